Context: an optimization exercise on an open-source flow, tuned for small area. The choices shown serve that exercise and are no tape-out recipe. The RTL was checked by simulation tests, not by an equivalence proof against the original design. The runs stand in the order in which they began. Some may have run side by side, so a run need not build on the results above it, and the first need not be the original design. Not every run is shown, and edits may drop behaviour that the tests do not exercise. Power figures rest on the tool's default switching activity, not on a simulated workload.

### design/flow/design.v
module font(
    input [7:0]  word_column,
    input [7:0]  word_row,
    input [7:0]  pixel_char,
    input [15:0] pixel_cnt,
    output [15:0] x_start,
    output [15:0] x_end,
    output [15:0] y_start,
    output [15:0] y_end,
    output [15:0] pixel    
);
assign x_start = 8'h28 + word_column*16;
assign x_end   = 8'h37 + word_column*16;
assign y_start = 8'h34 + word_row*15;
assign y_end   = 8'h42 + word_row*15;
wire [15:0] symbol_A [15:0];
wire [15:0] symbol_B [15:0];
wire [15:0] symbol_C [15:0];
wire [15:0] symbol_D [15:0];
wire [15:0] symbol_E [15:0];
wire [15:0] symbol_F [15:0];
wire [15:0] symbol_G [15:0];
wire [15:0] symbol_H [15:0];
wire [15:0] symbol_I [15:0];
wire [15:0] symbol_J [15:0];
wire [15:0] symbol_K [15:0];
wire [15:0] symbol_L [15:0];
wire [15:0] symbol_M [15:0];
wire [15:0] symbol_N [15:0];
wire [15:0] symbol_O [15:0];
wire [15:0] symbol_P [15:0];
wire [15:0] symbol_Q [15:0];
wire [15:0] symbol_R [15:0];
wire [15:0] symbol_S [15:0];
wire [15:0] symbol_T [15:0];
wire [15:0] symbol_U [15:0];
wire [15:0] symbol_V [15:0];
wire [15:0] symbol_W [15:0];
wire [15:0] symbol_X [15:0];
wire [15:0] symbol_Y [15:0];
wire [15:0] symbol_Z [15:0];
wire [15:0] _n0 [15:0];
wire [15:0] _n1 [15:0];
wire [15:0] _n2 [15:0];
wire [15:0] _n3 [15:0];
wire [15:0] _n4 [15:0];
wire [15:0] _n5 [15:0];
wire [15:0] _n6 [15:0];
wire [15:0] _n7 [15:0];
wire [15:0] _n8 [15:0];
wire [15:0] _n9 [15:0];
wire [15:0] _space = 16'h0000;
assign symbol_A[0]  = 16'h0000;
assign symbol_A[1]  = 16'h0600;
assign symbol_A[2]  = 16'h0e00;
assign symbol_A[3]  = 16'h0f00;
assign symbol_A[4]  = 16'h1f00;
assign symbol_A[5]  = 16'h1b00;
assign symbol_A[6]  = 16'h1380;
assign symbol_A[7]  = 16'h3f80;
assign symbol_A[8]  = 16'h31c0;
assign symbol_A[9]  = 16'h61c0;
assign symbol_A[10] = 16'h60e0;
assign symbol_A[11] = 16'hf1f0;
assign symbol_A[12] = 16'h0000;
assign symbol_A[13] = 16'h0000;
assign symbol_A[14] = 16'h0000;
assign symbol_A[15] = 16'h0000;
assign symbol_B[0]  = 16'h0000;
assign symbol_B[1]  = 16'hff80;
assign symbol_B[2]  = 16'h73c0;
assign symbol_B[3]  = 16'h71c0;
assign symbol_B[4]  = 16'h71c0;
assign symbol_B[5]  = 16'h7380;
assign symbol_B[6]  = 16'h7f80;
assign symbol_B[7]  = 16'h73c0;
assign symbol_B[8]  = 16'h71c0;
assign symbol_B[9]  = 16'h71c0;
assign symbol_B[10] = 16'h73c0;
assign symbol_B[11] = 16'hff80;
assign symbol_B[12] = 16'h0000;
assign symbol_B[13] = 16'h0000;
assign symbol_B[14] = 16'h0000;
assign symbol_B[15] = 16'h0000;
assign symbol_C[0]  = 16'h0000;
assign symbol_C[1]  = 16'h3fC0;
assign symbol_C[2]  = 16'h79C0;
assign symbol_C[3]  = 16'h70C0;
assign symbol_C[4]  = 16'hE040;
assign symbol_C[5]  = 16'hE000;
assign symbol_C[6]  = 16'hE000;
assign symbol_C[7]  = 16'hE000;
assign symbol_C[8]  = 16'hE000;
assign symbol_C[9]  = 16'h7060;
assign symbol_C[10] = 16'h79C0;
assign symbol_C[11] = 16'h3F80;
assign symbol_C[12] = 16'h0000;
assign symbol_C[13] = 16'h0000;
assign symbol_C[14] = 16'h0000;
assign symbol_C[15] = 16'h0000;
assign symbol_D[0]  = 16'h0000;
assign symbol_D[1]  = 16'hFF80;
assign symbol_D[2]  = 16'h73C0;
assign symbol_D[3]  = 16'h70E0;
assign symbol_D[4]  = 16'h70E0;
assign symbol_D[5]  = 16'h7060;
assign symbol_D[6]  = 16'h7060;
assign symbol_D[7]  = 16'h7060;
assign symbol_D[8]  = 16'h70E0;
assign symbol_D[9]  = 16'h70E0;
assign symbol_D[10] = 16'h73c0;
assign symbol_D[11] = 16'hff80;
assign symbol_D[12] = 16'h0000;
assign symbol_D[13] = 16'h0000;
assign symbol_D[14] = 16'h0000;
assign symbol_D[15] = 16'h0000;
assign symbol_E[0]  = 16'h0000;
assign symbol_E[1]  = 16'hff80;
assign symbol_E[2]  = 16'h7180;
assign symbol_E[3]  = 16'h7080;
assign symbol_E[4]  = 16'h7300;
assign symbol_E[5]  = 16'h7F00;
assign symbol_E[6]  = 16'h7300;
assign symbol_E[7]  = 16'h7100;
assign symbol_E[8]  = 16'h7000;
assign symbol_E[9]  = 16'h70C0;
assign symbol_E[10] = 16'h71C0;
assign symbol_E[11] = 16'hff80;
assign symbol_E[12] = 16'h0000;
assign symbol_E[13] = 16'h0000;
assign symbol_E[14] = 16'h0000;
assign symbol_E[15] = 16'h0000;
assign symbol_F[0]  = 16'hff80;
assign symbol_F[1]  = 16'hff80;
assign symbol_F[2]  = 16'h7180;
assign symbol_F[3]  = 16'h7380;
assign symbol_F[4]  = 16'h7600;
assign symbol_F[5]  = 16'h7e00;
assign symbol_F[6]  = 16'h7e00;
assign symbol_F[7]  = 16'h7200;
assign symbol_F[8]  = 16'h7000;
assign symbol_F[9]  = 16'h7000;
assign symbol_F[10] = 16'hf800;
assign symbol_F[11] = 16'hf800;
assign symbol_F[12] = 16'h0000;
assign symbol_F[13] = 16'h0000;
assign symbol_F[14] = 16'h0000;
assign symbol_F[15] = 16'h0000;
assign symbol_G[0]  = 16'h1fc0;
assign symbol_G[1]  = 16'h3fc0;
assign symbol_G[2]  = 16'h78e0;
assign symbol_G[3]  = 16'hf060;
assign symbol_G[4]  = 16'he1f0;
assign symbol_G[5]  = 16'he1f0;
assign symbol_G[6]  = 16'he0e0;
assign symbol_G[7]  = 16'he0e0;
assign symbol_G[8]  = 16'hf0e0;
assign symbol_G[9]  = 16'h78e0;
assign symbol_G[10] = 16'h7fe0;
assign symbol_G[11] = 16'h1fc0;
assign symbol_G[12] = 16'h0000;
assign symbol_G[13] = 16'h0000;
assign symbol_G[14] = 16'h0000;
assign symbol_G[15] = 16'h0000;
assign symbol_H[0]  = 16'h70e0;
assign symbol_H[1]  = 16'h70e0;
assign symbol_H[2]  = 16'h70e0;
assign symbol_H[3]  = 16'h7f30;
assign symbol_H[4]  = 16'h7fe0;
assign symbol_H[5]  = 16'h7fe0;
assign symbol_H[6]  = 16'h7fe0;
assign symbol_H[7]  = 16'h7fe0;
assign symbol_H[8]  = 16'h70e0;
assign symbol_H[9]  = 16'h70e0;
assign symbol_H[10] = 16'h70e0;
assign symbol_H[11] = 16'h70e0;
assign symbol_H[12] = 16'h70e0;
assign symbol_H[13] = 16'h0000;
assign symbol_H[14] = 16'h0000;
assign symbol_H[15] = 16'h0000;
assign symbol_I[0]  = 16'h7c00;
assign symbol_I[1]  = 16'h7c00;
assign symbol_I[2]  = 16'h7c00;
assign symbol_I[3]  = 16'h3800;
assign symbol_I[4]  = 16'h3800;
assign symbol_I[5]  = 16'h3800;
assign symbol_I[6]  = 16'h3800;
assign symbol_I[7]  = 16'h3800;
assign symbol_I[8]  = 16'h3800;
assign symbol_I[9]  = 16'h3800;
assign symbol_I[10] = 16'h7c00;
assign symbol_I[11] = 16'h7c00;
assign symbol_I[12] = 16'h7c00;
assign symbol_I[13] = 16'h0000;
assign symbol_I[14] = 16'h0000;
assign symbol_I[15] = 16'h0000;
assign symbol_J[0]  = 16'h7c00;
assign symbol_J[1]  = 16'h7e00;
assign symbol_J[2]  = 16'h1800;
assign symbol_J[3]  = 16'h1800;
assign symbol_J[4]  = 16'h1800;
assign symbol_J[5]  = 16'h1800;
assign symbol_J[6]  = 16'h1800;
assign symbol_J[7]  = 16'h1800;
assign symbol_J[8]  = 16'h5800;
assign symbol_J[9]  = 16'hf800;
assign symbol_J[10] = 16'hf800;
assign symbol_J[11] = 16'hf000;
assign symbol_J[12] = 16'h0000;
assign symbol_J[13] = 16'h0000;
assign symbol_J[14] = 16'h0000;
assign symbol_J[15] = 16'h0000;
assign symbol_K[0]  = 16'hfbe0;
assign symbol_K[1]  = 16'hfbe0;
assign symbol_K[2]  = 16'h7780;
assign symbol_K[3]  = 16'h7f00;
assign symbol_K[4]  = 16'h7e00;
assign symbol_K[5]  = 16'h7c00;
assign symbol_K[6]  = 16'h7e00;
assign symbol_K[7]  = 16'h7f00;
assign symbol_K[8]  = 16'h7f80;
assign symbol_K[9]  = 16'h77c0;
assign symbol_K[10] = 16'hfbf0;
assign symbol_K[11] = 16'hfbf0;
assign symbol_K[12] = 16'h0000;
assign symbol_K[13] = 16'h0000;
assign symbol_K[14] = 16'h0000;
assign symbol_K[15] = 16'h0000;
assign symbol_L[0]  = 16'hf800;
assign symbol_L[1]  = 16'hfc00;
assign symbol_L[2]  = 16'h7000;
assign symbol_L[3]  = 16'h7000;
assign symbol_L[4]  = 16'h7000;
assign symbol_L[5]  = 16'h7000;
assign symbol_L[6]  = 16'h7000;
assign symbol_L[7]  = 16'h7040;
assign symbol_L[8]  = 16'h70c0;
assign symbol_L[9]  = 16'h71c0;
assign symbol_L[10] = 16'hffc0;
assign symbol_L[11] = 16'hff80;
assign symbol_L[12] = 16'h0000;
assign symbol_L[13] = 16'h0000;
assign symbol_L[14] = 16'h0000;
assign symbol_L[15] = 16'h0000;
assign symbol_M[0]  = 16'hf03c;
assign symbol_M[1]  = 16'hf83c;
assign symbol_M[2]  = 16'h7878;
assign symbol_M[3]  = 16'h7878;
assign symbol_M[4]  = 16'h7cf8;
assign symbol_M[5]  = 16'h7cf8;
assign symbol_M[6]  = 16'h7ff8;
assign symbol_M[7]  = 16'h6fb8;
assign symbol_M[8]  = 16'h6fb8;
assign symbol_M[9]  = 16'h67b8;
assign symbol_M[10] = 16'hf77c;
assign symbol_M[11] = 16'hf37c;
assign symbol_M[12] = 16'h0000;
assign symbol_M[13] = 16'h0000;
assign symbol_M[14] = 16'h0000;
assign symbol_M[15] = 16'h0000;
assign symbol_N[0]  = 16'hf1f0;
assign symbol_N[1]  = 16'hf9f0;
assign symbol_N[2]  = 16'h7840;
assign symbol_N[3]  = 16'h7c40;
assign symbol_N[4]  = 16'h7e40;
assign symbol_N[5]  = 16'h7f40;
assign symbol_N[6]  = 16'h6fc0;
assign symbol_N[7]  = 16'h67c0;
assign symbol_N[8]  = 16'h63c0;
assign symbol_N[9]  = 16'h61c0;
assign symbol_N[10] = 16'hf8c0;
assign symbol_N[11] = 16'hf8c0;
assign symbol_N[12] = 16'h0000;
assign symbol_N[13] = 16'h0000;
assign symbol_N[14] = 16'h0000;
assign symbol_N[15] = 16'h0000;
assign symbol_O[0]  = 16'h1f80;
assign symbol_O[1]  = 16'h7fc0;
assign symbol_O[2]  = 16'h79e0;
assign symbol_O[3]  = 16'hf0e0;
assign symbol_O[4]  = 16'he0e0;
assign symbol_O[5]  = 16'he060;
assign symbol_O[6]  = 16'he060;
assign symbol_O[7]  = 16'he0e0;
assign symbol_O[8]  = 16'hf0e0;
assign symbol_O[9]  = 16'h79e0;
assign symbol_O[10] = 16'h7fc0;
assign symbol_O[11] = 16'h3f80;
assign symbol_O[12] = 16'h0000;
assign symbol_O[13] = 16'h0000;
assign symbol_O[14] = 16'h0000;
assign symbol_O[15] = 16'h0000;
assign symbol_P[0]  = 16'hff00;
assign symbol_P[1]  = 16'hff80;
assign symbol_P[2]  = 16'h7780;
assign symbol_P[3]  = 16'h7380;
assign symbol_P[4]  = 16'h7780;
assign symbol_P[5]  = 16'h7f80;
assign symbol_P[6]  = 16'h7f00;
assign symbol_P[7]  = 16'h7000;
assign symbol_P[8]  = 16'h7000;
assign symbol_P[9]  = 16'h7000;
assign symbol_P[10] = 16'hf800;
assign symbol_P[11] = 16'hf800;
assign symbol_P[12] = 16'h0000;
assign symbol_P[13] = 16'h0000;
assign symbol_P[14] = 16'h0000;
assign symbol_P[15] = 16'h0000;
assign symbol_Q[0]  = 16'h0000;
assign symbol_Q[1]  = 16'h0000;
assign symbol_Q[2]  = 16'h0000;
assign symbol_Q[3]  = 16'h7e00;
assign symbol_Q[4]  = 16'h6600;
assign symbol_Q[5]  = 16'he600;
assign symbol_Q[6]  = 16'hc600;
assign symbol_Q[7]  = 16'hc600;
assign symbol_Q[8]  = 16'he600;
assign symbol_Q[9]  = 16'hfe00;
assign symbol_Q[10] = 16'h7e00;
assign symbol_Q[11] = 16'h0600;
assign symbol_Q[12] = 16'h0600;
assign symbol_Q[13] = 16'h0600;
assign symbol_Q[14] = 16'h0700;
assign symbol_Q[15] = 16'h0000;
assign symbol_R[0]  = 16'hff00;
assign symbol_R[1]  = 16'hff80;
assign symbol_R[2]  = 16'h7780;
assign symbol_R[3]  = 16'h7380;
assign symbol_R[4]  = 16'h7780;
assign symbol_R[5]  = 16'h7f80;
assign symbol_R[6]  = 16'h7f00;
assign symbol_R[7]  = 16'h7f00;
assign symbol_R[8]  = 16'h7780;
assign symbol_R[9]  = 16'h73c0;
assign symbol_R[10] = 16'hfbe0;
assign symbol_R[11] = 16'hf9e0;
assign symbol_R[12] = 16'h0000;
assign symbol_R[13] = 16'h0000;
assign symbol_R[14] = 16'h0000;
assign symbol_R[15] = 16'h0000;
assign symbol_S[0]  = 16'h3f00;
assign symbol_S[1]  = 16'h7f00;
assign symbol_S[2]  = 16'h6700;
assign symbol_S[3]  = 16'h7300;
assign symbol_S[4]  = 16'h7f00;
assign symbol_S[5]  = 16'h7e00;
assign symbol_S[6]  = 16'h3f00;
assign symbol_S[7]  = 16'h4f00;
assign symbol_S[8]  = 16'h4780;
assign symbol_S[9]  = 16'h6780;
assign symbol_S[10] = 16'h7f00;
assign symbol_S[11] = 16'h7f00;
assign symbol_S[12] = 16'h0000;
assign symbol_S[13] = 16'h0000;
assign symbol_S[14] = 16'h0000;
assign symbol_S[15] = 16'h0000;
assign symbol_T[0]  = 16'hffc0;
assign symbol_T[1]  = 16'hffc0;
assign symbol_T[2]  = 16'hccc0;
assign symbol_T[3]  = 16'h8c40;
assign symbol_T[4]  = 16'h0c00;
assign symbol_T[5]  = 16'h0c00;
assign symbol_T[6]  = 16'h0c00;
assign symbol_T[7]  = 16'h0c00;
assign symbol_T[8]  = 16'h0c00;
assign symbol_T[9]  = 16'h0c00;
assign symbol_T[10] = 16'h3f00;
assign symbol_T[11] = 16'h3f00;
assign symbol_T[12] = 16'h0000;
assign symbol_T[13] = 16'h0000;
assign symbol_T[14] = 16'h0000;
assign symbol_T[15] = 16'h0000;
assign symbol_U[0]  = 16'hf9f0;
assign symbol_U[1]  = 16'hf9f0;
assign symbol_U[2]  = 16'h7040;
assign symbol_U[3]  = 16'h7040;
assign symbol_U[4]  = 16'h7040;
assign symbol_U[5]  = 16'h7040;
assign symbol_U[6]  = 16'h7040;
assign symbol_U[7]  = 16'h7040;
assign symbol_U[8]  = 16'h70c0;
assign symbol_U[9]  = 16'h79c0;
assign symbol_U[10] = 16'h3fc0;
assign symbol_U[11] = 16'h3f80;
assign symbol_U[12] = 16'h0000;
assign symbol_U[13] = 16'h0000;
assign symbol_U[14] = 16'h0000;
assign symbol_U[15] = 16'h0000;
assign symbol_V[0]  = 16'hf8f0;
assign symbol_V[1]  = 16'hf8f0;
assign symbol_V[2]  = 16'h70e0;
assign symbol_V[3]  = 16'h78c0;
assign symbol_V[4]  = 16'h39c0;
assign symbol_V[5]  = 16'h3d80;
assign symbol_V[6]  = 16'h1d80;
assign symbol_V[7]  = 16'h1f80;
assign symbol_V[8]  = 16'h0f00;
assign symbol_V[9]  = 16'h0f00;
assign symbol_V[10] = 16'h0600;
assign symbol_V[11] = 16'h0600;
assign symbol_V[12] = 16'h0000;
assign symbol_V[13] = 16'h0000;
assign symbol_V[14] = 16'h0000;
assign symbol_V[15] = 16'h0000;
assign symbol_W[0]  = 16'hf7de;
assign symbol_W[1]  = 16'hffde;
assign symbol_W[2]  = 16'h738c;
assign symbol_W[3]  = 16'h73cc;
assign symbol_W[4]  = 16'h3bdc;
assign symbol_W[5]  = 16'h3bd8;
assign symbol_W[6]  = 16'h3ff8;
assign symbol_W[7]  = 16'h1ef8;
assign symbol_W[8]  = 16'h1ef0;
assign symbol_W[9]  = 16'h1e70;
assign symbol_W[10] = 16'h0c60;
assign symbol_W[11] = 16'h0c60;
assign symbol_W[12] = 16'h0000;
assign symbol_W[13] = 16'h0000;
assign symbol_W[14] = 16'h0000;
assign symbol_W[15] = 16'h0000;
assign symbol_X[0]  = 16'h0000;
assign symbol_X[1]  = 16'hfdf0;
assign symbol_X[2]  = 16'h3dc0;
assign symbol_X[3]  = 16'h3f80;
assign symbol_X[4]  = 16'h1f00;
assign symbol_X[5]  = 16'h0f00;
assign symbol_X[6]  = 16'h0f00;
assign symbol_X[7]  = 16'h1f80;
assign symbol_X[8]  = 16'h3bc0;
assign symbol_X[9]  = 16'h7bc0;
assign symbol_X[10] = 16'h73f0;
assign symbol_X[11] = 16'hf3f0;
assign symbol_X[12] = 16'h0000;
assign symbol_X[13] = 16'h0000;
assign symbol_X[14] = 16'h0000;
assign symbol_X[15] = 16'h0000;
assign symbol_Y[0]  = 16'h0000;
assign symbol_Y[1]  = 16'hf9f0;
assign symbol_Y[2]  = 16'h79c0;
assign symbol_Y[3]  = 16'h39c0;
assign symbol_Y[4]  = 16'h3f80;
assign symbol_Y[5]  = 16'h1f00;
assign symbol_Y[6]  = 16'h0f00;
assign symbol_Y[7]  = 16'h0e00;
assign symbol_Y[8]  = 16'h0e00;
assign symbol_Y[9]  = 16'h0e00;
assign symbol_Y[10] = 16'h1f00;
assign symbol_Y[11] = 16'h1f00;
assign symbol_Y[12] = 16'h0000;
assign symbol_Y[13] = 16'h0000;
assign symbol_Y[14] = 16'h0000;
assign symbol_Y[15] = 16'h0000;
assign symbol_Z[0]  = 16'h0000;
assign symbol_Z[1]  = 16'h7fc0;
assign symbol_Z[2]  = 16'h6780;
assign symbol_Z[3]  = 16'h4f00;
assign symbol_Z[4]  = 16'h0f00;
assign symbol_Z[5]  = 16'h1e00;
assign symbol_Z[6]  = 16'h3c00;
assign symbol_Z[7]  = 16'h3c00;
assign symbol_Z[8]  = 16'h78c0;
assign symbol_Z[9]  = 16'hf0c0;
assign symbol_Z[10] = 16'hffc0;
assign symbol_Z[11] = 16'hff80;
assign symbol_Z[12] = 16'h0000;
assign symbol_Z[13] = 16'h0000;
assign symbol_Z[14] = 16'h0000;
assign symbol_Z[15] = 16'h0000;
assign _n0[0]  = 16'h0000;
assign _n0[1]  = 16'h7e00;
assign _n0[2]  = 16'h7600;
assign _n0[3]  = 16'h7600;
assign _n0[4]  = 16'he700;
assign _n0[5]  = 16'he700;
assign _n0[6]  = 16'he700;
assign _n0[7]  = 16'he700;
assign _n0[8]  = 16'he700;
assign _n0[9]  = 16'h6600;
assign _n0[10] = 16'h7e00;
assign _n0[11] = 16'h3c00;
assign _n0[12] = 16'h0000;
assign _n0[13] = 16'h0000;
assign _n0[14] = 16'h0000;
assign _n0[15] = 16'h0000;
assign _n1[0]  = 16'h0000;
assign _n1[1]  = 16'h1e00;
assign _n1[2]  = 16'h3e00;
assign _n1[3]  = 16'h3e00;
assign _n1[4]  = 16'h3e00;
assign _n1[5]  = 16'h0e00;
assign _n1[6]  = 16'h0e00;
assign _n1[7]  = 16'h0e00;
assign _n1[8]  = 16'h0e00;
assign _n1[9]  = 16'h0e00;
assign _n1[10] = 16'h0e00;
assign _n1[11] = 16'h3f80;
assign _n1[12] = 16'h3f80;
assign _n1[13] = 16'h0000;
assign _n1[14] = 16'h0000;
assign _n1[15] = 16'h0000;
assign _n2[0]  = 16'h0000;
assign _n2[1]  = 16'h7f80;
assign _n2[2]  = 16'h7f80;
assign _n2[3]  = 16'h6380;
assign _n2[4]  = 16'h0380;
assign _n2[5]  = 16'h0380;
assign _n2[6]  = 16'h0780;
assign _n2[7]  = 16'h0f00;
assign _n2[8]  = 16'h3e00;
assign _n2[9]  = 16'h7c00;
assign _n2[10] = 16'h7fc0;
assign _n2[11] = 16'h7fc0;
assign _n2[12] = 16'h7fc0;
assign _n2[13] = 16'h0000;
assign _n2[14] = 16'h0000;
assign _n2[15] = 16'h0000;
assign _n3[0]  = 16'h0000;
assign _n3[1]  = 16'h7f80;
assign _n3[2]  = 16'h7f80;
assign _n3[3]  = 16'h6380;
assign _n3[4]  = 16'h0f80;
assign _n3[5]  = 16'h0f80;
assign _n3[6]  = 16'h0f80;
assign _n3[7]  = 16'h0f80;
assign _n3[8]  = 16'h0180;
assign _n3[9]  = 16'h4380;
assign _n3[10] = 16'h7f80;
assign _n3[11] = 16'h7f80;
assign _n3[12] = 16'h7f00;
assign _n3[13] = 16'h0000;
assign _n3[14] = 16'h0000;
assign _n3[15] = 16'h0000;
assign _n4[0]  = 16'h0000;
assign _n4[1]  = 16'h0f00;
assign _n4[2]  = 16'h1f00;
assign _n4[3]  = 16'h3f00;
assign _n4[4]  = 16'h3f00;
assign _n4[5]  = 16'h7b00;
assign _n4[6]  = 16'hffc0;
assign _n4[7]  = 16'hffc0;
assign _n4[8]  = 16'hffc0;
assign _n4[9]  = 16'hffc0;
assign _n4[10] = 16'h0300;
assign _n4[11] = 16'h0300;
assign _n4[12] = 16'h0300;
assign _n4[13] = 16'h0000;
assign _n4[14] = 16'h0000;
assign _n4[15] = 16'h0000;
assign _n5[0]  = 16'h0000;
assign _n5[1]  = 16'h7f80;
assign _n5[2]  = 16'h7f80;
assign _n5[3]  = 16'h7000;
assign _n5[4]  = 16'h7800;
assign _n5[5]  = 16'h7f00;
assign _n5[6]  = 16'h7f80;
assign _n5[7]  = 16'h7f80;
assign _n5[8]  = 16'h01c0;
assign _n5[9]  = 16'h43c0;
assign _n5[10] = 16'h7f80;
assign _n5[11] = 16'h7f80;
assign _n5[12] = 16'h7f00;
assign _n5[13] = 16'h0000;
assign _n5[14] = 16'h0000;
assign _n5[15] = 16'h0000;
assign _n6[0]  = 16'h0000;
assign _n6[1]  = 16'h3f80;
assign _n6[2]  = 16'h7f80;
assign _n6[3]  = 16'h7800;
assign _n6[4]  = 16'h7f80;
assign _n6[5]  = 16'h7f80;
assign _n6[6]  = 16'h7fc0;
assign _n6[7]  = 16'h61c0;
assign _n6[8]  = 16'h61c0;
assign _n6[9]  = 16'h71c0;
assign _n6[10] = 16'h7fc0;
assign _n6[11] = 16'h7f80;
assign _n6[12] = 16'h3f00;
assign _n6[13] = 16'h0000;
assign _n6[14] = 16'h0000;
assign _n6[15] = 16'h0000;
assign _n7[0]  = 16'h0000;
assign _n7[1]  = 16'h7fc0;
assign _n7[2]  = 16'h7fc0;
assign _n7[3]  = 16'h0380;
assign _n7[4]  = 16'h0380;
assign _n7[5]  = 16'h0700;
assign _n7[6]  = 16'h0f00;
assign _n7[7]  = 16'h0e00;
assign _n7[8]  = 16'h1e00;
assign _n7[9]  = 16'h1c00;
assign _n7[10] = 16'h3c00;
assign _n7[11] = 16'h3800;
assign _n7[12] = 16'h3800;
assign _n7[13] = 16'h0000;
assign _n7[14] = 16'h0000;
assign _n7[15] = 16'h0000;
assign _n8[0]  = 16'h0000;
assign _n8[1]  = 16'h7f80;
assign _n8[2]  = 16'h7f80;
assign _n8[3]  = 16'h7180;
assign _n8[4]  = 16'h7b80;
assign _n8[5]  = 16'h7f80;
assign _n8[6]  = 16'h7f80;
assign _n8[7]  = 16'h7fc0;
assign _n8[8]  = 16'he3c0;
assign _n8[9]  = 16'hf1c0;
assign _n8[10] = 16'h7fc0;
assign _n8[11] = 16'h7f80;
assign _n8[12] = 16'h3f00;
assign _n8[13] = 16'h0000;
assign _n8[14] = 16'h0000;
assign _n8[15] = 16'h0000;
assign _n9[0]  = 16'h0000;
assign _n9[1]  = 16'h7f80;
assign _n9[2]  = 16'h7f80;
assign _n9[3]  = 16'he380;
assign _n9[4]  = 16'he1c0;
assign _n9[5]  = 16'hffc0;
assign _n9[6]  = 16'h7fc0;
assign _n9[7]  = 16'h7fc0;
assign _n9[8]  = 16'h1f80;
assign _n9[9]  = 16'h0780;
assign _n9[10] = 16'h3f80;
assign _n9[11] = 16'h3f00;
assign _n9[12] = 16'h3e00;
assign _n9[13] = 16'h0000;
assign _n9[14] = 16'h0000;
assign _n9[15] = 16'h0000;
wire [15:0] pixel_a   = (symbol_A[pixel_cnt/16][15-(pixel_cnt%16)]) ? 16'h07e0:16'h0000;
wire [15:0] pixel_b   = (symbol_B[pixel_cnt/16][15-(pixel_cnt%16)]) ? 16'h07e0:16'h0000;
wire [15:0] pixel_c   = (symbol_C[pixel_cnt/16][15-(pixel_cnt%16)]) ? 16'h07e0:16'h0000;
wire [15:0] pixel_d   = (symbol_D[pixel_cnt/16][15-(pixel_cnt%16)]) ? 16'h07e0:16'h0000;
wire [15:0] pixel_e   = (symbol_E[pixel_cnt/16][15-(pixel_cnt%16)]) ? 16'h07e0:16'h0000;
wire [15:0] pixel_f   = (symbol_F[pixel_cnt/16][15-(pixel_cnt%16)]) ? 16'h07e0:16'h0000;
wire [15:0] pixel_g   = (symbol_G[pixel_cnt/16][15-(pixel_cnt%16)]) ? 16'h07e0:16'h0000;
wire [15:0] pixel_h   = (symbol_H[pixel_cnt/16][15-(pixel_cnt%16)]) ? 16'h07e0:16'h0000;
wire [15:0] pixel_i   = (symbol_I[pixel_cnt/16][15-(pixel_cnt%16)]) ? 16'h07e0:16'h0000;
wire [15:0] pixel_j   = (symbol_J[pixel_cnt/16][15-(pixel_cnt%16)]) ? 16'h07e0:16'h0000;
wire [15:0] pixel_k   = (symbol_K[pixel_cnt/16][15-(pixel_cnt%16)]) ? 16'h07e0:16'h0000;
wire [15:0] pixel_l   = (symbol_L[pixel_cnt/16][15-(pixel_cnt%16)]) ? 16'h07e0:16'h0000;
wire [15:0] pixel_m   = (symbol_M[pixel_cnt/16][15-(pixel_cnt%16)]) ? 16'h07e0:16'h0000;
wire [15:0] pixel_n   = (symbol_N[pixel_cnt/16][15-(pixel_cnt%16)]) ? 16'h07e0:16'h0000;
wire [15:0] pixel_o   = (symbol_O[pixel_cnt/16][15-(pixel_cnt%16)]) ? 16'h07e0:16'h0000;
wire [15:0] pixel_p   = (symbol_P[pixel_cnt/16][15-(pixel_cnt%16)]) ? 16'h07e0:16'h0000;
wire [15:0] pixel_q   = (symbol_Q[pixel_cnt/16][15-(pixel_cnt%16)]) ? 16'h07e0:16'h0000;
wire [15:0] pixel_r   = (symbol_R[pixel_cnt/16][15-(pixel_cnt%16)]) ? 16'h07e0:16'h0000;
wire [15:0] pixel_s   = (symbol_S[pixel_cnt/16][15-(pixel_cnt%16)]) ? 16'h07e0:16'h0000;
wire [15:0] pixel_t   = (symbol_T[pixel_cnt/16][15-(pixel_cnt%16)]) ? 16'h07e0:16'h0000;
wire [15:0] pixel_u   = (symbol_U[pixel_cnt/16][15-(pixel_cnt%16)]) ? 16'h07e0:16'h0000;
wire [15:0] pixel_v   = (symbol_V[pixel_cnt/16][15-(pixel_cnt%16)]) ? 16'h07e0:16'h0000;
wire [15:0] pixel_w   = (symbol_W[pixel_cnt/16][15-(pixel_cnt%16)]) ? 16'h07e0:16'h0000;
wire [15:0] pixel_x   = (symbol_X[pixel_cnt/16][15-(pixel_cnt%16)]) ? 16'h07e0:16'h0000;
wire [15:0] pixel_y   = (symbol_Y[pixel_cnt/16][15-(pixel_cnt%16)]) ? 16'h07e0:16'h0000;
wire [15:0] pixel_z   = (symbol_Z[pixel_cnt/16][15-(pixel_cnt%16)]) ? 16'h07e0:16'h0000;
wire [15:0] pixel_n0   = (_n0[pixel_cnt/16][15-(pixel_cnt%16)]) ? 16'h07e0:16'h0000;
wire [15:0] pixel_n1   = (_n1[pixel_cnt/16][15-(pixel_cnt%16)]) ? 16'h07e0:16'h0000;
wire [15:0] pixel_n2   = (_n2[pixel_cnt/16][15-(pixel_cnt%16)]) ? 16'h07e0:16'h0000;
wire [15:0] pixel_n3   = (_n3[pixel_cnt/16][15-(pixel_cnt%16)]) ? 16'h07e0:16'h0000;
wire [15:0] pixel_n4   = (_n4[pixel_cnt/16][15-(pixel_cnt%16)]) ? 16'h07e0:16'h0000;
wire [15:0] pixel_n5   = (_n5[pixel_cnt/16][15-(pixel_cnt%16)]) ? 16'h07e0:16'h0000;
wire [15:0] pixel_n6   = (_n6[pixel_cnt/16][15-(pixel_cnt%16)]) ? 16'h07e0:16'h0000;
wire [15:0] pixel_n7   = (_n7[pixel_cnt/16][15-(pixel_cnt%16)]) ? 16'h07e0:16'h0000;
wire [15:0] pixel_n8   = (_n8[pixel_cnt/16][15-(pixel_cnt%16)]) ? 16'h07e0:16'h0000;
wire [15:0] pixel_n9   = (_n9[pixel_cnt/16][15-(pixel_cnt%16)]) ? 16'h07e0:16'h0000;
wire [15:0] ch_z  = ( pixel_char == 8'h5a)? pixel_z : 16'h0000;
wire [15:0] ch_y  = ( pixel_char == 8'h59)? pixel_y : ch_z;
wire [15:0] ch_x  = ( pixel_char == 8'h58)? pixel_x : ch_y;
wire [15:0] ch_w  = ( pixel_char == 8'h57)? pixel_w : ch_x;
wire [15:0] ch_v  = ( pixel_char == 8'h56)? pixel_v : ch_w;
wire [15:0] ch_u  = ( pixel_char == 8'h55)? pixel_u : ch_v;
wire [15:0] ch_t  = ( pixel_char == 8'h54)? pixel_t : ch_u;
wire [15:0] ch_s  = ( pixel_char == 8'h53)? pixel_s : ch_t;
wire [15:0] ch_r  = ( pixel_char == 8'h52)? pixel_r : ch_s;
wire [15:0] ch_q  = ( pixel_char == 8'h51)? pixel_q : ch_r;
wire [15:0] ch_p  = ( pixel_char == 8'h50)? pixel_p : ch_q;
wire [15:0] ch_o  = ( pixel_char == 8'h4f)? pixel_o : ch_p;
wire [15:0] ch_n  = ( pixel_char == 8'h4e)? pixel_n : ch_o;
wire [15:0] ch_m  = ( pixel_char == 8'h4d)? pixel_m : ch_n;
wire [15:0] ch_l  = ( pixel_char == 8'h4c)? pixel_l : ch_m;
wire [15:0] ch_k  = ( pixel_char == 8'h4b)? pixel_k : ch_l;
wire [15:0] ch_j  = ( pixel_char == 8'h4a)? pixel_j : ch_k;
wire [15:0] ch_i  = ( pixel_char == 8'h49)? pixel_i : ch_j;
wire [15:0] ch_h  = ( pixel_char == 8'h48)? pixel_h : ch_i;
wire [15:0] ch_g  = ( pixel_char == 8'h47)? pixel_g : ch_h;
wire [15:0] ch_f  = ( pixel_char == 8'h46)? pixel_f : ch_g;
wire [15:0] ch_e  = ( pixel_char == 8'h45)? pixel_e : ch_f;
wire [15:0] ch_d  = ( pixel_char == 8'h44)? pixel_d : ch_e;
wire [15:0] ch_c  = ( pixel_char == 8'h43)? pixel_c : ch_d;
wire [15:0] ch_b  = ( pixel_char == 8'h42)? pixel_b : ch_c;
wire [15:0] ch_a  = ( pixel_char == 8'h41)? pixel_a : ch_b;
wire [15:0] ch_n9 = ( pixel_char == 8'h39)? pixel_n9 : ch_a;
wire [15:0] ch_n8 = ( pixel_char == 8'h38)? pixel_n8 : ch_n9;
wire [15:0] ch_n7 = ( pixel_char == 8'h37)? pixel_n7 : ch_n8;
wire [15:0] ch_n6 = ( pixel_char == 8'h36)? pixel_n6 : ch_n7;
wire [15:0] ch_n5 = ( pixel_char == 8'h35)? pixel_n5 : ch_n6;
wire [15:0] ch_n4 = ( pixel_char == 8'h34)? pixel_n4 : ch_n5;
wire [15:0] ch_n3 = ( pixel_char == 8'h33)? pixel_n3 : ch_n4;
wire [15:0] ch_n2 = ( pixel_char == 8'h32)? pixel_n2 : ch_n3;
wire [15:0] ch_n1 = ( pixel_char == 8'h31)? pixel_n1 : ch_n2;
wire [15:0] ch    = ( pixel_char == 8'h30)? pixel_n0 : ch_n1;
assign pixel = ch;
endmodule
module lcd(
	input clk,  
	input resetn,
    output led_blink,
	output lcd_resetn,
	output lcd_cs,
	output lcd_rs,
	output lcd_data
);
localparam MAX_CMDS = 69;
wire [8:0] init_cmd[MAX_CMDS:0];
assign init_cmd[ 0] = 9'h036;
assign init_cmd[ 1] = 9'h1a0;
assign init_cmd[ 2] = 9'h03A;
assign init_cmd[ 3] = 9'h105;
assign init_cmd[ 4] = 9'h0B2;
assign init_cmd[ 5] = 9'h10C;
assign init_cmd[ 6] = 9'h10C;
assign init_cmd[ 7] = 9'h100;
assign init_cmd[ 8] = 9'h133;
assign init_cmd[ 9] = 9'h133;
assign init_cmd[10] = 9'h0B7;
assign init_cmd[11] = 9'h135;
assign init_cmd[12] = 9'h0BB;
assign init_cmd[13] = 9'h119;
assign init_cmd[14] = 9'h0C0;
assign init_cmd[15] = 9'h12C;
assign init_cmd[16] = 9'h0C2;
assign init_cmd[17] = 9'h101;
assign init_cmd[18] = 9'h0C3;
assign init_cmd[19] = 9'h112;
assign init_cmd[20] = 9'h0C4;
assign init_cmd[21] = 9'h120;
assign init_cmd[22] = 9'h0C6;
assign init_cmd[23] = 9'h10F;
assign init_cmd[24] = 9'h0D0;
assign init_cmd[25] = 9'h1A4;
assign init_cmd[26] = 9'h1A1;
assign init_cmd[27] = 9'h0E0;
assign init_cmd[28] = 9'h1D0;
assign init_cmd[29] = 9'h104;
assign init_cmd[30] = 9'h10D;
assign init_cmd[31] = 9'h111;
assign init_cmd[32] = 9'h113;
assign init_cmd[33] = 9'h12B;
assign init_cmd[34] = 9'h13F;
assign init_cmd[35] = 9'h154;
assign init_cmd[36] = 9'h14C;
assign init_cmd[37] = 9'h118;
assign init_cmd[38] = 9'h10D;
assign init_cmd[39] = 9'h10B;
assign init_cmd[40] = 9'h11F;
assign init_cmd[41] = 9'h123;
assign init_cmd[42] = 9'h0E1;
assign init_cmd[43] = 9'h1D0;
assign init_cmd[44] = 9'h104;
assign init_cmd[45] = 9'h10C;
assign init_cmd[46] = 9'h111;
assign init_cmd[47] = 9'h113;
assign init_cmd[48] = 9'h12C;
assign init_cmd[49] = 9'h13F;
assign init_cmd[50] = 9'h144;
assign init_cmd[51] = 9'h151;
assign init_cmd[52] = 9'h12F;
assign init_cmd[53] = 9'h11F;
assign init_cmd[54] = 9'h11F;
assign init_cmd[55] = 9'h120;
assign init_cmd[56] = 9'h123;
assign init_cmd[57] = 9'h021;
assign init_cmd[58] = 9'h029;
assign init_cmd[59] = 9'h02A;  
assign init_cmd[60] = 9'h100;
assign init_cmd[61] = 9'h128;
assign init_cmd[62] = 9'h100;
assign init_cmd[63] = 9'h137;
assign init_cmd[64] = 9'h02B;  
assign init_cmd[65] = 9'h100;
assign init_cmd[66] = 9'h134;
assign init_cmd[67] = 9'h100;
assign init_cmd[68] = 9'h142;
assign init_cmd[69] = 9'h02C;  
reg [23:0] blink_cnt;
reg blink;
always @(posedge clk or negedge resetn) begin
    if (~resetn) begin 
        blink_cnt <= 0;
        blink     <= 0;
    end
    else begin 
        if(blink_cnt < 24'd134999) begin   
            blink_cnt <= blink_cnt + 1'b1; 
            blink     <= blink; 
        end else begin 
            blink_cnt <= 0;
            blink     <= ~blink; 
        end
    end
end 
assign led_blink = blink;
wire [7:0]  word_column;
wire [7:0]  word_row   ;
wire [7:0]  pixel_char;
wire [15:0] pixel_cnt;
wire [15:0] x_start;
wire [15:0] x_end;
wire [15:0] y_start;
wire [15:0] y_end;
wire [15:0] pixel;
font u_font(
    .word_column(word_column),
    .word_row(word_row),
    .pixel_char(pixel_char),
    .pixel_cnt(pixel_cnt),
    .x_start(x_start),
    .x_end(x_end),
    .y_start(y_start),
    .y_end(y_end),
    .pixel(pixel) );
localparam INIT_RESET   = 4'b0000;  
localparam INIT_PREPARE = 4'b0001;  
localparam INIT_WAKEUP  = 4'b0010;  
localparam INIT_SNOOZE  = 4'b0011;  
localparam INIT_WORKING = 4'b0100;  
localparam INIT_DONE    = 4'b0101;  
localparam INIT_10MS      = 4'b0111;
localparam INIT_NEXT_WORD = 4'b1001;
localparam INIT_PIXEL     = 4'b1011;
localparam CNT_10MS  = 32'd2700;     
localparam CNT_100MS = 32'd27000;
localparam CNT_120MS = 32'd32400;
localparam CNT_200MS = 32'd54000;
reg [ 3:0] init_state;
reg [ 6:0] cmd_index;
reg [31:0] clk_cnt;
reg [ 4:0] bit_loop;
reg lcd_cs_r;
reg lcd_rs_r;
reg lcd_reset_r;
reg [ 7:0] spi_data;
reg [ 7:0] word_column1;
reg [ 7:0] word_row1   ;
reg [ 7:0] pixel_char1;
reg [15:0] pixel_cnt1;
reg if_init_done;
reg lcd_cs_r2;
reg lcd_rs_r2;
reg lcd_reset_r2;
reg [7:0] spi_data2;
reg [7:0]  word_column2;
reg [7:0]  word_row2   ;
reg [7:0]  pixel_char2;
reg [15:0] pixel_cnt2;
reg [31:0] printcmd;
reg [31:0] printcmd_r;
reg cmd_en_wr;
always @(posedge clk) begin
    if(~resetn) begin 
        printcmd_r <= 0;
    end
    else begin 
        if(cmd_en_wr) begin
            printcmd_r       <= printcmd;
        end
        else begin  
            printcmd_r[31:24] <= 8'd0;
        end
   end
end
reg [31:0] printcmd_2r;
assign lcd_resetn = (~if_init_done) ? lcd_reset_r : lcd_reset_r2;
assign lcd_cs     = (~if_init_done) ? lcd_cs_r    : lcd_cs_r2;
assign lcd_rs     = (~if_init_done) ? lcd_rs_r    : lcd_rs_r2;
assign lcd_data   = (~if_init_done) ? spi_data[7] : spi_data2[7];  
assign  word_column = (~if_init_done) ? word_column1 : word_column2;
assign  word_row    = (~if_init_done) ? word_row1    : word_row2;
assign  pixel_char  = (~if_init_done) ? pixel_char1  : pixel_char2;
assign  pixel_cnt   = (~if_init_done) ? pixel_cnt1   : pixel_cnt2; 
reg [7:0] cmd_cnt;
reg [2:0] char_cnt;
always@(posedge clk or negedge resetn) begin 
	if (~resetn) begin
		clk_cnt <= 0;
		cmd_index <= 0;
		init_state <= INIT_RESET;
		lcd_cs_r <= 1;
		lcd_rs_r <= 1;
		lcd_reset_r <= 0;
		spi_data <= 8'hFF;
		bit_loop <= 0;
		char_cnt <= 0;
        cmd_cnt <= 0;
        word_column1 <= 0;
        word_row1    <= 0;
        pixel_char1  <= 8'h30;
        pixel_cnt1   <= 0;    
        if_init_done <= 0;
 	end else begin
		case (init_state)
			INIT_RESET : begin
				if (clk_cnt == CNT_100MS) begin
					clk_cnt <= 0;
					init_state <= INIT_PREPARE;
					lcd_reset_r <= 1;
				end else begin
					clk_cnt <= clk_cnt + 1;
				end
			end
			INIT_PREPARE : begin
				if (clk_cnt == CNT_200MS) begin
					clk_cnt <= 0;
					init_state <= INIT_WAKEUP;
				end else begin
					clk_cnt <= clk_cnt + 1;
				end
			end
			INIT_WAKEUP : begin
				if (bit_loop == 0) begin
					lcd_cs_r <= 0;
					lcd_rs_r <= 0;
					spi_data <= 8'h11;  
					bit_loop <= bit_loop + 1;
				end else if (bit_loop == 8) begin
					lcd_cs_r <= 1;
					lcd_rs_r <= 1;
					bit_loop <= 0;
					init_state <= INIT_SNOOZE;
				end else begin
					spi_data <= { spi_data[6:0], 1'b1 };
					bit_loop <= bit_loop + 1;
				end
			end
			INIT_SNOOZE : begin
				if (clk_cnt == CNT_120MS) begin
					clk_cnt <= 0;
					init_state <= INIT_WORKING;
				end else begin
					clk_cnt <= clk_cnt + 1;
				end
			end
			INIT_WORKING : begin
				if (cmd_index == MAX_CMDS + 1) begin
					init_state <= INIT_DONE;
				end else begin
					if (bit_loop == 0) begin
						lcd_cs_r <= 0;
						lcd_rs_r <= init_cmd[cmd_index][8];
						spi_data <= init_cmd[cmd_index][7:0];
						bit_loop <= bit_loop + 1;
					end else if (bit_loop == 8) begin
						lcd_cs_r <= 1;
						lcd_rs_r <= 1;
						bit_loop <= 0;
						cmd_index <= cmd_index + 1;  
					end else begin
						spi_data <= { spi_data[6:0], 1'b1 };
						bit_loop <= bit_loop + 1;
					end
				end
			end
			INIT_DONE : begin
				if (pixel_cnt == 240) begin
					init_state <= INIT_10MS;  
                    clk_cnt    <= 0;
                    word_column1<= 1;
                    char_cnt   <= 1;
                    pixel_cnt1  <= 0;
				end else begin
					if (bit_loop == 0) begin
						lcd_cs_r <= 0;
						lcd_rs_r <= 1;
						spi_data <= pixel[15:8];
						bit_loop <= bit_loop + 1;
					end else if (bit_loop == 8) begin
						spi_data <= pixel[7:0];
						bit_loop <= bit_loop + 1;
					end else if (bit_loop == 16) begin
						lcd_cs_r <= 1;
						lcd_rs_r <= 1;
						bit_loop <= 0;
						pixel_cnt1 <= pixel_cnt1 + 1;  
					end 
                    else begin
						spi_data <= { spi_data[6:0], 1'b1 };
						bit_loop <= bit_loop + 1;
					end
				end
			end
            INIT_10MS : begin 
                if (clk_cnt == CNT_10MS) begin
					clk_cnt <= 0;
                    cmd_cnt <= 0;
					init_state <= INIT_NEXT_WORD;
				end else begin
					clk_cnt <= clk_cnt + 1;
				end
            end
           INIT_NEXT_WORD : begin 
                if (cmd_cnt ==  11) begin
					init_state <= INIT_PIXEL;
				end else begin
					if (bit_loop == 0) begin
                        lcd_cs_r <= 0;
                        case (cmd_cnt)
                            0:begin 
                                lcd_rs_r <= 0;
                                spi_data <= 8'h2a;
                            end
                            1:begin 
                                lcd_rs_r <= 1;
                                spi_data <= x_start[15:8];
                            end
                            2:begin 
                                lcd_rs_r <= 1;
                                spi_data <= x_start[7:0];
                            end
                            3:begin 
                                lcd_rs_r <= 1;
                                spi_data <= x_end[15:8];
                            end                 
                            4:begin 
                                lcd_rs_r <= 1;
                                spi_data <= x_end[7:0];
                            end
                            5:begin 
                                lcd_rs_r <= 0;
                                spi_data <= 8'h2b;
                            end
                            6:begin 
                                lcd_rs_r <= 1;
                                spi_data <= y_start[15:8];
                            end
                            7:begin 
                                lcd_rs_r <= 1;
                                spi_data <= y_start[7:0];
                            end
                            8:begin 
                                lcd_rs_r <= 1;
                                spi_data <= y_end[15:8];
                            end
                            9:begin 
                                lcd_rs_r <= 1;
                                spi_data <= y_end[7:0];
                            end
                            10:begin 
                                lcd_rs_r <= 0;
                                spi_data <= 8'h2c;
                            end
                            default:begin 
                                ;
                            end
                        endcase
						bit_loop <= bit_loop + 1;
					end else if (bit_loop == 8) begin
						lcd_cs_r <= 1;
						lcd_rs_r <= 1;
						bit_loop <= 0;
						cmd_cnt <= cmd_cnt + 1;  
					end else begin
						spi_data <= { spi_data[6:0], 1'b1 };
						bit_loop <= bit_loop + 1;
					end
				end                
           end
           INIT_PIXEL : begin
                if (pixel_cnt == 240) begin
                    if( word_row1 <= 8 && word_column1 < 15) begin
                        char_cnt   <= char_cnt +1;
                        init_state <= INIT_10MS;
                        pixel_cnt1  <= 0;
                        clk_cnt    <= 0;
                        word_column1 <= word_column1+1;
                        if ( pixel_char1 == 8'h5b) begin 
                             pixel_char1 <= 8'h30;
                        end else begin 
                             pixel_char1 <= pixel_char1+1;
                        end
                    end
                    else if ( word_row1 <= 8 && word_column1 == 15 )begin
                          char_cnt   <= char_cnt +1;
                          init_state <= INIT_10MS;
                          pixel_cnt1  <= 0;
                          clk_cnt    <= 0; 
                          word_column1 <= 0;
                          word_row1   <= word_row1+1;
                          if ( pixel_char1 == 8'h5b) begin 
                             pixel_char1 <= 8'h30;
                           end else begin 
                             pixel_char1 <= pixel_char1+1;
                           end
                    end
                    else if ( word_row1 > 8)begin
                          init_state <= init_state;
                          if_init_done <= 1;
                    end
                    else begin
                          init_state <= init_state;
                          if_init_done <= 1;
                    end
				end else begin
					if (bit_loop == 0) begin
						lcd_cs_r <= 0;
						lcd_rs_r <= 1;
						spi_data <= pixel[15:8];
						bit_loop <= bit_loop + 1;
					end else if (bit_loop == 8) begin
						spi_data <= pixel[7:0];
						bit_loop <= bit_loop + 1;
					end else if (bit_loop == 16) begin
						lcd_cs_r <= 1;
						lcd_rs_r <= 1;
						bit_loop <= 0;
						pixel_cnt1 <= pixel_cnt1 + 1;  
					end 
                    else begin
						spi_data <= { spi_data[6:0], 1'b1 };
						bit_loop <= bit_loop + 1;
					end
				end
           end
		endcase
	end
end
reg [3:0] state;
reg [ 7:0] cmd_cnt2;
reg [ 2:0] char_cnt2;
reg [31:0] clk_cnt2;
reg [ 4:0] bit_loop2;
always@(posedge clk or negedge resetn) begin 
    if (~resetn) begin
       	lcd_cs_r2 <= 1;
		lcd_rs_r2 <= 1;
		lcd_reset_r2 <= 1;
		spi_data2 <= 8'hFF;
        word_column2 <= 0;
        word_row2    <= 0;
        pixel_char2  <= 8'h41;
        pixel_cnt2   <= 0;
        state     <= 4'd0;
        char_cnt2 <= 0;
        cmd_cnt2  <= 0;
        bit_loop2 <= 0;
        clk_cnt2  <= 0;
    end 
    else begin
        case (state) 
            4'd0 :begin 
                if( printcmd_r[31:24] == 8'h01 ) begin 
                      state        <= 4'd1;
                      word_column2 <= printcmd_r[23:16];
                      word_row2    <= printcmd_r[15:8];
                      pixel_char2  <= printcmd_r[7:0];
                end
                else begin 
                    state <= state;
                end
            end
            4'd1 : begin 
                if (clk_cnt2 == CNT_10MS) begin
					clk_cnt2 <= 0;
                    cmd_cnt2 <= 0;
					state    <= 4'd2;
				end else begin
					clk_cnt2 <= clk_cnt2 + 1;
				end
            end
           4'd2 : begin 
                if (cmd_cnt2 ==  11) begin
					state <= 4'd3;
				end else begin
					if (bit_loop2 == 0) begin
                        lcd_cs_r2 <= 0;
                        case (cmd_cnt2)
                            0:begin 
                                lcd_rs_r2 <= 0;
                                spi_data2 <= 8'h2a;
                            end
                            1:begin 
                                lcd_rs_r2 <= 1;
                                spi_data2 <= x_start[15:8];
                            end
                            2:begin 
                                lcd_rs_r2 <= 1;
                                spi_data2 <= x_start[7:0];
                            end
                            3:begin 
                                lcd_rs_r2 <= 1;
                                spi_data2 <= x_end[15:8];
                            end                 
                            4:begin 
                                lcd_rs_r2 <= 1;
                                spi_data2 <= x_end[7:0];
                            end
                            5:begin 
                                lcd_rs_r2 <= 0;
                                spi_data2 <= 8'h2b;
                            end
                            6:begin 
                                lcd_rs_r2 <= 1;
                                spi_data2 <= y_start[15:8];
                            end
                            7:begin 
                                lcd_rs_r2 <= 1;
                                spi_data2 <= y_start[7:0];
                            end
                            8:begin 
                                lcd_rs_r2 <= 1;
                                spi_data2 <= y_end[15:8];
                            end
                            9:begin 
                                lcd_rs_r2 <= 1;
                                spi_data2 <= y_end[7:0];
                            end
                            10:begin 
                                lcd_rs_r2 <= 0;
                                spi_data2 <= 8'h2c;
                            end
                            default:begin 
                                ;
                            end
                        endcase
						bit_loop2 <= bit_loop2 + 1;
					end else if (bit_loop2 == 8) begin
						lcd_cs_r2 <= 1;
						lcd_rs_r2 <= 1;
						bit_loop2 <= 0;
						cmd_cnt2 <= cmd_cnt2 + 1;  
					end else begin
						spi_data2 <= { spi_data2[6:0], 1'b1 };
						bit_loop2 <= bit_loop2 + 1;
					end
				end                
           end
           4'd3 : begin
                if (pixel_cnt2 == 240) begin
                    state <= 4'd0;
                    pixel_cnt2 <= 0;
                    bit_loop2  <= 0;
                    spi_data2  <= 0;
                    lcd_cs_r2 <= 1'b1;
                    clk_cnt2 <= 0;
                    cmd_cnt2 <= 0;
				end else begin
					if (bit_loop2 == 0) begin
						lcd_cs_r2 <= 1'b0;
						lcd_rs_r2 <= 1'b1;
						spi_data2 <= pixel[15:8];
						bit_loop2 <= bit_loop2 + 1'b1;
					end else if (bit_loop2 == 8) begin
						spi_data2 <= pixel[7:0];
						bit_loop2 <= bit_loop2 + 1'b1;
					end else if (bit_loop2 == 16) begin
						lcd_cs_r2 <= 1;
						lcd_rs_r2 <= 1;
						bit_loop2 <= 0;
						pixel_cnt2 <= pixel_cnt2 + 1'b1;  
					end 
                    else begin
						spi_data2 <= { spi_data2[6:0], 1'b1 };
						bit_loop2 <= bit_loop2 + 1'b1;
					end
				end
           end
           default: begin 
                ;
           end
        endcase
    end
end
reg [31:0] clk_cnt3;
always@(posedge clk or negedge resetn) begin 
    if(~resetn) begin 
        cmd_en_wr <= 0;
        printcmd  <= 32'd0;
        clk_cnt3  <= 0;
    end
    else begin 
        if(if_init_done) begin
              clk_cnt3 <= clk_cnt3 +1'b1;
        end
        if(clk_cnt3     == CNT_100MS*1 ) begin
            cmd_en_wr <= 1;
            printcmd  <= {8'h01,8'd0,8'd0,8'h00};
        end
        else if(clk_cnt3 == CNT_100MS*3 ) begin
            cmd_en_wr <= 1;
            printcmd  <= {8'h01,8'd6,8'd6,8'h45};
        end
        else if(clk_cnt3 == CNT_100MS*5 ) begin
            cmd_en_wr <= 1;
            printcmd  <= {8'h01,8'd14,8'd7,8'h41};
        end
        else if(clk_cnt3 == CNT_100MS*7 ) begin
            cmd_en_wr <= 1;
            printcmd  <= {8'h01,8'd10,8'd8,8'h42};
        end
        else begin 
            cmd_en_wr <= 0;
        end
    end
end
endmodule
### design/flow/run.sh
#!/bin/bash
# synth_recipe.tcl (not shown) runs the flow's synth.tcl, then flattens the netlist and writes it again
# the make line also repeats each setting of config.mk as NAME=value (left out here)
make -C /OpenROAD-flow-scripts/flow DESIGN_CONFIG=/design/flow/config.mk WORK_HOME=/design/flow/orfs CLKGATE_MAP_FILE= SYNTH_SCRIPT=/design/flow/synth_recipe.tcl finish
### design/flow/config.mk
export PLATFORM = sky130hd
export DESIGN_NAME = lcd
export DESIGN_NICKNAME = lcd
export VERILOG_FILES = /design/flow/design.v
export SDC_FILE = /design/flow/constraint.sdc
export NUM_CORES = 4
export LEC_CHECK = 0
export CAP_MARGIN = 20
export CORE_MARGIN = 2
export CORE_UTILIZATION = 40
export SLEW_MARGIN = 20
### design/flow/constraint.sdc
create_clock -name core_clock -period 10.0 [get_ports {clk}]
set_input_delay 2.0000 -clock core_clock [delete_from_list [all_inputs] [get_ports {clk}]]
set_output_delay 2.0000 -clock core_clock [all_outputs]
set_load 0.01 [all_outputs]
==> results.rst, run 1 <==
.. list-table::
   :header-rows: 1

   * - Metric
     - Value
   * - Largest buffer count on any clock path
     - 3
   * - Final setup violation count
     - 0
   * - Worst hold margin
     - 0.410 ns
   * - Routed Antenna Nets
     - 0
   * - Area of the mapped netlist
     - 22400 µm²
   * - Unique masters post-synth
     - 110
   * - Complex-gate fraction of the synthesized area
     - 0.261
   * - Number of gates resized after CTS
     - 0
   * - Path type of the worst setup path
     - reg2reg
   * - Gp weighted congestion
     - 1.08
   * - Antenna Cells
     - 0
   * - Multiplexer area fraction after synthesis
     - 0.0178
   * - Number of H-tree branching levels
     - 1
   * - Critical path endpoint category
     - register
   * - Number of standard-cell rows in the floorplan
     - 86
   * - Post-detailed-route via-to-cell ratio
     - 6.65
   * - Setup tns final
     - 0 ns
   * - Flip-flop cell with the highest count after synthesis
     - sky130_fd_sc_hd__dfrtp_1
   * - Xor and xnor fraction of the mapped netlist area
     - 0.0641
   * - Element type at the critical path start
     - register
   * - Setup repair after global routing missed its margin
     - false
   * - Post-Syn Area per Cell
     - 7.72 µm²
   * - Clock slew at the register clock pins of the worst setup and hold paths
     - 0.06 ns
   * - Crit Reg-Reg Startpoint
     - if_init_done
   * - Hold path startpoint
     - word_row1[4]
   * - Maximum clock frequency
     - 165 MHz
   * - Wire length per cell after detailed routing
     - 25.7 µm
   * - Layout overhead on the synthesized area
     - 8.22%
   * - Worst reg-to-reg path cell count
     - 16
   * - Share of synthesized registers carrying an async set or reset
     - 0.973
   * - Arrival time reported for the critical path endpoint
     - 6.57 ns
   * - Slack of the worst reg-to-reg path
     - 3.95 ns
   * - Area share of fa/ha/maj cells after synthesis
     - 0.0431
   * - Vias in the first global route
     - 22400
   * - Detailed-routing iteration count for the pre-antenna-repair pass
     - 10
   * - Normalized max-slew margin
     - 0.197
   * - Worst-case clock skew
     - 0.0200 ns
   * - Net total in the final layout
     - 2892
   * - Hpwl dp
     - 65000 µm
   * - Worst slack, placed
     - 4.05 ns
   * - Endpoint with the worst hold slack
     - word_row1[4]
   * - Number of port buffers
     - 6
   * - Final Hold Vio Count
     - 0
   * - Routed vias
     - 23900
   * - Yosys warns
     - 2
   * - Count leader, synth
     - sky130_fd_sc_hd__nor2_1
   * - Sum of routed wire length over all layers
     - 92300 µm
   * - Critical path required time
     - 10.52 ns
   * - Cells after Synth
     - 2902
   * - Fraction of the yosys area taken by sequential cells
     - 0.291
   * - Status
     - no timing/DRC/antenna violations
   * - Number of top-level pins
     - 7
   * - Number of clock sinks
     - 261
   * - Quantity of hold-fixing buffers added after cts
     - 0
   * - Final Util
     - 0.439
   * - Transition time at the pin with the least slew margin
     - 1.20 ns
   * - Simple-Gate Fraction of Synth Area
     - 0.276
   * - EDFF count, synth
     - 0
   * - Total routing usage reported by global routing
     - 0.316
   * - Source-to-sink clock delay at the later pin of the worst-skew pair
     - 0.59 ns
   * - Clock Tree Root
     - sky130_fd_sc_hd__clkbuf_16
   * - First-pass GRT wire length
     - 141000 µm
   * - Final number of max-transition violations
     - 0
   * - Part of the cycle the worst path needs
     - 0.605
   * - Post-CTS Setup Bufs
     - 0
   * - Largest net degree at the start of global routing
     - 168
   * - Ratio of cells with drive above 1 in the final layout
     - 0.0843
   * - Width of the die
     - 241 µm
   * - Area contributors post-synth
     - sky130_fd_sc_hd__dfrtp_1 (26%), sky130_fd_sc_hd__nor2_1 (5.1%), sky130_fd_sc_hd__nand2_1 (4.9%)
   * - Die Outline Area
     - 57900 µm²
   * - Number of storage elements in the synthesis netlist
     - 261
   * - Initial antenna violation count
     - 2
   * - Worst Path Max Fanout
     - 51
   * - Number of buffers created by CTS
     - 31
   * - Number of maximum-capacitance constraint violations
     - 0
   * - Dominant cell type by area after synthesis
     - sky130_fd_sc_hd__dfrtp_1
   * - Worst Hold Class
     - reg2reg
   * - Clock tree from TritonCTS
     - yes
   * - Final worst setup slack
     - 3.95 ns
   * - Instance count along the most critical hold path
     - 0
   * - DRC Markers
     - 0
   * - Proportion of netlist area held by the largest area contributor
     - 0.257
   * - Floorplan Core Area
     - 55200 µm²
   * - Endpoint of the worst register-to-register path
     - spi_data[2]
   * - Dominant combinational cell family by area after synthesis
     - simple AND/OR/NAND/NOR gates
   * - Die span in y
     - 241 µm
   * - Period minus WS final
     - 6.05 ns
   * - DRC violation total after the first TritonRoute iteration
     - 3093
   * - Synth cell count leaders
     - sky130_fd_sc_hd__nor2_1 (303), sky130_fd_sc_hd__nand2_1 (294), sky130_fd_sc_hd__dfrtp_1 (230), sky130_fd_sc_hd__o21ai_0 (196), sky130_fd_sc_hd__a21oi_1 (190)
   * - Grt ovf
     - 0
   * - Starting Density
     - 0.406
per-layer routing:
| metal | part of all wire | GRT usage | up-vias |
|---|---|---|---|
| li1 | - | - | 10600 |
| met1 | 0.41 | 0.422 | 11500 |
| met2 | 0.42 | 0.478 | 1402 |
| met3 | 0.11 | 0.0809 | 382 |
| met4 | 0.059 | 0.147 | 2 |
| met5 | 0.00012 | 0 | - |
through the flow:
| stage | instance area (µm²) | std cells |
|---|---|---|
| after floorplan | 22400 | 2907 |
| after global placement | 23200 | 3538 |
| after detailed placement | 23200 | 3538 |
| after CTS | 24200 | 3596 |
| after global routing | 24300 | 3596 |
| final | 24300 | 3596 |
worst max path at each step:
stage                      start          end  slack, ns  cells past startpoint
finish              if_init_done  spi_data[2]       3.95                     16
global route        if_init_done  spi_data[2]       3.45                     16
CTS                 if_init_done  spi_data[2]       4.02                     18
detailed placement  if_init_done  spi_data[3]       4.05                     17
global placement    if_init_done  spi_data[2]       4.14                     16
floorplan           if_init_done  spi_data[2]       3.74                     25
critical path, stage by stage, from the launching register on:
cell,delay [ns]
sky130_fd_sc_hd__dfrtp_4,0.79
sky130_fd_sc_hd__inv_1,0.55
sky130_fd_sc_hd__a21boi_0,0.45
sky130_fd_sc_hd__inv_1,0.18
sky130_fd_sc_hd__fa_1,0.57
sky130_fd_sc_hd__fa_1,0.43
sky130_fd_sc_hd__ha_1,0.38
sky130_fd_sc_hd__nand4_1,0.13
sky130_fd_sc_hd__nand4b_1,0.16
sky130_fd_sc_hd__xor2_1,0.59
sky130_fd_sc_hd__nor3b_1,0.64
sky130_fd_sc_hd__nand2_1,0.14
sky130_fd_sc_hd__xor2_1,0.21
sky130_fd_sc_hd__o211ai_1,0.14
sky130_fd_sc_hd__a211oi_1,0.30
sky130_fd_sc_hd__nand4_1,0.14
sky130_fd_sc_hd__a21o_1,0.19
layout make-up:
class,count,area (µm²)
flip-flops and latches,261,6530
well taps,748,936
inverters,79,297
fillers,5499,30900
clock inverters,19,193
clock buffers,39,856
repair buffers,65,520
multi-input cells,2385,14900
cells by family (layout without fill, tap and decap cells):
family                     Yosys count  in the layout
DFF                                261            261
AOI/OAI and AO/OA                  872            872
buffers and inverters              261            202
other                                1              6
and+or+nand+nor                   1235           1235
adders and majority gates           70             70
muxes                               38             38
xor gates and xnor gates           164            164
flip-flops by register name, summed over array words and instances, names as in the netlist, 8 cells and up:
register,count
cmd_cnt2,8
word_column1,8
spi_data2,8
cmd_cnt,8
clk_cnt2,32
word_row1,8
clk_cnt,32
clk_cnt3,32
pixel_cnt2,16
blink_cnt,24
pixel_char1,8
pixel_cnt1,16
spi_data,8
cells in the final DEF, fill, tap and decap left out, types with 27 or more instances in the layout:
cell / Yosys / routed
sky130_fd_sc_hd__o221ai_1: 29 / 29
sky130_fd_sc_hd__inv_1: 77 / 77
sky130_fd_sc_hd__o21ai_0: 196 / 196
sky130_fd_sc_hd__o31ai_1: 28 / 28
sky130_fd_sc_hd__o211ai_1: 27 / 27
sky130_fd_sc_hd__a211oi_1: 34 / 33
sky130_fd_sc_hd__dfrtp_1: 230 / 229
sky130_fd_sc_hd__xnor2_1: 79 / 79
sky130_fd_sc_hd__nand2b_1: 52 / 52
sky130_fd_sc_hd__nor3_1: 91 / 90
sky130_fd_sc_hd__xor2_1: 85 / 85
sky130_fd_sc_hd__buf_4: 4 / 58
sky130_fd_sc_hd__nor2b_1: 39 / 39
sky130_fd_sc_hd__nand4_1: 50 / 50
sky130_fd_sc_hd__o22ai_1: 49 / 46
sky130_fd_sc_hd__or2_2: 29 / 29
sky130_fd_sc_hd__a31oi_1: 49 / 49
sky130_fd_sc_hd__nor4_1: 46 / 46
sky130_fd_sc_hd__nand3_1: 130 / 130
sky130_fd_sc_hd__nor2_1: 303 / 302
sky130_fd_sc_hd__clkbuf_16: 0 / 31
sky130_fd_sc_hd__nand2_1: 294 / 294
sky130_fd_sc_hd__ha_1: 54 / 54
sky130_fd_sc_hd__and3_1: 51 / 51
sky130_fd_sc_hd__a21oi_1: 190 / 190
Power of run 1 is not shown: the default activity estimate is doubtful for this run.
## Run 2: large edit since run 1, in outline
design/flow/design.v: 1303 -> 3714 lines; modules unchanged: 0
  font: edited, 702 -> 3536 lines, shown in part
  lcd: edited, 601 -> 178 lines
==> module font as of run 2, first 24 of 3536 lines <==
module font(input [5:0] ch, input [3:0] row, input [3:0] col, output dot);
  wire new_n16, new_n17, new_n18, new_n19, new_n20, new_n21, new_n22,
    new_n23, new_n24, new_n25, new_n26, new_n27, new_n28, new_n29, new_n30,
    new_n31, new_n32, new_n33, new_n34, new_n35, new_n36, new_n37, new_n38,
    new_n39, new_n40, new_n41, new_n42, new_n43, new_n44, new_n45, new_n46,
    new_n47, new_n48, new_n49, new_n50, new_n51, new_n52, new_n53, new_n54,
    new_n55, new_n56, new_n57, new_n58, new_n59, new_n60, new_n61, new_n62,
    new_n63, new_n64, new_n65, new_n66, new_n67, new_n68, new_n69, new_n70,
    new_n71, new_n72, new_n73, new_n74, new_n75, new_n76, new_n77, new_n78,
    new_n79, new_n80, new_n81, new_n82, new_n83, new_n84, new_n85, new_n86,
    new_n87, new_n88, new_n89, new_n90, new_n91, new_n92, new_n93, new_n94,
    new_n95, new_n96, new_n97, new_n98, new_n99, new_n100, new_n101,
    new_n102, new_n103, new_n104, new_n105, new_n106, new_n107, new_n108,
    new_n109, new_n110, new_n111, new_n112, new_n113, new_n114, new_n115,
    new_n116, new_n117, new_n118, new_n119, new_n120, new_n121, new_n122,
    new_n123, new_n124, new_n125, new_n126, new_n127, new_n128, new_n129,
    new_n130, new_n131, new_n132, new_n133, new_n134, new_n135, new_n136,
    new_n137, new_n138, new_n139, new_n140, new_n141, new_n142, new_n143,
    new_n144, new_n145, new_n146, new_n147, new_n148, new_n149, new_n150,
    new_n151, new_n152, new_n153, new_n154, new_n155, new_n156, new_n157,
    new_n158, new_n159, new_n160, new_n161, new_n162, new_n163, new_n164,
    new_n165, new_n166, new_n167, new_n168, new_n169, new_n170, new_n171,
    new_n172, new_n173, new_n174, new_n175, new_n176, new_n177, new_n178,
    new_n179, new_n180, new_n181, new_n182, new_n183, new_n184, new_n185,
==> module lcd as of run 2 <==
module lcd(
    input  clk,
    input  resetn,
    output led_blink,
    output lcd_resetn,
    output lcd_cs,
    output lcd_rs,
    output lcd_data
);
localparam [3:0] PH_RST = 4'd0, PH_PREP = 4'd1, PH_WAKE = 4'd2, PH_SNOOZE = 4'd3,
                 PH_INIT = 4'd4, PH_PIX = 4'd5, PH_W10 = 4'd6, PH_WIN = 4'd7,
                 PH_IDLE = 4'd8, PH_DONE = 4'd9;
reg [17:0] bc;
reg        blink;
wire bc_wrap = bc[17] & bc[11] & bc[10] & bc[9] & bc[8] & bc[6] & bc[4] & bc[2] & bc[1] & bc[0];
always @(posedge clk or negedge resetn) begin
    if (~resetn) begin
        bc    <= 18'd0;
        blink <= 1'b0;
    end else begin
        bc    <= bc_wrap ? 18'd0 : bc + 18'd1;
        blink <= blink ^ bc_wrap;
    end
end
assign led_blink = blink;
wire t_rst    = bc[14] & bc[13] & bc[11] & bc[8] & bc[6] & bc[5] & bc[4] & bc[3];                  
wire t_prep   = bc[16] & bc[13] & bc[12] & bc[11] & bc[10] & bc[6] & bc[5] & bc[3] & bc[0];        
wire t_snooze = bc[16] & bc[15] & bc[13] & bc[12] & bc[11] & bc[9] & bc[8] & bc[1] & bc[0];        
wire t_idle0  = bc[15] & bc[14] & bc[12] & bc[11] & bc[9] & bc[8] & bc[6] & bc[2] & bc[1];         
wire t_idle1  = bc[16] & bc[15] & bc[13] & bc[11] & bc[10] & bc[9] & bc[5] & bc[4] & bc[2] & bc[1];  
wire t_idle2  = ~bc[15] & bc[14] & bc[13] & bc[12] & bc[8] & bc[7] & bc[6] & bc[3] & bc[2] & bc[1];  
wire t_idle3  = bc[16] & bc[14] & bc[10] & bc[7] & bc[5] & bc[4] & bc[3] & bc[2] & bc[1];          
reg [3:0] ph;
reg [4:0] bt;       
reg [7:0] item;     
reg [7:0] pos;      
reg [5:0] ci;       
reg [1:0] q;        
reg       post;     
wire t_idle = (q == 2'd0) ? t_idle0 : (q == 2'd1) ? t_idle1 : (q == 2'd2) ? t_idle2 : t_idle3;
wire bytes  = (ph == PH_WAKE) | (ph == PH_INIT) | (ph == PH_WIN);
wire long_c = (ph == PH_PIX) | (ph == PH_W10);
wire bt_end = bytes ? bt[3] : bt[4];
wire init_end = item[6] & item[2] & item[1];         
wire win_end  = item[3] & item[1] & item[0];         
wire pix_end  = item[7] & item[6] & item[5] & item[4];  
wire w10_end  = item[7] & item[4] & item[3] & item[2] & item[1] & bt[3] & bt[2] & bt[1];  
wire grid_end = pos[7] & pos[4];                     
wire ci_end   = ci[5] & ci[3] & ci[1] & ci[0];       
always @(posedge clk or negedge resetn) begin
    if (~resetn) begin
        ph   <= PH_RST;
        bt   <= 5'd0;
        item <= 8'd0;
        pos  <= 8'd0;
        ci   <= 6'd0;
        q    <= 2'd0;
        post <= 1'b0;
    end else begin
        case (ph)
        PH_RST:    if (t_rst)    ph <= PH_PREP;
        PH_PREP:   if (t_prep)   ph <= PH_WAKE;
        PH_SNOOZE: if (t_snooze) ph <= PH_INIT;
        PH_IDLE:   if (t_idle)   ph <= PH_W10;
        PH_WAKE: begin
            if (bt_end) begin
                bt <= 5'd0;
                ph <= PH_SNOOZE;
            end else
                bt <= bt + 5'd1;
        end
        PH_W10: begin
            if (w10_end) begin
                bt   <= 5'd0;
                item <= 8'd0;
                ph   <= PH_WIN;
            end else if (bt_end) begin
                bt   <= 5'd0;
                item <= item + 8'd1;
            end else
                bt <= bt + 5'd1;
        end
        PH_INIT, PH_WIN, PH_PIX: begin
            if (bt == 5'd0 && (ph == PH_INIT ? init_end : ph == PH_WIN ? win_end : pix_end)) begin
                item <= 8'd0;
                if (ph != PH_PIX)
                    ph <= PH_PIX;
                else if (post) begin
                    q  <= q + 2'd1;
                    ph <= (q == 2'd3) ? PH_DONE : PH_IDLE;
                end else begin
                    pos <= pos + 8'd1;
                    if (pos != 8'd0)
                        ci <= ci_end ? 6'd0 : ci + 6'd1;
                    if (grid_end) begin
                        post <= 1'b1;
                        ph   <= PH_IDLE;
                    end else
                        ph <= PH_W10;
                end
            end else if (bt_end) begin
                bt   <= 5'd0;
                item <= item + 8'd1;
            end else
                bt <= bt + 5'd1;
        end
        default: ;
        endcase
    end
end
wire [7:0] col = post ? ((q == 2'd0) ? 8'd0 : (q == 2'd1) ? 8'd6 : (q == 2'd2) ? 8'd14 : 8'd10) : {4'd0, pos[3:0]};
wire [7:0] row = post ? ((q == 2'd0) ? 8'd0 : (q == 2'd1) ? 8'd6 : (q == 2'd2) ? 8'd7  : 8'd8)  : {4'd0, pos[7:4]};
wire [5:0] chr = post ? ((q == 2'd0) ? 6'd10 : (q == 2'd1) ? 6'd21 : (q == 2'd2) ? 6'd17 : 6'd18) : ci;
wire [15:0] x_start = 16'h28 + {col, 4'd0};
wire [15:0] x_end   = 16'h37 + {col, 4'd0};
wire [15:0] y_start = 16'h34 + row * 15;
wire [15:0] y_end   = 16'h42 + row * 15;
reg [8:0] cmd;     
always @* begin
    cmd = 9'h1ff;
    case (ph)
    PH_WAKE: cmd = 9'h011;
    PH_INIT: cmd = init_cmd(item[6:0]);
    default: case (item[3:0])
        4'd0:  cmd = 9'h02a;
        4'd1:  cmd = {1'b1, x_start[15:8]};
        4'd2:  cmd = {1'b1, x_start[7:0]};
        4'd3:  cmd = {1'b1, x_end[15:8]};
        4'd4:  cmd = {1'b1, x_end[7:0]};
        4'd5:  cmd = 9'h02b;
        4'd6:  cmd = {1'b1, y_start[15:8]};
        4'd7:  cmd = {1'b1, y_start[7:0]};
        4'd8:  cmd = {1'b1, y_end[15:8]};
        4'd9:  cmd = {1'b1, y_end[7:0]};
        default: cmd = 9'h02c;
        endcase
    endcase
end
wire dot;
font u_font(.ch(chr), .row(item[7:4]), .col(item[3:0]), .dot(dot));
wire [3:0] bsel = bt[3:0] - 4'd1;      
assign lcd_resetn = (ph != PH_RST);
assign lcd_cs     = ~((bytes | (ph == PH_PIX)) & (bt != 5'd0));
assign lcd_rs     = (ph == PH_PIX) | cmd[8];
assign lcd_data   = (ph == PH_PIX) ? (dot & (bt >= 5'd6) & (bt <= 5'd11)) : cmd[3'd7 - bsel[2:0]];
function [8:0] init_cmd(input [6:0] i);
    case (i)
    7'd0:  init_cmd = 9'h036;  7'd1:  init_cmd = 9'h1a0;
    7'd2:  init_cmd = 9'h03A;  7'd3:  init_cmd = 9'h105;
    7'd4:  init_cmd = 9'h0B2;  7'd5:  init_cmd = 9'h10C;  7'd6:  init_cmd = 9'h10C;
    7'd7:  init_cmd = 9'h100;  7'd8:  init_cmd = 9'h133;  7'd9:  init_cmd = 9'h133;
    7'd10: init_cmd = 9'h0B7;  7'd11: init_cmd = 9'h135;
    7'd12: init_cmd = 9'h0BB;  7'd13: init_cmd = 9'h119;
    7'd14: init_cmd = 9'h0C0;  7'd15: init_cmd = 9'h12C;
    7'd16: init_cmd = 9'h0C2;  7'd17: init_cmd = 9'h101;
    7'd18: init_cmd = 9'h0C3;  7'd19: init_cmd = 9'h112;
    7'd20: init_cmd = 9'h0C4;  7'd21: init_cmd = 9'h120;
    7'd22: init_cmd = 9'h0C6;  7'd23: init_cmd = 9'h10F;
    7'd24: init_cmd = 9'h0D0;  7'd25: init_cmd = 9'h1A4;  7'd26: init_cmd = 9'h1A1;
    7'd27: init_cmd = 9'h0E0;  7'd28: init_cmd = 9'h1D0;  7'd29: init_cmd = 9'h104;
    7'd30: init_cmd = 9'h10D;  7'd31: init_cmd = 9'h111;  7'd32: init_cmd = 9'h113;
    7'd33: init_cmd = 9'h12B;  7'd34: init_cmd = 9'h13F;  7'd35: init_cmd = 9'h154;
    7'd36: init_cmd = 9'h14C;  7'd37: init_cmd = 9'h118;  7'd38: init_cmd = 9'h10D;
    7'd39: init_cmd = 9'h10B;  7'd40: init_cmd = 9'h11F;  7'd41: init_cmd = 9'h123;
    7'd42: init_cmd = 9'h0E1;  7'd43: init_cmd = 9'h1D0;  7'd44: init_cmd = 9'h104;
    7'd45: init_cmd = 9'h10C;  7'd46: init_cmd = 9'h111;  7'd47: init_cmd = 9'h113;
    7'd48: init_cmd = 9'h12C;  7'd49: init_cmd = 9'h13F;  7'd50: init_cmd = 9'h144;
    7'd51: init_cmd = 9'h151;  7'd52: init_cmd = 9'h12F;  7'd53: init_cmd = 9'h11F;
    7'd54: init_cmd = 9'h11F;  7'd55: init_cmd = 9'h120;  7'd56: init_cmd = 9'h123;
    7'd57: init_cmd = 9'h021;  7'd58: init_cmd = 9'h029;
    7'd59: init_cmd = 9'h02A;  7'd60: init_cmd = 9'h100;  7'd61: init_cmd = 9'h128;
    7'd62: init_cmd = 9'h100;  7'd63: init_cmd = 9'h137;
    7'd64: init_cmd = 9'h02B;  7'd65: init_cmd = 9'h100;  7'd66: init_cmd = 9'h134;
    7'd67: init_cmd = 9'h100;  7'd68: init_cmd = 9'h142;
    default: init_cmd = 9'h02C;
    endcase
endfunction
endmodule
==> results.rst, run 2 <==
.. list-table::
   :header-rows: 1

   * - Metric
     - Value
   * - Status
     - no timing/DRC/antenna violations
   * - Arrival time reported for the critical path endpoint
     - 6.51 ns
   * - Critical path required time
     - 8.00 ns
   * - Worst reg-to-reg path cell count
     - 10
   * - Hpwl dp
     - 36000 µm
   * - Sum of routed wire length over all layers
     - 53800 µm
   * - Top library cells by usage in the layout, fill and taps aside
     - sky130_fd_sc_hd__nor2_1 (166), sky130_fd_sc_hd__nand2_1 (140), sky130_fd_sc_hd__o21ai_0 (110)
   * - Synth cell count leaders
     - sky130_fd_sc_hd__nor2_1 (167), sky130_fd_sc_hd__nand2_1 (140), sky130_fd_sc_hd__o21ai_0 (110), sky130_fd_sc_hd__a21oi_1 (105), sky130_fd_sc_hd__clkbuf_1 (79)
   * - Number of clock sinks
     - 53
   * - DRC Markers
     - 0
   * - Normalized max-slew margin
     - 0.212
   * - Series of cell instances along the critical path
     - nand2_1 > o21ai_0 > inv_1 > fa_1 > fa_1 > fa_1 > xor2_1 > nand3_1 > a31o_2 > and3_1 > nor3_1 > o31ai_1 > a221o_1 > a32oi_1 > a41o_1 > clkdlybuf4s50_1
   * - Yosys warns
     - 1
   * - Critical Path Slowest Stage Cell
     - sky130_fd_sc_hd__dfrtp_2
   * - Worst Hold Class
     - reg2reg
   * - Period minus WS final
     - 8.51 ns
   * - Width of the die
     - 164 µm
   * - Share of synthesized registers carrying an async set or reset
     - 1.00
   * - Number of buffers created by CTS
     - 5
   * - Met2 capacity usage during global routing
     - 0.531
   * - Grt ovf
     - 0
   * - Quantity of hold-fixing buffers added after cts
     - 0
   * - EDFF count, synth
     - 0
   * - Number of H-tree branching levels
     - 2
   * - Total routing usage reported by global routing
     - 0.389
   * - Net total in the final layout
     - 1480
   * - Detailed-routing iteration count for the pre-antenna-repair pass
     - 8
   * - Post-Syn Area per Cell
     - 6.68 µm²
   * - Final Util
     - 0.415
   * - Routed vias
     - 13500
   * - Post-CTS Setup Bufs
     - 0
   * - Largest net degree at the start of global routing
     - 76
   * - Number of storage elements in the synthesis netlist
     - 53
   * - Floorplan Core Area
     - 25300 µm²
   * - Flip-flop count of the largest register, all copies and words added
     - 18
   * - Area occupied by multi-input gates
     - 8080 µm²
   * - Footprint of the flip-flops and latches
     - 1340 µm²
   * - Maximum single-stage delay on the critical path
     - 1.00 ns
   * - Most common cell after layout, fill and taps aside
     - sky130_fd_sc_hd__nor2_1
   * - Worst Path Max Fanout
     - 49
   * - Worst-case clock skew
     - 0.00673 ns
   * - Cells after Synth
     - 1541
   * - Source-to-sink clock delay at the later pin of the worst-skew pair
     - 0.30 ns
   * - Number of maximum-capacitance constraint violations
     - 0
   * - Dominant cell type by area after synthesis
     - sky130_fd_sc_hd__dfrtp_1
   * - Setup repair after global routing missed its margin
     - false
   * - Path type of the worst setup path
     - reg2out
   * - Count leader, synth
     - sky130_fd_sc_hd__nor2_1
   * - Routing usage on met1
     - 0.535
   * - Fraction of the yosys area taken by sequential cells
     - 0.129
   * - Number of gates resized after CTS
     - 0
   * - Clock Tree Root
     - sky130_fd_sc_hd__clkbuf_16
   * - First-pass GRT wire length
     - 79100 µm
   * - Number of top-level pins
     - 7
   * - Antenna Cells
     - 0
   * - Flip-flop cell with the highest count after synthesis
     - sky130_fd_sc_hd__dfrtp_1
   * - Largest buffer count on any clock path
     - 2
   * - Layout overhead on the synthesized area
     - 1.69%
   * - Post-DP Area
     - 10300 µm²
   * - Maximum clock frequency
     - 118 MHz
   * - Finished layout cell area
     - 10500 µm²
   * - Unique masters post-synth
     - 98
   * - Part of the cycle the worst path needs
     - 0.851
   * - Setup tns final
     - 0 ns
   * - Die span in y
     - 164 µm
   * - Post-detailed-route via-to-cell ratio
     - 7.65
   * - Starting Density
     - 0.408
   * - Clock slew at the register clock pins of the worst setup and hold paths
     - 0.07 ns
   * - Number of standard-cell rows in the floorplan
     - 58
   * - Registers with the highest flip-flop counts
     - bc x18, item x8, pos x8
   * - Transition time at the pin with the least slew margin
     - 1.18 ns
   * - DRC violation total after the first TritonRoute iteration
     - 2623
   * - Element type at the critical path start
     - register
   * - Final number of max-transition violations
     - 0
   * - Instance count along the most critical hold path
     - 1
   * - Final Hold Vio Count
     - 0
   * - Proportion of netlist area held by the largest area contributor
     - 0.129
   * - Largest Register
     - bc
   * - Layer with the highest usage after global routing
     - met1
   * - Final setup violation count
     - 0
   * - Global routing met3 resource utilization
     - 0.134
   * - Wire length per cell after detailed routing
     - 30.6 µm
   * - Fill cell instance count of the final layout
     - 2660
   * - Worst path most repeated cell
     - sky130_fd_sc_hd__fa_1
   * - Initial antenna violation count
     - 1
   * - Die Outline Area
     - 27000 µm²
   * - Ratio of cells with drive above 1 in the final layout
     - 0.0735
   * - Clock tree from TritonCTS
     - yes
   * - Critical path endpoint category
     - primary output
   * - Gp weighted congestion
     - 1.06
   * - Area of the mapped netlist
     - 10300 µm²
   * - Vias in the first global route
     - 12200
   * - Number of port buffers
     - 6
   * - Area contributors post-synth
     - sky130_fd_sc_hd__dfrtp_1 (13%), sky130_fd_sc_hd__nor2_1 (6.1%), sky130_fd_sc_hd__ha_1 (5.5%)
   * - Routed Antenna Nets
     - 0
==> run 2: cell count changes after synthesis, sizes merged, moves of 68 or more <==
cell / delta
dfrtp: -177
nand2: -155
nor2: -133
o21ai: -86
a21oi: -83
xor2: -74
nand3: -68
==> run 2: critical path: cells and delay by family, from the launching register on <==
family                   cells  cell delay (ns)
AO/OA/AOI/OAI                6             1.60
adder cells (fa/ha/maj)      3             1.51
flip-flops                   1             1.00
AND/OR/NAND/NOR              4             0.86
buffers and inverters        2             0.72
XOR/XNOR                     1             0.53
==> run 2: final timing paths <==
check	endpoint	startpoint	slack, ns
max	lcd_data	post	1.49
min	blink	blink	0.47
max reg2reg	ci[4]	item[6]	5.93
min reg2reg	blink	blink	0.47
max in group asynchronous	item[3]	resetn	7.68
min in group asynchronous	ci[3]	resetn	1.81
==> run 2: area by class of cell <==
class / count / area share
Clock buffer: 6 / 0.0123
Timing Repair Buffer: 40 / 0.0296
Multi-Input combinational cell: 1278 / 0.772
Tap cell: 330 / 0.0394
Inverter: 50 / 0.0179
Sequential cell: 53 / 0.128
Clock inverter: 2 / 0.00131
==> run 2: stage by stage <==
step | hold WS, ns | instances | setup WS, ns
after floorplan | 0.435 | 1541 | 3.34
after global placement | 0.457 | 1751 | 2.02
after detailed placement | 0.461 | 1751 | 1.91
after CTS | 0.476 | 1759 | 1.60
after global routing | 0.497 | 1759 | 1.22
final | 0.474 | 1759 | 1.49
==> run 2: logic make-up after synthesis <==
logic type / share of synthesized area
simple gates: 0.283
mux: 0.0220
buf+inv: 0.0880
flops: 0.129
fa+ha+maj: 0.0644
xor+xnor: 0.0366
compound gates: 0.377
==> run 2: layer usage <==
metal / up-vias / share of wire
met1: 6273 / 0.39
met5: - / 0.00030
met3: 310 / 0.16
met2: 1258 / 0.39
li1: 5616 / -
met4: 2 / 0.066
Power of run 2 is not shown: the default activity estimate is doubtful for this run.
==> run 3: too many edits to list; what changed since run 2 <==
design/flow/design.v: 3714 -> 3780 lines; modules unchanged: 0
  lcd: edited, 178 -> 3780 lines, shown in part
  removed: font
==> module lcd as of run 3, first 114 of 3780 lines <==
module lcd(clk, resetn, led_blink, lcd_resetn, lcd_cs, lcd_rs, lcd_data);
  input clk;
  wire clk;
  input resetn;
  wire resetn;
  output led_blink;
  reg led_blink;
  output lcd_resetn;
  wire lcd_resetn;
  output lcd_cs;
  wire lcd_cs;
  output lcd_rs;
  wire lcd_rs;
  output lcd_data;
  wire lcd_data;
  wire [17:0] _0000_;
  wire _0001_;
  wire _0002_;
  wire _0003_;
  wire _0004_;
  wire _0005_;
  wire _0006_;
  wire _0007_;
  wire _0008_;
  wire _0009_;
  wire _0010_;
  wire _0011_;
  wire _0012_;
  wire _0013_;
  wire _0014_;
  wire _0015_;
  wire _0016_;
  wire _0017_;
  wire _0018_;
  wire _0019_;
  wire _0020_;
  wire _0021_;
  wire _0022_;
  wire _0023_;
  wire _0024_;
  wire _0025_;
  wire _0026_;
  wire _0027_;
  wire _0028_;
  wire _0029_;
  wire _0030_;
  wire _0031_;
  wire _0032_;
  wire _0033_;
  wire _0034_;
  wire _0035_;
  wire _0036_;
  wire _0037_;
  wire _0038_;
  wire _0039_;
  wire _0040_;
  wire _0041_;
  wire _0042_;
  wire _0043_;
  wire _0044_;
  wire _0045_;
  wire _0046_;
  wire _0047_;
  wire _0048_;
  wire _0049_;
  wire _0050_;
  wire _0051_;
  wire _0052_;
  wire _0053_;
  wire _0054_;
  wire _0055_;
  wire _0056_;
  wire _0057_;
  wire _0058_;
  wire _0059_;
  wire _0060_;
  wire _0061_;
  wire _0062_;
  wire _0063_;
  wire _0064_;
  wire _0065_;
  wire _0066_;
  wire _0067_;
  wire _0068_;
  wire _0069_;
  wire _0070_;
  wire _0071_;
  wire _0072_;
  wire _0073_;
  wire _0074_;
  wire _0075_;
  wire _0076_;
  wire _0077_;
  wire _0078_;
  wire _0079_;
  wire _0080_;
  wire _0081_;
  wire _0082_;
  wire _0083_;
  wire _0084_;
  wire _0085_;
  wire _0086_;
  wire _0087_;
  wire _0088_;
  wire _0089_;
  wire _0090_;
  wire _0091_;
  wire _0092_;
  wire _0093_;
  wire _0094_;
  wire _0095_;
  wire _0096_;
  wire _0097_;
  wire _0098_;
--- a/design/flow/config.mk
+++ b/design/flow/config.mk
@@ -5,7 +5,9 @@
 export SDC_FILE = /design/flow/constraint.sdc
 export NUM_CORES = 4
 export LEC_CHECK = 0
+export ABC_AREA = 1
 export CAP_MARGIN = 20
 export CORE_MARGIN = 2
-export CORE_UTILIZATION = 40
+export CORE_UTILIZATION = 70
+export PLACE_DENSITY = 0.8
 export SLEW_MARGIN = 20
==> results.rst, run 3 <==
.. list-table::
   :header-rows: 1

   * - Metric
     - Value
   * - Status
     - did not finish
   * - Stage reached
     - 5_1_grt
   * - Error message
     - [ERROR GRT-0116] Global routing finished with congestion. Check the congestion regions in the DRC Viewer.
   * - Number of buffers created by CTS
     - 5
   * - Cells after Synth
     - 1592
   * - Fraction of the yosys area taken by sequential cells
     - 0.148
   * - Area contributors post-synth
     - sky130_fd_sc_hd__nand2_1 (22%), sky130_fd_sc_hd__dfrtp_1 (12%), sky130_fd_sc_hd__nor2_1 (8.7%)
   * - Number of top-level pins
     - 7
   * - Count leader, synth
     - sky130_fd_sc_hd__nand2_1
   * - Flip-flop cell with the highest count after synthesis
     - sky130_fd_sc_hd__dfrtp_1
   * - Hpwl dp
     - 28200 µm
   * - Post-CTS Setup Bufs
     - 0
   * - Share of synthesized registers carrying an async set or reset
     - 0.755
   * - Proportion of netlist area held by the largest area contributor
     - 0.220
   * - Starting Density
     - 0.714
   * - Grt ovf
     - 2
   * - Number of port buffers
     - 6
   * - Largest net degree at the start of global routing
     - 43
   * - Synth cell count leaders
     - sky130_fd_sc_hd__nand2_1 (500), sky130_fd_sc_hd__nor2_1 (197), sky130_fd_sc_hd__inv_1 (166), sky130_fd_sc_hd__o21ai_0 (141), sky130_fd_sc_hd__nand3_1 (135)
   * - Quantity of hold-fixing buffers added after cts
     - 0
   * - Dominant cell type by area after synthesis
     - sky130_fd_sc_hd__nand2_1
   * - Number of clock sinks
     - 53
   * - Clock Tree Root
     - sky130_fd_sc_hd__clkbuf_16
   * - Unique masters post-synth
     - 51
   * - Vias in the first global route
     - 12200
   * - Worst slack, placed
     - 3.78 ns
   * - Largest buffer count on any clock path
     - 2
   * - Number of H-tree branching levels
     - 2
   * - Total routing usage reported by global routing
     - 0.734
   * - Gp weighted congestion
     - 1.43
   * - Area of the mapped netlist
     - 8540 µm²
   * - Post-Syn Area per Cell
     - 5.36 µm²
   * - Total instance count after detailed placement
     - 1685
   * - EDFF count, synth
     - 0
   * - Number of storage elements in the synthesis netlist
     - 53
   * - Width of the die
     - 114 µm
   * - Number of standard-cell rows in the floorplan
     - 40
   * - Die span in y
     - 114 µm
   * - Yosys warns
     - 1
   * - First-pass GRT wire length
     - 72100 µm
   * - Number of gates resized after CTS
     - 0
run 3: cell types whose count changed after synthesis, moves of 21 or more:
| cell | delta |
|---|---|
| sky130_fd_sc_hd__nor2_1 | +30 |
| sky130_fd_sc_hd__nor4_1 | -21 |
| sky130_fd_sc_hd__o21ai_0 | +31 |
| sky130_fd_sc_hd__nand2_1 | +360 |
| sky130_fd_sc_hd__nor3_1 | -25 |
| sky130_fd_sc_hd__clkbuf_1 | -65 |
| sky130_fd_sc_hd__a31oi_1 | -28 |
| sky130_fd_sc_hd__inv_1 | +120 |
| sky130_fd_sc_hd__xnor2_1 | -31 |
| sky130_fd_sc_hd__nand3_1 | +72 |
| sky130_fd_sc_hd__a211oi_1 | -24 |
run 3: per-layer routing:
layer / overflow / GRT usage
met5: 0 / 0.353
met4: 2 / 0.628
met3: 0 / 0.625
met2: 0 / 0.851
met1: 0 / 0.778
run 3: per-stage QoR:
step | hold slack [ns] | area [µm²] | power [mW]
floorplan | 0.354 | 8540 | 0.218
global placement | 0.361 | 8480 | 0.221
detailed placement | 0.367 | 8480 | 0.221
CTS | 0.386 | 8640 | 0.404
run 3: how the worst max path moves through the flow:
| stage | to | cells after the start |
|---|---|---|
| after CTS | lcd_data | 19 |
| after floorplan | lcd_data | 22 |
| after detailed placement | lcd_data | 19 |
| after global placement | lcd_data | 19 |
run 3: cells by family after synthesis:
kind of cell / after synthesis / share of synthesized area
AND/OR/NAND/NOR: 932 / 0.463
AO/OA/AOI/OAI: 312 / 0.203
buffers and inverters: 251 / 0.125
flip-flops: 53 / 0.148
adder cells (fa/ha/maj): 37 / 0.0542
XOR/XNOR: 7 / 0.00718
run 3: power by group through the flow:
stage | clock [mW] | combinational [mW] | sequential [mW]
3_5_place_dp | 0 | 0.00330 | 0.218
3_3_place_gp | 0 | 0.00325 | 0.218
2_1_floorplan | 0 | 0.00000401 | 0.218
4_1_cts | 0.187 | 0.00331 | 0.213
--- run 4: outline of the changes from run 3 ---
design/flow/design.v: 3780 -> 3097 lines; modules unchanged: 0
  font: new, 1743 lines, shown in part
  lcd: edited, 3780 -> 1354 lines, not shown
==> module font as of run 4, first 117 of 1743 lines <==
module font(ch, row, col, dot);
  input [5:0] ch;
  wire [5:0] ch;
  input [3:0] row;
  wire [3:0] row;
  input [3:0] col;
  wire [3:0] col;
  output dot;
  wire dot;
  wire _0000_;
  wire _0001_;
  wire _0002_;
  wire _0003_;
  wire _0004_;
  wire _0005_;
  wire _0006_;
  wire _0007_;
  wire _0008_;
  wire _0009_;
  wire _0010_;
  wire _0011_;
  wire _0012_;
  wire _0013_;
  wire _0014_;
  wire _0015_;
  wire _0016_;
  wire _0017_;
  wire _0018_;
  wire _0019_;
  wire _0020_;
  wire _0021_;
  wire _0022_;
  wire _0023_;
  wire _0024_;
  wire _0025_;
  wire _0026_;
  wire _0027_;
  wire _0028_;
  wire _0029_;
  wire _0030_;
  wire _0031_;
  wire _0032_;
  wire _0033_;
  wire _0034_;
  wire _0035_;
  wire _0036_;
  wire _0037_;
  wire _0038_;
  wire _0039_;
  wire _0040_;
  wire _0041_;
  wire _0042_;
  wire _0043_;
  wire _0044_;
  wire _0045_;
  wire _0046_;
  wire _0047_;
  wire _0048_;
  wire _0049_;
  wire _0050_;
  wire _0051_;
  wire _0052_;
  wire _0053_;
  wire _0054_;
  wire _0055_;
  wire _0056_;
  wire _0057_;
  wire _0058_;
  wire _0059_;
  wire _0060_;
  wire _0061_;
  wire _0062_;
  wire _0063_;
  wire _0064_;
  wire _0065_;
  wire _0066_;
  wire _0067_;
  wire _0068_;
  wire _0069_;
  wire _0070_;
  wire _0071_;
  wire _0072_;
  wire _0073_;
  wire _0074_;
  wire _0075_;
  wire _0076_;
  wire _0077_;
  wire _0078_;
  wire _0079_;
  wire _0080_;
  wire _0081_;
  wire _0082_;
  wire _0083_;
  wire _0084_;
  wire _0085_;
  wire _0086_;
  wire _0087_;
  wire _0088_;
  wire _0089_;
  wire _0090_;
  wire _0091_;
  wire _0092_;
  wire _0093_;
  wire _0094_;
  wire _0095_;
  wire _0096_;
  wire _0097_;
  wire _0098_;
  wire _0099_;
  wire _0100_;
  wire _0101_;
  wire _0102_;
  wire _0103_;
  wire _0104_;
  wire _0105_;
  wire _0106_;
  wire _0107_;
--- a/design/flow/config.mk
+++ b/design/flow/config.mk
@@ -8,6 +8,5 @@
 export ABC_AREA = 1
 export CAP_MARGIN = 20
 export CORE_MARGIN = 2
-export CORE_UTILIZATION = 70
-export PLACE_DENSITY = 0.8
+export CORE_UTILIZATION = 40
 export SLEW_MARGIN = 20
==> results.rst, run 4 <==
.. list-table::
   :header-rows: 1

   * - Metric
     - Value
   * - Status
     - no timing/DRC/antenna violations
   * - Flip-flop cell with the highest count after synthesis
     - sky130_fd_sc_hd__dfrtp_1
   * - Grt ovf
     - 0
   * - Count leader, synth
     - sky130_fd_sc_hd__nand2_1
   * - Post-detailed-route via-to-cell ratio
     - 6.35
   * - Total routing usage reported by global routing
     - 0.359
   * - Clock Tree Root
     - sky130_fd_sc_hd__clkbuf_16
   * - Setup repair after global routing missed its margin
     - false
   * - Number of buffers created by CTS
     - 5
   * - CP Launch Point
     - item[7]
   * - Endpoint of the worst register-to-register path
     - item[7]
   * - Synth cell count leaders
     - sky130_fd_sc_hd__nand2_1 (387), sky130_fd_sc_hd__nor2_1 (156), sky130_fd_sc_hd__inv_1 (142), sky130_fd_sc_hd__nand3_1 (120), sky130_fd_sc_hd__o21ai_0 (82)
   * - Element type at the critical path start
     - register
   * - Number of gates resized after CTS
     - 0
   * - Largest buffer count on any clock path
     - 2
   * - Detailed-routing iteration count for the pre-antenna-repair pass
     - 8
   * - Cells after Synth
     - 1320
   * - Area contributors post-synth
     - sky130_fd_sc_hd__nand2_1 (20%), sky130_fd_sc_hd__dfrtp_1 (14%), sky130_fd_sc_hd__nand3_1 (8.2%)
   * - Worst Hold Class
     - reg2reg
   * - Layout overhead on the synthesized area
     - 4.00%
   * - Part of the cycle the worst path needs
     - 0.716
   * - Post-CTS Setup Bufs
     - 0
   * - Die span in y
     - 139 µm
   * - Normalized max-slew margin
     - 0.389
   * - Initial antenna violation count
     - 0
   * - Top library cells by usage in the layout, fill and taps aside
     - sky130_fd_sc_hd__nand2_1 (387), sky130_fd_sc_hd__nor2_1 (156), sky130_fd_sc_hd__inv_1 (142)
   * - Starting Density
     - 0.407
   * - Routed Antenna Nets
     - 0
   * - Critical path required time
     - 8.00 ns
   * - DRC violation total after the first TritonRoute iteration
     - 1607
   * - Final Hold Vio Count
     - 0
   * - Critical path endpoint category
     - primary output
   * - Critical Path Slowest Stage Cell
     - sky130_fd_sc_hd__ha_1
   * - Dominant cell type by area after synthesis
     - sky130_fd_sc_hd__nand2_1
   * - Gp weighted congestion
     - 1.17
   * - Worst reg-to-reg path cell count
     - 5
   * - First-pass GRT wire length
     - 53900 µm
   * - Net total in the final layout
     - 1327
   * - Registers with the highest flip-flop counts
     - bc x18, item x8, pos x8
   * - Worst Path Max Fanout
     - 19
   * - Post-Syn Area per Cell
     - 5.52 µm²
   * - Wire length per cell after detailed routing
     - 23.2 µm
   * - Fill cell instance count of the final layout
     - 2039
   * - Sum of routed wire length over all layers
     - 35200 µm
   * - Instance count along the most critical hold path
     - 0
   * - Hpwl dp
     - 25300 µm
   * - Share of synthesized registers carrying an async set or reset
     - 0.755
   * - Proportion of netlist area held by the largest area contributor
     - 0.199
   * - Worst-case clock skew
     - 0.00830 ns
   * - Die Outline Area
     - 19300 µm²
   * - Area of the mapped netlist
     - 7290 µm²
   * - EDFF count, synth
     - 0
   * - Ratio of cells with drive above 1 in the final layout
     - 0.0605
   * - Final number of max-transition violations
     - 0
   * - Number of port buffers
     - 6
   * - Maximum clock frequency
     - 140 MHz
   * - Number of maximum-capacitance constraint violations
     - 0
   * - Most common cell after layout, fill and taps aside
     - sky130_fd_sc_hd__nand2_1
   * - Number of storage elements in the synthesis netlist
     - 53
   * - Quantity of hold-fixing buffers added after cts
     - 0
   * - Largest Register
     - bc
   * - Clock tree from TritonCTS
     - yes
   * - Crit Reg-Reg Startpoint
     - item[7]
   * - Yosys warns
     - 1
   * - Floorplan Core Area
     - 17900 µm²
   * - Maximum single-stage delay on the critical path
     - 0.92 ns
   * - Final setup violation count
     - 0
   * - Arrival time reported for the critical path endpoint
     - 5.16 ns
   * - Routed vias
     - 9642
   * - Number of standard-cell rows in the floorplan
     - 49
   * - Period minus WS final
     - 7.16 ns
   * - Width of the die
     - 139 µm
   * - Setup tns final
     - 0 ns
   * - Vias in the first global route
     - 9048
   * - Antenna Cells
     - 0
   * - Slack of the worst reg-to-reg path
     - 6.97 ns
   * - Number of top-level pins
     - 7
   * - Number of clock sinks
     - 53
   * - Series of cell instances along the critical path
     - clkinv_1 > ha_1 > inv_1 > nand2_1 > inv_1 > nand2_1 > nand2_1 > nor2_1 > nand2_1 > nand2_1 > nand3_1 > a21oi_1 > nand2_1 > nand2_1 > nand2_1 > nand2_1 > nand2_1 > inv_1 > clkdlybuf4s50_1
   * - DRC Markers
     - 0
   * - Worst path most repeated cell
     - sky130_fd_sc_hd__nand2_1
   * - Flip-flop count of the largest register, all copies and words added
     - 18
   * - Source-to-sink clock delay at the later pin of the worst-skew pair
     - 0.31 ns
   * - Path type of the worst setup path
     - reg2out
   * - Largest net degree at the start of global routing
     - 41
   * - Fraction of the yosys area taken by sequential cells
     - 0.173
   * - Clock slew at the register clock pins of the worst setup and hold paths
     - 0.08 ns
   * - End of the critical path
     - lcd_data
   * - Number of H-tree branching levels
     - 2
   * - Unique masters post-synth
     - 52
   * - Transition time at the pin with the least slew margin
     - 0.913 ns
## run 4: through the flow
stage	std cells	utilization	hold WS [ns]	cell area (µm²)	setup slack [ns]
after floorplan	1320	-	0.354	7290	5.23
after global placement	1511	0.415	0.362	7430	3.20
after detailed placement	1511	0.415	0.363	7430	3.42
after CTS	1519	0.424	0.381	7580	3.07
after global routing	1519	0.424	0.395	7580	2.76
final	1519	0.424	0.380	7580	2.84
## run 4: layout make-up
cell class,instances,area [µm²],area share
Inverter,166,626,0.0825
Sequential cell,53,1260,0.166
Clock buffer,5,125,0.0165
Multi-Input combinational cell,1049,5140,0.678
Clock inverter,3,28.8,0.00379
Timing Repair Buffer,14,115,0.0152
Tap cell,229,287,0.0378
## run 4: critical path: cells and delay by family, from the launching register on
| family | cells | cell delay (ns) |
|---|---|---|
| adder cells (fa/ha/maj) | 1 | 0.92 |
| AO/OA/AOI/OAI | 1 | 0.20 |
| AND/OR/NAND/NOR | 12 | 1.33 |
| buffers and inverters | 5 | 1.53 |
| flip-flops | 1 | 0.85 |
## run 4: cell families (layout without fill, tap and decap cells)
group	after synthesis	in the layout	synth area share
xor+xnor	4	4	0.00481
simple gates	764	764	0.448
mux	1	1	0.00154
compound gates	244	244	0.189
fa+ha+maj	36	36	0.0618
flops	53	53	0.173
buf+inv	218	188	0.122
## run 4: per-layer routing
layer / vias up / track usage / part of all wire
met2: 881 / 0.568 / 0.44
li1: 4297 / - / -
met3: 243 / 0.0746 / 0.13
met4: 0 / 0.210 / 0.075
met1: 4221 / 0.451 / 0.36
met5: - / 0 / 0
## run 4: worst min path at each step
stage	startpoint	to	slack, ns
global route	bc[6]	bc[7]	0.40
floorplan	bc[6]	bc[7]	0.35
CTS	bc[6]	bc[7]	0.38
global placement	bc[6]	bc[7]	0.36
detailed placement	bc[6]	bc[7]	0.36
finish	bc[6]	bc[7]	0.38
Power of run 4 is not shown: the default activity estimate is doubtful for this run.
## Run 5: large edit since run 4, in outline
design/flow/design.v: 3097 -> 3077 lines; modules unchanged: 0
  font: edited, 1743 -> 1691 lines, shown in part
  lcd: edited, 1354 -> 1386 lines, not shown
==> module font as of run 5, first 117 of 1691 lines <==
module font(ch, row, col, dot);
  input [5:0] ch;
  wire [5:0] ch;
  input [3:0] row;
  wire [3:0] row;
  input [3:0] col;
  wire [3:0] col;
  output dot;
  wire dot;
  wire _0000_;
  wire _0001_;
  wire _0002_;
  wire _0003_;
  wire _0004_;
  wire _0005_;
  wire _0006_;
  wire _0007_;
  wire _0008_;
  wire _0009_;
  wire _0010_;
  wire _0011_;
  wire _0012_;
  wire _0013_;
  wire _0014_;
  wire _0015_;
  wire _0016_;
  wire _0017_;
  wire _0018_;
  wire _0019_;
  wire _0020_;
  wire _0021_;
  wire _0022_;
  wire _0023_;
  wire _0024_;
  wire _0025_;
  wire _0026_;
  wire _0027_;
  wire _0028_;
  wire _0029_;
  wire _0030_;
  wire _0031_;
  wire _0032_;
  wire _0033_;
  wire _0034_;
  wire _0035_;
  wire _0036_;
  wire _0037_;
  wire _0038_;
  wire _0039_;
  wire _0040_;
  wire _0041_;
  wire _0042_;
  wire _0043_;
  wire _0044_;
  wire _0045_;
  wire _0046_;
  wire _0047_;
  wire _0048_;
  wire _0049_;
  wire _0050_;
  wire _0051_;
  wire _0052_;
  wire _0053_;
  wire _0054_;
  wire _0055_;
  wire _0056_;
  wire _0057_;
  wire _0058_;
  wire _0059_;
  wire _0060_;
  wire _0061_;
  wire _0062_;
  wire _0063_;
  wire _0064_;
  wire _0065_;
  wire _0066_;
  wire _0067_;
  wire _0068_;
  wire _0069_;
  wire _0070_;
  wire _0071_;
  wire _0072_;
  wire _0073_;
  wire _0074_;
  wire _0075_;
  wire _0076_;
  wire _0077_;
  wire _0078_;
  wire _0079_;
  wire _0080_;
  wire _0081_;
  wire _0082_;
  wire _0083_;
  wire _0084_;
  wire _0085_;
  wire _0086_;
  wire _0087_;
  wire _0088_;
  wire _0089_;
  wire _0090_;
  wire _0091_;
  wire _0092_;
  wire _0093_;
  wire _0094_;
  wire _0095_;
  wire _0096_;
  wire _0097_;
  wire _0098_;
  wire _0099_;
  wire _0100_;
  wire _0101_;
  wire _0102_;
  wire _0103_;
  wire _0104_;
  wire _0105_;
  wire _0106_;
  wire _0107_;
==> results.rst, run 5 <==
.. list-table::
   :header-rows: 1

   * - Metric
     - Value
   * - Status
     - no timing/DRC/antenna violations
   * - Final worst setup slack
     - 2.50 ns
   * - Number of clock sinks
     - 53
   * - Setup repair after global routing missed its margin
     - false
   * - Number of standard-cell rows in the floorplan
     - 49
   * - Worst Hold Class
     - reg2reg
   * - Largest Register
     - bc
   * - Final number of max-transition violations
     - 0
   * - Routed vias
     - 9633
   * - Area contributors post-synth
     - sky130_fd_sc_hd__nand2_1 (19%), sky130_fd_sc_hd__ha_1 (9.2%), sky130_fd_sc_hd__dfxtp_1 (8.9%)
   * - Layout overhead on the synthesized area
     - 5.20%
   * - Area of the mapped netlist
     - 7190 µm²
   * - Post-detailed-route via-to-cell ratio
     - 6.44
   * - DRC violation total after the first TritonRoute iteration
     - 1503
   * - Sum of routed wire length over all layers
     - 36700 µm
   * - Critical path endpoint category
     - primary output
   * - Path type of the worst setup path
     - reg2out
   * - Number of buffers created by CTS
     - 5
   * - Area occupied by multi-input gates
     - 5210 µm²
   * - Synth cell count leaders
     - sky130_fd_sc_hd__nand2_1 (359), sky130_fd_sc_hd__nor2_1 (161), sky130_fd_sc_hd__inv_1 (149), sky130_fd_sc_hd__nand3_1 (118), sky130_fd_sc_hd__o21ai_0 (103)
   * - Setup tns final
     - 0 ns
   * - Yosys warns
     - 1
   * - Cells after Synth
     - 1288
   * - Total routing usage reported by global routing
     - 0.372
   * - Fraction of the yosys area taken by sequential cells
     - 0.162
   * - Normalized max-slew margin
     - 0.439
   * - Ratio of cells with drive above 1 in the final layout
     - 0.0371
   * - Clock Tree Root
     - sky130_fd_sc_hd__clkbuf_16
   * - Width of the die
     - 138 µm
   * - Worst Path Max Fanout
     - 32
   * - Number of maximum-capacitance constraint violations
     - 0
   * - Worst-case clock skew
     - 0.00897 ns
   * - Element type at the critical path start
     - register
   * - Clock tree from TritonCTS
     - yes
   * - Quantity of hold-fixing buffers added after cts
     - 0
   * - Gp weighted congestion
     - 1.10
   * - Source-to-sink clock delay at the later pin of the worst-skew pair
     - 0.30 ns
   * - Grt ovf
     - 0
   * - Share of synthesized registers carrying an async set or reset
     - 0.396
   * - Footprint of the flip-flops and latches
     - 1170 µm²
   * - Clock slew at the register clock pins of the worst setup and hold paths
     - 0.07 ns
   * - Antenna Cells
     - 0
   * - Transition time at the pin with the least slew margin
     - 0.841 ns
   * - DRC Markers
     - 0
   * - Maximum clock frequency
     - 133 MHz
   * - Number of H-tree branching levels
     - 2
   * - Post-CTS Setup Bufs
     - 0
   * - Number of top-level pins
     - 7
   * - Net total in the final layout
     - 1320
   * - Final Hold Vio Count
     - 0
   * - Initial antenna violation count
     - 2
   * - Fill cell instance count of the final layout
     - 2004
   * - Number of gates resized after CTS
     - 0
   * - Routed Antenna Nets
     - 0
   * - Flip-flop cell with the highest count after synthesis
     - sky130_fd_sc_hd__dfxtp_1
   * - Dominant cell type by area after synthesis
     - sky130_fd_sc_hd__nand2_1
   * - Detailed-routing iteration count for the pre-antenna-repair pass
     - 6
   * - Part of the cycle the worst path needs
     - 0.750
   * - Starting Density
     - 0.404
   * - Top library cells by usage in the layout, fill and taps aside
     - sky130_fd_sc_hd__nand2_1 (359), sky130_fd_sc_hd__nor2_1 (161), sky130_fd_sc_hd__inv_1 (149)
   * - Critical path required time
     - 8.00 ns
   * - Final Util
     - 0.425
   * - EDFF count, synth
     - 0
   * - Flip-flop count of the largest register, all copies and words added
     - 18
   * - Vias in the first global route
     - 8916
   * - Largest net degree at the start of global routing
     - 36
   * - Die span in y
     - 138 µm
   * - Number of storage elements in the synthesis netlist
     - 53
   * - Period minus WS final
     - 7.50 ns
   * - Hpwl dp
     - 26400 µm
   * - Most common cell after layout, fill and taps aside
     - sky130_fd_sc_hd__nand2_1
   * - Largest buffer count on any clock path
     - 2
   * - Wire length per cell after detailed routing
     - 24.5 µm
   * - Final setup violation count
     - 0
   * - Die Outline Area
     - 19100 µm²
   * - Proportion of netlist area held by the largest area contributor
     - 0.187
   * - Registers with the highest flip-flop counts
     - bc x18, item x8, pos x8
   * - Unique masters post-synth
     - 49
   * - Floorplan Core Area
     - 17800 µm²
   * - Post-Syn Area per Cell
     - 5.58 µm²
   * - Count leader, synth
     - sky130_fd_sc_hd__nand2_1
   * - Worst slack, placed
     - 3.10 ns
   * - Arrival time reported for the critical path endpoint
     - 5.50 ns
   * - Number of port buffers
     - 6
   * - First-pass GRT wire length
     - 54900 µm
-- run 5: area by class of cell --
cell class                      instances  area share
Sequential cell                        53       0.154
Multi-Input combinational cell       1031       0.688
Clock inverter                          2     0.00232
Tap cell                              229      0.0379
Timing Repair Buffer                   18      0.0199
Inverter                              156      0.0774
Clock buffer                            6      0.0199
-- run 5: worst max-delay path: stages (launching register included) --
cell	delay, ns
sky130_fd_sc_hd__dfxtp_1	0.31
sky130_fd_sc_hd__buf_4	0.39
sky130_fd_sc_hd__inv_1	0.47
sky130_fd_sc_hd__ha_1	0.68
sky130_fd_sc_hd__inv_1	0.73
sky130_fd_sc_hd__nand3_1	0.63
sky130_fd_sc_hd__nor3b_1	0.58
sky130_fd_sc_hd__a22oi_1	0.15
sky130_fd_sc_hd__nand3_1	0.12
sky130_fd_sc_hd__nand2_1	0.05
sky130_fd_sc_hd__nand2_1	0.07
sky130_fd_sc_hd__nand2_1	0.05
sky130_fd_sc_hd__nand2_1	0.05
sky130_fd_sc_hd__nand2_1	0.05
sky130_fd_sc_hd__nand2_1	0.05
sky130_fd_sc_hd__nand2_1	0.05
sky130_fd_sc_hd__nand2_1	0.08
sky130_fd_sc_hd__nand2_1	0.05
sky130_fd_sc_hd__nand2_1	0.11
sky130_fd_sc_hd__inv_1	0.05
sky130_fd_sc_hd__clkdlybuf4s50_1	0.47
-- run 5: layer usage --
layer  up-vias  GRT usage  wire length, µm
met1      4272      0.458            13200
met5         -          0               18
met3       243     0.0738             4490
li1       4231          -                -
met4         2      0.228             2980
met2       885      0.600            16000
-- run 5: cell families (layout without fill, tap and decap cells) --
family                   after synthesis  in the layout  share of synthesized area
AO/OA/AOI/OAI                        245            245                      0.195
XOR/XNOR                               4              4                    0.00487
adder cells (fa/ha/maj)               53             53                     0.0923
buffers and inverters                204            182                      0.113
flip-flops                            53             53                      0.162
multiplexers                           2              2                    0.00313
AND/OR/NAND/NOR                      727            727                      0.429
-- run 5: path summary, 6_finish.rpt --
| check | to | startpoint | slack, ns | cells past startpoint |
|---|---|---|---|---|
| min | bc[1] | bc[0] | 0.43 | 2 |
| min in group asynchronous | ci[1] | resetn | 2.06 | 2 |
| min reg2reg | bc[1] | bc[0] | 0.43 | 2 |
| max reg2reg | ci[4] | item[7] | 6.77 | 11 |
| max | lcd_data | item[7] | 2.50 | 20 |
| max in group asynchronous | ph[3] | resetn | 7.69 | 2 |
-- run 5: metrics by stage --
stage	hold slack, ns	instance area [µm²]	instances
3_3_place_gp	0.424	7390	1487
2_1_floorplan	0.409	7190	1288
6_report	0.431	7560	1495
5_1_grt	0.457	7560	1495
4_1_cts	0.434	7560	1495
3_5_place_dp	0.426	7390	1487
Power of run 5 is not shown: the default activity estimate is doubtful for this run.
==> run 6: changes to the inputs <==
--- a/design/flow/config.mk
+++ b/design/flow/config.mk
@@ -8,5 +8,6 @@
 export ABC_AREA = 1
 export CAP_MARGIN = 20
 export CORE_MARGIN = 2
-export CORE_UTILIZATION = 40
+export CORE_UTILIZATION = 47
+export PLACE_DENSITY = 0.55
 export SLEW_MARGIN = 20
==> results.rst, run 6 <==
.. list-table::
   :header-rows: 1

   * - Metric
     - Value
   * - Die Outline Area
     - 16300 µm²
   * - Routed Antenna Nets
     - 0
   * - Number of H-tree branching levels
     - 2
   * - Quantity of hold-fixing buffers added after cts
     - 0
   * - Net total in the final layout
     - 1321
   * - Yosys warns
     - 1
   * - Routed vias
     - 9676
   * - Post-detailed-route via-to-cell ratio
     - 6.65
   * - Proportion of netlist area held by the largest area contributor
     - 0.187
   * - Fraction of the yosys area taken by sequential cells
     - 0.162
   * - Status
     - no timing/DRC/antenna violations
   * - Transition time at the pin with the least slew margin
     - 1.12 ns
   * - First-pass GRT wire length
     - 55100 µm
   * - Part of the cycle the worst path needs
     - 0.731
   * - Gp weighted congestion
     - 1.15
   * - Worst-case clock skew
     - 0.00672 ns
   * - Post-Syn Area per Cell
     - 5.58 µm²
   * - Dominant cell type by area after synthesis
     - sky130_fd_sc_hd__nand2_1
   * - Crit Reg-Reg Startpoint
     - item[1]
   * - Element type at the critical path start
     - register
   * - Area contributors post-synth
     - sky130_fd_sc_hd__nand2_1 (19%), sky130_fd_sc_hd__ha_1 (9.2%), sky130_fd_sc_hd__dfxtp_1 (8.9%)
   * - Arrival time reported for the critical path endpoint
     - 5.31 ns
   * - Largest Register
     - bc
   * - Hold path startpoint
     - bc[0]
   * - Path type of the worst setup path
     - reg2out
   * - Number of maximum-capacitance constraint violations
     - 0
   * - Wire length per cell after detailed routing
     - 25.1 µm
   * - Registers with the highest flip-flop counts
     - bc x18, item x8, pos x8
   * - DRC Markers
     - 0
   * - Share of synthesized registers carrying an async set or reset
     - 0.396
   * - Area share of fa/ha/maj cells after synthesis
     - 0.0923
   * - Detailed-routing iteration count for the pre-antenna-repair pass
     - 7
   * - Clock tree from TritonCTS
     - yes
   * - Layer with the highest usage after global routing
     - met2
   * - Starting Density
     - 0.476
   * - Slack of the worst reg-to-reg path
     - 6.85 ns
   * - Multiplexer area fraction after synthesis
     - 0.00313
   * - Critical path endpoint category
     - primary output
   * - Setup tns final
     - 0 ns
   * - Largest net degree at the start of global routing
     - 36
   * - Number of buffers created by CTS
     - 5
   * - Floorplan Core Area
     - 15100 µm²
   * - Sum of routed wire length over all layers
     - 36500 µm
   * - EDFF count, synth
     - 0
   * - Synth cell count leaders
     - sky130_fd_sc_hd__nand2_1 (359), sky130_fd_sc_hd__nor2_1 (161), sky130_fd_sc_hd__inv_1 (149), sky130_fd_sc_hd__nand3_1 (118), sky130_fd_sc_hd__o21ai_0 (103)
   * - Maximum clock frequency
     - 137 MHz
   * - Area of the mapped netlist
     - 7190 µm²
   * - Number of port buffers
     - 6
   * - Routing usage on met1
     - 0.508
   * - Initial antenna violation count
     - 1
   * - Period minus WS final
     - 7.31 ns
   * - Count leader, synth
     - sky130_fd_sc_hd__nand2_1
   * - Fill cell instance count of the final layout
     - 1584
   * - Global routing met3 resource utilization
     - 0.162
   * - Instance count along the most critical hold path
     - 2
   * - Largest buffer count on any clock path
     - 2
   * - Hpwl dp
     - 25800 µm
   * - Met2 capacity usage during global routing
     - 0.706
   * - Die span in y
     - 128 µm
   * - Source-to-sink clock delay at the later pin of the worst-skew pair
     - 0.30 ns
   * - Endpoint with the worst hold slack
     - bc[1]
   * - Clock slew at the register clock pins of the worst setup and hold paths
     - 0.07 ns
   * - Simple-Gate Fraction of Synth Area
     - 0.429
   * - Ratio of cells with drive above 1 in the final layout
     - 0.0371
   * - Layout overhead on the synthesized area
     - 4.33%
   * - Flip-flop count of the largest register, all copies and words added
     - 18
   * - Setup repair after global routing missed its margin
     - false
   * - Width of the die
     - 128 µm
   * - Dominant combinational cell family by area after synthesis
     - simple AND/OR/NAND/NOR gates
   * - Cells after Synth
     - 1288
   * - Final Hold Vio Count
     - 0
   * - Endpoint of the worst register-to-register path
     - ci[4]
   * - Worst Path Max Fanout
     - 32
   * - Number of top-level pins
     - 7
   * - Number of storage elements in the synthesis netlist
     - 53
   * - Number of clock sinks
     - 53
   * - Critical path required time
     - 8.00 ns
   * - Worst reg-to-reg path cell count
     - 10
   * - Normalized max-slew margin
     - 0.250
   * - Xor and xnor fraction of the mapped netlist area
     - 0.00487
   * - Top library cells by usage in the layout, fill and taps aside
     - sky130_fd_sc_hd__nand2_1 (359), sky130_fd_sc_hd__nor2_1 (161), sky130_fd_sc_hd__inv_1 (149)
   * - Complex-gate fraction of the synthesized area
     - 0.195
   * - Worst Hold Class
     - reg2reg
   * - Final number of max-transition violations
     - 0
   * - Flip-flop cell with the highest count after synthesis
     - sky130_fd_sc_hd__dfxtp_1
   * - Number of gates resized after CTS
     - 0
   * - Post-CTS Setup Bufs
     - 0
   * - Final setup violation count
     - 0
   * - Vias in the first global route
     - 9222
   * - Number of standard-cell rows in the floorplan
     - 45
   * - Grt ovf
     - 0
   * - DRC violation total after the first TritonRoute iteration
     - 1626
   * - Unique masters post-synth
     - 49
   * - Clock Tree Root
     - sky130_fd_sc_hd__clkbuf_16
   * - Most common cell after layout, fill and taps aside
     - sky130_fd_sc_hd__nand2_1
   * - Total routing usage reported by global routing
     - 0.452
-- run 6: cell counts after synthesis --
Identical to the previous run, type by type.
-- run 6: worst max-delay path, cell delays in order (launching register included) --
cell and delay (ns):
sky130_fd_sc_hd__dfxtp_1 0.31, sky130_fd_sc_hd__buf_4 0.35, sky130_fd_sc_hd__inv_1 0.44, sky130_fd_sc_hd__ha_1 0.79, sky130_fd_sc_hd__inv_1 0.52, sky130_fd_sc_hd__ha_1 0.45
sky130_fd_sc_hd__inv_1 0.19, sky130_fd_sc_hd__nor2_1 0.08, sky130_fd_sc_hd__o21ai_0 0.15, sky130_fd_sc_hd__o21ai_0 0.14, sky130_fd_sc_hd__o211ai_1 0.12, sky130_fd_sc_hd__nand2_1 0.07
sky130_fd_sc_hd__nor2_1 0.19, sky130_fd_sc_hd__nand2_1 0.07, sky130_fd_sc_hd__nand2_1 0.07, sky130_fd_sc_hd__nand2_1 0.04, sky130_fd_sc_hd__nand2_1 0.08, sky130_fd_sc_hd__nand2_1 0.05
sky130_fd_sc_hd__nand2_1 0.06, sky130_fd_sc_hd__nand2_1 0.10, sky130_fd_sc_hd__nand2_1 0.08, sky130_fd_sc_hd__nand2_1 0.07, sky130_fd_sc_hd__inv_1 0.05, sky130_fd_sc_hd__clkdlybuf4s50_1 0.52
-- run 6: cells by family (layout without fill, tap and decap cells) --
kind of cell	Yosys count	in the layout
other	0	1
multiplexers	2	2
adder cells (fa/ha/maj)	53	53
buffers and inverters	204	183
AND/OR/NAND/NOR	727	727
flip-flops	53	53
AO/OA/AOI/OAI	245	245
XOR/XNOR	4	4
-- run 6: layer usage --
layer  wire length, µm  up-vias
met5                11        -
met1             12400     4273
met4              3430        2
met3              5090      298
li1                  -     4235
met2             15600      868
-- run 6: worst max-delay path by stage --
stage	to	start	cells past startpoint	slack (ns)
floorplan	lcd_data	item[7]	25	4.78
global placement	lcd_data	item[7]	23	3.26
global route	lcd_data	item[7]	23	2.43
finish	lcd_data	item[7]	23	2.69
detailed placement	lcd_data	item[7]	23	3.27
CTS	lcd_data	item[7]	23	2.94
-- run 6: cell type report --
type	count	area, µm²	area share
Antenna cell	1	2.50	0.000334
Multi-Input combinational cell	1031	5210	0.694
Clock inverter	3	21.3	0.00284
Sequential cell	53	1170	0.155
Clock buffer	5	125	0.0167
Tap cell	188	235	0.0314
Timing Repair Buffer	19	158	0.0210
Inverter	156	586	0.0781
-- run 6: through the flow --
| step | utilization | hold slack [ns] | worst slack (ns) | instances | cell area, µm² |
|---|---|---|---|---|---|
| floorplan | - | 0.409 | 4.78 | 1288 | 7190 |
| global placement | 0.487 | 0.418 | 3.26 | 1447 | 7350 |
| detailed placement | 0.487 | 0.431 | 3.27 | 1447 | 7350 |
| CTS | 0.497 | 0.437 | 2.94 | 1455 | 7500 |
| global route | 0.497 | 0.469 | 2.43 | 1455 | 7500 |
| finish | 0.497 | 0.431 | 2.69 | 1456 | 7500 |
Power of run 6 is not shown: the default activity estimate is doubtful for this run.
==> run 7: changes to the inputs <==
--- a/design/flow/config.mk
+++ b/design/flow/config.mk
@@ -9,5 +9,6 @@
 export CAP_MARGIN = 20
 export CORE_MARGIN = 2
 export CORE_UTILIZATION = 47
+export CTS_BUF_LIST = sky130_fd_sc_hd__clkbuf_8
 export PLACE_DENSITY = 0.55
 export SLEW_MARGIN = 20
==> results.rst, run 7 <==
.. list-table::
   :header-rows: 1

   * - Metric
     - Value
   * - Grt ovf
     - 0
   * - Slack of the worst reg-to-reg path
     - 6.91 ns
   * - DRC Markers
     - 0
   * - Count leader, synth
     - sky130_fd_sc_hd__nand2_1
   * - Proportion of netlist area held by the largest area contributor
     - 0.187
   * - Largest buffer count on any clock path
     - 2
   * - Area contributors post-synth
     - sky130_fd_sc_hd__nand2_1 (19%), sky130_fd_sc_hd__ha_1 (9.2%), sky130_fd_sc_hd__dfxtp_1 (8.9%)
   * - Element type at the critical path start
     - register
   * - Worst reg-to-reg path cell count
     - 11
   * - Clock Tree Root
     - sky130_fd_sc_hd__clkbuf_8
   * - Number of port buffers
     - 6
   * - Share of synthesized registers carrying an async set or reset
     - 0.396
   * - Source-to-sink clock delay at the later pin of the worst-skew pair
     - 0.33 ns
   * - Post-CTS Setup Bufs
     - 0
   * - Top library cells by usage in the layout, fill and taps aside
     - sky130_fd_sc_hd__nand2_1 (359), sky130_fd_sc_hd__nor2_1 (161), sky130_fd_sc_hd__inv_1 (149)
   * - Number of buffers created by CTS
     - 5
   * - Crit Reg-Reg Startpoint
     - item[7]
   * - Unique masters post-synth
     - 49
   * - Routed Antenna Nets
     - 0
   * - Gp weighted congestion
     - 1.15
   * - Flip-flop cell with the highest count after synthesis
     - sky130_fd_sc_hd__dfxtp_1
   * - Part of the cycle the worst path needs
     - 0.739
   * - Area of the mapped netlist
     - 7190 µm²
   * - Ratio of cells with drive above 1 in the final layout
     - 0.0371
   * - Maximum clock frequency
     - 135 MHz
   * - Net total in the final layout
     - 1321
   * - First-pass GRT wire length
     - 54900 µm
   * - Die Outline Area
     - 16300 µm²
   * - Critical path required time
     - 8.00 ns
   * - Total routing usage reported by global routing
     - 0.449
   * - Period minus WS final
     - 7.39 ns
   * - Floorplan Core Area
     - 15100 µm²
   * - Cells after Synth
     - 1288
   * - Number of top-level pins
     - 7
   * - Arrival time reported for the critical path endpoint
     - 5.39 ns
   * - Normalized max-slew margin
     - 0.242
   * - Finished layout cell area
     - 7440 µm²
   * - Post-DP Area
     - 7350 µm²
   * - Initial antenna violation count
     - 0
   * - Quantity of hold-fixing buffers added after cts
     - 0
   * - CP Launch Point
     - item[7]
   * - Detailed-routing iteration count for the pre-antenna-repair pass
     - 10
   * - End of the critical path
     - lcd_data
   * - Width of the die
     - 128 µm
   * - Wire length per cell after detailed routing
     - 25.1 µm
   * - Setup tns final
     - 0 ns
   * - Largest Register
     - bc
   * - Setup repair after global routing missed its margin
     - false
   * - Final Hold Vio Count
     - 0
   * - Number of H-tree branching levels
     - 2
   * - EDFF count, synth
     - 0
   * - Final number of max-transition violations
     - 0
   * - Post-detailed-route via-to-cell ratio
     - 6.61
   * - Largest net degree at the start of global routing
     - 36
   * - Dominant cell type by area after synthesis
     - sky130_fd_sc_hd__nand2_1
   * - Hpwl dp
     - 25800 µm
   * - Synth cell count leaders
     - sky130_fd_sc_hd__nand2_1 (359), sky130_fd_sc_hd__nor2_1 (161), sky130_fd_sc_hd__inv_1 (149), sky130_fd_sc_hd__nand3_1 (118), sky130_fd_sc_hd__o21ai_0 (103)
   * - Transition time at the pin with the least slew margin
     - 1.14 ns
   * - Path type of the worst setup path
     - reg2out
   * - Most common cell after layout, fill and taps aside
     - sky130_fd_sc_hd__nand2_1
   * - Number of maximum-capacitance constraint violations
     - 0
   * - Endpoint of the worst register-to-register path
     - ci[4]
   * - Flip-flop count of the largest register, all copies and words added
     - 18
   * - Fraction of the yosys area taken by sequential cells
     - 0.162
   * - Clock slew at the register clock pins of the worst setup and hold paths
     - 0.11 ns
   * - Worst-case clock skew
     - 0.00990 ns
   * - Status
     - no timing/DRC/antenna violations
   * - Critical path endpoint category
     - primary output
   * - Number of gates resized after CTS
     - 0
   * - Fill cell instance count of the final layout
     - 1596
   * - Number of storage elements in the synthesis netlist
     - 53
   * - Non-filler cells in the finished layout
     - 1456
   * - Routed vias
     - 9618
   * - Number of standard-cell rows in the floorplan
     - 45
   * - Worst Path Max Fanout
     - 32
   * - Clock tree from TritonCTS
     - yes
   * - Final setup violation count
     - 0
   * - Vias in the first global route
     - 9202
   * - Post-Syn Area per Cell
     - 5.58 µm²
   * - Number of clock sinks
     - 53
   * - Sum of routed wire length over all layers
     - 36500 µm
   * - DRC violation total after the first TritonRoute iteration
     - 1549
   * - Starting Density
     - 0.476
   * - Registers with the highest flip-flop counts
     - bc x18, item x8, pos x8
   * - Worst Hold Class
     - reg2reg
   * - Yosys warns
     - 1
   * - Die span in y
     - 128 µm
   * - Total instance count after detailed placement
     - 1447
   * - Layout overhead on the synthesized area
     - 3.55%
   * - Final Util
     - 0.493
[run 7: cell counts after synthesis]
Identical to the previous run, type by type.
[run 7: layout make-up]
type,instances,area [µm²],share of cell area
clock buffer,5,68.8,0.00925
clock inverter,3,21.3,0.00286
sequential,53,1170,0.157
tap,188,235,0.0316
inverter,156,586,0.0787
antenna,1,2.50,0.000336
multi-input combinational,1031,5210,0.699
timing repair buffer,19,158,0.0212
[run 7: worst min-delay path by stage]
stage,start,to,slack (ns),cells after the start
floorplan,bc[0],bc[1],0.41,2
global placement,bc[0],bc[1],0.42,2
detailed placement,bc[0],bc[1],0.43,2
CTS,bc[0],bc[1],0.44,2
global route,bc[0],bc[1],0.47,2
finish,bc[0],bc[1],0.44,2
[run 7: cell families after synthesis]
kind of cell,after synthesis,share of synthesized area
AND/OR/NAND/NOR,727,0.429
AO/OA/AOI/OAI,245,0.195
buffers and inverters,204,0.113
adder cells (fa/ha/maj),53,0.0923
flip-flops,53,0.162
XOR/XNOR,4,0.00487
multiplexers,2,0.00313
[run 7: per-layer routing]
| metal | wire [µm] | global-route usage | share of wire | vias up |
|---|---|---|---|---|
| li1 | - | - | - | 4235 |
| met1 | 12400 | 0.501 | 0.34 | 4186 |
| met2 | 15500 | 0.704 | 0.42 | 898 |
| met3 | 5170 | 0.164 | 0.14 | 299 |
| met4 | 3460 | 0.330 | 0.095 | 0 |
| met5 | 0 | 0 | 0 | - |
[run 7: worst max-delay path: stages (launching register included)]
cell and delay [ns]:
sky130_fd_sc_hd__dfxtp_1 0.32, sky130_fd_sc_hd__buf_4 0.35, sky130_fd_sc_hd__inv_1 0.44, sky130_fd_sc_hd__ha_1 0.79, sky130_fd_sc_hd__inv_1 0.54, sky130_fd_sc_hd__ha_1 0.46, sky130_fd_sc_hd__inv_1 0.19, sky130_fd_sc_hd__nor2_1 0.09
sky130_fd_sc_hd__o21ai_0 0.15, sky130_fd_sc_hd__o21ai_0 0.13, sky130_fd_sc_hd__o211ai_1 0.12, sky130_fd_sc_hd__nand2_1 0.07, sky130_fd_sc_hd__nor2_1 0.19, sky130_fd_sc_hd__nand2_1 0.07, sky130_fd_sc_hd__nand2_1 0.07, sky130_fd_sc_hd__nand2_1 0.04
sky130_fd_sc_hd__nand2_1 0.08, sky130_fd_sc_hd__nand2_1 0.05, sky130_fd_sc_hd__nand2_1 0.06, sky130_fd_sc_hd__nand2_1 0.11, sky130_fd_sc_hd__nand2_1 0.08, sky130_fd_sc_hd__nand2_1 0.06, sky130_fd_sc_hd__inv_1 0.05, sky130_fd_sc_hd__clkdlybuf4s50_1 0.52
[run 7: stage by stage]
stage	setup WS, ns	hold WS [ns]
2_1_floorplan	4.78	0.409
3_3_place_gp	3.26	0.418
3_5_place_dp	3.27	0.431
4_1_cts	2.90	0.442
5_1_grt	2.38	0.475
6_report	2.61	0.436
Power of run 7 is not shown: the default activity estimate is doubtful for this run.
--- run 8: outline of the changes from run 7 ---
design/flow/design.v: 3077 -> 3065 lines; modules unchanged: 1
  font: edited, 1691 -> 1679 lines, shown in part
==> module font, changes in run 8, first 45 of 1684 lines <==
@@ -841,851 +841,839 @@
   wire _0831_;
   wire _0832_;
   wire _0833_;
-  wire _0834_;
-  wire _0835_;
-  wire _0836_;
-  wire _0837_;
-  wire _0838_;
-  wire _0839_;
-  assign _0060_ = 4'h4 >> { row[0], col[2] };
-  assign _0071_ = 4'h2 >> { _0060_, ch[0] };
-  assign _0082_ = 4'h8 >> { row[1], row[3] };
-  assign _0093_ = 4'h4 >> { row[2], ch[1] };
-  assign _0104_ = 4'h8 >> { row[2], row[0] };
-  assign _0115_ = 4'h4 >> { _0104_, row[3] };
+  assign _0060_ = 4'h4 >> { row[0], ch[3] };
+  assign _0071_ = 4'h2 >> { ch[2], row[3] };
+  assign _0082_ = 4'h1 >> { ch[0], row[1] };
+  assign _0093_ = 4'h8 >> { _0082_, _0071_ };
+  assign _0104_ = 4'h4 >> { ch[4], row[2] };
+  assign _0115_ = 4'h4 >> { _0104_, col[0] };
   assign _0126_ = 4'h1 >> { _0115_, _0093_ };
-  assign _0137_ = 4'h4 >> { ch[3], ch[5] };
-  assign _0148_ = 4'h8 >> { _0137_, row[0] };
-  assign _0159_ = 4'h1 >> { ch[4], ch[5] };
-  assign _0170_ = 4'h2 >> { ch[2], ch[3] };
-  assign _0181_ = 4'h8 >> { _0170_, row[3] };
-  assign _0192_ = 4'h8 >> { _0181_, _0159_ };
-  assign _0203_ = 4'h1 >> ch[4:3];
-  assign _0214_ = 4'h4 >> { _0203_, ch[5] };
-  assign _0225_ = 4'h1 >> { _0214_, _0192_ };
-  assign _0236_ = 4'h1 >> { _0225_, _0148_ };
-  assign _0247_ = 4'h4 >> { _0236_, _0126_ };
-  assign _0258_ = 4'h2 >> { _0247_, col[1] };
-  assign _0269_ = 4'h1 >> { _0258_, _0082_ };
-  assign _0280_ = 4'h4 >> { _0269_, _0071_ };
-  assign _0291_ = 4'h8 >> { row[1], ch[3] };
-  assign _0302_ = 4'h2 >> { ch[3], ch[5] };
-  assign _0313_ = 4'h1 >> { _0302_, _0137_ };
-  assign _0324_ = 4'h2 >> { _0313_, col[3] };
-  assign _0335_ = 4'h4 >> { _0324_, _0291_ };
-  assign _0346_ = 4'h1 >> { _0335_, _0280_ };
-  assign _0357_ = 4'h2 >> { col[1], row[0] };
-  assign _0368_ = 4'h8 >> { ch[4], row[2] };
==> results.rst, run 8 <==
.. list-table::
   :header-rows: 1

   * - Metric
     - Value
   * - Critical Path Slowest Stage Cell
     - sky130_fd_sc_hd__dfrtp_1
   * - Layout overhead on the synthesized area
     - 4.67%
   * - Die Outline Area
     - 16000 µm²
   * - Number of H-tree branching levels
     - 2
   * - Routing usage on met1
     - 0.502
   * - Detailed-routing iteration count for the pre-antenna-repair pass
     - 6
   * - Largest buffer count on any clock path
     - 2
   * - Starting Density
     - 0.483
   * - Number of top-level pins
     - 7
   * - Largest net degree at the start of global routing
     - 31
   * - Setup repair after global routing missed its margin
     - false
   * - Final number of max-transition violations
     - 0
   * - Status
     - no timing/DRC/antenna violations
   * - Sum of routed wire length over all layers
     - 36200 µm
   * - Grt ovf
     - 0
   * - Count leader, synth
     - sky130_fd_sc_hd__nand2_1
   * - Worst path most repeated cell
     - sky130_fd_sc_hd__nand2_1
   * - First-pass GRT wire length
     - 53600 µm
   * - Path type of the worst setup path
     - reg2out
   * - Width of the die
     - 127 µm
   * - Fill cell instance count of the final layout
     - 1543
   * - Dominant cell type by area after synthesis
     - sky130_fd_sc_hd__nand2_1
   * - Worst Hold Class
     - reg2reg
   * - Fraction of the yosys area taken by sequential cells
     - 0.165
   * - Post-CTS Setup Bufs
     - 0
   * - Period minus WS final
     - 7.24 ns
   * - Cells after Synth
     - 1252
   * - Post-Syn Area per Cell
     - 5.65 µm²
   * - Share of synthesized registers carrying an async set or reset
     - 0.396
   * - Largest Register
     - bc
   * - Number of port buffers
     - 6
   * - Setup tns final
     - 0 ns
   * - Normalized max-slew margin
     - 0.358
   * - Met2 capacity usage during global routing
     - 0.704
   * - EDFF count, synth
     - 0
   * - Flip-flop count of the largest register, all copies and words added
     - 18
   * - Wire length per cell after detailed routing
     - 25.4 µm
   * - Series of cell instances along the critical path
     - nand3_1 > nand2_2 > ha_1 > buf_4 > inv_1 > nand2_1 > inv_1 > o21ai_0 > nand3_1 > nand3_1 > nand2_1 > nand3_1 > nand2_1 > nand3_1 > nor2_1 > nand2_1 > a21oi_1 > nand2_1 > nand2_1 > nand2_1 > inv_1 > clkdlybuf4s50_1
   * - Number of maximum-capacitance constraint violations
     - 0
   * - Number of buffers created by CTS
     - 5
   * - Die span in y
     - 127 µm
   * - Area contributors post-synth
     - sky130_fd_sc_hd__nand2_1 (16%), sky130_fd_sc_hd__ha_1 (9.4%), sky130_fd_sc_hd__dfxtp_1 (9.1%)
   * - Maximum clock frequency
     - 138 MHz
   * - Total routing usage reported by global routing
     - 0.440
   * - Number of standard-cell rows in the floorplan
     - 44
   * - Synth cell count leaders
     - sky130_fd_sc_hd__nand2_1 (306), sky130_fd_sc_hd__nor2_1 (167), sky130_fd_sc_hd__inv_1 (152), sky130_fd_sc_hd__nand3_1 (104), sky130_fd_sc_hd__o21ai_0 (100)
   * - Post-DP Area
     - 7280 µm²
   * - Most common cell after layout, fill and taps aside
     - sky130_fd_sc_hd__nand2_1
   * - Registers with the highest flip-flop counts
     - bc x18, item x8, pos x8
   * - Initial antenna violation count
     - 0
   * - Arrival time reported for the critical path endpoint
     - 5.24 ns
   * - Final setup violation count
     - 0
   * - Vias in the first global route
     - 8946
   * - Number of clock sinks
     - 53
   * - Net total in the final layout
     - 1292
   * - Critical path endpoint category
     - primary output
   * - Element type at the critical path start
     - register
   * - Floorplan Core Area
     - 14600 µm²
   * - Unique masters post-synth
     - 52
   * - Clock slew at the register clock pins of the worst setup and hold paths
     - 0.11 ns
   * - Clock tree from TritonCTS
     - yes
   * - Final Util
     - 0.506
   * - Routed vias
     - 9671
   * - Worst Path Max Fanout
     - 24
   * - Finished layout cell area
     - 7400 µm²
   * - Clock Tree Root
     - sky130_fd_sc_hd__clkbuf_8
   * - Number of storage elements in the synthesis netlist
     - 53
   * - DRC Markers
     - 0
   * - Transition time at the pin with the least slew margin
     - 0.962 ns
   * - Worst-case clock skew
     - 0.0113 ns
   * - Global routing met3 resource utilization
     - 0.134
   * - Critical path required time
     - 8.00 ns
   * - Area of the mapped netlist
     - 7070 µm²
   * - Maximum single-stage delay on the critical path
     - 0.78 ns
   * - Hpwl dp
     - 26000 µm
   * - Source-to-sink clock delay at the later pin of the worst-skew pair
     - 0.33 ns
   * - Proportion of netlist area held by the largest area contributor
     - 0.162
   * - Layer with the highest usage after global routing
     - met2
   * - Yosys warns
     - 1
   * - Top library cells by usage in the layout, fill and taps aside
     - sky130_fd_sc_hd__nand2_1 (306), sky130_fd_sc_hd__nor2_1 (167), sky130_fd_sc_hd__inv_1 (152)
   * - Quantity of hold-fixing buffers added after cts
     - 0
   * - Post-detailed-route via-to-cell ratio
     - 6.80
   * - Gp weighted congestion
     - 1.13
   * - Number of gates resized after CTS
     - 0
   * - Part of the cycle the worst path needs
     - 0.724
   * - Flip-flop cell with the highest count after synthesis
     - sky130_fd_sc_hd__dfxtp_1
   * - Final Hold Vio Count
     - 0
   * - DRC violation total after the first TritonRoute iteration
     - 1617
   * - Ratio of cells with drive above 1 in the final layout
     - 0.0420
   * - Routed Antenna Nets
     - 0
[run 8: stage by stage]
| stage | std cells | hold slack [ns] | setup slack, ns |
|---|---|---|---|
| 2_1_floorplan | 1252 | 0.409 | 5.27 |
| 4_1_cts | 1422 | 0.438 | 2.98 |
| 5_1_grt | 1422 | 0.454 | 2.55 |
| 3_3_place_gp | 1414 | 0.418 | 3.29 |
| 6_report | 1423 | 0.435 | 2.76 |
| 3_5_place_dp | 1414 | 0.426 | 3.35 |
[run 8: kinds of logic (layout without fill, tap and decap cells)]
group / Yosys count / in the layout / synth area share
and+or+nand+nor: 662 / 662 / 0.400
AOI/OAI and AO/OA: 267 / 267 / 0.216
buffers and inverters: 212 / 198 / 0.119
adders and majority gates: 53 / 53 / 0.0938
DFF: 53 / 53 / 0.165
xor gates and xnor gates: 4 / 4 / 0.00495
muxes: 1 / 1 / 0.00159
other: 0 / 1 / 0
[run 8: cell type report]
class	count	area, µm²	area share
multi-input combinational	987	5060	0.684
sequential	53	1170	0.158
inverter	168	636	0.0859
tap	184	230	0.0311
timing repair buffer	22	180	0.0243
clock buffer	6	82.6	0.0112
clock inverter	2	41.3	0.00558
antenna	1	2.50	0.000338
[run 8: worst paths after layout]
| check | cells after the start | to | slack, ns | from |
|---|---|---|---|---|
| max reg2reg | 10 | ci[4] | 6.71 | item[4] |
| min in group asynchronous | 2 | post | 2.01 | resetn |
| min | 2 | bc[1] | 0.44 | bc[0] |
| max | 22 | lcd_data | 2.76 | post |
| max in group asynchronous | 2 | pos[1] | 7.75 | resetn |
| min reg2reg | 2 | bc[1] | 0.44 | bc[0] |
[run 8: critical path: cells and delay by family (launching register included)]
| family | cells | cell delay [ns] |
|---|---|---|
| AND/OR/NAND/NOR | 14 | 1.90 |
| buffers and inverters | 5 | 1.59 |
| flip-flops | 1 | 0.78 |
| adder cells (fa/ha/maj) | 1 | 0.34 |
| AO/OA/AOI/OAI | 2 | 0.25 |
[run 8: per-layer routing]
layer  share of wire  up-vias
li1                -     4154
met1            0.34     4298
met2            0.43      943
met3            0.14      276
met4           0.098        0
met5               0        -
Power of run 8 is not shown: the default activity estimate is doubtful for this run.
==> run 9: changes to the inputs <==
--- a/design/flow/config.mk
+++ b/design/flow/config.mk
@@ -9,6 +9,5 @@
 export CAP_MARGIN = 20
 export CORE_MARGIN = 2
 export CORE_UTILIZATION = 47
-export CTS_BUF_LIST = sky130_fd_sc_hd__clkbuf_8
 export PLACE_DENSITY = 0.55
 export SLEW_MARGIN = 20
==> results.rst, run 9 <==
.. list-table::
   :header-rows: 1

   * - Metric
     - Value
   * - Flip-flop count of the largest register, all copies and words added
     - 18
   * - Dominant cell type by area after synthesis
     - sky130_fd_sc_hd__nand2_1
   * - Hpwl dp
     - 26000 µm
   * - Normalized max-slew margin
     - 0.358
   * - Area of the mapped netlist
     - 7070 µm²
   * - Quantity of hold-fixing buffers added after cts
     - 0
   * - Status
     - no timing/DRC/antenna violations
   * - Source-to-sink clock delay at the later pin of the worst-skew pair
     - 0.31 ns
   * - Worst Path Max Fanout
     - 24
   * - Width of the die
     - 127 µm
   * - Vias in the first global route
     - 8980
   * - Count leader, synth
     - sky130_fd_sc_hd__nand2_1
   * - Post-CTS Setup Bufs
     - 0
   * - Largest Register
     - bc
   * - Xor and xnor fraction of the mapped netlist area
     - 0.00495
   * - Largest buffer count on any clock path
     - 2
   * - Number of storage elements in the synthesis netlist
     - 53
   * - Area contributors post-synth
     - sky130_fd_sc_hd__nand2_1 (16%), sky130_fd_sc_hd__ha_1 (9.4%), sky130_fd_sc_hd__dfxtp_1 (9.1%)
   * - Flip-flop cell with the highest count after synthesis
     - sky130_fd_sc_hd__dfxtp_1
   * - Fraction of the yosys area taken by sequential cells
     - 0.165
   * - Antenna Cells
     - 0
   * - Number of buffers created by CTS
     - 5
   * - Post-detailed-route via-to-cell ratio
     - 6.81
   * - Routed Antenna Nets
     - 0
   * - Starting Density
     - 0.483
   * - Most common cell after layout, fill and taps aside
     - sky130_fd_sc_hd__nand2_1
   * - Final Hold Vio Count
     - 0
   * - Grt ovf
     - 0
   * - First-pass GRT wire length
     - 53900 µm
   * - Die Outline Area
     - 16000 µm²
   * - Wire length per cell after detailed routing
     - 25.6 µm
   * - Critical path required time
     - 8.00 ns
   * - Number of standard-cell rows in the floorplan
     - 44
   * - Sum of routed wire length over all layers
     - 36400 µm
   * - Die span in y
     - 127 µm
   * - Gp weighted congestion
     - 1.13
   * - Routed vias
     - 9682
   * - Synth cell count leaders
     - sky130_fd_sc_hd__nand2_1 (306), sky130_fd_sc_hd__nor2_1 (167), sky130_fd_sc_hd__inv_1 (152), sky130_fd_sc_hd__nand3_1 (104), sky130_fd_sc_hd__o21ai_0 (100)
   * - Number of gates resized after CTS
     - 0
   * - Hold path startpoint
     - bc[0]
   * - Critical path endpoint category
     - primary output
   * - Period minus WS final
     - 7.23 ns
   * - Clock slew at the register clock pins of the worst setup and hold paths
     - 0.08 ns
   * - Number of clock sinks
     - 53
   * - Endpoint of the worst register-to-register path
     - ci[4]
   * - Worst reg-to-reg path cell count
     - 10
   * - Worst-case clock skew
     - 0.00831 ns
   * - End of the critical path
     - lcd_data
   * - EDFF count, synth
     - 0
   * - Floorplan Core Area
     - 14600 µm²
   * - Part of the cycle the worst path needs
     - 0.723
   * - Number of H-tree branching levels
     - 2
   * - Setup tns final
     - 0 ns
   * - Registers with the highest flip-flop counts
     - bc x18, item x8, pos x8
   * - Maximum clock frequency
     - 138 MHz
   * - Arrival time reported for the critical path endpoint
     - 5.23 ns
   * - Share of synthesized registers carrying an async set or reset
     - 0.396
   * - Proportion of netlist area held by the largest area contributor
     - 0.162
   * - Ratio of cells with drive above 1 in the final layout
     - 0.0420
   * - Slack of the worst reg-to-reg path
     - 6.70 ns
   * - Post-Syn Area per Cell
     - 5.65 µm²
   * - Total routing usage reported by global routing
     - 0.442
   * - Detailed-routing iteration count for the pre-antenna-repair pass
     - 8
   * - Final setup violation count
     - 0
   * - Top library cells by usage in the layout, fill and taps aside
     - sky130_fd_sc_hd__nand2_1 (306), sky130_fd_sc_hd__nor2_1 (167), sky130_fd_sc_hd__inv_1 (152)
   * - Final number of max-transition violations
     - 0
   * - Yosys warns
     - 1
   * - Unique masters post-synth
     - 52
   * - CP Launch Point
     - post
   * - Area share of fa/ha/maj cells after synthesis
     - 0.0938
   * - Number of port buffers
     - 6
   * - Layout overhead on the synthesized area
     - 5.43%
   * - Fill cell instance count of the final layout
     - 1531
   * - Setup repair after global routing missed its margin
     - false
   * - Net total in the final layout
     - 1292
   * - Number of maximum-capacitance constraint violations
     - 0
   * - Dominant combinational cell family by area after synthesis
     - simple AND/OR/NAND/NOR gates
   * - Transition time at the pin with the least slew margin
     - 0.962 ns
   * - Path type of the worst setup path
     - reg2out
   * - DRC Markers
     - 0
   * - Multiplexer area fraction after synthesis
     - 0.00159
   * - Clock Tree Root
     - sky130_fd_sc_hd__clkbuf_16
   * - Simple-Gate Fraction of Synth Area
     - 0.400
   * - Initial antenna violation count
     - 0
   * - DRC violation total after the first TritonRoute iteration
     - 1685
   * - Complex-gate fraction of the synthesized area
     - 0.216
   * - Number of top-level pins
     - 7
   * - Crit Reg-Reg Startpoint
     - item[4]
   * - Worst Hold Class
     - reg2reg
   * - Cells after Synth
     - 1252
   * - Clock tree from TritonCTS
     - yes
   * - Largest net degree at the start of global routing
     - 31
   * - Element type at the critical path start
     - register
## run 9: how the worst min path moves through the flow
stage / endpoint / cells after the start
after floorplan: bc[1] / 2
after global placement: bc[1] / 2
after detailed placement: bc[1] / 2
after CTS: bc[1] / 2
after global routing: bc[1] / 2
final: bc[1] / 2
## run 9: cells by family after synthesis
family / Yosys count
AO/OA/AOI/OAI: 267
XOR/XNOR: 4
adder cells (fa/ha/maj): 53
buffers and inverters: 212
flip-flops: 53
multiplexers: 1
AND/OR/NAND/NOR: 662
## run 9: cell type report
cell class	count	area (µm²)	area share
inverter	168	636	0.0852
multi-input combinational	987	5060	0.679
tap	184	230	0.0309
clock buffer	6	139	0.0186
timing repair buffer	22	180	0.0242
sequential	53	1170	0.156
clock inverter	2	41.3	0.00554
## run 9: stage by stage
stage	utilization	hold WS [ns]	instance area [µm²]	std cells	setup slack [ns]
after floorplan	-	0.409	7070	1252	5.27
after global placement	0.497	0.418	7280	1414	3.29
after detailed placement	0.497	0.426	7280	1414	3.35
after CTS	0.509	0.433	7460	1422	3.02
after global routing	0.509	0.450	7460	1422	2.61
final	0.509	0.431	7460	1422	2.77
## run 9: worst max-delay path, stage by stage, from the launching register on
cell                              delay [ns]
sky130_fd_sc_hd__dfrtp_1                0.77
sky130_fd_sc_hd__nand3_1                0.31
sky130_fd_sc_hd__nand2_2                0.52
sky130_fd_sc_hd__ha_1                   0.34
sky130_fd_sc_hd__buf_4                  0.25
sky130_fd_sc_hd__inv_1                  0.58
sky130_fd_sc_hd__nand2_1                0.10
sky130_fd_sc_hd__inv_1                  0.19
sky130_fd_sc_hd__o21ai_0                0.14
sky130_fd_sc_hd__nand3_1                0.13
sky130_fd_sc_hd__nand3_1                0.07
sky130_fd_sc_hd__nand2_1                0.06
sky130_fd_sc_hd__nand3_1                0.08
sky130_fd_sc_hd__nand2_1                0.11
sky130_fd_sc_hd__nand3_1                0.10
sky130_fd_sc_hd__nor2_1                 0.10
sky130_fd_sc_hd__nand2_1                0.07
sky130_fd_sc_hd__a21oi_1                0.12
sky130_fd_sc_hd__nand2_1                0.13
sky130_fd_sc_hd__nand2_1                0.08
sky130_fd_sc_hd__nand2_1                0.06
sky130_fd_sc_hd__inv_1                  0.05
sky130_fd_sc_hd__clkdlybuf4s50_1        0.52
## run 9: routing by layer
layer  vias to the layer above  track usage  wire length, µm
li1                       4161            -                -
met1                      4304        0.509            12300
met2                       951        0.700            15700
met3                       266        0.135             5060
met4                         0        0.315             3410
met5                         -            0                0
Power of run 9 is not shown: the default activity estimate is doubtful for this run.

port drivers added, routing unchanged:
The flow's constraints put no driver on any port. The routed layouts listed below were extracted and timed again, unchanged, in two steps.
Step 1, drivers: a clkbuf_16 drives clk and a buf_2 each remaining input, both assumed.
Step 2 moves the port delays by t, midway between the first and last clock arrival at a register: inputs arrive t later, outputs are due t later. That takes back most of the time a late clock gives input paths.
Slacks: ideal / step 1 / step 2; pairs: ideal / step 1.
run	t (ns)	setup WS [ns]	worst slew at a driven data input, ns
run 1	0.641	3.951 / 3.951 / 3.951	0.05
run 2	0.334	1.493 / 1.453 / 1.786	0.03
run 4	0.340	2.845 / 2.810 / 3.150	0.03
run 5	0.335	2.500 / 2.464 / 2.798	0.03
run 6	0.337	2.692 / 2.653 / 2.989	0.03
run 7	0.349	2.614 / 2.586 / 2.935	0.03
run 8	0.359	2.760 / 2.729 / 3.089	0.03
run 9	0.339	2.766 / 2.730 / 3.069	0.03
After both steps every run listed still meets setup and hold.
